This is an optimization exercise on Yosys and OpenROAD, whose aim is small area, a short achievable clock period and few clock cycles, not a production implementation. Only simulation tests tie the RTL to the original design; equivalence was not proved. Order is by start time. A run may have started before the one above it ended, and the first run may already hold edits. Some runs may be left out. An edit can pass the tests and still lose a function that they never use. No driver is modelled on the clock port, so clocking that relies on it looks cheaper here than on a real chip. Power and IR drop assume default switching activity.

[design/flow/run.sh]
#!/bin/bash
# synth_recipe.tcl (not shown) runs the flow's synth.tcl, then flattens the netlist and writes it again
# the make line also repeats each setting of config.mk as NAME=value (left out here)
make -C /OpenROAD-flow-scripts/flow DESIGN_CONFIG=/design/flow/config.mk WORK_HOME=/design/flow/orfs CLKGATE_MAP_FILE= SYNTH_SCRIPT=/design/flow/synth_recipe.tcl finish
[design/flow/config.mk]
export PLATFORM = sky130hd
export DESIGN_NAME = fnn_imgclsfctn
export DESIGN_NICKNAME = fnn_imgclsfctn
export VERILOG_FILES = /design/flow/design.v
export SDC_FILE = /design/flow/constraint.sdc
export NUM_CORES = 4
export LEC_CHECK = 0
export CAP_MARGIN = 20
export CORE_MARGIN = 2
export CORE_UTILIZATION = 40
export SLEW_MARGIN = 20
[design/flow/design.v]
module hidden_layer (
    input              clk,
    input              acc_clr,    
    input              acc_en,     
    input              pix,        
    input              bias_en,    
    input      [159:0] w_data,     
    output reg [159:0] neu_out     
);
    reg [15:0] acc [0:9];         
    integer j;
    always @(posedge clk) begin
        for (j = 0; j < 10; j = j + 1) begin
            if (acc_en)
                acc[j] <= (acc_clr ? 16'd0 : acc[j]) + (pix ? w_data[16*j +: 16] : 16'd0);
            if (bias_en)
                neu_out[16*j +: 16] <= acc[j] + w_data[16*j +: 16];
        end
    end
endmodule
module output_layer (
    input              clk,
    input              mac_clr,      
    input              mac_en,       
    input      [15:0]  hidden_in,    
    input              bias_en,      
    input      [159:0] w_data,
    output reg [159:0] final_out     
);
    reg [15:0] acc [0:9];            
    integer k;
    always @(posedge clk) begin
        for (k = 0; k < 10; k = k + 1) begin
            if (mac_en)
                acc[k] <= (mac_clr ? 16'd0 : acc[k]) + hidden_in * w_data[16*k +: 16];
            if (bias_en)
                final_out[16*k +: 16] <= acc[k] + w_data[16*k +: 16];
        end
    end
endmodule
module hardmax (
    input      [159:0] final_out,    
    input              clk,
    input              reset,
    input              en,           
    output reg [3:0]   max_index,    
    output reg         max_done      
);
    integer i;
    reg [15:0] max_value;
    reg [3:0]  idx;
    always @(*) begin
        max_value = final_out[15:0];
        idx = 4'd0;
        for (i = 1; i < 10; i = i + 1) begin
            if (final_out[16*i +: 16] > max_value) begin
                max_value = final_out[16*i +: 16];
                idx = i[3:0];
            end
        end
    end
    always @(posedge clk or posedge reset) begin
        if (reset) begin
            max_index <= 0;
            max_done <= 0;
        end else begin
            if (en)
                max_index <= idx;
            max_done <= en;
        end
    end
endmodule
module fnn_imgclsfctn (
    input          clk,
    input          reset,
    input  [27:0]  input_image,
    output         nxt_inp,
    output [3:0]   outp,
    output         outp_valid,
    output [9:0]   w_addr,
    input  [159:0] w_data
);
    reg [9:0] step;         
    reg [4:0] col_count;    
    reg [9:0] prev;         
    reg       pix_d;        
    reg       fin_d;        
    always @(posedge clk or posedge reset) begin
        if (reset) begin
            step <= 0;
            col_count <= 0;
            prev <= 10'h3ff;
            fin_d <= 0;
        end else begin
            step <= (step == 10'd795) ? 10'd0 : step + 10'd1;
            if (step < 10'd784)
                col_count <= (col_count == 5'd27) ? 5'd0 : col_count + 5'd1;
            prev <= step;
            fin_d <= (prev == 10'd795);
        end
    end
    always @(posedge clk)
        pix_d <= input_image[col_count];
    assign w_addr  = step;
    assign nxt_inp = (step < 10'd784) && (col_count == 5'd27);
    wire [159:0] neu_out;
    wire [159:0] final_out;
    wire [3:0]   hsel = prev[3:0] - 4'd1;    
    hidden_layer u_hidden (
        .clk(clk),
        .acc_clr(prev == 10'd0),
        .acc_en(prev < 10'd784),
        .pix(pix_d),
        .bias_en(prev == 10'd784),
        .w_data(w_data),
        .neu_out(neu_out)
    );
    output_layer u_output (
        .clk(clk),
        .mac_clr(prev == 10'd785),
        .mac_en(prev >= 10'd785 && prev <= 10'd794),
        .hidden_in(neu_out[16*hsel +: 16]),
        .bias_en(prev == 10'd795),
        .w_data(w_data),
        .final_out(final_out)
    );
    hardmax u_hardmax (
        .final_out(final_out),
        .clk(clk),
        .reset(reset),
        .en(fin_d),
        .max_index(outp),
        .max_done(outp_valid)
    );
endmodule
[design/flow/constraint.sdc]
create_clock -name core_clock -period 24.0 [get_ports {clk}]
set_input_delay 4.8000 -clock core_clock [delete_from_list [all_inputs] [get_ports {clk}]]
set_output_delay 4.8000 -clock core_clock [all_outputs]
set_load 0.01 [all_outputs]
==> results of run 1 <==
[flip-flops by register name, indices dropped and copies added, names as in the netlist]
name	cells
step	10
col_count	5
u_output.acc	160
prev	10
pix_d	1
u_output.final_out	160
u_hidden.acc	160
u_hardmax.max_index	4
u_hardmax.max_done	1
fin_d	1
u_hidden.neu_out	160
[power by group through the flow]
stage / Combinational (uW) / Clock (uW) / Sequential, uW
final: 1820 / 1310 / 1680
after global routing: 2040 / 1370 / 1700
after CTS: 1820 / 1340 / 1680
after detailed placement: 1800 / 0 / 1700
after global placement: 1760 / 0 / 1700
after floorplan: 1310 / 0 / 1670
[cells in the mapped netlist, types with 119 or more instances]
| library cell | instances |
|---|---|
| inv_1 | 1846 |
| nand2_1 | 1166 |
| ha_1 | 1113 |
| fa_1 | 970 |
| and2_1 | 852 |
| edfxtp_1 | 640 |
| xnor2_1 | 611 |
| a21oi_1 | 435 |
| o21ai_0 | 291 |
| clkbuf_1 | 262 |
| nor2_1 | 250 |
| xor2_1 | 181 |
| o21bai_1 | 149 |
| a21o_1 | 119 |
[timing repair]
action                                 4_1_cts  5_1_grt
setup endpoints to repair                    0        4
endpoints found under the hold margin        0        0
gates resized for setup                      0       10
buffers inserted                             0        9
[path summary, 6_finish.rpt]
check                                        from                endpoint  slack [ps]  cells after the start
setup / recovery           u_output.final_out[31]  u_hardmax.max_index[2]        1820                    111
hold / removal                            step[7]                 prev[7]         470                      0
setup reg to reg           u_output.final_out[31]  u_hardmax.max_index[2]        1820                    111
hold reg to reg                           step[7]                 prev[7]         470                      0
max in group asynchronous                   reset                 prev[5]       19170                      3
min in group asynchronous                   reset  u_hardmax.max_index[1]        4490                      3
[layer usage]
layer / part of all wire [%] / vias up / track usage [%]
met5: 0.0096 / - / 0
met4: 2.4 / 4 / 5.66
met3: 5.8 / 295 / 2.79
met2: 46 / 1724 / 37.8
met1: 46 / 32251 / 32.5
li1: - / 30052 / -
[cells by family after synthesis]
group                    count (synthesis)
AO/OA/AOI/OAI                         1132
AND/OR/NAND/NOR                       2462
flip-flops                             672
XOR/XNOR                               792
buffers and inverters                 2170
multiplexers                           171
adder cells (fa/ha/maj)               2084
[per-stage QoR]
stage	power (uW)	worst slack, ps
floorplan	2980	3450
global placement	3460	580
detailed placement	3500	258
CTS	4840	121
global route	5110	70.8
finish	4810	1820
[critical path: cells and delay by family (launching register included)]
family | cells | cell delay [ps]
buffers and inverters | 13 | 2140
flip-flops | 1 | 400
AO/OA/AOI/OAI | 49 | 9320
adder cells (fa/ha/maj) | 9 | 2500
AND/OR/NAND/NOR | 34 | 5660
multiplexers | 6 | 1990
[cell type report]
class	instances	area (sq um)	area share, %
repair buffers	304	2880	2.95
well taps	2975	3720	3.80
clock buffers	97	2140	2.19
inverters	1846	6930	7.08
clock inverters	55	627	0.640
diodes	5	12.5	0.0128
multi-input cells	6641	61500	62.9
flip-flops and latches	672	20000	20.5
==> metrics.yaml, run 1 <==
status: "timing/DRC/antenna clean"
max_slew_margin_pct: 20.7
nNetsFinal: 11819
p_per_area_nw_per_um2: 49.2
ir_worst_vdd_uv: 57.0
dp.cells: 12429
swShare_pct: 35.1
synth_top_family_by_area: "adder cells"
synth_edf_count: 640
io_buffers: 205
avgSynthCellArea_sq_um: 9.43
clk_pin_slew_ps: 70
crit_path_top_delay_cell: "or4_1"
drc_errors: 0
syn-cell-area_sq_um: 89400
hpwl_um: 194000
drive_gt1_share_pct: 4.04
grt.total_usage_pct: 23.1
worst_setup_path_end_kind: "flop"
numCtsBuffers: 81
wl_um: 260000
clock_latency_ps: 720
finalSetupViolations: 0
yosysTopAreaCell: "fa_1"
fmax_ghz: 0.0451
power_frac_clock_pct: 27.2
crit_type: "reg -> reg"
postSynth.asyncResetShare_pct: 4.61
antenna_found_initial: 27
drt_iter0_drc: 4433
fin_area_sq_um: 97900
synth-main-ff-cell: "edfxtp_1"
ant_nets: 0
hold_violations: 0
grt_pass1_vias: 67544
worstPathRequired_ps: 24630
clock_sinks: 672
drv_slew: 0
cts_tree: "done"
syn-num-nets: 11756
synth_compound_area_share_pct: 7.53
synth_adder_area_share_pct: 37.3
io_pins: 206
tns_ps: 0
clock_skew_ps: 35.6
worstMarginPinSlew_ps: 1190
muxShareOfSynthArea_pct: 2.57
final_common_cell: "inv_1"
power_frac_comb_pct: 37.8
grt_pass1_wl_um: 405000
finish.utilization_pct: 44.0
whs_ps: 467
synth_cells: 9483
synth-seq-cells: 672
clockBufferDepth: 3
yosys-top-cells-area: "fa_1, edfxtp_1, ha_1"
die_w_um: 477
clockRootBuffer: "clkbuf_16"
path_max_fanout: 20
die_area_sq_um: 227000
grt-ovfl-total: 0
placed_area_sq_um: 95000
arrival_ps: 22810
fp.coreArea_sq_um: 222000
cts_hold_buffers: 0
syn_to_final_growth_pct: 9.48
wl_per_cell_um: 20.7
crit_path_frequent_cell: "a21o_1"
synth_xor_xnor_area_share_pct: 7.76
place_congestion: 0.890
ctsHtreeMaxLevel: 3
hold_path.class: "reg -> reg"
rsz0062_at_grt: "no"
initial_core_util_pct: 40.2
p_switching_uw: 1690
num_rows: 173
p_leak_uw: 0.0448
fillers: 21202
die_h_um: 477
synth_warnings: 6
synthDominantCellAreaShare_pct: 21.7
critPathLaunchType: "flop"
ys_seq_area_share_pct: 22.4
via_per_inst: 5.11
drt-pass1-iter-count: 6
layout_common_cells: "inv_1, nand2_1, ha_1, fa_1, and2_1"
finalNonFillerCells: 12595
cap_violations: 0
cpPeakStageDelay_ps: 510
grt_max_degree: 160
layout_min_cycle_time_ps: 22180
via_count: 64326
seqPwrFrac_pct: 34.9
yosysUniqueCellTypes: 74
synth-simple-area-share_pct: 13.3
internal_power_uw: 3120
fin_crit_sh_pct: 92.4
Testbench counts, summed over its fixed seeds: cycles 25,496.
==> inputs of run 2 (changes only) <==
==> design/flow/design.v (replaced) <==
module hidden_layer (
    input              clk,
    input              load,
    input              add,
    input              rot,
    input      [159:0] w_data,     
    output reg [159:0] neu_out     
);
    integer j;
    always @(posedge clk) begin
        for (j = 0; j < 10; j = j + 1) begin
            if (load)
                neu_out[16*j +: 16] <= w_data[16*j +: 16];
            else if (add)
                neu_out[16*j +: 16] <= neu_out[16*j +: 16] + w_data[16*j +: 16];
            else if (rot)
                neu_out[16*j +: 16] <= neu_out[16*((j+1)%10) +: 16];
        end
    end
endmodule
module output_layer (
    input              clk,
    input              reset,
    input              c_in,         
    input              v_in,         
    input              last_in,      
    input      [3:0]   k_in,         
    input      [159:0] w_data,
    input      [15:0]  hidden_in,    
    output             rot,          
    output reg [15:0]  node_val,     
    output reg [3:0]   node_k,
    output reg         node_en
);
    reg        c2, v2, last2;
    reg [3:0]  k2;
    reg [15:0] fld;
    integer k;
    reg [15:0] sel;
    always @(*) begin
        sel = 16'd0;
        for (k = 0; k < 10; k = k + 1)
            if (k_in == k) sel = sel | w_data[16*k +: 16];
    end
    always @(posedge clk or posedge reset) begin
        if (reset) begin
            c2 <= 1'b0;
            v2 <= 1'b0;
            last2 <= 1'b0;
            node_en <= 1'b0;
        end else begin
            c2 <= c_in;
            v2 <= v_in;
            last2 <= last_in;
            node_en <= last2;
        end
    end
    always @(posedge clk) begin
        fld <= sel;
        k2 <= k_in;
        node_k <= k2;
        if (c2)
            node_val <= fld;
        else if (v2)
            node_val <= node_val + fld * hidden_in;
    end
    assign rot = v2;
endmodule
module hardmax (
    input              clk,
    input              reset,
    input              en,           
    input      [15:0]  val,
    input      [3:0]   k,
    output reg [3:0]   max_index,    
    output reg         max_done      
);
    reg [15:0] max_value;
    always @(posedge clk) begin
        if (en && (k == 4'd0 || val > max_value)) begin
            max_value <= val;
            max_index <= k;
        end
    end
    always @(posedge clk or posedge reset) begin
        if (reset)
            max_done <= 1'b0;
        else
            max_done <= en && (k == 4'd9);
    end
endmodule
module fnn_imgclsfctn (
    input          clk,
    input          reset,
    input  [27:0]  input_image,
    output         nxt_inp,
    output [3:0]   outp,
    output         outp_valid,
    output [9:0]   w_addr,
    input  [159:0] w_data
);
    localparam S_B   = 2'd0;    
    localparam S_PIX = 2'd1;    
    localparam S_OUT = 2'd2;    
    reg [1:0]  state;
    reg [3:0]  kcnt;            
    reg [3:0]  icnt;            
    reg [27:0] cur;
    reg [9:0]  cur_base;        
    reg [27:0] nrow;
    reg [9:0]  nrow_base;
    reg        nrow_v;
    reg [4:0]  rows_taken;      
    reg [9:0]  take_base;       
    reg [9:0]  addr_r;
    reg        t0_bias, t0_pix, t0_c, t0_v, t0_last;
    reg [3:0]  k0;
    wire take = !nrow_v && (rows_taken != 5'd28);
    assign nxt_inp = take;
    assign w_addr  = addr_r;
    reg [4:0] col;
    integer b;
    always @(*) begin
        col = 5'd0;
        for (b = 27; b >= 0; b = b - 1)
            if (cur[b]) col = b[4:0];
    end
    wire        have = (cur != 28'd0);
    wire        pop  = (state == S_PIX) && have;
    wire [27:0] rem  = pop ? (cur & (cur - 28'd1)) : cur;
    wire        rem_empty = (rem == 28'd0);
    wire        pix_done  = rem_empty && !nrow_v && (rows_taken == 5'd28);
    always @(posedge clk or posedge reset) begin
        if (reset) begin
            state <= S_B;
            kcnt <= 4'd0;
            icnt <= 4'd0;
            cur <= 28'd0;
            nrow_v <= 1'b0;
            rows_taken <= 5'd0;
            take_base <= 10'd0;
            t0_bias <= 1'b0;
            t0_pix <= 1'b0;
            t0_c <= 1'b0;
            t0_v <= 1'b0;
            t0_last <= 1'b0;
        end else begin
            if (rem_empty) begin
                if (nrow_v) begin
                    cur <= nrow;
                    nrow_v <= 1'b0;
                end else if (take)
                    cur <= input_image;
                else
                    cur <= 28'd0;
            end else begin
                cur <= rem;
                if (take)
                    nrow_v <= (input_image != 28'd0);
            end
            if (take) begin
                rows_taken <= rows_taken + 5'd1;
                take_base <= take_base + 10'd28;
            end
            t0_bias <= 1'b0;
            t0_pix <= 1'b0;
            t0_c <= 1'b0;
            t0_v <= 1'b0;
            t0_last <= 1'b0;
            case (state)
                S_B: begin
                    t0_bias <= 1'b1;
                    state <= S_PIX;
                end
                S_PIX: begin
                    t0_pix <= have;
                    if (pix_done) begin
                        state <= S_OUT;
                        kcnt <= 4'd0;
                        icnt <= 4'd0;
                        rows_taken <= 5'd0;
                        take_base <= 10'd0;
                    end
                end
                default: begin
                    t0_c <= (icnt == 4'd0);
                    t0_v <= (icnt != 4'd0);
                    t0_last <= (icnt == 4'd10);
                    if (icnt == 4'd10) begin
                        icnt <= 4'd0;
                        kcnt <= kcnt + 4'd1;
                        if (kcnt == 4'd9)
                            state <= S_B;
                    end else
                        icnt <= icnt + 4'd1;
                end
            endcase
        end
    end
    always @(posedge clk) begin
        if (rem_empty) begin
            if (nrow_v)
                cur_base <= nrow_base;
            else
                cur_base <= take_base;
        end
        if (take) begin
            nrow <= input_image;
            nrow_base <= take_base;
        end
        case (state)
            S_B:     addr_r <= 10'd784;
            S_PIX:   addr_r <= cur_base + {5'd0, col};
            default: addr_r <= (icnt == 4'd0) ? 10'd795 : 10'd784 + {6'd0, icnt};
        endcase
        k0 <= kcnt;
    end
    reg       t1_bias, t1_pix, t1_c, t1_v, t1_last;
    reg [3:0] k1;
    always @(posedge clk or posedge reset) begin
        if (reset) begin
            t1_bias <= 1'b0;
            t1_pix <= 1'b0;
            t1_c <= 1'b0;
            t1_v <= 1'b0;
            t1_last <= 1'b0;
        end else begin
            t1_bias <= t0_bias;
            t1_pix <= t0_pix;
            t1_c <= t0_c;
            t1_v <= t0_v;
            t1_last <= t0_last;
        end
    end
    always @(posedge clk)
        k1 <= k0;
    wire [159:0] neu_out;
    wire [15:0]  node_val;
    wire [3:0]   node_k;
    wire         node_en;
    wire         rot;
    hidden_layer u_hidden (
        .clk(clk),
        .load(t1_bias),
        .add(t1_pix),
        .rot(rot),
        .w_data(w_data),
        .neu_out(neu_out)
    );
    output_layer u_output (
        .clk(clk),
        .reset(reset),
        .c_in(t1_c),
        .v_in(t1_v),
        .last_in(t1_last),
        .k_in(k1),
        .w_data(w_data),
        .hidden_in(neu_out[15:0]),
        .rot(rot),
        .node_val(node_val),
        .node_k(node_k),
        .node_en(node_en)
    );
    hardmax u_hardmax (
        .clk(clk),
        .reset(reset),
        .en(node_en),
        .val(node_val),
        .k(node_k),
        .max_index(outp),
        .max_done(outp_valid)
    );
endmodule
==> run 2 against run 1 <==
Wire length shrank 66%. Utilization grew 2.5 points. Cell count shrank 68%. Global-route usage grew 1.6 points. Clock skew grew 39 ps. Critical endpoint is now u_hidden.neu_out[142]. Die area shrank 69%. Still clean. Synthesized area shrank 69%. Sequential share of layout area grew 10 points. Design area shrank 68%. Clock-buffer cell count shrank 44. Synthesized cell count shrank 69%.
==> metrics.yaml, run 2 <==
syn-cell-area_sq_um: 27400  # was 89400 sq um
clockRootBuffer: "clkbuf_16"  # unchanged
clock_latency_ps: 620  # was 720 ps
grt.total_usage_pct: 24.7  # was 23.1%
crit_type: "in -> reg"  # was reg -> reg
io_buffers: 205  # unchanged
cts_tree: "done"  # unchanged
muxShareOfSynthArea_pct: 5.92  # was 2.57%
status: "timing/DRC/antenna clean"  # unchanged
postSynth.asyncResetShare_pct: 19.2  # was 4.61%
synth_cells: 2896  # was 9483
yosysUniqueCellTypes: 65  # was 74
syn-num-nets: 3420  # was 11756
ys_top_cells_by_count: "nand2_1, o21ai_0, edfxtp_1"  # was inv_1, nand2_1, ha_1
layout_min_cycle_time_ps: 7500  # was 22180 ps
yosysMostFrequentCell: "nand2_1"  # was inv_1
clock_skew_ps: 74.8  # was 35.6 ps
nNetsFinal: 3574  # was 11819
wl_per_cell_um: 22.1  # was 20.7 um
grt_max_degree: 125  # was 160
yosys-top-cells-area: "edfxtp_1, ha_1, fa_1"  # was fa_1, edfxtp_1, ha_1
syn_to_final_growth_pct: 15.8  # was 9.48%
tns_ps: 0  # unchanged
synth-simple-area-share_pct: 14.5  # was 13.3%
via_per_inst: 5.71  # was 5.11
grt-ovfl-total: 0  # unchanged
drt_iter0_drc: 2000  # was 4433
layout_common_cells: "nand2_1, o21ai_0, edfxtp_1, ha_1, inv_1"  # was inv_1, nand2_1, ha_1, fa_1, and2_1
die_area_sq_um: 70700  # was 227000 sq um
synth_top_family_by_area: "adder cells"  # unchanged
crit_path_frequent_cell: "o21ai_0"  # was a21o_1
die_h_um: 266  # was 477 um
worstPathRequired_ps: 24340  # was 24630 ps
worst_setup_path_end_kind: "flop"  # unchanged
io_pins: 206  # unchanged
drive_gt1_share_pct: 4.25  # was 4.04%
clockBufferDepth: 3  # unchanged
wl_um: 87800  # was 260000 um
drc_errors: 0  # unchanged
finalSetupViolations: 0  # unchanged
synth-main-ff-cell: "edfxtp_1"  # unchanged
path_cells: "clkdlybuf4s50_1 -> ha_1 -> inv_1 -> fa_1 -> nor2b_1 -> o21ai_0 -> a21boi_0 -> o211ai_1 -> nand3_1 -> a41oi_1 -> xnor2_1 -> mux2i_1 -> o21ai_0"
die_w_um: 266  # was 477 um
fin_ws_ps: 16500  # was 1820 ps
arrival_ps: 7850  # was 22810 ps
clk_pin_slew_ps: 60  # was 70 ps
rsz0062_at_grt: "no"  # unchanged
final_common_cell: "nand2_1"  # was inv_1
place_congestion: 0.945  # was 0.890
cts_hold_buffers: 0  # unchanged
via_count: 22666  # was 64326
grt_pass1_wl_um: 133000  # was 405000 um
ant_nets: 0  # unchanged
post_cts_resized: 0  # unchanged
drv_slew: 0  # unchanged
ys_seq_area_share_pct: 35.5  # was 22.4%
clock_sinks: 349  # was 672
num_rows: 96  # was 173
synthDominantCellAreaShare_pct: 26.3  # was 21.7%
crit_path_top_delay_cell: "clkdlybuf4s50_1"  # was or4_1
regMostFlops: "u_hidden.neu_out"
grt_pass1_vias: 22255  # was 67544
initial_core_util_pct: 40.2  # about the same
synth_edf_count: 240  # was 640
numCtsBuffers: 44  # was 81
max_slew_margin_pct: 28.0  # was 20.7%
ctsHtreeMaxLevel: 2  # was 3
hold_path.class: "reg -> reg"  # unchanged
largest_reg_flops: 160
fmax_ghz: 0.133  # was 0.0451 GHz
synth_warnings: 4  # was 6
fin_crit_sh_pct: 31.3  # was 92.4%
path_max_fanout: 4  # was 20
hold_violations: 0  # unchanged
synth_xor_xnor_area_share_pct: 6.10  # was 7.76%
critPathLaunchType: "input pin"  # was flop
synth_adder_area_share_pct: 18.1  # was 37.3%
reg.largest.list: "u_hidden.neu_out (160), cur (28), nrow (28)"
fp.coreArea_sq_um: 68200  # was 222000 sq um
cap_violations: 0  # unchanged
worstMarginPinSlew_ps: 1070  # was 1190 ps
synth-seq-cells: 349  # was 672
cpPeakStageDelay_ps: 770  # was 510 ps
avgSynthCellArea_sq_um: 9.47  # was 9.43 sq um
drt-pass1-iter-count: 6  # unchanged
cts_setup_buffers: 0  # unchanged
place_ws_ps: 15850  # was 258 ps
yosysTopAreaCell: "edfxtp_1"  # was fa_1
hpwl_um: 67700  # was 194000 um
synth_compound_area_share_pct: 15.3  # was 7.53%
antenna_found_initial: 7  # was 27
==> run 2: cell count changes in the layout (fill, tap and decap cells not counted), moves of 316 or more <==
cell / before / now
inv_1: 1846 / 214
ha_1: 1112 / 230
fa_1: 970 / 104
and2_1: 852 / 49
nand2_1: 1165 / 370
xnor2_1: 609 / 155
edfxtp_1: 640 / 240
a21oi_1: 434 / 118
==> run 2: worst paths after layout <==
| path | startpoint | end | slack (ps) | cells past startpoint |
|---|---|---|---|---|
| hold reg to reg | k0[2] | k1[2] | 330 | 0 |
| min in group asynchronous | reset | u_hardmax.max_done | 4760 | 3 |
| setup reg to reg | u_hidden.neu_out[1] | u_output.node_val[14] | 18090 | 17 |
| hold / removal | k0[2] | k1[2] | 330 | 0 |
| max in group asynchronous | reset | t1_pix | 18560 | 3 |
| setup / recovery | w_data[128] | u_hidden.neu_out[142] | 16500 | 13 |
==> run 2: worst max-delay path, delay by kind of cell <==
kind	cells	cell delay (ps)
AND/OR/NAND/NOR	2	250
XOR/XNOR	1	150
adder cells (fa/ha/maj)	2	680
AO/OA/AOI/OAI	5	970
buffers and inverters	2	840
multiplexers	1	130
==> run 2: kinds of logic (layout without fill, tap and decap cells) <==
| logic type | count (synthesis) | count (layout) |
|---|---|---|
| AOI/OAI and AO/OA | 681 | 681 |
| xor gates and xnor gates | 191 | 191 |
| DFF | 349 | 349 |
| buffers and inverters | 328 | 517 |
| muxes | 161 | 161 |
| other | 1 | 2 |
| adders and majority gates | 335 | 335 |
| and+or+nand+nor | 850 | 850 |
==> run 2: layer usage <==
layer	global-route usage [%]	routed length [um]	share of wire (%)	up-vias
met5	0	82	0.093	-
met4	9.63	3520	4.0	12
met3	5.15	7560	8.6	183
met2	37.9	38200	44	822
met1	34.2	38400	44	10994
li1	-	-	-	10655
==> run 2: layout make-up <==
| class | count | area (sq um) |
|---|---|---|
| diodes | 1 | 2.50 |
| clock buffers | 53 | 1200 |
| clock inverters | 28 | 211 |
| fillers | 6430 | 36500 |
| inverters | 215 | 807 |
| multi-input cells | 2219 | 16500 |
| flip-flops and latches | 349 | 9730 |
| well taps | 882 | 1100 |
| repair buffers | 221 | 2190 |
==> run 2: metrics by stage <==
step	instance area [sq um]	utilization [%]	hold WS, ps	std cells
6_report	31800	46.6	326	3968
5_1_grt	31800	46.6	338	3968
4_1_cts	31800	46.5	327	3967
3_5_place_dp	30300	44.5	312	3886
3_3_place_gp	30300	44.4	311	3885
2_1_floorplan	27400	-	310	2896
Testbench counts for the RTL of run 2, summed over its fixed seeds: cycles 13,696.
Power of run 2 is not shown: the default activity estimate is doubtful for this run.
==> inputs of run 3 (changes only) <==
--- a/design/flow/design.v
+++ b/design/flow/design.v
@@ -1,20 +1,44 @@
 module hidden_layer (
     input              clk,
-    input              load,
+    input              clr,
     input              add,
-    input              rot,
-    input      [159:0] w_data,     
-    output reg [159:0] neu_out     
+    input      [159:0] w,          
+    input      [3:0]   sel,
+    output reg [15:0]  h_out
 );
+    reg [159:0] acc;
+    reg [9:0]   cy;                
+    function [8:0] ripple8(input [7:0] a, input [7:0] b, input ci);
+        integer n;
+        reg c;
+        begin
+            c = ci;
+            for (n = 0; n < 8; n = n + 1) begin
+                ripple8[n] = a[n] ^ b[n] ^ c;
+                c = (a[n] & b[n]) | (c & (a[n] ^ b[n]));
+            end
+            ripple8[8] = c;
+        end
+    endfunction
     integer j;
+    reg [15:0] a, b;
+    reg        c;
+    reg [8:0]  lo, hi;
     always @(posedge clk) begin
         for (j = 0; j < 10; j = j + 1) begin
-            if (load)
-                neu_out[16*j +: 16] <= w_data[16*j +: 16];
-            else if (add)
-                neu_out[16*j +: 16] <= neu_out[16*j +: 16] + w_data[16*j +: 16];
-            else if (rot)
-                neu_out[16*j +: 16] <= neu_out[16*((j+1)%10) +: 16];
-        end
+            a = clr ? 16'd0 : acc[16*j +: 16];
+            b = add ? w[16*j +: 16] : 16'd0;
+            c = clr ? 1'b0 : cy[j];
+            lo = ripple8(a[7:0], b[7:0], 1'b0);
+            hi = ripple8(a[15:8], b[15:8], c);
+            acc[16*j +: 16] <= {hi[7:0], lo[7:0]};
+            cy[j] <= lo[8];
+        end
+    end
+    integer s;
+    always @(*) begin
+        h_out = 16'd0;
+        for (s = 0; s < 10; s = s + 1)
+            if (sel == s) h_out = h_out | acc[16*s +: 16];
     end
 endmodule
@@ -26,14 +50,15 @@
     input              last_in,      
     input      [3:0]   k_in,         
-    input      [159:0] w_data,
+    input      [159:0] w,
     input      [15:0]  hidden_in,    
-    output             rot,          
     output reg [15:0]  node_val,     
     output reg [3:0]   node_k,
     output reg         node_en
 );
-    reg        c2, v2, last2;
-    reg [3:0]  k2;
-    reg [15:0] fld;
+    reg        c3, last3, c4, last4;
+    reg [3:0]  k3, k4;
+    reg [15:0] fld, hv;
+    reg [15:0] p_lo;
+    reg [7:0]  p_hi;
     integer k;
     reg [15:0] sel;
@@ -41,29 +66,31 @@
         sel = 16'd0;
         for (k = 0; k < 10; k = k + 1)
-            if (k_in == k) sel = sel | w_data[16*k +: 16];
+            if (k_in == k) sel = sel | w[16*k +: 16];
     end
     always @(posedge clk or posedge reset) begin
         if (reset) begin
-            c2 <= 1'b0;
-            v2 <= 1'b0;
-            last2 <= 1'b0;
+            c3 <= 1'b0;
+            last3 <= 1'b0;
+            c4 <= 1'b0;
+            last4 <= 1'b0;
             node_en <= 1'b0;
         end else begin
-            c2 <= c_in;
-            v2 <= v_in;
-            last2 <= last_in;
-            node_en <= last2;
+            c3 <= c_in;
+            last3 <= last_in;
+            c4 <= c3;
+            last4 <= last3;
+            node_en <= last4;
         end
     end
     always @(posedge clk) begin
         fld <= sel;
-        k2 <= k_in;
-        node_k <= k2;
-        if (c2)
-            node_val <= fld;
-        else if (v2)
-            node_val <= node_val + fld * hidden_in;
-    end
-    assign rot = v2;
+        hv <= c_in ? 16'd1 : hidden_in;
+        k3 <= k_in;
+        p_lo <= fld * hv[7:0];
+        p_hi <= fld[7:0] * hv[15:8];
+        k4 <= k3;
+        node_val <= (c4 ? 16'd0 : node_val) + p_lo + {p_hi, 8'd0};
+        node_k <= k4;
+    end
 endmodule
 module hardmax (
@@ -115,5 +142,5 @@
     reg [9:0]  addr_r;
     reg        t0_bias, t0_pix, t0_c, t0_v, t0_last;
-    reg [3:0]  k0;
+    reg [3:0]  k0, i0;
     wire take = !nrow_v && (rows_taken != 5'd28);
     assign nxt_inp = take;
@@ -215,7 +242,11 @@
         endcase
         k0 <= kcnt;
+        i0 <= icnt - 4'd1;
     end
     reg       t1_bias, t1_pix, t1_c, t1_v, t1_last;
-    reg [3:0] k1;
+    reg [3:0] k1, i1;
+    reg       t2_bias, t2_pix, t2_c, t2_v, t2_last;
+    reg [3:0] k2, i2;
+    reg [159:0] wreg;
     always @(posedge clk or posedge reset) begin
         if (reset) begin
@@ -225,4 +256,9 @@
             t1_v <= 1'b0;
             t1_last <= 1'b0;
+            t2_bias <= 1'b0;
+            t2_pix <= 1'b0;
+            t2_c <= 1'b0;
+            t2_v <= 1'b0;
+            t2_last <= 1'b0;
         end else begin
             t1_bias <= t0_bias;
@@ -231,31 +267,39 @@
             t1_v <= t0_v;
             t1_last <= t0_last;
-        end
-    end
-    always @(posedge clk)
+            t2_bias <= t1_bias;
+            t2_pix <= t1_pix;
+            t2_c <= t1_c;
+            t2_v <= t1_v;
+            t2_last <= t1_last;
+        end
+    end
+    always @(posedge clk) begin
+        wreg <= w_data;
         k1 <= k0;
-    wire [159:0] neu_out;
+        i1 <= i0;
+        k2 <= k1;
+        i2 <= i1;
+    end
+    wire [15:0]  h_val;
     wire [15:0]  node_val;
     wire [3:0]   node_k;
     wire         node_en;
-    wire         rot;
     hidden_layer u_hidden (
         .clk(clk),
-        .load(t1_bias),
-        .add(t1_pix),
-        .rot(rot),
-        .w_data(w_data),
-        .neu_out(neu_out)
+        .clr(t2_bias),
+        .add(t2_bias | t2_pix),
+        .w(wreg),
+        .sel(i2),
+        .h_out(h_val)
     );
     output_layer u_output (
         .clk(clk),
         .reset(reset),
-        .c_in(t1_c),
-        .v_in(t1_v),
-        .last_in(t1_last),
-        .k_in(k1),
-        .w_data(w_data),
-        .hidden_in(neu_out[15:0]),
-        .rot(rot),
+        .c_in(t2_c),
+        .v_in(t2_v),
+        .last_in(t2_last),
+        .k_in(k2),
+        .w(wreg),
+        .hidden_in(h_val),
         .node_val(node_val),
         .node_k(node_k),
==> run 3 against run 2 <==
Largest cell class unchanged. Wire length decreased by 21%. Die area decreased by 0.44%. Clock-buffer cell count increased by 29. Sequential share of layout area increased by 8.2 points. Maximum frequency increased by 3.3%. First-iteration DRC count decreased by 34%. Critical path depth decreased by 7. Cell count decreased by 9.4%. Utilization increased by 1.7 points. Global-route usage decreased by 4.7 points. Hold slack got worse by 1.6 ps. Clock skew decreased by 26 ps.
==> metrics.yaml, run 3 <==
synth_warnings: 4  # unchanged
wl_per_cell_um: 19.4  # was 22.1 um
place_congestion: 0.854  # was 0.945
layout_min_cycle_time_ps: 7260  # was 7500 ps
p_leak_uw: 0.0136
syn-num-nets: 2990  # was 3420
fin_ws_ps: 16740  # was 16500 ps
yosys-top-cells-area: "dfxtp_1, fa_1, edfxtp_1"  # was edfxtp_1, ha_1, fa_1
io_pins: 206  # unchanged
crit_type: "reg -> out"  # was in -> reg
fin_area_sq_um: 32500  # was 31800 sq um
drc_errors: 0  # unchanged
hp-start: "u_output.k4[3]"  # was k0[2]
cts_hold_buffers: 0  # unchanged
via_per_inst: 5.11  # was 5.71
clock_latency_ps: 650  # was 620 ps
avgSynthCellArea_sq_um: 11.0  # was 9.47 sq um
post_cts_resized: 0  # unchanged
yosysMostFrequentCell: "dfxtp_1"  # was nand2_1
drt_iter0_drc: 1329  # was 2000
ir_worst_vdd_uv: 71.7
worstPathRequired_ps: 19200  # was 24340 ps
io_buffers: 205  # unchanged
die_w_um: 265  # was 266 um
layout_common_cells: "dfxtp_1, fa_1, nand2_1, clkdlybuf4s50_1, and2_1"  # was nand2_1, o21ai_0, edfxtp_1, ha_1, inv_1
ctsHtreeMaxLevel: 2  # unchanged
yosysTopAreaCell: "dfxtp_1"  # was edfxtp_1
finalPower_uw: 3390
synth_edf_count: 64  # was 240
synth_cells: 2479  # was 2896
r2r_slack_ps: 18430  # was 18090 ps
finalSetupViolations: 0  # unchanged
syn-cell-area_sq_um: 27300  # was 27400 sq um
critPathLaunchType: "flop"  # was input pin
clockBufferDepth: 3  # unchanged
drt-pass1-iter-count: 8  # was 6
rr_startpoint: "t2_bias"  # was u_hidden.neu_out[1]
p_per_area_nw_per_um2: 104
grt_pass1_wl_um: 110000  # was 133000 um
drv_slew: 0  # unchanged
finish.utilization_pct: 48.3  # was 46.6%
grt_max_degree: 80  # was 125
worstMarginPinSlew_ps: 1120  # was 1070 ps
hold_path.class: "reg -> reg"  # unchanged
fillers: 6017  # was 6430
rsz0062_at_grt: "no"  # unchanged
synthDominantCellAreaShare_pct: 32.8  # was 26.3%
grt_pass1_vias: 19523  # was 22255
cap_violations: 0  # unchanged
max_slew_margin_pct: 25.4  # was 28.0%
via_count: 18374  # was 22666
min_to: "u_output.node_k[3]"  # was k1[2]
arrival_ps: 2460  # was 7850 ps
tns_ps: 0  # unchanged
wl_um: 69700  # was 87800 um
cts_setup_buffers: 0  # unchanged
drive_gt1_share_pct: 6.80  # was 4.25%
die_h_um: 265  # was 266 um
reg.largest.list: "u_hidden.acc (160), wreg (160)"  # was u_hidden.neu_out (160), cur (28), nrow (28)
synth-seq-cells: 582  # was 349
ys_top_cells_by_count: "dfxtp_1, fa_1, nand2_1"  # was nand2_1, o21ai_0, edfxtp_1
r2r_end: "u_hidden.acc[7]"  # was u_output.node_val[14]
r2r_cells: 15  # was 17
ys_seq_area_share_pct: 46.3  # was 35.5%
path_max_fanout: 30  # was 4
final_common_cell: "dfxtp_1"  # was nand2_1
hpwl_um: 52800  # was 67700 um
fin_crit_sh_pct: 30.3  # was 31.3%
clock_skew_ps: 48.9  # was 74.8 ps
antenna_found_initial: 2  # was 7
multiInputGateArea_sq_um: 13600  # was 16500 sq um
whs_path_depth: 0  # unchanged
synth-main-ff-cell: "dfxtp_1"  # was edfxtp_1
fmax_ghz: 0.138  # was 0.133 GHz
num_rows: 95  # was 96
seq_area_sq_um: 12600  # was 9730 sq um
status: "timing/DRC/antenna clean"  # unchanged
yosysUniqueCellTypes: 71  # was 65
clock_sinks: 582  # was 349
place_ws_ps: 17400  # was 15850 ps
numCtsBuffers: 61  # was 44
ant_nets: 0  # unchanged
hold_violations: 0  # unchanged
fp.coreArea_sq_um: 67400  # was 68200 sq um
postSynth.asyncResetShare_pct: 12.0  # was 19.2%
syn_to_final_growth_pct: 19.1  # was 15.8%
initial_core_util_pct: 40.5  # was 40.2%
placed_area_sq_um: 30300  # about the same
nNetsFinal: 3179  # was 3574
die_area_sq_um: 70400  # was 70700 sq um
cts_tree: "done"  # unchanged
clockRootBuffer: "clkbuf_16"  # unchanged
grt-ovfl-total: 0  # unchanged
worst_setup_path_end_kind: "output port"  # was flop
grt.total_usage_pct: 20.0  # was 24.7%
clk_pin_slew_ps: 70  # was 60 ps
run 3: cell types whose count changed in the layout (fill, tap and decap cells not counted), moves of 129 or more:
cell and delta:
edfxtp_1 -176, nand2_1 -159, mux2i_1 -150, o21ai_0 -203, and2_1 +150, dfxtp_1 +406
ha_1 -129
run 3: logic make-up (layout without fill, tap and decap cells):
family	count (synthesis)	count (layout)	synth area share (%)
AO/OA/AOI/OAI	388	388	10.1
XOR/XNOR	86	86	2.76
adder cells (fa/ha/maj)	323	323	20.8
buffers and inverters	304	546	4.31
flip-flops	582	582	46.3
multiplexers	7	7	0.284
other	1	2	0.0137
AND/OR/NAND/NOR	788	788	15.4
run 3: metrics by stage:
step / std cells / hold WS [ps]
finish: 3595 / 324
CTS: 3594 / 324
global route: 3594 / 323
detailed placement: 3478 / 312
global placement: 3478 / 310
floorplan: 2479 / 310
run 3: how the worst max path moves through the flow:
stage	startpoint	end
floorplan	rows_taken[0]	nxt_inp
global placement	rows_taken[0]	nxt_inp
detailed placement	rows_taken[0]	nxt_inp
CTS	rows_taken[0]	nxt_inp
global route	rows_taken[0]	nxt_inp
finish	rows_taken[0]	nxt_inp
run 3: area by class of cell:
class                   instances  share of cell area, %
clock buffers                  82                   5.45
diodes                          1                0.00769
inverters                     199                   2.30
multi-input cells            1593                   41.8
repair buffers                231                   6.91
flip-flops and latches        582                   38.9
well taps                     873                   3.36
clock inverters                34                   1.28
run 3: metal layers:
metal,wire length [um],track usage [%],vias up
met1,30600,26.8,9042
met2,32900,33.0,513
met4,1980,6.66,0
met5,0,0,-
li1,-,-,8703
met3,4230,3.56,116
run 3: report_power, final:
part           switching, uW  internal [uW]
combinational            547            456
sequential               147           1230
clock                    410            598
run 3: critical path, cell delays in order, from the launching register on:
cell and delay, ps:
dfrtp_1 400, inv_1 70, ha_1 190, nand4_1 90, buf_4 300, nor2b_4 210, clkdlybuf4s50_1 530
Testbench counts for the RTL of run 3, summed over its fixed seeds: cycles 13,712.
==> inputs of run 4 (changes only) <==
==> design/flow/design.v (replaced) <==
module hidden_layer (
    input              clk,
    input              clr,
    input              add,
    input      [159:0] w,          
    input      [3:0]   sel,
    output     [15:0]  h_out
);
    reg [159:0] acc;
    reg [29:0]  cy;                
    function [4:0] ripple4(input [3:0] a, input [3:0] b, input ci);
        integer n;
        reg c;
        begin
            c = ci;
            for (n = 0; n < 4; n = n + 1) begin
                ripple4[n] = a[n] ^ b[n] ^ c;
                c = (a[n] & b[n]) | (c & (a[n] ^ b[n]));
            end
            ripple4[4] = c;
        end
    endfunction
    integer j, q;
    reg [15:0] a, b;
    reg [2:0]  c;
    reg [4:0]  s;
    always @(posedge clk) begin
        for (j = 0; j < 10; j = j + 1) begin
            a = clr ? 16'd0 : acc[16*j +: 16];
            b = add ? w[16*j +: 16] : 16'd0;
            c = clr ? 3'd0 : cy[3*j +: 3];
            for (q = 0; q < 4; q = q + 1) begin
                s = ripple4(a[4*q +: 4], b[4*q +: 4], (q == 0) ? 1'b0 : c[q-1]);
                acc[16*j + 4*q +: 4] <= s[3:0];
                if (q < 3)
                    cy[3*j + q] <= s[4];
            end
        end
    end
    integer m;
    reg [15:0] hs;
    reg [2:0]  cs;
    always @(*) begin
        hs = 16'd0;
        cs = 3'd0;
        for (m = 0; m < 10; m = m + 1)
            if (sel == m) begin
                hs = hs | acc[16*m +: 16];
                cs = cs | cy[3*m +: 3];
            end
    end
    assign h_out = hs + {cs[2], 3'd0, cs[1], 3'd0, cs[0], 4'd0};
endmodule
module output_layer (
    input              clk,
    input              reset,
    input              c_in,         
    input              last_in,      
    input      [3:0]   k_in,         
    input      [159:0] w,
    input      [15:0]  hidden_in,    
    output reg [15:0]  node_val,     
    output reg [3:0]   node_k,
    output reg         node_en
);
    reg        c2, last2;
    reg [3:0]  k2;
    reg [15:0] fld, hv;
    integer k;
    reg [15:0] sel;
    always @(*) begin
        sel = 16'd0;
        for (k = 0; k < 10; k = k + 1)
            if (k_in == k) sel = sel | w[16*k +: 16];
    end
    always @(posedge clk or posedge reset) begin
        if (reset) begin
            c2 <= 1'b0;
            last2 <= 1'b0;
            node_en <= 1'b0;
        end else begin
            c2 <= c_in;
            last2 <= last_in;
            node_en <= last2;
        end
    end
    always @(posedge clk) begin
        fld <= sel;
        hv <= c_in ? 16'd1 : hidden_in;
        k2 <= k_in;
        node_val <= (c2 ? 16'd0 : node_val) + fld * hv;
        node_k <= k2;
    end
endmodule
module hardmax (
    input              clk,
    input              reset,
    input              en,           
    input      [15:0]  val,
    input      [3:0]   k,
    output reg [3:0]   max_index,    
    output reg         max_done      
);
    reg [15:0] max_value;
    always @(posedge clk) begin
        if (en && (k == 4'd0 || val > max_value)) begin
            max_value <= val;
            max_index <= k;
        end
    end
    always @(posedge clk or posedge reset) begin
        if (reset)
            max_done <= 1'b0;
        else
            max_done <= en && (k == 4'd9);
    end
endmodule
module fnn_imgclsfctn (
    input          clk,
    input          reset,
    input  [27:0]  input_image,
    output         nxt_inp,
    output [3:0]   outp,
    output         outp_valid,
    output [9:0]   w_addr,
    input  [159:0] w_data
);
    localparam S_B   = 2'd0;    
    localparam S_PIX = 2'd1;    
    localparam S_OUT = 2'd2;    
    reg [1:0]  state;
    reg [3:0]  kcnt;            
    reg [3:0]  icnt;            
    reg [27:0] cur;
    reg [9:0]  base;            
    reg [4:0]  rows;            
    reg        take;
    reg [9:0]  addr_r;
    reg        t0_bias, t0_pix, t0_c, t0_last;
    reg [3:0]  k0, i0;
    assign nxt_inp = take;
    assign w_addr  = addr_r;
    reg [4:0] col;
    integer b;
    always @(*) begin
        col = 5'd0;
        for (b = 27; b >= 0; b = b - 1)
            if (cur[b]) col = b[4:0];
    end
    wire        have = (cur != 28'd0);
    wire        pop  = (state == S_PIX) && have;
    wire [27:0] rem  = pop ? (cur & (cur - 28'd1)) : cur;
    wire        pix_done = (state == S_PIX) && (rem == 28'd0) && (rows == 5'd28);
    reg [1:0]  state_n;
    reg [4:0]  rows_n;
    reg [27:0] cur_n;
    always @(*) begin
        state_n = state;
        case (state)
            S_B:     state_n = S_PIX;
            S_PIX:   if (pix_done) state_n = S_OUT;
            default: if (icnt == 4'd10 && kcnt == 4'd9) state_n = S_B;
        endcase
        rows_n = pix_done ? 5'd0 : take ? rows + 5'd1 : rows;
        cur_n = take ? input_image : rem;
    end
    wire cur_n_le1 = ((cur_n & (cur_n - 28'd1)) == 28'd0);
    wire take_n = !take && (rows_n != 5'd28) &&
                  ((cur_n == 28'd0) || (cur_n_le1 && state_n == S_PIX));
    always @(posedge clk or posedge reset) begin
        if (reset) begin
            state <= S_B;
            kcnt <= 4'd0;
            icnt <= 4'd0;
            cur <= 28'd0;
            rows <= 5'd0;
            take <= 1'b1;
            t0_bias <= 1'b0;
            t0_pix <= 1'b0;
            t0_c <= 1'b0;
            t0_last <= 1'b0;
        end else begin
            state <= state_n;
            rows <= rows_n;
            take <= take_n;
            cur <= cur_n;
            t0_bias <= (state == S_B);
            t0_pix <= pop;
            t0_c <= (state == S_OUT) && (icnt == 4'd0);
            t0_last <= (state == S_OUT) && (icnt == 4'd10);
            if (state == S_OUT) begin
                if (icnt == 4'd10) begin
                    icnt <= 4'd0;
                    kcnt <= (kcnt == 4'd9) ? 4'd0 : kcnt + 4'd1;
                end else
                    icnt <= icnt + 4'd1;
            end
        end
    end
    always @(posedge clk) begin
        if (take)
            base <= (rows == 5'd0) ? 10'd0 : base + 10'd28;
        case (state)
            S_B:     addr_r <= 10'd784;
            S_PIX:   addr_r <= base + {5'd0, col};
            default: addr_r <= (icnt == 4'd0) ? 10'd795 : 10'd784 + {6'd0, icnt};
        endcase
        k0 <= kcnt;
        i0 <= icnt - 4'd1;
    end
    reg       t1_bias, t1_pix, t1_c, t1_last;
    reg [3:0] k1, i1;
    always @(posedge clk or posedge reset) begin
        if (reset) begin
            t1_bias <= 1'b0;
            t1_pix <= 1'b0;
            t1_c <= 1'b0;
            t1_last <= 1'b0;
        end else begin
            t1_bias <= t0_bias;
            t1_pix <= t0_pix;
            t1_c <= t0_c;
            t1_last <= t0_last;
        end
    end
    always @(posedge clk) begin
        k1 <= k0;
        i1 <= i0;
    end
    wire [15:0]  h_val;
    wire [15:0]  node_val;
    wire [3:0]   node_k;
    wire         node_en;
    hidden_layer u_hidden (
        .clk(clk),
        .clr(t1_bias),
        .add(t1_bias | t1_pix),
        .w(w_data),
        .sel(i1),
        .h_out(h_val)
    );
    output_layer u_output (
        .clk(clk),
        .reset(reset),
        .c_in(t1_c),
        .last_in(t1_last),
        .k_in(k1),
        .w(w_data),
        .hidden_in(h_val),
        .node_val(node_val),
        .node_k(node_k),
        .node_en(node_en)
    );
    hardmax u_hardmax (
        .clk(clk),
        .reset(reset),
        .en(node_en),
        .val(node_val),
        .k(node_k),
        .max_index(outp),
        .max_done(outp_valid)
    );
endmodule
==> run 4 against run 3 <==
Global-route usage up 2.4 points. Non-clock buffer count up 2. Largest power group is now combinational logic. Combinational power about the same. Worst setup slack better by 82 ps. Clock-buffer cell count down 19. Critical endpoint is now take. Utilization down 0.19 points.
==> metrics.yaml, run 4 <==
nNetsFinal: 3111  # was 3179
drc_errors: 0  # unchanged
cts_tree: "done"  # unchanged
drive_gt1_share_pct: 4.80  # was 6.80%
via_count: 17851  # was 18374
ir_worst_vdd_uv: 81.9  # was 71.7 uV
synth_edf_count: 28  # was 64
yosysMostFrequentCell: "inv_1"  # was dfxtp_1
cts_hold_buffers: 0  # unchanged
fp.coreArea_sq_um: 56500  # was 67400 sq um
die_area_sq_um: 59200  # was 70400 sq um
ctsHtreeMaxLevel: 2  # unchanged
antenna_found_initial: 24  # was 2
worstPathRequired_ps: 24510  # was 19200 ps
status: "timing/DRC/antenna clean"  # unchanged
drt_iter0_drc: 1086  # was 1329
yosys-top-cells-area: "dfxtp_1, fa_1, dfrtp_1"  # was dfxtp_1, fa_1, edfxtp_1
yosysTopAreaCell: "dfxtp_1"  # unchanged
hold_violations: 0  # unchanged
fin_crit_sh_pct: 29.9  # was 30.3%
worst_setup_path_end_kind: "flop"  # was output port
grt-ovfl-total: 0  # unchanged
p_per_area_nw_per_um2: 96.2  # was 104 nW/um^2
synth-main-ff-cell: "dfxtp_1"  # unchanged
clock_sinks: 356  # was 582
syn_to_final_growth_pct: 18.7  # was 19.1%
fin_area_sq_um: 27200  # was 32500 sq um
drt-pass1-iter-count: 5  # was 8
p_leak_uw: 0.0124  # was 0.0136 uW
grt_pass1_vias: 18799  # was 19523
grt_pass1_wl_um: 104000  # was 110000 um
rsz0062_at_grt: "no"  # unchanged
fmax_ghz: 0.139  # was 0.138 GHz
syn-cell-area_sq_um: 22900  # was 27300 sq um
hpwl_um: 51700  # was 52800 um
ys_seq_area_share_pct: 33.6  # was 46.3%
top_usage_layer: "met2"  # unchanged
placed_area_sq_um: 25800  # was 30300 sq um
hold_path.class: "reg -> reg"  # unchanged
path_max_fanout: 7  # was 30
clk_pin_slew_ps: 60  # was 70 ps
dp.cells: 3304  # was 3478
grt.total_usage_pct: 22.5  # was 20.0%
yosysUniqueCellTypes: 72  # was 71
cap_violations: 0  # unchanged
wl_per_cell_um: 19.4  # about the same
met1_usage_pct: 28.2  # was 26.8%
regMostFlops: "u_hidden.acc"
gr-usage-met2_pct: 36.6  # was 33.0%
ant_nets: 0  # unchanged
largest_reg_flops: 160
clock_latency_ps: 560  # was 650 ps
arrival_ps: 7690  # was 2460 ps
synth-seq-cells: 356  # was 582
cts_setup_buffers: 0  # unchanged
reg.largest.list: "u_hidden.acc (160), u_hidden.cy (30), cur (28)"  # was u_hidden.acc (160), wreg (160)
place_congestion: 0.912  # was 0.854
die_h_um: 243  # was 265 um
synthDominantCellAreaShare_pct: 23.8  # was 32.8%
final_common_cell: "inv_1"  # was dfxtp_1
die_w_um: 243  # was 265 um
finalSetupViolations: 0  # unchanged
grtUsageMet3_pct: 6.09  # was 3.56%
whs_ps: 324  # about the same
synth_cells: 2425  # was 2479
initial_core_util_pct: 40.5  # about the same
numCtsBuffers: 43  # was 61
grt_max_degree: 89  # was 80
io_pins: 206  # unchanged
avgSynthCellArea_sq_um: 9.44  # was 11.0 sq um
worstMarginPinSlew_ps: 1040  # was 1120 ps
critPathLaunchType: "input pin"  # was flop
synth_warnings: 4  # unchanged
layout_common_cells: "inv_1, nand2_1, dfxtp_1, fa_1, clkdlybuf4s50_1"  # was dfxtp_1, fa_1, nand2_1, clkdlybuf4s50_1, and2_1
clockBufferDepth: 3  # unchanged
via_per_inst: 5.27  # was 5.11
clock_skew_ps: 12.8  # was 48.9 ps
postSynth.asyncResetShare_pct: 15.7  # was 12.0%
num_rows: 87  # was 95
syn-num-nets: 2942  # was 2990
drv_slew: 0  # unchanged
clockRootBuffer: "clkbuf_16"  # unchanged
crit_type: "in -> reg"  # was reg -> out
wl_um: 65800  # was 69700 um
ys_top_cells_by_count: "inv_1, nand2_1, dfxtp_1"  # was dfxtp_1, fa_1, nand2_1
io_buffers: 205  # unchanged
tns_ps: 0  # unchanged
layout_min_cycle_time_ps: 7180  # was 7260 ps
post_cts_resized: 0  # unchanged
finalNonFillerCells: 3387  # was 3595
max_slew_margin_pct: 29.7  # was 25.4%
==> run 4: cell types whose count changed in the layout (fill, tap and decap cells not counted), moves of 30 or more <==
| cell | before | now |
|---|---|---|
| nand2_1 | 211 | 319 |
| nor2b_1 | 149 | 99 |
| a21oi_1 | 77 | 47 |
| inv_1 | 196 | 351 |
| a22oi_1 | 18 | 97 |
| dfxtp_1 | 448 | 272 |
| a222oi_1 | 32 | 1 |
| edfxtp_1 | 64 | 28 |
| and2_1 | 199 | 127 |
==> run 4: worst max-delay path, stage by stage <==
cell and delay (ps):
clkdlybuf4s50_1 420, a21oi_1 240, o21ai_0 250, nor4b_2 330, nand3_1 270, or4_1 570, maj3_2 330, nor3_2 180
and4b_1 200, or3_1 110
==> run 4: final cells by class <==
cell class,instances,area [sq um]
Clock buffer,63,1210
Fill cell,5268,29300
Multi-Input combinational cell,1606,13500
Tap cell,756,946
Antenna cell,6,15.0
Timing Repair Buffer,233,2270
Sequential cell,356,7690
Clock inverter,13,176
Inverter,354,1330
==> run 4: cell families (layout without fill, tap and decap cells) <==
kind of cell | Yosys count | count (layout) | synth area share [%]
mux | 5 | 5 | 0.230
flops | 356 | 356 | 33.6
fa+ha+maj | 332 | 332 | 25.8
buf+inv | 463 | 663 | 7.64
other cells | 0 | 6 | 0
simple gates | 815 | 815 | 18.1
xor+xnor | 75 | 75 | 2.87
compound gates | 379 | 379 | 11.7
==> run 4: metal layers <==
metal	wire length (um)	share of wire [%]	up-vias
li1	-	-	8268
met1	27200	41	8811
met4	2710	4.1	36
met5	247	0.38	-
met2	30700	47	557
met3	4990	7.6	179
==> run 4: worst paths after layout <==
path	startpoint	end	slack, ps	depth (start not counted)
worst max-delay path	input_image[2]	take	16820	10
worst min-delay path	k0[2]	k1[2]	320	0
worst max register to register	u_output.fld[2]	u_output.node_val[15]	18550	22
worst min register to register	k0[2]	k1[2]	320	0
max in group asynchronous	reset	t1_bias	18670	3
min in group asynchronous	reset	icnt[1]	4770	3
==> run 4: power by group <==
part	switching [uW]	internal, uW
Combinational	556	425
Clock	259	392
Sequential	150	830
==> run 4: through the flow <==
stage               total power [uW]  setup slack (ps)  util (%)
finish                          2610             16820      48.1
global route                    2840             16680      48.1
CTS                             2630             16870      48.0
detailed placement              1960             16280      45.6
global placement                1910             16310      45.6
floorplan                       1640             17030         -
Testbench counts for the RTL of run 4, summed over its fixed seeds: cycles 13,728.
==> inputs of run 5 (changes only) <==
--- a/design/flow/design.v
+++ b/design/flow/design.v
@@ -165,7 +165,7 @@
         cur_n = take ? input_image : rem;
     end
-    wire cur_n_le1 = ((cur_n & (cur_n - 28'd1)) == 28'd0);
+    wire rem_le1 = ((rem & (rem - 28'd1)) == 28'd0);
     wire take_n = !take && (rows_n != 5'd28) &&
-                  ((cur_n == 28'd0) || (cur_n_le1 && state_n == S_PIX));
+                  ((rem == 28'd0) || (rem_le1 && state_n == S_PIX));
     always @(posedge clk or posedge reset) begin
         if (reset) begin
@@ -175,5 +175,5 @@
             cur <= 28'd0;
             rows <= 5'd0;
-            take <= 1'b1;
+            take <= 1'b0;
             t0_bias <= 1'b0;
             t0_pix <= 1'b0;
==> design/flow/flow/run.sh (new file) <==
#!/bin/bash
# The standard layout, with each port buffered by a buf_2 instead of the
# resizer's default choice (clkdlybuf4s50_1, larger and slower).
set -o pipefail
bash standard.sh "BUFFER_PORTS_ARGS=-buffer_cell sky130_fd_sc_hd__buf_2" finish > standard.log 2>&1
==> design/flow/standard.sh (new file) <==
#!/bin/bash
# synth_recipe.tcl (not shown) runs the flow's synth.tcl, then flattens the netlist and writes it again
# the make line also repeats each setting of config.mk as NAME=value (left out here)
make -C /OpenROAD-flow-scripts/flow DESIGN_CONFIG=/design/flow/config.mk WORK_HOME=/design/flow/orfs CLKGATE_MAP_FILE= SYNTH_SCRIPT=/design/flow/synth_recipe.tcl "${@:-finish}"
removed: design/flow/run.sh
==> run 5 against run 4 <==
Total power fell by 4.0%. First-iteration DRC count rose by 17%. Clock-buffer cell count fell by 10. Global-route usage fell by 0.13 points. Register-to-register slack got worse by 40 ps. Largest cell class unchanged. Largest power group is now registers.
==> metrics.yaml, run 5 <==
cts_setup_buffers: 0  # unchanged
ctsHtreeMaxLevel: 2  # unchanged
yosysUniqueCellTypes: 88  # was 72
regMostFlops: "u_hidden.acc"  # unchanged
synth-seq-cells: 356  # unchanged
postSynth.asyncResetShare_pct: 15.7  # unchanged
arrival_ps: 6680  # was 7690 ps
synth_adder_area_share_pct: 25.8  # about the same
clock_skew_ps: 35.2  # was 12.8 ps
clock_sinks: 356  # unchanged
critPathLaunchType: "input pin"  # unchanged
status: "timing/DRC/antenna clean"  # unchanged
fillers: 5422  # was 5268
antenna_found_initial: 21  # was 24
yosysTopAreaCell: "dfxtp_1"  # unchanged
hold_violations: 0  # unchanged
cpPeakStageDelay_ps: 460  # was 570 ps
synth_warnings: 4  # unchanged
grt_pass1_vias: 18341  # was 18799
place_congestion: 0.912  # about the same
p_leak_uw: 0.0122  # was 0.0124 uW
grt.total_usage_pct: 22.4  # was 22.5%
worstMarginPinSlew_ps: 967  # was 1040 ps
tns_ps: 0  # unchanged
cap_violations: 0  # unchanged
num_rows: 87  # unchanged
cts_hold_buffers: 0  # unchanged
synth-simple-area-share_pct: 17.9  # was 18.1%
syn-cell-area_sq_um: 22900  # about the same
fin_ws_ps: 17820  # was 16820 ps
worstPathRequired_ps: 24500  # was 24510 ps
via_per_inst: 5.26  # was 5.27
p_per_area_nw_per_um2: 96.1  # was 96.2 nW/um^2
grt-ovfl-total: 0  # unchanged
synth_edf_count: 28  # unchanged
clockBufferDepth: 3  # unchanged
cts_tree: "done"  # unchanged
fmax_ghz: 0.162  # was 0.139 GHz
crit_path_top_delay_cell: "fa_1"  # was or4_1
place_ws_ps: 17250  # was 16280 ps
layout_common_cells: "inv_1, nand2_1, dfxtp_1, fa_1, buf_2"  # was inv_1, nand2_1, dfxtp_1, fa_1, clkdlybuf4s50_1
synth_compound_area_share_pct: 11.7  # about the same
drt_iter0_drc: 1275  # was 1086
hpwl_um: 50700  # was 51700 um
synth_cells: 2397  # was 2425
die_h_um: 243  # about the same
crit_family: "adder cells"  # was simple AND/OR/NAND/NOR gates
drv_slew: 0  # unchanged
ant_nets: 0  # unchanged
clk_pin_slew_ps: 60  # about the same
crit_buf_inv: 4  # was 1
die_area_sq_um: 59200  # about the same
final_common_cell: "inv_1"  # unchanged
initial_core_util_pct: 40.6  # was 40.5%
synth-main-ff-cell: "dfxtp_1"  # unchanged
layout_min_cycle_time_ps: 6180  # was 7180 ps
reg.largest.list: "u_hidden.acc (160), u_hidden.cy (30), cur (28)"  # unchanged
drive_gt1_share_pct: 13.8  # was 4.80%
worst_setup_path_end_kind: "flop"  # unchanged
wl_um: 65500  # was 65800 um
synth_top_family_by_area: "adder cells"  # unchanged
crit_type: "in -> reg"  # unchanged
fin_crit_sh_pct: 25.7  # was 29.9%
max_slew_margin_pct: 35.5  # was 29.7%
post_cts_resized: 0  # unchanged
wl_per_cell_um: 19.5  # was 19.4 um
path_max_fanout: 2  # was 7
yosys-top-cells-area: "dfxtp_1, fa_1, dfrtp_1"  # unchanged
syn_to_final_growth_pct: 13.9  # was 18.7%
avgSynthCellArea_sq_um: 9.56  # was 9.44 sq um
die_w_um: 243  # about the same
numCtsBuffers: 42  # was 43
synthDominantCellAreaShare_pct: 23.8  # about the same
clockRootBuffer: "clkbuf_16"  # unchanged
path_cells: "buf_2 -> nand2_1 -> fa_1 -> inv_1 -> fa_1 -> fa_1 -> inv_1 -> fa_1 -> inv_1"  # was clkdlybuf4s50_1 -> a21oi_1 -> o21ai_0 -> nor4b_2 -> nand3_1 -> or4_1 -> maj3_2 -> nor3_2 -> and4b_1 -> or3_1
rsz0062_at_grt: "no"  # unchanged
via_count: 17641  # was 17851
ys_seq_area_share_pct: 33.5  # was 33.6%
grt_max_degree: 90  # was 89
io_buffers: 205  # unchanged
muxShareOfSynthArea_pct: 0.289  # was 0.230%
yosysMostFrequentCell: "inv_1"  # unchanged
drc_errors: 0  # unchanged
crit_path_frequent_cell: "fa_1"
hold_path.class: "reg -> reg"  # unchanged
largest_reg_flops: 160  # unchanged
finalSetupViolations: 0  # unchanged
synth_xor_xnor_area_share_pct: 2.90  # was 2.87%
ys_top_cells_by_count: "inv_1, nand2_1, dfxtp_1"  # unchanged
drt-pass1-iter-count: 6  # was 5
grt_pass1_wl_um: 103000  # was 104000 um
syn-num-nets: 2914  # was 2942
io_pins: 206  # unchanged
clock_latency_ps: 580  # was 560 ps
fp.coreArea_sq_um: 56500  # unchanged
ir_worst_vdd_uv: 107  # was 81.9 uV
nNetsFinal: 3076  # was 3111
==> run 5: report_power, final <==
group	total, uW	internal [uW]	switching, uW
clock network	631	357	274
logic	876	371	504
registers	1000	832	171
==> run 5: worst register-to-register path: stages, from the launching register on <==
cell and delay [ps]:
dfxtp_1 760, nand2_1 180, fa_1 580, inv_1 60, fa_1 530, inv_1 50, fa_1 500, inv_1 50
fa_1 540, inv_1 60, fa_1 480, inv_1 50, fa_1 400, xnor2_1 210, xnor2_1 160, xnor2_1 150
xnor2_1 120, xnor2_1 370, xnor2_1 160
==> run 5: cells by family after synthesis <==
| family | Yosys count |
|---|---|
| AO/OA/AOI/OAI | 371 |
| XOR/XNOR | 76 |
| adder cells (fa/ha/maj) | 332 |
| buffers and inverters | 462 |
| flip-flops | 356 |
| multiplexers | 4 |
| AND/OR/NAND/NOR | 796 |
==> run 5: final cells by class <==
class                      instances  area [sq um]  share of cell area [%]
sequential                       356          7690                    29.5
clock buffer                      53          1190                    4.57
tap                              756           946                    3.62
inverter                         350          1320                    5.04
clock inverter                    24           178                   0.681
antenna                            8          20.0                  0.0767
multi-input combinational       1579         13500                    51.9
timing repair buffer             230          1210                    4.65
==> run 5: final timing paths <==
check | from | end | slack [ps] | cells past startpoint
min in group asynchronous | reset | cur[24] | 4450 | 3
max in group asynchronous | reset | t1_bias | 19000 | 3
max reg2reg | u_output.hv[1] | u_output.node_val[15] | 18510 | 18
min | u_output.k2[3] | u_output.node_k[3] | 330 | 0
max | w_data[56] | u_hidden.acc[59] | 17820 | 9
min reg2reg | u_output.k2[3] | u_output.node_k[3] | 330 | 0
==> run 5: per-layer routing <==
layer,vias to the layer above,wire length [um],global-route usage (%)
li1,8153,-,-
met1,8758,27400,28.5
met2,553,31200,37.3
met3,151,4380,4.63
met4,26,2300,8.61
met5,-,170,0
==> run 5: through the flow <==
step           cells  hold slack, ps  utilization [%]  total power [uW]  cell area, sq um
5_1_grt         3354             326             46.2              2730             26100
3_5_place_dp    3271             312             43.7              1880             24700
6_report        3356             326             46.2              2510             26100
2_1_floorplan   2397             310                -              1620             22900
3_3_place_gp    3271             314             43.7              1840             24700
4_1_cts         3348             322             46.2              2530             26100
Testbench counts for the RTL of run 5, summed over its fixed seeds: cycles 13,736.
==> inputs of run 6 (changes only) <==
--- a/design/flow/design.v
+++ b/design/flow/design.v
@@ -67,4 +67,23 @@
     reg [3:0]  k2;
     reg [15:0] fld, hv;
+    integer d;
+    reg [15:0] prod_pp, prod_neg, mag, pp;
+    reg        b2, b1, b0, one, two, ng;
+    always @(*) begin
+        prod_pp = 16'd0;
+        prod_neg = 16'd0;
+        for (d = 0; d < 8; d = d + 1) begin
+            b2 = hv[2*d+1];
+            b1 = hv[2*d];
+            b0 = (d == 0) ? 1'b0 : hv[2*d-1];
+            one = b1 ^ b0;
+            two = (b2 & ~b1 & ~b0) | (~b2 & b1 & b0);
+            ng = b2 & ~(b1 & b0);
+            mag = ({16{one}} & fld) | ({16{two}} & {fld[14:0], 1'b0});
+            pp = (mag ^ {16{ng}}) << (2*d);
+            prod_pp = prod_pp + pp;
+            prod_neg[2*d] = ng;
+        end
+    end
     integer k;
     reg [15:0] sel;
@@ -89,5 +108,5 @@
         hv <= c_in ? 16'd1 : hidden_in;
         k2 <= k_in;
-        node_val <= (c2 ? 16'd0 : node_val) + fld * hv;
+        node_val <= (c2 ? 16'd0 : node_val) + prod_pp + prod_neg;
         node_k <= k2;
     end
@@ -135,5 +154,6 @@
     reg [9:0]  base;            
     reg [4:0]  rows;            
-    reg        take;
+    reg        ntake;           
+    wire       take = !ntake;
     reg [9:0]  addr_r;
     reg        t0_bias, t0_pix, t0_c, t0_last;
@@ -173,7 +193,6 @@
             kcnt <= 4'd0;
             icnt <= 4'd0;
-            cur <= 28'd0;
             rows <= 5'd0;
-            take <= 1'b0;
+            ntake <= 1'b0;
             t0_bias <= 1'b0;
             t0_pix <= 1'b0;
@@ -183,6 +202,5 @@
             state <= state_n;
             rows <= rows_n;
-            take <= take_n;
-            cur <= cur_n;
+            ntake <= !take_n;
             t0_bias <= (state == S_B);
             t0_pix <= pop;
@@ -199,4 +217,5 @@
     end
     always @(posedge clk) begin
+        cur <= cur_n;
         if (take)
             base <= (rows == 5'd0) ? 10'd0 : base + 10'd28;
==> design/flow/flow/run.sh (replaced) <==
#!/bin/bash
# The standard layout, with each port buffered by a buf_2 instead of the
# resizer's default choice (clkdlybuf4s50_1, larger and slower), and the
# resizer's timing repair asked for 18.2 ns of setup slack so that it works
# on the paths that set the achieved period.
set -o pipefail
bash standard.sh "BUFFER_PORTS_ARGS=-buffer_cell sky130_fd_sc_hd__buf_2" "SETUP_SLACK_MARGIN=18.2" finish > standard.log 2>&1
--- a/design/flow/config.mk
+++ b/design/flow/config.mk
@@ -8,4 +8,6 @@
 export CAP_MARGIN = 20
 export CORE_MARGIN = 2
-export CORE_UTILIZATION = 40
+export CORE_UTILIZATION = 60
+export CTS_CLUSTER_DIAMETER = 100
+export CTS_CLUSTER_SIZE = 20
 export SLEW_MARGIN = 20
==> run 6 against run 5 <==
Critical endpoint is now nxt_inp. Hold slack better by 7.4 ps. Sequential cell count stayed put. Utilization increased by 23 points. Synthesized cell count decreased by 3.9%. Total power down 4.5%. Highest routed layer is now met4. Critical path type is now reg -> out. Design area down 2.9%. Largest cell class unchanged.
==> metrics.yaml, run 6 <==
status: "timing/DRC/antenna clean"  # unchanged
antenna_found_initial: 1  # was 21
layout_min_cycle_time_ps: 6100  # was 6180 ps
place_ws_ps: 17330  # was 17250 ps
finish.utilization_pct: 69.4  # was 46.2%
synthDominantCellAreaShare_pct: 27.1  # was 23.8%
ctsHtreeMaxLevel: 1  # was 2
regMostFlops: "u_hidden.acc"  # unchanged
nNetsFinal: 2930  # was 3076
internal_power_uw: 1460  # was 1560 uW
synth_compound_area_share_pct: 13.9  # was 11.7%
min_to: "k1[1]"  # was u_output.node_k[3]
yosys-top-cells-area: "dfxtp_1, fa_1, ha_1"  # was dfxtp_1, fa_1, dfrtp_1
syn-num-nets: 2776  # was 2914
arrival_ps: 1300  # was 6680 ps
clock_skew_ps: 15.4  # was 35.2 ps
via_per_inst: 5.92  # was 5.26
r2r_end: "u_output.node_val[15]"  # unchanged
grt_pass1_vias: 17425  # was 18341
cap_violations: 0  # unchanged
path_max_fanout: 2  # unchanged
synth-seq-cells: 356  # unchanged
grt_pass1_wl_um: 98400  # was 103000 um
wl_per_cell_um: 21.5  # was 19.5 um
fin_ws_ps: 17900  # was 17820 ps
crit_type: "reg -> out"  # was in -> reg
syn_to_final_growth_pct: 14.3  # was 13.9%
synth_cells: 2303  # was 2397
power_frac_comb_pct: 43.5  # was 34.9%
largest_reg_flops: 160  # unchanged
rr_startpoint: "u_output.hv[1]"  # unchanged
cts_hold_buffers: 0  # unchanged
fp.coreArea_sq_um: 36500  # was 56500 sq um
max_slew_margin_pct: 22.5  # was 35.5%
seqPwrFrac_pct: 41.1  # was 39.9%
synth_adder_area_share_pct: 22.8  # was 25.8%
p_per_area_nw_per_um2: 94.6  # was 96.1 nW/um^2
hp-start: "k0[1]"  # was u_output.k2[3]
power_frac_clock_pct: 15.4  # was 25.2%
muxShareOfSynthArea_pct: 0.722  # was 0.289%
r2r_cells: 26  # was 18
grt_max_degree: 89  # was 90
rsz0062_at_grt: "yes"  # was no
clock_sinks: 356  # unchanged
die_h_um: 196  # was 243 um
cts_tree: "done"  # unchanged
critPathLaunchType: "flop"  # was input pin
place_congestion: 0.925  # was 0.912
synth-main-ff-cell: "dfxtp_1"  # unchanged
initial_core_util_pct: 60.7  # was 40.6%
swShare_pct: 39.3  # was 37.8%
postSynth.asyncResetShare_pct: 7.87  # was 15.7%
worstMarginPinSlew_ps: 1160  # was 967 ps
die_area_sq_um: 38500  # was 59200 sq um
yosysMostFrequentCell: "dfxtp_1"  # was inv_1
io_pins: 206  # unchanged
fin_crit_sh_pct: 25.4  # was 25.7%
syn-cell-area_sq_um: 22200  # was 22900 sq um
ir_worst_vdd_uv: 97.3  # was 107 uV
ys_top_cells_by_count: "dfxtp_1, inv_1, nand2_1"  # was inv_1, nand2_1, dfxtp_1
r2r_slack_ps: 18490  # was 18510 ps
synth_xor_xnor_area_share_pct: 5.10  # was 2.90%
clockRootBuffer: "clkbuf_16"  # unchanged
reg.largest.list: "u_hidden.acc (160), u_hidden.cy (30), cur (28)"  # unchanged
synth_edf_count: 28  # unchanged
grt.total_usage_pct: 33.0  # was 22.4%
die_w_um: 196  # was 243 um
hold_violations: 0  # unchanged
layout_common_cells: "dfxtp_1, nand2_1, inv_1, buf_2, fa_2"  # was inv_1, nand2_1, dfxtp_1, fa_1, buf_2
wl_um: 62900  # was 65500 um
numCtsBuffers: 21  # was 42
fmax_ghz: 0.164  # was 0.162 GHz
num_rows: 70  # was 87
clk_pin_slew_ps: 80  # was 60 ps
ant_nets: 0  # unchanged
p_leak_uw: 0.0113  # was 0.0122 uW
synth_top_family_by_area: "adder cells"  # unchanged
final_common_cell: "dfxtp_1"  # was inv_1
drc_errors: 0  # unchanged
hpwl_um: 46700  # was 50700 um
p_switching_uw: 941  # was 949 uW
finalNonFillerCells: 2933  # was 3356
drv_slew: 0  # unchanged
fillers: 2869  # was 5422
yosysUniqueCellTypes: 87  # was 88
yosysTopAreaCell: "dfxtp_1"  # unchanged
synth-simple-area-share_pct: 16.4  # was 17.9%
drt_iter0_drc: 1857  # was 1275
grt-ovfl-total: 0  # unchanged
worstPathRequired_ps: 19200  # was 24500 ps
io_buffers: 205  # unchanged
whs_ps: 333  # was 326 ps
hold_path.class: "reg -> reg"  # unchanged
dp.cells: 2890  # was 3271
worst_setup_path_end_kind: "output port"  # was flop
synth_warnings: 4  # unchanged
clock_latency_ps: 540  # was 580 ps
ys_seq_area_share_pct: 34.0  # was 33.5%
drive_gt1_share_pct: 25.0  # was 13.8%
drt-pass1-iter-count: 6  # unchanged
finalSetupViolations: 0  # unchanged
whs_path_depth: 0  # unchanged
clockBufferDepth: 3  # unchanged
avgSynthCellArea_sq_um: 9.63  # was 9.56 sq um
via_count: 17356  # was 17641
tns_ps: 0  # unchanged
-- run 6: layout make-up --
type | count | area (sq um) | share of cell area [%]
Antenna cell | 1 | 2.50 | 0.00988
Inverter | 289 | 1090 | 4.30
Clock buffer | 30 | 579 | 2.29
Sequential cell | 356 | 7560 | 29.9
Tap cell | 468 | 586 | 2.31
Timing Repair Buffer | 250 | 1640 | 6.47
Multi-Input combinational cell | 1539 | 13900 | 54.8
-- run 6: worst max path at each step --
stage                     startpoint               end  slack, ps  depth (start not counted)
after floorplan            w_data[8]  u_hidden.acc[11]      17680                          8
after global placement         ntake           nxt_inp      17370                          3
after detailed placement       ntake           nxt_inp      17330                          3
after CTS                      ntake           nxt_inp      17890                          3
after global routing           ntake           nxt_inp      17860                          3
final                          ntake           nxt_inp      17900                          3
-- run 6: through the flow --
| stage | total power [uW] | cell area [sq um] |
|---|---|---|
| 2_1_floorplan | 1700 | 22800 |
| 3_3_place_gp | 1950 | 24300 |
| 3_5_place_dp | 1990 | 24300 |
| 4_1_cts | 2380 | 25100 |
| 5_1_grt | 2590 | 25300 |
| 6_report | 2400 | 25300 |
-- run 6: layer usage --
layer  global-route usage, %  vias up  wire, um
met1                    49.2     8500     28300
met5                       0        -         0
met4                    7.83        0      1430
li1                        -     8027         -
met3                    4.61       86      5120
met2                    51.1      743     28000
-- run 6: logic make-up (layout without fill, tap and decap cells) --
kind of cell,after synthesis,count (layout)
multiplexers,15,15
other,0,1
AND/OR/NAND/NOR,684,684
adder cells (fa/ha/maj),287,287
AO/OA/AOI/OAI,424,424
flip-flops,356,356
buffers and inverters,408,569
XOR/XNOR,129,129
-- run 6: worst max-delay path, cell delays in order, from the launching register on --
cell and delay [ps]:
dfrtp_4 510, clkinv_4 70, buf_12 100, buf_6 90
-- run 6: what timing repair did --
action | in CTS | in global routing
pin swaps | 20 | 26
resized for setup | 39 | 70
buffers inserted | 4 | 6
cloned | 1 | 1
endpoints found under the setup margin | 43 | 69
-- run 6: power by group through the flow --
stage | Clock [uW] | Combinational (uW) | Sequential (uW)
2_1_floorplan | 0 | 778 | 926
3_3_place_gp | 0 | 963 | 983
3_5_place_dp | 0 | 1010 | 983
4_1_cts | 374 | 1030 | 975
5_1_grt | 396 | 1190 | 1000
6_report | 370 | 1040 | 984
Testbench counts for the RTL of run 6, summed over its fixed seeds: cycles 13,728.
==> inputs of run 7 (changes only) <==
==> design/flow/flow/run.sh (replaced) <==
#!/bin/bash
# The standard layout, with each port buffered by a buf_2 instead of the
# resizer's default choice (clkdlybuf4s50_1, larger and slower).
set -o pipefail
bash standard.sh "BUFFER_PORTS_ARGS=-buffer_cell sky130_fd_sc_hd__buf_2" finish > standard.log 2>&1
==> run 7 against run 6 <==
Combinational power down 12%. Highest routed layer unchanged. Design area down 4.4%. Largest power group is now registers. Wire length down 7.2%. Critical endpoint unchanged.
==> metrics.yaml, run 7 <==
num_rows: 70  # unchanged
drt-pass1-iter-count: 6  # unchanged
max_slew_margin_pct: 20.8  # was 22.5%
drive_gt1_share_pct: 12.8  # was 25.0%
clock_latency_ps: 530  # was 540 ps
clock_sinks: 356  # unchanged
worstPathRequired_ps: 19200  # about the same
hold_violations: 0  # unchanged
status: "timing/DRC/antenna clean"  # unchanged
layout_common_cells: "dfxtp_1, inv_1, nand2_1, buf_2, fa_1"  # was dfxtp_1, nand2_1, inv_1, buf_2, fa_2
fin_crit_sh_pct: 30.0  # was 25.4%
clock_skew_ps: 20.0  # was 15.4 ps
die_area_sq_um: 38500  # unchanged
cts_tree: "done"  # unchanged
regMostFlops: "u_hidden.acc"  # unchanged
seqPwrFrac_pct: 43.5  # was 41.1%
cts_setup_buffers: 0  # was 4
critPathLaunchType: "flop"  # unchanged
yosysUniqueCellTypes: 87  # unchanged
whs_path_depth: 0  # unchanged
grt_max_degree: 92  # was 89
synth-main-ff-cell: "dfxtp_1"  # unchanged
grt_pass1_wl_um: 94500  # was 98400 um
fmax_ghz: 0.139  # was 0.164 GHz
yosys-top-cells-area: "dfxtp_1, fa_1, ha_1"  # unchanged
path_max_fanout: 32  # was 2
p_per_area_nw_per_um2: 93.4  # was 94.6 nW/um^2
largest_reg_flops: 160  # unchanged
ant_nets: 0  # unchanged
nNetsFinal: 2917  # was 2930
internal_power_uw: 1390  # was 1460 uW
grt.total_usage_pct: 31.2  # was 33.0%
ys_seq_area_share_pct: 34.0  # unchanged
drc_errors: 0  # unchanged
syn-cell-area_sq_um: 22200  # unchanged
place_ws_ps: 17230  # was 17330 ps
crit_type: "reg -> out"  # unchanged
cts_hold_buffers: 0  # unchanged
final_common_cell: "dfxtp_1"  # unchanged
clockRootBuffer: "clkbuf_16"  # unchanged
clockBufferDepth: 3  # unchanged
ctsHtreeMaxLevel: 1  # unchanged
synth_warnings: 4  # unchanged
hpwl_um: 44300  # was 46700 um
r2r_cells: 23  # was 26
synthDominantCellAreaShare_pct: 27.1  # unchanged
swShare_pct: 38.8  # was 39.3%
reg.largest.list: "u_hidden.acc (160), u_hidden.cy (30), cur (28)"  # unchanged
p_leak_uw: 0.0112  # was 0.0113 uW
wl_um: 58400  # was 62900 um
antenna_found_initial: 4  # was 1
synth-seq-cells: 356  # unchanged
die_w_um: 196  # unchanged
syn_to_final_growth_pct: 9.28  # was 14.3%
clk_pin_slew_ps: 90  # was 80 ps
numCtsBuffers: 21  # unchanged
wl_per_cell_um: 20.0  # was 21.5 um
rsz0062_at_grt: "no"  # was yes
grt_pass1_vias: 17357  # was 17425
synth_edf_count: 28  # unchanged
yosysMostFrequentCell: "dfxtp_1"  # unchanged
avgSynthCellArea_sq_um: 9.63  # unchanged
worstMarginPinSlew_ps: 1180  # was 1160 ps
yosysTopAreaCell: "dfxtp_1"  # unchanged
arrival_ps: 2410  # was 1300 ps
p_switching_uw: 877  # was 941 uW
drv_slew: 0  # unchanged
grt-ovfl-total: 0  # unchanged
layout_min_cycle_time_ps: 7210  # was 6100 ps
synth_cells: 2303  # unchanged
drt_iter0_drc: 1474  # was 1857
postSynth.asyncResetShare_pct: 7.87  # unchanged
fin_ws_ps: 16790  # was 17900 ps
ir_worst_vdd_uv: 73.7  # was 97.3 uV
io_buffers: 205  # unchanged
hold_path.class: "reg -> reg"  # unchanged
via_per_inst: 5.90  # was 5.92
tns_ps: 0  # unchanged
syn-num-nets: 2776  # unchanged
worst_setup_path_end_kind: "output port"  # unchanged
io_pins: 206  # unchanged
power_frac_clock_pct: 15.9  # was 15.4%
via_count: 17240  # was 17356
initial_core_util_pct: 60.7  # unchanged
die_h_um: 196  # unchanged
power_frac_comb_pct: 40.6  # was 43.5%
cap_violations: 0  # unchanged
fp.coreArea_sq_um: 36500  # unchanged
post_cts_resized: 0  # was 39
finalSetupViolations: 0  # unchanged
place_congestion: 0.893  # was 0.925
ys_top_cells_by_count: "dfxtp_1, inv_1, nand2_1"  # unchanged
-- run 7: final timing paths --
kind | to | slack, ps | from
setup reg to reg | u_output.node_val[15] | 18070 | u_output.hv[1]
max in group asynchronous | t1_bias | 19260 | reset
hold reg to reg | k1[2] | 330 | k0[2]
setup / recovery | nxt_inp | 16790 | ntake
hold / removal | k1[2] | 330 | k0[2]
min in group asynchronous | rows[1] | 4320 | reset
-- run 7: cells by family (layout without fill, tap and decap cells) --
family,Yosys count,in the layout,share of synthesized area (%)
XOR/XNOR,129,129,5.10
flip-flops,356,356,34.0
AO/OA/AOI/OAI,424,424,13.9
buffers and inverters,408,556,7.03
AND/OR/NAND/NOR,684,684,16.4
adder cells (fa/ha/maj),287,287,22.8
other,0,3,0
multiplexers,15,15,0.722
-- run 7: critical path: stages, from the launching register on --
cell      delay, ps
dfrtp_1        1040
clkinv_1        310
buf_4           330
buf_2           190
-- run 7: through the flow --
stage | std cells | power [uW] | hold slack (ps) | instance area (sq um) | util, %
2_1_floorplan | 2303 | 1640 | 310 | 22200 | -
6_report | 2922 | 2260 | 331 | 24200 | 66.3
5_1_grt | 2921 | 2470 | 341 | 24200 | 66.3
3_3_place_gp | 2889 | 1850 | 312 | 23700 | 64.8
4_1_cts | 2919 | 2270 | 335 | 24200 | 66.3
3_5_place_dp | 2889 | 1900 | 312 | 23700 | 64.8
-- run 7: layout make-up --
| cell class | instances | area [sq um] |
|---|---|---|
| fillers | 3009 | 12300 |
| clock inverters | 1 | 5.00 |
| inverters | 289 | 1080 |
| multi-input cells | 1539 | 13200 |
| well taps | 468 | 586 |
| diodes | 3 | 7.51 |
| flip-flops and latches | 356 | 7550 |
| repair buffers | 237 | 1270 |
| clock buffers | 29 | 556 |
-- run 7: metal layers --
metal / global-route usage, % / routed length (um) / vias up
met1: 43.6 / 25200 / 8536
met4: 7.41 / 1220 / 0
met3: 3.85 / 4230 / 72
met5: 0 / 0 / -
li1: - / - / 7989
met2: 52.0 / 27800 / 643
-- run 7: power groups by stage --
stage | registers, uW | clock network (uW) | logic [uW]
final | 984 | 360 | 919
after floorplan | 926 | 0 | 710
after global placement | 984 | 0 | 867
after detailed placement | 986 | 0 | 918
after CTS | 977 | 370 | 924
after global routing | 1000 | 389 | 1070
==> inputs of run 8 (changes only) <==
--- a/design/flow/design.v
+++ b/design/flow/design.v
@@ -66,30 +66,38 @@
     reg        c2, last2;
     reg [3:0]  k2;
-    reg [15:0] fld, hv;
+    reg [15:0] fld;
+    reg [7:0]  d_one, d_two, d_neg;    
+    integer k;
+    reg [15:0] sel;
+    always @(*) begin
+        sel = 16'd0;
+        for (k = 0; k < 10; k = k + 1)
+            if (k_in == k) sel = sel | w[16*k +: 16];
+    end
+    integer e;
+    reg [15:0] mplr;
+    reg        b2, b1, b0;
+    reg [7:0]  e_one, e_two, e_neg;
+    always @(*) begin
+        mplr = c_in ? 16'd1 : hidden_in;
+        for (e = 0; e < 8; e = e + 1) begin
+            b2 = mplr[2*e+1];
+            b1 = mplr[2*e];
+            b0 = (e == 0) ? 1'b0 : mplr[2*e-1];
+            e_one[e] = b1 ^ b0;
+            e_two[e] = (b2 & ~b1 & ~b0) | (~b2 & b1 & b0);
+            e_neg[e] = b2 & ~(b1 & b0);
+        end
+    end
     integer d;
-    reg [15:0] prod_pp, prod_neg, mag, pp;
-    reg        b2, b1, b0, one, two, ng;
+    reg [15:0] prod_pp, prod_neg, mag;
     always @(*) begin
         prod_pp = 16'd0;
         prod_neg = 16'd0;
         for (d = 0; d < 8; d = d + 1) begin
-            b2 = hv[2*d+1];
-            b1 = hv[2*d];
-            b0 = (d == 0) ? 1'b0 : hv[2*d-1];
-            one = b1 ^ b0;
-            two = (b2 & ~b1 & ~b0) | (~b2 & b1 & b0);
-            ng = b2 & ~(b1 & b0);
-            mag = ({16{one}} & fld) | ({16{two}} & {fld[14:0], 1'b0});
-            pp = (mag ^ {16{ng}}) << (2*d);
-            prod_pp = prod_pp + pp;
-            prod_neg[2*d] = ng;
-        end
-    end
-    integer k;
-    reg [15:0] sel;
-    always @(*) begin
-        sel = 16'd0;
-        for (k = 0; k < 10; k = k + 1)
-            if (k_in == k) sel = sel | w[16*k +: 16];
+            mag = ({16{d_one[d]}} & fld) | ({16{d_two[d]}} & {fld[14:0], 1'b0});
+            prod_pp = prod_pp + ((mag ^ {16{d_neg[d]}}) << (2*d));
+            prod_neg[2*d] = d_neg[d];
+        end
     end
     always @(posedge clk or posedge reset) begin
@@ -106,5 +114,7 @@
     always @(posedge clk) begin
         fld <= sel;
-        hv <= c_in ? 16'd1 : hidden_in;
+        d_one <= e_one;
+        d_two <= e_two;
+        d_neg <= e_neg;
         k2 <= k_in;
         node_val <= (c2 ? 16'd0 : node_val) + prod_pp + prod_neg;
@@ -145,4 +155,5 @@
     input  [159:0] w_data
 );
+    localparam S_INIT = 2'd3;   
     localparam S_B   = 2'd0;    
     localparam S_PIX = 2'd1;    
@@ -154,6 +165,5 @@
     reg [9:0]  base;            
     reg [4:0]  rows;            
-    reg        ntake;           
-    wire       take = !ntake;
+    reg        take;
     reg [9:0]  addr_r;
     reg        t0_bias, t0_pix, t0_c, t0_last;
@@ -178,7 +188,8 @@
         state_n = state;
         case (state)
+            S_INIT:  state_n = S_B;
             S_B:     state_n = S_PIX;
             S_PIX:   if (pix_done) state_n = S_OUT;
-            default: if (icnt == 4'd10 && kcnt == 4'd9) state_n = S_B;
+            S_OUT:   if (icnt == 4'd10 && kcnt == 4'd9) state_n = S_B;
         endcase
         rows_n = pix_done ? 5'd0 : take ? rows + 5'd1 : rows;
@@ -187,12 +198,12 @@
     wire rem_le1 = ((rem & (rem - 28'd1)) == 28'd0);
     wire take_n = !take && (rows_n != 5'd28) &&
-                  ((rem == 28'd0) || (rem_le1 && state_n == S_PIX));
+                  ((state == S_INIT) || (rem == 28'd0) || (rem_le1 && state_n == S_PIX));
     always @(posedge clk or posedge reset) begin
         if (reset) begin
-            state <= S_B;
+            state <= S_INIT;
             kcnt <= 4'd0;
             icnt <= 4'd0;
             rows <= 5'd0;
-            ntake <= 1'b0;
+            take <= 1'b0;
             t0_bias <= 1'b0;
             t0_pix <= 1'b0;
@@ -202,5 +213,5 @@
             state <= state_n;
             rows <= rows_n;
-            ntake <= !take_n;
+            take <= take_n;
             t0_bias <= (state == S_B);
             t0_pix <= pop;
@@ -221,7 +232,7 @@
             base <= (rows == 5'd0) ? 10'd0 : base + 10'd28;
         case (state)
-            S_B:     addr_r <= 10'd784;
             S_PIX:   addr_r <= base + {5'd0, col};
-            default: addr_r <= (icnt == 4'd0) ? 10'd795 : 10'd784 + {6'd0, icnt};
+            S_OUT:   addr_r <= (icnt == 4'd0) ? 10'd795 : 10'd784 + {6'd0, icnt};
+            default: addr_r <= 10'd784;
         endcase
         k0 <= kcnt;
==> run 8 against run 7 <==
Global-route usage shrank 0.059 points. Non-clock buffer count decreased by 4. Register-to-register slack gained 570 ps. Hold slack lost 11 ps. Synthesized cell count rose by 2.4%. Clock power grew 9.2%. Design area increased by 2.6%. First-iteration DRC count down 15%. Largest cell class unchanged. Die area is 2.8% higher. Worst setup slack gained 1000 ps. Sequential power down 0.4%.
==> metrics.yaml, run 8 <==
drt_iter0_drc: 1254  # was 1474
initial_core_util_pct: 60.7  # about the same
syn-num-nets: 2835  # was 2776
synth-seq-cells: 364  # was 356
antenna_found_initial: 2  # was 4
drc_errors: 0  # unchanged
syn-cell-area_sq_um: 22800  # was 22200 sq um
largest_reg_flops: 160  # unchanged
io_buffers: 205  # unchanged
ant_nets: 0  # unchanged
p_switching_uw: 884  # was 877 uW
via_count: 17442  # was 17240
clockRootBuffer: "clkbuf_16"  # unchanged
synth-main-ff-cell: "dfxtp_1"  # unchanged
wl_um: 59200  # was 58400 um
yosysMostFrequentCell: "dfxtp_1"  # unchanged
hpwl_um: 45000  # was 44300 um
avgSynthCellArea_sq_um: 9.67  # was 9.63 sq um
seqPwrFrac_pct: 42.4  # was 43.5%
finalSetupViolations: 0  # unchanged
grt.total_usage_pct: 31.1  # was 31.2%
cts_hold_buffers: 0  # unchanged
ctsHtreeMaxLevel: 1  # unchanged
post_cts_resized: 0  # unchanged
p_per_area_nw_per_um2: 93.0  # was 93.4 nW/um^2
crit_type: "in -> reg"  # was reg -> out
synth_edf_count: 28  # unchanged
grt-ovfl-total: 0  # unchanged
regMostFlops: "u_hidden.acc"  # unchanged
p_leak_uw: 0.0112  # about the same
max_slew_margin_pct: 35.1  # was 20.8%
ys_seq_area_share_pct: 33.8  # was 34.0%
yosys-top-cells-area: "dfxtp_1, fa_1, ha_1"  # unchanged
cts_tree: "done"  # unchanged
r2r_cells: 20  # was 23
power_frac_clock_pct: 17.0  # was 15.9%
ir_worst_vdd_uv: 75.3  # was 73.7 uV
finish.utilization_pct: 66.1  # was 66.3%
nNetsFinal: 2963  # was 2917
synth_cells: 2358  # was 2303
layout_common_cells: "dfxtp_1, inv_1, nand2_1, buf_2, fa_1"  # unchanged
grt_max_degree: 89  # was 92
drt-pass1-iter-count: 5  # was 6
status: "timing/DRC/antenna clean"  # unchanged
path_max_fanout: 2  # was 32
yosysUniqueCellTypes: 90  # was 87
internal_power_uw: 1430  # was 1390 uW
io_pins: 206  # unchanged
numCtsBuffers: 22  # was 21
clock_sinks: 364  # was 356
grt_pass1_wl_um: 96100  # was 94500 um
drv_slew: 0  # unchanged
place_congestion: 0.896  # was 0.893
die_h_um: 199  # was 196 um
final_common_cell: "dfxtp_1"  # unchanged
die_area_sq_um: 39600  # was 38500 sq um
ys_top_cells_by_count: "dfxtp_1, inv_1, nand2_1"  # unchanged
whs_path_depth: 0  # unchanged
clock_skew_ps: 19.9  # was 20.0 ps
worstMarginPinSlew_ps: 948  # was 1180 ps
antenna_cells: 0  # was 3
reg.largest.list: "u_hidden.acc (160), u_hidden.cy (30), cur (28)"  # unchanged
critPathLaunchType: "input pin"  # was flop
via_per_inst: 5.80  # was 5.90
clockBufferDepth: 3  # unchanged
hold_violations: 0  # unchanged
power_frac_comb_pct: 40.6  # about the same
clk_pin_slew_ps: 90  # about the same
grt_pass1_vias: 17916  # was 17357
cts_setup_buffers: 0  # unchanged
worstPathRequired_ps: 24500  # was 19200 ps
finalPower_uw: 2310  # was 2260 uW
wl_per_cell_um: 19.7  # was 20.0 um
fp.coreArea_sq_um: 37600  # was 36500 sq um
fin_crit_sh_pct: 25.7  # was 30.0%
rsz0062_at_grt: "no"  # unchanged
yosysTopAreaCell: "dfxtp_1"  # unchanged
drive_gt1_share_pct: 13.2  # was 12.8%
synthDominantCellAreaShare_pct: 27.1  # about the same
tns_ps: 0  # unchanged
swShare_pct: 38.2  # was 38.8%
postSynth.asyncResetShare_pct: 7.69  # was 7.87%
cap_violations: 0  # unchanged
layout_min_cycle_time_ps: 6160  # was 7210 ps
num_rows: 71  # was 70
die_w_um: 199  # was 196 um
fmax_ghz: 0.162  # was 0.139 GHz
arrival_ps: 6660  # was 2410 ps
worst_setup_path_end_kind: "flop"  # was output port
syn_to_final_growth_pct: 9.01  # was 9.28%
clock_latency_ps: 560  # was 530 ps
hold_path.class: "reg -> reg"  # unchanged
synth_warnings: 4  # unchanged
-- run 8: logic make-up after synthesis --
logic type,count (synthesis),synth area share (%)
XOR/XNOR,132,5.07
AO/OA/AOI/OAI,437,13.6
AND/OR/NAND/NOR,693,16.2
flip-flops,364,33.8
adder cells (fa/ha/maj),291,22.4
multiplexers,30,1.95
buffers and inverters,411,6.94
-- run 8: stage by stage --
step | cells | hold WS (ps) | setup WS, ps | area (sq um)
after floorplan | 2358 | 310 | 17510 | 22800
after global placement | 2973 | 311 | 17300 | 24200
after detailed placement | 2973 | 312 | 17270 | 24200
after CTS | 3006 | 332 | 17850 | 24800
after global routing | 3006 | 330 | 17720 | 24800
final | 3006 | 320 | 17840 | 24800
-- run 8: cell type report --
class,count,area (sq um)
flip-flops and latches,364,7710
clock buffers,32,629
fillers,3155,12700
clock inverters,1,16.3
repair buffers,233,1240
multi-input cells,1583,13600
well taps,511,639
inverters,282,1060
-- run 8: power groups by stage --
| stage | clock, uW | sequential [uW] | combinational, uW |
|---|---|---|---|
| detailed placement | 0 | 986 | 937 |
| CTS | 403 | 976 | 949 |
| finish | 393 | 980 | 938 |
| global placement | 0 | 983 | 897 |
| global route | 424 | 1000 | 1110 |
| floorplan | 0 | 929 | 727 |
-- run 8: routing by layer --
layer	vias up	GRT usage (%)	routed length, um
met4	2	9.18	1750
li1	8148	-	-
met3	96	3.51	3740
met5	-	0	10
met1	8607	41.4	24600
met2	589	53.6	29100
-- run 8: critical path, stage by stage --
cell	delay, ps
buf_2	130
nand2_1	80
fa_1	170
inv_1	50
fa_1	450
fa_1	430
inv_1	90
fa_1	390
inv_1	60
-- run 8: path summary, 6_finish.rpt --
| path | slack [ps] | from | to |
|---|---|---|---|
| worst min-delay path | 320 | i0[3] | i1[3] |
| max in group asynchronous | 19380 | reset | state[0] |
| worst min register to register | 320 | i0[3] | i1[3] |
| worst max register to register | 18640 | u_output.fld[1] | u_output.node_val[15] |
| worst max-delay path | 17840 | w_data[56] | u_hidden.acc[59] |
| min in group asynchronous | 4300 | reset | u_hardmax.max_done |
Testbench counts for the RTL of run 8, summed over its fixed seeds: cycles 13,736.
==> inputs of run 9 (changes only) <==
--- a/design/flow/design.v
+++ b/design/flow/design.v
@@ -8,47 +8,41 @@
 );
     reg [159:0] acc;
-    reg [29:0]  cy;                
-    function [4:0] ripple4(input [3:0] a, input [3:0] b, input ci);
-        integer n;
-        reg c;
-        begin
-            c = ci;
-            for (n = 0; n < 4; n = n + 1) begin
-                ripple4[n] = a[n] ^ b[n] ^ c;
-                c = (a[n] & b[n]) | (c & (a[n] ^ b[n]));
-            end
-            ripple4[4] = c;
-        end
-    endfunction
-    integer j, q;
+    reg [49:0]  cy;                
+    integer j, n;
     reg [15:0] a, b;
-    reg [2:0]  c;
-    reg [4:0]  s;
+    reg [4:0]  c, co;
+    reg [15:0] s;
+    reg        t;
     always @(posedge clk) begin
         for (j = 0; j < 10; j = j + 1) begin
             a = clr ? 16'd0 : acc[16*j +: 16];
             b = add ? w[16*j +: 16] : 16'd0;
-            c = clr ? 3'd0 : cy[3*j +: 3];
-            for (q = 0; q < 4; q = q + 1) begin
-                s = ripple4(a[4*q +: 4], b[4*q +: 4], (q == 0) ? 1'b0 : c[q-1]);
-                acc[16*j + 4*q +: 4] <= s[3:0];
-                if (q < 3)
-                    cy[3*j + q] <= s[4];
+            c = clr ? 5'd0 : cy[5*j +: 5];
+            t = 1'b0;
+            for (n = 0; n < 16; n = n + 1) begin
+                if (n % 3 == 0 && n > 0) begin
+                    co[n/3 - 1] = t;
+                    t = c[n/3 - 1];
+                end
+                s[n] = a[n] ^ b[n] ^ t;
+                t = (a[n] & b[n]) | (t & (a[n] ^ b[n]));
             end
+            acc[16*j +: 16] <= s;
+            cy[5*j +: 5] <= co;
         end
     end
     integer m;
     reg [15:0] hs;
-    reg [2:0]  cs;
+    reg [4:0]  cs;
     always @(*) begin
         hs = 16'd0;
-        cs = 3'd0;
+        cs = 5'd0;
         for (m = 0; m < 10; m = m + 1)
             if (sel == m) begin
                 hs = hs | acc[16*m +: 16];
-                cs = cs | cy[3*m +: 3];
+                cs = cs | cy[5*m +: 5];
             end
     end
-    assign h_out = hs + {cs[2], 3'd0, cs[1], 3'd0, cs[0], 4'd0};
+    assign h_out = hs + {cs[4], 2'd0, cs[3], 2'd0, cs[2], 2'd0, cs[1], 2'd0, cs[0], 3'd0};
 endmodule
 module output_layer (
==> run 9 against run 8 <==
Still clean on timing, DRC and antenna. Sequential cell count grew 20. Maximum frequency rose by 3.3%. Clock-buffer cell count down 2. Sequential share of layout area increased by 0.43 points. Sequential power up 8%. Clock power up 3%. Critical path depth down 8. Utilization up 0.29 points. Non-clock buffer count is 2 lower. Critical path type is now reg -> out. Critical endpoint is now nxt_inp. Largest power group unchanged. Highest routed layer unchanged.
==> metrics.yaml, run 9 <==
status: "timing/DRC/antenna clean"  # unchanged
ctsHtreeMaxLevel: 1  # unchanged
via_count: 18548  # was 17442
synth_top_family_by_area: "adder cells"  # unchanged
wl_um: 66600  # was 59200 um
clock_sinks: 384  # was 364
ir_worst_vdd_uv: 84.4  # was 75.3 uV
initial_core_util_pct: 61.1  # was 60.7%
fillers: 3205  # was 3155
crit_type: "reg -> out"  # was in -> reg
clock_latency_ps: 580  # was 560 ps
avgSynthCellArea_sq_um: 9.58  # was 9.67 sq um
hpwl_um: 50200  # was 45000 um
synth_xor_xnor_area_share_pct: 5.02  # was 5.07%
arrival_ps: 1160  # was 6660 ps
synth-seq-cells: 384  # was 364
wl_per_cell_um: 21.3  # was 19.7 um
grt.total_usage_pct: 32.6  # was 31.1%
synth-main-ff-cell: "dfxtp_1"  # unchanged
io_buffers: 205  # unchanged
synth-simple-area-share_pct: 16.5  # was 16.2%
io_pins: 206  # unchanged
rsz0062_at_grt: "no"  # unchanged
clockBufferDepth: 3  # unchanged
clock_skew_ps: 30.1  # was 19.9 ps
grt_max_degree: 115  # was 89
r2r_end: "u_output.node_val[15]"  # unchanged
finalSetupViolations: 0  # unchanged
whs_path_depth: 0  # unchanged
hold_violations: 0  # unchanged
via_per_inst: 5.93  # was 5.80
syn-cell-area_sq_um: 23700  # was 22800 sq um
tns_ps: 0  # unchanged
num_rows: 72  # was 71
rr_startpoint: "u_output.fld[0]"  # was u_output.fld[1]
yosysTopAreaCell: "dfxtp_1"  # unchanged
cts_setup_buffers: 0  # unchanged
synth_cells: 2476  # was 2358
drc_errors: 0  # unchanged
endpoint: "nxt_inp"  # was u_hidden.acc[59]
largest_reg_flops: 160  # unchanged
hold_path.class: "reg -> reg"  # unchanged
r2r_cells: 21  # was 20
crit_family: "flip-flops"  # was adder cells
cap_violations: 0  # unchanged
cts_tree: "done"  # unchanged
yosysUniqueCellTypes: 85  # was 90
p_leak_uw: 0.0120  # was 0.0112 uW
grt_pass1_vias: 18483  # was 17916
final_common_cell: "inv_1"  # was dfxtp_1
synth_compound_area_share_pct: 13.9  # was 13.6%
postSynth.asyncResetShare_pct: 7.29  # was 7.69%
crit_start: "take"  # was w_data[56]
post_cts_resized: 0  # unchanged
clockRootBuffer: "clkbuf_16"  # unchanged
fmax_ghz: 0.168  # was 0.162 GHz
numCtsBuffers: 23  # was 22
p_per_area_nw_per_um2: 93.8  # was 93.0 nW/um^2
path_max_fanout: 2  # unchanged
crit_buf_inv: 1  # was 4
worst_setup_path_end_kind: "output port"  # was flop
die_w_um: 203  # was 199 um
fp.coreArea_sq_um: 38800  # was 37600 sq um
ys_seq_area_share_pct: 34.2  # was 33.8%
r2r_slack_ps: 18290  # was 18640 ps
yosysMostFrequentCell: "inv_1"  # was dfxtp_1
clk_pin_slew_ps: 80  # was 90 ps
path_cells: "buf_2"  # was buf_2 -> nand2_1 -> fa_1 -> inv_1 -> fa_1 -> fa_1 -> inv_1 -> fa_1 -> inv_1
yosys-top-cells-area: "dfxtp_1, fa_1, inv_1"  # was dfxtp_1, fa_1, ha_1
finish.utilization_pct: 66.4  # was 66.1%
cts_hold_buffers: 0  # unchanged
grt_pass1_wl_um: 104000  # was 96100 um
worst-path-stages: 1  # was 9
finalPower_uw: 2420  # was 2310 uW
layout_common_cells: "inv_1, dfxtp_1, buf_2, fa_1, nand2_1"  # was dfxtp_1, inv_1, nand2_1, buf_2, fa_1
ys_top_cells_by_count: "inv_1, dfxtp_1, fa_1"  # was dfxtp_1, inv_1, nand2_1
synthDominantCellAreaShare_pct: 27.7  # was 27.1%
worstMarginPinSlew_ps: 1070  # was 948 ps
fin_crit_sh_pct: 24.8  # was 25.7%
grt-ovfl-total: 0  # unchanged
nNetsFinal: 3077  # was 2963
syn-num-nets: 2954  # was 2835
drv_slew: 0  # unchanged
synth_adder_area_share_pct: 21.5  # was 22.4%
ant_nets: 0  # unchanged
synth_warnings: 4  # unchanged
muxShareOfSynthArea_pct: 1.17  # was 1.95%
max_slew_margin_pct: 28.6  # was 35.1%
critPathLaunchType: "flop"  # was input pin
drive_gt1_share_pct: 11.5  # was 13.2%
regMostFlops: "u_hidden.acc"  # unchanged
die_area_sq_um: 41100  # was 39600 sq um
synth_edf_count: 28  # unchanged
reg.largest.list: "u_hidden.acc (160), u_hidden.cy (50), cur (28)"  # was u_hidden.acc (160), u_hidden.cy (30), cur (28)
antenna_found_initial: 7  # was 2
place_congestion: 0.933  # was 0.896
die_h_um: 203  # was 199 um
drt-pass1-iter-count: 9  # was 5
layout_min_cycle_time_ps: 5960  # was 6160 ps
cpPeakStageDelay_ps: 430  # was 450 ps
syn_to_final_growth_pct: 8.75  # was 9.01%
drt_iter0_drc: 1637  # was 1254
crit_path_top_delay_cell: "dfrtp_2"  # was fa_1
worstPathRequired_ps: 19200  # was 24500 ps
## run 9: cell type report
type	instances	area (sq um)	area share (%)
Multi-Input combinational cell	1610	13900	53.7
Tap cell	518	648	2.51
Clock buffer	30	602	2.33
Antenna cell	5	12.5	0.0485
Timing Repair Buffer	231	1220	4.74
Clock inverter	3	26.3	0.102
Inverter	349	1310	5.08
Sequential cell	384	8120	31.5
## run 9: per-stage QoR
step | instance area (sq um) | hold WS (ps) | std cells | worst slack (ps)
finish | 25800 | 331 | 3130 | 18040
global route | 25800 | 336 | 3129 | 17960
CTS | 25800 | 332 | 3125 | 18020
detailed placement | 25100 | 312 | 3092 | 17550
global placement | 25100 | 310 | 3092 | 17550
floorplan | 23700 | 310 | 2476 | 17810
## run 9: cells by family after synthesis
group | Yosys count
AND/OR/NAND/NOR | 703
buffers and inverters | 482
flip-flops | 384
multiplexers | 27
adder cells (fa/ha/maj) | 290
XOR/XNOR | 136
AO/OA/AOI/OAI | 454
## run 9: per-layer routing
| layer | vias up | routed length (um) | GRT usage [%] |
|---|---|---|---|
| met1 | 9110 | 28600 | 46.0 |
| met3 | 129 | 5920 | 6.08 |
| met2 | 800 | 29700 | 51.0 |
| li1 | 8503 | - | - |
| met5 | - | 34 | 0 |
| met4 | 6 | 2250 | 10.4 |
## run 9: worst min-delay path by stage
stage,to,slack [ps],startpoint
after floorplan,i1[0],310,i0[0]
after global placement,i1[1],310,i0[1]
after detailed placement,k1[0],310,k0[0]
after CTS,k1[0],330,k0[0]
after global routing,k1[0],340,k0[0]
final,k1[0],330,k0[0]
## run 9: report_power, final
group          leakage [uW]  internal, uW  switching, uW
combinational       0.00835           403            556
sequential          0.00334           889            169
clock              0.000305           178            225
Testbench counts for the RTL of run 9, summed over its fixed seeds: cycles 13,736.
==> inputs of run 10 (changes only) <==
--- a/design/flow/design.v
+++ b/design/flow/design.v
@@ -7,5 +7,6 @@
     output     [15:0]  h_out
 );
-    reg [159:0] acc;
+    reg [159:0] nacc;              
+    wire [159:0] acc = ~nacc;
     reg [49:0]  cy;                
     integer j, n;
@@ -26,7 +27,7 @@
                 end
                 s[n] = a[n] ^ b[n] ^ t;
-                t = (a[n] & b[n]) | (t & (a[n] ^ b[n]));
+                t = (a[n] & b[n]) | (a[n] & t) | (b[n] & t);
             end
-            acc[16*j +: 16] <= s;
+            nacc[16*j +: 16] <= ~s;
             cy[5*j +: 5] <= co;
         end
==> run 10 against run 9 <==
Worst setup slack better by 14 ps. Design area shrank 1.9%. Sequential share of layout area is 0.62 points higher. Sequential power about the same. Clock skew down 12 ps. Wire length shrank 2.2%. Critical path depth stayed put. Critical endpoint unchanged.
==> metrics.yaml, run 10 <==
syn-cell-area_sq_um: 23300  # was 23700 sq um
drive_gt1_share_pct: 13.3  # was 11.5%
clk_pin_slew_ps: 80  # about the same
grt_pass1_vias: 17663  # was 18483
worst_setup_path_end_kind: "output port"  # unchanged
hpwl_um: 50300  # was 50200 um
place_ws_ps: 17520  # was 17550 ps
initial_core_util_pct: 60.5  # was 61.1%
io_buffers: 205  # unchanged
yosysMostFrequentCell: "dfxtp_1"  # was inv_1
avgSynthCellArea_sq_um: 9.57  # was 9.58 sq um
clock_sinks: 384  # unchanged
tns_ps: 0  # unchanged
finalNonFillerCells: 3077  # was 3130
wl_um: 65100  # was 66600 um
layout_min_cycle_time_ps: 5950  # was 5960 ps
cts_hold_buffers: 0  # unchanged
yosysTopAreaCell: "dfxtp_1"  # unchanged
ant_nets: 0  # unchanged
rsz0062_at_grt: "no"  # unchanged
synth-seq-cells: 384  # unchanged
via_count: 18104  # was 18548
grt-ovfl-total: 0  # unchanged
fmax_ghz: 0.168  # about the same
fin_ws_ps: 18050  # was 18040 ps
grt_pass1_wl_um: 101000  # was 104000 um
largest_reg_flops: 160  # unchanged
finalSetupViolations: 0  # unchanged
layout_common_cells: "dfxtp_1, inv_1, buf_2, fa_1, nor2_1"  # was inv_1, dfxtp_1, buf_2, fa_1, nand2_1
hold_violations: 0  # unchanged
grt.total_usage_pct: 32.6  # about the same
status: "timing/DRC/antenna clean"  # unchanged
numCtsBuffers: 23  # unchanged
fp.coreArea_sq_um: 38500  # was 38800 sq um
wl_per_cell_um: 21.2  # was 21.3 um
hold_path.class: "reg -> reg"  # unchanged
ir_worst_vdd_uv: 94.9  # was 84.4 uV
p_leak_uw: 0.0113  # was 0.0120 uW
path_max_fanout: 2  # unchanged
ys_seq_area_share_pct: 34.8  # was 34.2%
reg.largest.list: "u_hidden.nacc (160), u_hidden.cy (50), cur (28)"  # was u_hidden.acc (160), u_hidden.cy (50), cur (28)
crit_type: "reg -> out"  # unchanged
crit_buf_inv: 1  # unchanged
drt-pass1-iter-count: 6  # was 9
nNetsFinal: 3026  # was 3077
synth_edf_count: 28  # unchanged
dp.cells: 3041  # was 3092
via_per_inst: 5.88  # was 5.93
path_cells: "buf_2"  # unchanged
drc_errors: 0  # unchanged
worstPathRequired_ps: 19200  # about the same
p_per_area_nw_per_um2: 94.1  # was 93.8 nW/um^2
grt_max_degree: 98  # was 115
clockRootBuffer: "clkbuf_16"  # unchanged
die_h_um: 201  # was 203 um
finish.utilization_pct: 65.7  # was 66.4%
cap_violations: 0  # unchanged
synth_cells: 2433  # was 2476
yosys-top-cells-area: "dfxtp_1, fa_1, ha_1"  # was dfxtp_1, fa_1, inv_1
die_area_sq_um: 40400  # was 41100 sq um
final_common_cell: "dfxtp_1"  # was inv_1
critPathLaunchType: "flop"  # unchanged
yosysUniqueCellTypes: 85  # unchanged
clock_latency_ps: 570  # was 580 ps
cts_tree: "done"  # unchanged
worstMarginPinSlew_ps: 1130  # was 1070 ps
syn-num-nets: 2911  # was 2954
crit_family: "flip-flops"  # unchanged
drv_slew: 0  # unchanged
place_congestion: 0.963  # was 0.933
num_rows: 72  # unchanged
die_w_um: 201  # was 203 um
synthDominantCellAreaShare_pct: 28.2  # was 27.7%
post_cts_resized: 0  # unchanged
clock_skew_ps: 18.3  # was 30.1 ps
postSynth.asyncResetShare_pct: 7.29  # unchanged
ys_top_cells_by_count: "dfxtp_1, inv_1, fa_1"  # was inv_1, dfxtp_1, fa_1
antenna_found_initial: 7  # unchanged
max_slew_margin_pct: 24.5  # was 28.6%
clockBufferDepth: 3  # unchanged
syn_to_final_growth_pct: 8.59  # was 8.75%
arrival_ps: 1150  # was 1160 ps
regMostFlops: "u_hidden.nacc"  # was u_hidden.acc
cts_setup_buffers: 0  # unchanged
whs_ps: 330  # was 331 ps
drt_iter0_drc: 1839  # was 1637
ctsHtreeMaxLevel: 1  # unchanged
crit_path_top_delay_cell: "dfrtp_2"  # unchanged
cpPeakStageDelay_ps: 430  # about the same
synth-main-ff-cell: "dfxtp_1"  # unchanged
fin_crit_sh_pct: 24.8  # about the same
io_pins: 206  # unchanged
synth_warnings: 4  # unchanged
## run 10: cell types whose count changed in the layout (fill, tap and decap cells not counted), sizes merged, moves of 44 or more
cell    before  now
nand2b     158   21
o22ai        6   60
and2        56  112
nor2        64  195
inv        352  285
nand2      177  133
## run 10: cell type report
type,instances,area (sq um)
flip-flops and latches,384,8120
well taps,518,648
fillers,3211,13200
multi-input cells,1628,13600
diodes,3,7.51
clock buffers,30,602
clock inverters,3,30.0
repair buffers,227,1190
inverters,284,1070
## run 10: power by group
group	switching (uW)	internal, uW	total, uW
Clock	220	178	398
Sequential	196	886	1080
Combinational	498	403	901
Total	914	1470	2380
## run 10: kinds of logic (layout without fill, tap and decap cells)
group	Yosys count	count (layout)	share of synthesized area [%]
other	0	3	0
and+or+nand+nor	717	717	16.0
xor gates and xnor gates	137	137	5.15
buffers and inverters	421	544	6.86
DFF	384	384	34.8
AOI/OAI and AO/OA	467	467	14.3
adders and majority gates	292	292	21.9
muxes	15	15	0.994
## run 10: layer usage
| metal | share of wire, % | wire [um] | vias to the layer above | global-route usage [%] |
|---|---|---|---|---|
| li1 | - | - | 8380 | - |
| met1 | 45 | 29100 | 8847 | 49.1 |
| met2 | 42 | 27200 | 783 | 46.7 |
| met3 | 11 | 7250 | 88 | 8.78 |
| met4 | 2.4 | 1540 | 6 | 7.51 |
| met5 | 0.063 | 41 | - | 0 |
## run 10: per-stage QoR
stage / cell area (sq um) / power [uW]
2_1_floorplan: 23300 / 1690
3_3_place_gp: 24600 / 1930
3_5_place_dp: 24600 / 1980
4_1_cts: 25300 / 2390
5_1_grt: 25300 / 2580
6_report: 25300 / 2380
## run 10: worst paths after layout
path / startpoint / endpoint / slack (ps) / cells past startpoint
min in group asynchronous: reset / rows[0] / 4280 / 3
setup reg to reg: u_output.fld[0] / u_output.node_val[15] / 18490 / 21
setup / recovery: take / nxt_inp / 18050 / 1
hold / removal: u_output.k2[0] / u_output.node_k[0] / 330 / 0
max in group asynchronous: reset / state[0] / 19410 / 3
hold reg to reg: u_output.k2[0] / u_output.node_k[0] / 330 / 0
Testbench counts for the RTL of run 10, summed over its fixed seeds: cycles 13,736.
==> inputs of run 11 (changes only) <==
--- a/design/flow/design.v
+++ b/design/flow/design.v
@@ -9,41 +9,47 @@
     reg [159:0] nacc;              
     wire [159:0] acc = ~nacc;
-    reg [49:0]  cy;                
-    integer j, n;
+    reg [29:0]  cy;                
+    function [4:0] ripple4(input [3:0] a, input [3:0] b, input ci);
+        integer n;
+        reg c;
+        begin
+            c = ci;
+            for (n = 0; n < 4; n = n + 1) begin
+                ripple4[n] = a[n] ^ b[n] ^ c;
+                c = (a[n] & b[n]) | (a[n] & c) | (b[n] & c);
+            end
+            ripple4[4] = c;
+        end
+    endfunction
+    integer j, q;
     reg [15:0] a, b;
-    reg [4:0]  c, co;
-    reg [15:0] s;
-    reg        t;
+    reg [2:0]  c;
+    reg [4:0]  s;
     always @(posedge clk) begin
         for (j = 0; j < 10; j = j + 1) begin
             a = clr ? 16'd0 : acc[16*j +: 16];
             b = add ? w[16*j +: 16] : 16'd0;
-            c = clr ? 5'd0 : cy[5*j +: 5];
-            t = 1'b0;
-            for (n = 0; n < 16; n = n + 1) begin
-                if (n % 3 == 0 && n > 0) begin
-                    co[n/3 - 1] = t;
-                    t = c[n/3 - 1];
-                end
-                s[n] = a[n] ^ b[n] ^ t;
-                t = (a[n] & b[n]) | (a[n] & t) | (b[n] & t);
-            end
-            nacc[16*j +: 16] <= ~s;
-            cy[5*j +: 5] <= co;
+            c = clr ? 3'd0 : cy[3*j +: 3];
+            for (q = 0; q < 4; q = q + 1) begin
+                s = ripple4(a[4*q +: 4], b[4*q +: 4], (q == 0) ? 1'b0 : c[q-1]);
+                nacc[16*j + 4*q +: 4] <= ~s[3:0];
+                if (q < 3)
+                    cy[3*j + q] <= s[4];
+            end
         end
     end
     integer m;
     reg [15:0] hs;
-    reg [4:0]  cs;
+    reg [2:0]  cs;
     always @(*) begin
         hs = 16'd0;
-        cs = 5'd0;
+        cs = 3'd0;
         for (m = 0; m < 10; m = m + 1)
             if (sel == m) begin
                 hs = hs | acc[16*m +: 16];
-                cs = cs | cy[5*m +: 5];
-            end
-    end
-    assign h_out = hs + {cs[4], 2'd0, cs[3], 2'd0, cs[2], 2'd0, cs[1], 2'd0, cs[0], 3'd0};
+                cs = cs | cy[3*m +: 3];
+            end
+    end
+    assign h_out = hs + {cs[2], 3'd0, cs[1], 3'd0, cs[0], 4'd0};
 endmodule
 module output_layer (
==> run 11 against run 10 <==
Still clean on timing, DRC and antenna. Wire length shrank 1.7%. Register-to-register slack gained 140 ps. Sequential power shrank 6%. Sequential cell count shrank 20. First-iteration DRC count shrank 28%. Worst setup slack lost 300 ps. Cell count shrank 3.1%. Design area shrank 2.9%. Critical endpoint is now u_hidden.nacc[27]. Largest power group unchanged.
==> metrics.yaml, run 11 <==
antenna_found_initial: 0  # was 7
path_max_fanout: 2  # unchanged
clock_skew_ps: 24.0  # was 18.3 ps
yosysTopAreaCell: "dfxtp_1"  # unchanged
crit_type: "in -> reg"  # was reg -> out
yosys-top-cells-area: "dfxtp_1, fa_1, ha_1"  # unchanged
fmax_ghz: 0.160  # was 0.168 GHz
via_per_inst: 5.97  # was 5.88
numCtsBuffers: 22  # was 23
arrival_ps: 6730  # was 1150 ps
via_count: 17795  # was 18104
drt_iter0_drc: 1328  # was 1839
nNetsFinal: 2941  # was 3026
hp-start: "u_output.k2[2]"  # was u_output.k2[0]
grt.total_usage_pct: 33.4  # was 32.6%
max_slew_margin_pct: 29.9  # was 24.5%
ys_seq_area_share_pct: 34.2  # was 34.8%
hold_violations: 0  # unchanged
finalSetupViolations: 0  # unchanged
largest_reg_flops: 160  # unchanged
synth_cells: 2343  # was 2433
whs_ps: 330  # about the same
wl_um: 64000  # was 65100 um
finalNonFillerCells: 2983  # was 3077
seq_area_sq_um: 7720  # was 8120 sq um
clock_latency_ps: 560  # was 570 ps
dp.cells: 2951  # was 3041
fin_crit_sh_pct: 26.0  # was 24.8%
regMostFlops: "u_hidden.nacc"  # unchanged
cts_setup_buffers: 0  # unchanged
die_area_sq_um: 39200  # was 40400 sq um
rr_startpoint: "u_output.fld[0]"  # unchanged
final_common_cell: "dfxtp_1"  # unchanged
drc_errors: 0  # unchanged
clockBufferDepth: 3  # unchanged
drv_slew: 0  # unchanged
antenna_cells: 0  # was 3
initial_core_util_pct: 60.4  # was 60.5%
avgSynthCellArea_sq_um: 9.63  # was 9.57 sq um
cts_hold_buffers: 0  # unchanged
clk_pin_slew_ps: 80  # about the same
worst_setup_path_end_kind: "flop"  # was output port
crit_start: "w_data[24]"  # was take
layout_common_cells: "dfxtp_1, inv_1, buf_2, fa_1, nand2_1"  # was dfxtp_1, inv_1, buf_2, fa_1, nor2_1
r2r_slack_ps: 18630  # was 18490 ps
ys_top_cells_by_count: "dfxtp_1, inv_1, fa_1"  # unchanged
synth-main-ff-cell: "dfxtp_1"  # unchanged
grt-ovfl-total: 0  # unchanged
synth_warnings: 4  # unchanged
multiInputGateArea_sq_um: 13500  # was 13600 sq um
status: "timing/DRC/antenna clean"  # unchanged
rsz0062_at_grt: "no"  # unchanged
fp.coreArea_sq_um: 37400  # was 38500 sq um
syn-num-nets: 2820  # was 2911
die_w_um: 198  # was 201 um
layout_min_cycle_time_ps: 6250  # was 5950 ps
reg.largest.list: "u_hidden.nacc (160), u_hidden.cy (30), cur (28)"  # was u_hidden.nacc (160), u_hidden.cy (50), cur (28)
synth_edf_count: 28  # unchanged
synth-seq-cells: 364  # was 384
die_h_um: 198  # was 201 um
clockRootBuffer: "clkbuf_16"  # unchanged
grt_pass1_wl_um: 100000  # was 101000 um
grt_pass1_vias: 17848  # was 17663
io_buffers: 205  # unchanged
synthDominantCellAreaShare_pct: 27.3  # was 28.2%
syn_to_final_growth_pct: 8.80  # was 8.59%
worstMarginPinSlew_ps: 1050  # was 1130 ps
p_per_area_nw_per_um2: 96.8  # was 94.1 nW/um^2
place_ws_ps: 17200  # was 17520 ps
ir_worst_vdd_uv: 65.7  # was 94.9 uV
grt_max_degree: 108  # was 98
hold_path.class: "reg -> reg"  # unchanged
clock_sinks: 364  # was 384
tns_ps: 0  # unchanged
critPathLaunchType: "input pin"  # was flop
syn-cell-area_sq_um: 22600  # was 23300 sq um
ctsHtreeMaxLevel: 1  # unchanged
drt-pass1-iter-count: 8  # was 6
cts_tree: "done"  # unchanged
drive_gt1_share_pct: 15.2  # was 13.3%
finish.utilization_pct: 65.7  # about the same
wl_per_cell_um: 21.4  # was 21.2 um
fillers: 3159  # was 3211
yosysMostFrequentCell: "dfxtp_1"  # unchanged
fin_ws_ps: 17750  # was 18050 ps
worstPathRequired_ps: 24490  # was 19200 ps
post_cts_resized: 0  # unchanged
hpwl_um: 48900  # was 50300 um
place_congestion: 0.937  # was 0.963
p_leak_uw: 0.0110  # was 0.0113 uW
postSynth.asyncResetShare_pct: 7.69  # was 7.29%
io_pins: 206  # unchanged
yosysUniqueCellTypes: 86  # was 85
num_rows: 71  # was 72
cap_violations: 0  # unchanged
ant_nets: 0  # unchanged
run 11: cell types whose count changed in the layout (fill, tap and decap cells not counted), moves of 9 or more:
| cell | before | now |
|---|---|---|
| and2_1 | 112 | 84 |
| nor2_1 | 194 | 153 |
| inv_1 | 280 | 244 |
| nor3_1 | 41 | 32 |
| nand2_1 | 133 | 157 |
| xor2_1 | 52 | 42 |
| dfxtp_1 | 328 | 307 |
| or2_2 | 43 | 74 |
run 11: metal layers:
layer	global-route usage, %	wire length, um	vias to the layer above
li1	-	-	8149
met1	46.2	27200	8767
met2	52.9	29000	726
met3	5.67	5240	153
met4	12.6	2620	0
met5	0	0	-
run 11: critical path: stages:
cell and delay [ps]:
buf_2 120, and2_1 160, fa_1 170, inv_1 50
fa_1 450, fa_1 420, inv_1 90, fa_1 400
inv_1 60
run 11: kinds of logic after synthesis:
| logic type | count (synthesis) | synth area share, % |
|---|---|---|
| AND/OR/NAND/NOR | 710 | 16.6 |
| buffers and inverters | 377 | 6.35 |
| adder cells (fa/ha/maj) | 292 | 22.6 |
| flip-flops | 364 | 34.2 |
| XOR/XNOR | 130 | 5.04 |
| multiplexers | 18 | 1.15 |
| AO/OA/AOI/OAI | 452 | 14.1 |
run 11: stage by stage:
stage,total power (uW),cell area (sq um)
after global placement,1940,23900
after CTS,2380,24600
after global routing,2570,24600
final,2380,24600
after detailed placement,1990,23900
after floorplan,1670,22600
run 11: final cells by class:
cell class                      instances  area share (%)
Multi-Input combinational cell       1602            54.8
Inverter                              247            3.78
Clock inverter                          1          0.0662
Sequential cell                       364            31.4
Clock buffer                           31            2.47
Timing Repair Buffer                  227            4.85
Tap cell                              511            2.60
run 11: power by group:
part	switching, uW	internal, uW	total, uW
Combinational	538	434	971
Clock	212	177	389
Sequential	174	843	1020
run 11: worst paths after layout:
check,end,depth (start not counted)
max,u_hidden.nacc[27],9
min,u_output.node_k[2],0
max reg2reg,u_output.node_val[15],20
min reg2reg,u_output.node_k[2],0
max in group asynchronous,t1_bias,3
min in group asynchronous,t1_last,3
Testbench counts for the RTL of run 11, summed over its fixed seeds: cycles 13,736.
==> inputs of run 12 (changes only) <==
--- a/design/flow/design.v
+++ b/design/flow/design.v
@@ -9,47 +9,41 @@
     reg [159:0] nacc;              
     wire [159:0] acc = ~nacc;
-    reg [29:0]  cy;                
-    function [4:0] ripple4(input [3:0] a, input [3:0] b, input ci);
-        integer n;
-        reg c;
-        begin
-            c = ci;
-            for (n = 0; n < 4; n = n + 1) begin
-                ripple4[n] = a[n] ^ b[n] ^ c;
-                c = (a[n] & b[n]) | (a[n] & c) | (b[n] & c);
-            end
-            ripple4[4] = c;
-        end
-    endfunction
-    integer j, q;
+    reg [49:0]  cy;                
+    integer j, n;
     reg [15:0] a, b;
-    reg [2:0]  c;
-    reg [4:0]  s;
+    reg [4:0]  c, co;
+    reg [15:0] s;
+    reg        t;
     always @(posedge clk) begin
         for (j = 0; j < 10; j = j + 1) begin
             a = clr ? 16'd0 : acc[16*j +: 16];
             b = add ? w[16*j +: 16] : 16'd0;
-            c = clr ? 3'd0 : cy[3*j +: 3];
-            for (q = 0; q < 4; q = q + 1) begin
-                s = ripple4(a[4*q +: 4], b[4*q +: 4], (q == 0) ? 1'b0 : c[q-1]);
-                nacc[16*j + 4*q +: 4] <= ~s[3:0];
-                if (q < 3)
-                    cy[3*j + q] <= s[4];
+            c = clr ? 5'd0 : cy[5*j +: 5];
+            t = 1'b0;
+            for (n = 0; n < 16; n = n + 1) begin
+                if (n % 3 == 0 && n > 0) begin
+                    co[n/3 - 1] = t;
+                    t = c[n/3 - 1];
+                end
+                s[n] = a[n] ^ b[n] ^ t;
+                t = (a[n] & b[n]) | (a[n] & t) | (b[n] & t);
             end
+            nacc[16*j +: 16] <= ~s;
+            cy[5*j +: 5] <= co;
         end
     end
     integer m;
     reg [15:0] hs;
-    reg [2:0]  cs;
+    reg [4:0]  cs;
     always @(*) begin
         hs = 16'd0;
-        cs = 3'd0;
+        cs = 5'd0;
         for (m = 0; m < 10; m = m + 1)
             if (sel == m) begin
                 hs = hs | acc[16*m +: 16];
-                cs = cs | cy[3*m +: 3];
+                cs = cs | cy[5*m +: 5];
             end
     end
-    assign h_out = hs + {cs[2], 3'd0, cs[1], 3'd0, cs[0], 4'd0};
+    assign h_out = hs + {cs[4], 2'd0, cs[3], 2'd0, cs[2], 2'd0, cs[1], 2'd0, cs[0], 3'd0};
 endmodule
 module output_layer (
@@ -163,8 +157,12 @@
     reg [3:0]  kcnt;            
     reg [3:0]  icnt;            
-    reg [27:0] cur;
-    reg [9:0]  base;            
     reg [4:0]  rows;            
     reg        take;
+    reg        fresh;           
+    reg [4:0]  lastc;           
+    reg [9:0]  rbase;           
+    reg        took;            
+    reg        colv;            
+    reg [4:0]  colr;
     reg [9:0]  addr_r;
     reg        t0_bias, t0_pix, t0_c, t0_last;
@@ -172,32 +170,23 @@
     assign nxt_inp = take;
     assign w_addr  = addr_r;
+    wire scan = (state == S_B || state == S_PIX) && (rows != 5'd28);
+    reg [27:0] m;
+    integer b;
+    always @(*) begin
+        for (b = 0; b < 28; b = b + 1)
+            m[b] = input_image[b] && (fresh || b > lastc);
+    end
     reg [4:0] col;
-    integer b;
     always @(*) begin
         col = 5'd0;
         for (b = 27; b >= 0; b = b - 1)
-            if (cur[b]) col = b[4:0];
-    end
-    wire        have = (cur != 28'd0);
-    wire        pop  = (state == S_PIX) && have;
-    wire [27:0] rem  = pop ? (cur & (cur - 28'd1)) : cur;
-    wire        pix_done = (state == S_PIX) && (rem == 28'd0) && (rows == 5'd28);
-    reg [1:0]  state_n;
-    reg [4:0]  rows_n;
-    reg [27:0] cur_n;
-    always @(*) begin
-        state_n = state;
-        case (state)
-            S_INIT:  state_n = S_B;
-            S_B:     state_n = S_PIX;
-            S_PIX:   if (pix_done) state_n = S_OUT;
-            S_OUT:   if (icnt == 4'd10 && kcnt == 4'd9) state_n = S_B;
-        endcase
-        rows_n = pix_done ? 5'd0 : take ? rows + 5'd1 : rows;
-        cur_n = take ? input_image : rem;
-    end
-    wire rem_le1 = ((rem & (rem - 28'd1)) == 28'd0);
-    wire take_n = !take && (rows_n != 5'd28) &&
-                  ((state == S_INIT) || (rem == 28'd0) || (rem_le1 && state_n == S_PIX));
+            if (m[b]) col = b[4:0];
+    end
+    wire [27:0] m1 = m & (m - 28'd1);       
+    wire [27:0] m2 = m1 & (m1 - 28'd1);     
+    wire        le2 = (m2 == 28'd0);
+    wire have = scan && (m != 28'd0);
+    wire pix_done = (state == S_PIX) && (rows == 5'd28);
+    wire take_n = scan && !take && le2;
     always @(posedge clk or posedge reset) begin
         if (reset) begin
@@ -207,4 +196,7 @@
             rows <= 5'd0;
             take <= 1'b0;
+            fresh <= 1'b1;
+            took <= 1'b0;
+            colv <= 1'b0;
             t0_bias <= 1'b0;
             t0_pix <= 1'b0;
@@ -212,9 +204,23 @@
             t0_last <= 1'b0;
         end else begin
-            state <= state_n;
-            rows <= rows_n;
+            case (state)
+                S_INIT:  state <= S_B;
+                S_B:     state <= S_PIX;
+                S_PIX:   if (pix_done) state <= S_OUT;
+                S_OUT:   if (icnt == 4'd10 && kcnt == 4'd9) state <= S_B;
+            endcase
+            if (pix_done)
+                rows <= 5'd0;
+            else if (take)
+                rows <= rows + 5'd1;
             take <= take_n;
+            if (take)
+                fresh <= 1'b1;
+            else if (have)
+                fresh <= 1'b0;
+            took <= take;
+            colv <= have;
             t0_bias <= (state == S_B);
-            t0_pix <= pop;
+            t0_pix <= (state == S_PIX) && colv;
             t0_c <= (state == S_OUT) && (icnt == 4'd0);
             t0_last <= (state == S_OUT) && (icnt == 4'd10);
@@ -229,9 +235,14 @@
     end
     always @(posedge clk) begin
-        cur <= cur_n;
-        if (take)
-            base <= (rows == 5'd0) ? 10'd0 : base + 10'd28;
+        if (have) begin
+            lastc <= col;
+            colr <= col;
+        end
+        if (pix_done || state == S_INIT)
+            rbase <= 10'd0;
+        else if (took)
+            rbase <= rbase + 10'd28;
         case (state)
-            S_PIX:   addr_r <= base + {5'd0, col};
+            S_PIX:   addr_r <= rbase + {5'd0, colr};
             S_OUT:   addr_r <= (icnt == 4'd0) ? 10'd795 : 10'd784 + {6'd0, icnt};
             default: addr_r <= 10'd784;
==> run 12 against run 11 <==
Sequential share of layout area decreased by 0.71 points. Clock skew decreased by 1.7 ps. Largest cell class unchanged. Die area rose by 2.4%. Register-to-register slack gained 80 ps. Critical path depth up 1. Utilization up 0.61 points. Maximum frequency shrank 11%. Via count is 2.6% higher. Worst setup slack lost 740 ps. Sequential cell count is the same. Still clean.
==> metrics.yaml, run 12 <==
die_area_sq_um: 40100  # was 39200 sq um
io_pins: 206  # unchanged
p_per_area_nw_per_um2: 84.7  # was 96.8 nW/um^2
highest_layer: "met5"  # was met4
place_congestion: 0.959  # was 0.937
finish.utilization_pct: 66.3  # was 65.7%
ys_top_cells_by_count: "dfxtp_1, inv_1, fa_1"  # unchanged
worst_setup_path_end_kind: "flop"  # unchanged
critPathLaunchType: "input pin"  # unchanged
hold_path.class: "reg -> reg"  # unchanged
grt-ovfl-total: 0  # unchanged
max_slew_margin_pct: 17.7  # was 29.9%
syn-num-nets: 2894  # was 2820
multiInputGateArea_sq_um: 13800  # was 13500 sq um
cap_violations: 0  # unchanged
synth-seq-cells: 364  # unchanged
whs_ps: 325  # was 330 ps
numCtsBuffers: 22  # unchanged
initial_core_util_pct: 61.1  # was 60.4%
rsz0062_at_grt: "no"  # unchanged
hpwl_um: 52500  # was 48900 um
yosysUniqueCellTypes: 100  # was 86
fillers: 3152  # was 3159
drv_slew: 0  # unchanged
wl_met2_um: 29200  # was 29000 um
power_frac_clock_pct: 18.3  # was 16.4%
postSynth.asyncResetShare_pct: 8.52  # was 7.69%
post_cts_resized: 0  # unchanged
ys_seq_area_share_pct: 33.3  # was 34.2%
seq_area_sq_um: 7700  # was 7720 sq um
syn-cell-area_sq_um: 23100  # was 22600 sq um
avgSynthCellArea_sq_um: 9.57  # was 9.63 sq um
cts_setup_buffers: 0  # unchanged
worstPathRequired_ps: 24460  # was 24490 ps
io_buffers: 205  # unchanged
p_leak_uw: 0.0113  # was 0.0110 uW
grt_pass1_wl_um: 105000  # was 100000 um
synth_cells: 2416  # was 2343
cts_hold_buffers: 0  # unchanged
tns_ps: 0  # unchanged
r2r_cells: 19  # was 20
yosysMostFrequentCell: "dfxtp_1"  # unchanged
drt-pass1-iter-count: 6  # was 8
clock_latency_ps: 560  # about the same
wl_um: 68100  # was 64000 um
path_max_fanout: 11  # was 2
routed-wl-met3_um: 8780  # was 5240 um
whs_path_depth: 0  # unchanged
drt-met1-wl_um: 28800  # was 27200 um
num_rows: 71  # unchanged
drt_iter0_drc: 1684  # was 1328
yosys-top-cells-area: "dfxtp_1, fa_1, ha_1"  # unchanged
status: "timing/DRC/antenna clean"  # unchanged
die_w_um: 200  # was 198 um
power_frac_comb_pct: 35.1  # was 40.9%
antenna_found_initial: 3  # was 0
synth_edf_count: 25  # was 28
finalSetupViolations: 0  # unchanged
internal_power_uw: 1330  # was 1450 uW
grt_pass1_vias: 18311  # was 17848
worstMarginPinSlew_ps: 1230  # was 1050 ps
clockBufferDepth: 3  # unchanged
via_per_inst: 5.96  # was 5.97
ant_nets: 0  # unchanged
drive_gt1_share_pct: 14.2  # was 15.2%
ir_worst_vdd_uv: 65.1  # was 65.7 uV
yosysTopAreaCell: "dfxtp_1"  # unchanged
die_h_um: 200  # was 198 um
synthDominantCellAreaShare_pct: 26.7  # was 27.3%
via_count: 18255  # was 17795
finalPower_uw: 2130  # was 2380 uW
layout_common_cells: "dfxtp_1, inv_1, buf_2, fa_1, nor2_1"  # was dfxtp_1, inv_1, buf_2, fa_1, nand2_1
grt_max_degree: 103  # was 108
synth_warnings: 4  # unchanged
seqPwrFrac_pct: 46.6  # was 42.8%
fin_crit_sh_pct: 29.1  # was 26.0%
fp.coreArea_sq_um: 37800  # was 37400 sq um
final_common_cell: "dfxtp_1"  # unchanged
syn_to_final_growth_pct: 8.49  # was 8.80%
clk_pin_slew_ps: 90  # was 80 ps
swShare_pct: 37.4  # was 38.9%
wl_per_cell_um: 22.3  # was 21.4 um
fmax_ghz: 0.143  # was 0.160 GHz
ctsHtreeMaxLevel: 1  # unchanged
grt.total_usage_pct: 34.0  # was 33.4%
cts_tree: "done"  # unchanged
clock_skew_ps: 22.3  # was 24.0 ps
regMostFlops: "u_hidden.nacc"  # unchanged
fin_area_sq_um: 25100  # was 24600 sq um
reg.largest.list: "u_hidden.nacc (160), u_hidden.cy (50)"  # was u_hidden.nacc (160), u_hidden.cy (30), cur (28)
clockRootBuffer: "clkbuf_16"  # unchanged
placed_area_sq_um: 24400  # was 23900 sq um
layout_min_cycle_time_ps: 6980  # was 6250 ps
nNetsFinal: 3018  # was 2941
p_switching_uw: 796  # was 924 uW
crit_type: "in -> reg"  # unchanged
clock_sinks: 364  # unchanged
synth-main-ff-cell: "dfxtp_1"  # unchanged
largest_reg_flops: 160  # unchanged
hold_violations: 0  # unchanged
drc_errors: 0  # unchanged
arrival_ps: 7450  # was 6730 ps
==> run 12: changes by cell type after synthesis, moves of 8 or more <==
cell      before  now
a21boi_0       0   10
a22oi_1      122  134
a31oi_1        3   11
and2_1        84  116
clkbuf_1     114   95
inv_1        244  290
nand2_1      157  115
nor2_1       153  183
nor2b_1       58   67
o21ai_0       67   50
or2_2         75   49
xnor2_1       88   79
xor2_1        42   57
==> run 12: through the flow <==
step           setup slack [ps]  std cells
2_1_floorplan             16980       2416
3_3_place_gp              16540       3026
3_5_place_dp              16510       3026
4_1_cts                   17060       3058
5_1_grt                   16770       3061
6_report                  17020       3061
==> run 12: path summary, 6_finish.rpt <==
check	startpoint	to	slack [ps]
max	input_image[1]	take	17020
min	k0[1]	k1[1]	320
max reg2reg	u_output.d_neg[2]	u_output.node_val[15]	18710
min reg2reg	k0[1]	k1[1]	320
max in group asynchronous	reset	fresh	19350
min in group asynchronous	reset	u_output.last2	4310
==> run 12: area by class of cell <==
class / instances / share of cell area [%]
Multi-Input combinational cell: 1637 / 55.2
Sequential cell: 364 / 30.7
Timing Repair Buffer: 224 / 4.65
Inverter: 291 / 4.35
Tap cell: 511 / 2.55
Clock buffer: 30 / 2.44
Clock inverter: 2 / 0.0698
Antenna cell: 2 / 0.0200
==> run 12: cells by family after synthesis <==
family	after synthesis	synth area share (%)
simple gates	718	16.6
compound gates	471	14.7
buf+inv	415	7.11
flops	364	33.3
fa+ha+maj	291	22.0
xor+xnor	136	5.15
mux	21	1.11
==> run 12: power groups by stage <==
| stage | clock network, uW | registers (uW) | logic [uW] |
|---|---|---|---|
| global placement | 0 | 990 | 693 |
| detailed placement | 0 | 990 | 738 |
| floorplan | 0 | 915 | 565 |
| global route | 413 | 1010 | 870 |
| CTS | 391 | 981 | 745 |
| finish | 389 | 991 | 745 |
==> run 12: routing by layer <==
| metal | vias up | track usage [%] |
|---|---|---|
| li1 | 8345 | - |
| met1 | 8979 | 47.3 |
| met2 | 834 | 50.8 |
| met3 | 95 | 13.0 |
| met4 | 2 | 7.43 |
| met5 | - | 0 |
==> run 12: critical path, cell delays in order <==
cell	delay [ps]
buf_2	140
o21a_1	190
a31oi_1	370
o21ai_2	290
nor4_4	460
a31oi_1	160
a221oi_1	360
o2111ai_1	150
or3_1	340
a211oi_2	190
Testbench counts for the RTL of run 12, summed over its fixed seeds: cycles 13,738.
==> inputs of run 13 (changes only) <==
--- a/design/flow/config.mk
+++ b/design/flow/config.mk
@@ -10,4 +10,4 @@
 export CORE_UTILIZATION = 60
 export CTS_CLUSTER_DIAMETER = 100
-export CTS_CLUSTER_SIZE = 20
+export CTS_CLUSTER_SIZE = 30
 export SLEW_MARGIN = 20
==> run 13 against run 12 <==
Via count rose by 0.36%. First-iteration DRC count fell by 2.7%. Die area did not move. Clock skew rose by 5.8 ps. Clock-buffer cell count fell by 9. Critical endpoint unchanged. Hold slack improved by 5.1 ps. Largest power group unchanged. Still clean on timing, DRC and antenna. Global-route usage fell by 0.26 points. Clock power fell by 12%. Non-clock buffer count did not move.
==> metrics.yaml, run 13 <==
syn-cell-area_sq_um: 23100  # unchanged
layout_common_cells: "dfxtp_1, inv_1, buf_2, fa_1, nor2_1"  # unchanged
synth_adder_area_share_pct: 22.0  # unchanged
worstPathRequired_ps: 24450  # was 24460 ps
met1_usage_pct: 47.5  # was 47.3%
largest_reg_flops: 160  # unchanged
dp.cells: 3026  # unchanged
swShare_pct: 37.8  # was 37.4%
rsz0062_at_grt: "no"  # unchanged
worstMarginPinSlew_ps: 1210  # was 1230 ps
worst_setup_path_end_kind: "flop"  # unchanged
grt.total_usage_pct: 33.8  # was 34.0%
gr-usage-met2_pct: 50.1  # was 50.8%
clock_skew_ps: 28.1  # was 22.3 ps
initial_core_util_pct: 61.1  # unchanged
max_slew_margin_pct: 19.0  # was 17.7%
cts_setup_buffers: 0  # unchanged
syn-num-nets: 2894  # unchanged
via_count: 18321  # was 18255
grt-ovfl-total: 0  # unchanged
clock_latency_ps: 540  # was 560 ps
clockRootBuffer: "clkbuf_16"  # unchanged
ir_worst_vdd_uv: 62.1  # was 65.1 uV
p_leak_uw: 0.0112  # was 0.0113 uW
synth_edf_count: 25  # unchanged
drive_gt1_share_pct: 14.0  # was 14.2%
grtUsageMet3_pct: 12.1  # was 13.0%
synth_compound_area_share_pct: 14.7  # unchanged
drt_iter0_drc: 1638  # was 1684
p_switching_uw: 787  # was 796 uW
die_h_um: 200  # unchanged
avgSynthCellArea_sq_um: 9.57  # unchanged
synth_xor_xnor_area_share_pct: 5.15  # unchanged
crit_type: "in -> reg"  # unchanged
yosysTopAreaCell: "dfxtp_1"  # unchanged
ys_top_cells_by_count: "dfxtp_1, inv_1, fa_1"  # unchanged
clock_sinks: 364  # unchanged
tns_ps: 0  # unchanged
drc_errors: 0  # unchanged
hold_path.class: "reg -> reg"  # unchanged
io_pins: 206  # unchanged
die_w_um: 200  # unchanged
via_per_inst: 6.00  # was 5.96
drt-pass1-iter-count: 6  # unchanged
syn_to_final_growth_pct: 7.92  # was 8.49%
ctsHtreeMaxLevel: 1  # unchanged
synth_warnings: 4  # unchanged
drv_slew: 0  # unchanged
power_frac_clock_pct: 16.5  # was 18.3%
yosysUniqueCellTypes: 100  # unchanged
numCtsBuffers: 16  # was 22
path_max_fanout: 11  # unchanged
internal_power_uw: 1290  # was 1330 uW
grt_max_degree: 103  # unchanged
critPathLaunchType: "input pin"  # unchanged
die_area_sq_um: 40100  # unchanged
seq_area_sq_um: 7700  # unchanged
fp.coreArea_sq_um: 37800  # unchanged
synth-simple-area-share_pct: 16.6  # unchanged
synth_top_family_by_area: "adder cells"  # unchanged
synth_cells: 2416  # unchanged
regMostFlops: "u_hidden.nacc"  # unchanged
synth-seq-cells: 364  # unchanged
nNetsFinal: 3012  # was 3018
muxShareOfSynthArea_pct: 1.11  # unchanged
num_rows: 71  # unchanged
hold_violations: 0  # unchanged
finish.utilization_pct: 65.9  # was 66.3%
grt_pass1_vias: 18270  # was 18311
clk_pin_slew_ps: 120  # was 90 ps
place_congestion: 0.959  # unchanged
synth-main-ff-cell: "dfxtp_1"  # unchanged
p_per_area_nw_per_um2: 83.4  # was 84.7 nW/um^2
reg.largest.list: "u_hidden.nacc (160), u_hidden.cy (50)"  # unchanged
yosys-top-cells-area: "dfxtp_1, fa_1, ha_1"  # unchanged
status: "timing/DRC/antenna clean"  # unchanged
fin_area_sq_um: 25000  # was 25100 sq um
power_frac_comb_pct: 35.8  # was 35.1%
multiInputGateArea_sq_um: 13800  # unchanged
fin_crit_sh_pct: 29.1  # about the same
finalNonFillerCells: 3054  # was 3061
cts_tree: "done"  # unchanged
wl_um: 67700  # was 68100 um
top_usage_layer: "met2"  # unchanged
finalSetupViolations: 0  # unchanged
ys_seq_area_share_pct: 33.3  # unchanged
final_common_cell: "dfxtp_1"  # unchanged
layout_min_cycle_time_ps: 6980  # about the same
synthDominantCellAreaShare_pct: 26.7  # unchanged
cts_hold_buffers: 0  # unchanged
hpwl_um: 52500  # unchanged
cap_violations: 0  # unchanged
fmax_ghz: 0.143  # about the same
seqPwrFrac_pct: 47.7  # was 46.6%
ant_nets: 0  # unchanged
arrival_ps: 7430  # was 7450 ps
placed_area_sq_um: 24400  # unchanged
yosysMostFrequentCell: "dfxtp_1"  # unchanged
fillers: 3161  # was 3152
grt_pass1_wl_um: 105000  # about the same
io_buffers: 205  # unchanged
post_cts_resized: 0  # unchanged
antenna_found_initial: 2  # was 3
postSynth.asyncResetShare_pct: 8.52  # unchanged
wl_per_cell_um: 22.2  # was 22.3 um
clockBufferDepth: 3  # unchanged
## run 13: critical path, cell delays in order
cell and delay, ps:
buf_2 140, o21a_1 190, a31oi_1 370, o21ai_2 290, nor4_4 450, a31oi_1 160
a221oi_1 350, o2111ai_1 150, or3_1 340, a211oi_2 190
## run 13: cells by family after synthesis
kind of cell | after synthesis
and+or+nand+nor | 718
AOI/OAI and AO/OA | 471
xor gates and xnor gates | 136
adders and majority gates | 291
buffers and inverters | 415
DFF | 364
muxes | 21
## run 13: path summary, 6_finish.rpt
kind | startpoint | to | slack (ps) | depth (start not counted)
hold reg to reg | k0[1] | k1[1] | 330 | 0
max in group asynchronous | reset | fresh | 19330 | 3
hold / removal | k0[1] | k1[1] | 330 | 0
min in group asynchronous | reset | t1_c | 4340 | 3
setup / recovery | input_image[1] | take | 17020 | 10
setup reg to reg | u_output.fld[0] | u_output.node_val[15] | 18730 | 20
## run 13: final cells by class
type	count	share of cell area [%]
Clock buffer	21	1.77
Sequential cell	364	30.9
Clock inverter	4	0.236
Timing Repair Buffer	224	4.67
Tap cell	511	2.56
Inverter	291	4.38
Antenna cell	2	0.0201
Multi-Input combinational cell	1637	55.5
## run 13: power by group through the flow
stage / Sequential, uW / Clock [uW] / Combinational, uW
after floorplan: 915 / 0 / 565
final: 992 / 343 / 746
after detailed placement: 990 / 0 / 738
after global routing: 1010 / 367 / 870
after global placement: 990 / 0 / 693
after CTS: 980 / 348 / 746
## run 13: per-stage QoR
| stage | hold slack (ps) | total power [uW] | worst slack (ps) |
|---|---|---|---|
| final | 330 | 2080 | 17020 |
| after floorplan | 310 | 1480 | 16980 |
| after global placement | 312 | 1680 | 16540 |
| after global routing | 343 | 2240 | 16760 |
| after CTS | 335 | 2070 | 17050 |
| after detailed placement | 312 | 1730 | 16510 |
## run 13: per-layer routing
| layer | wire [um] | share of wire, % |
|---|---|---|
| met2 | 28900 | 43 |
| met4 | 1590 | 2.3 |
| met5 | 0 | 0 |
| met3 | 8600 | 13 |
| met1 | 28600 | 42 |
==> inputs of run 14 (changes only) <==
--- a/design/flow/design.v
+++ b/design/flow/design.v
@@ -56,9 +56,7 @@
     input      [15:0]  hidden_in,    
     output reg [15:0]  node_val,     
-    output reg [3:0]   node_k,
     output reg         node_en
 );
     reg        c2, last2;
-    reg [3:0]  k2;
     reg [15:0] fld;
     reg [7:0]  d_one, d_two, d_neg;    
@@ -112,7 +110,5 @@
         d_two <= e_two;
         d_neg <= e_neg;
-        k2 <= k_in;
         node_val <= (c2 ? 16'd0 : node_val) + prod_pp + prod_neg;
-        node_k <= k2;
     end
 endmodule
@@ -122,9 +118,9 @@
     input              en,           
     input      [15:0]  val,
-    input      [3:0]   k,
     output reg [3:0]   max_index,    
     output reg         max_done      
 );
     reg [15:0] max_value;
+    reg [3:0]  k;                    
     always @(posedge clk) begin
         if (en && (k == 4'd0 || val > max_value)) begin
@@ -134,8 +130,12 @@
     end
     always @(posedge clk or posedge reset) begin
-        if (reset)
+        if (reset) begin
+            k <= 4'd0;
             max_done <= 1'b0;
-        else
+        end else begin
+            if (en)
+                k <= (k == 4'd9) ? 4'd0 : k + 4'd1;
             max_done <= en && (k == 4'd9);
+        end
     end
 endmodule
@@ -157,36 +157,40 @@
     reg [3:0]  kcnt;            
     reg [3:0]  icnt;            
+    reg [27:0] cur;
+    reg [9:0]  base;            
     reg [4:0]  rows;            
     reg        take;
-    reg        fresh;           
-    reg [4:0]  lastc;           
-    reg [9:0]  rbase;           
-    reg        took;            
-    reg        colv;            
-    reg [4:0]  colr;
     reg [9:0]  addr_r;
     reg        t0_bias, t0_pix, t0_c, t0_last;
-    reg [3:0]  k0, i0;
     assign nxt_inp = take;
     assign w_addr  = addr_r;
-    wire scan = (state == S_B || state == S_PIX) && (rows != 5'd28);
-    reg [27:0] m;
+    reg [4:0] col;
     integer b;
-    always @(*) begin
-        for (b = 0; b < 28; b = b + 1)
-            m[b] = input_image[b] && (fresh || b > lastc);
-    end
-    reg [4:0] col;
     always @(*) begin
         col = 5'd0;
         for (b = 27; b >= 0; b = b - 1)
-            if (m[b]) col = b[4:0];
-    end
-    wire [27:0] m1 = m & (m - 28'd1);       
-    wire [27:0] m2 = m1 & (m1 - 28'd1);     
-    wire        le2 = (m2 == 28'd0);
-    wire have = scan && (m != 28'd0);
-    wire pix_done = (state == S_PIX) && (rows == 5'd28);
-    wire take_n = scan && !take && le2;
+            if (cur[b]) col = b[4:0];
+    end
+    wire        have = (cur != 28'd0);
+    wire        pop  = (state == S_PIX) && have;
+    wire [27:0] rem  = pop ? (cur & (cur - 28'd1)) : cur;
+    wire        pix_done = (state == S_PIX) && (rem == 28'd0) && (rows == 5'd28);
+    reg [1:0]  state_n;
+    reg [4:0]  rows_n;
+    reg [27:0] cur_n;
+    always @(*) begin
+        state_n = state;
+        case (state)
+            S_INIT:  state_n = S_B;
+            S_B:     state_n = S_PIX;
+            S_PIX:   if (pix_done) state_n = S_OUT;
+            S_OUT:   if (icnt == 4'd10 && kcnt == 4'd9) state_n = S_B;
+        endcase
+        rows_n = pix_done ? 5'd0 : take ? rows + 5'd1 : rows;
+        cur_n = take ? input_image : rem;
+    end
+    wire rem_le1 = ((rem & (rem - 28'd1)) == 28'd0);
+    wire take_n = !take && (rows_n != 5'd28) &&
+                  ((state == S_INIT) || (rem == 28'd0) || (rem_le1 && state_n == S_PIX));
     always @(posedge clk or posedge reset) begin
         if (reset) begin
@@ -196,7 +200,4 @@
             rows <= 5'd0;
             take <= 1'b0;
-            fresh <= 1'b1;
-            took <= 1'b0;
-            colv <= 1'b0;
             t0_bias <= 1'b0;
             t0_pix <= 1'b0;
@@ -204,23 +205,9 @@
             t0_last <= 1'b0;
         end else begin
-            case (state)
-                S_INIT:  state <= S_B;
-                S_B:     state <= S_PIX;
-                S_PIX:   if (pix_done) state <= S_OUT;
-                S_OUT:   if (icnt == 4'd10 && kcnt == 4'd9) state <= S_B;
-            endcase
-            if (pix_done)
-                rows <= 5'd0;
-            else if (take)
-                rows <= rows + 5'd1;
+            state <= state_n;
+            rows <= rows_n;
             take <= take_n;
-            if (take)
-                fresh <= 1'b1;
-            else if (have)
-                fresh <= 1'b0;
-            took <= take;
-            colv <= have;
             t0_bias <= (state == S_B);
-            t0_pix <= (state == S_PIX) && colv;
+            t0_pix <= pop;
             t0_c <= (state == S_OUT) && (icnt == 4'd0);
             t0_last <= (state == S_OUT) && (icnt == 4'd10);
@@ -235,22 +222,16 @@
     end
     always @(posedge clk) begin
-        if (have) begin
-            lastc <= col;
-            colr <= col;
-        end
-        if (pix_done || state == S_INIT)
-            rbase <= 10'd0;
-        else if (took)
-            rbase <= rbase + 10'd28;
+        cur <= cur_n;
+        if (take)
+            base <= (rows == 5'd0) ? 10'd0 : base + 10'd28;
         case (state)
-            S_PIX:   addr_r <= rbase + {5'd0, colr};
+            S_PIX:   addr_r <= base + {5'd0, col};
             S_OUT:   addr_r <= (icnt == 4'd0) ? 10'd795 : 10'd784 + {6'd0, icnt};
             default: addr_r <= 10'd784;
         endcase
-        k0 <= kcnt;
-        i0 <= icnt - 4'd1;
     end
     reg       t1_bias, t1_pix, t1_c, t1_last;
-    reg [3:0] k1, i1;
+    reg [3:0] k1;               
+    reg [3:0] i1;               
     always @(posedge clk or posedge reset) begin
         if (reset) begin
@@ -267,10 +248,12 @@
     end
     always @(posedge clk) begin
-        k1 <= k0;
-        i1 <= i0;
+        if (t1_bias)
+            k1 <= 4'd0;
+        else if (t1_last)
+            k1 <= k1 + 4'd1;
+        i1 <= t1_c ? 4'd0 : i1 + 4'd1;
     end
     wire [15:0]  h_val;
     wire [15:0]  node_val;
-    wire [3:0]   node_k;
     wire         node_en;
     hidden_layer u_hidden (
@@ -291,5 +274,4 @@
         .hidden_in(h_val),
         .node_val(node_val),
-        .node_k(node_k),
         .node_en(node_en)
     );
@@ -299,5 +281,4 @@
         .en(node_en),
         .val(node_val),
-        .k(node_k),
         .max_index(outp),
         .max_done(outp_valid)
--- a/design/flow/config.mk
+++ b/design/flow/config.mk
@@ -10,4 +10,4 @@
 export CORE_UTILIZATION = 60
 export CTS_CLUSTER_DIAMETER = 100
-export CTS_CLUSTER_SIZE = 30
+export CTS_CLUSTER_SIZE = 20
 export SLEW_MARGIN = 20
==> run 14 against run 13 <==
Cell count up 4.6%. Utilization is 0.14 points higher. Worst setup slack improved by 540 ps. Synthesized area increased by 2.7%. Design area rose by 2.8%. Sequential power up 9.9%. First-iteration DRC count up 20%. Wire length up 7.3%. Sequential share of layout area decreased by 0.082 points. Global-route usage grew 2.0 points. Sequential cell count grew 8.
==> metrics.yaml, run 14 <==
via_per_inst: 6.03  # was 6.00
io_buffers: 205  # unchanged
synth_edf_count: 28  # was 25
initial_core_util_pct: 61.2  # was 61.1%
finish.utilization_pct: 66.1  # was 65.9%
synth_adder_area_share_pct: 21.6  # was 22.0%
synth-seq-cells: 372  # was 364
clock_skew_ps: 17.6  # was 28.1 ps
layout_min_cycle_time_ps: 6440  # was 6980 ps
cts_setup_buffers: 0  # unchanged
fmax_ghz: 0.155  # was 0.143 GHz
finalNonFillerCells: 3195  # was 3054
swShare_pct: 40.3  # was 37.8%
synth_top_family_by_area: "adder cells"  # unchanged
regMostFlops: "u_hidden.nacc"  # unchanged
wl_um: 72600  # was 67700 um
grt_max_degree: 99  # was 103
syn-cell-area_sq_um: 23700  # was 23100 sq um
seqPwrFrac_pct: 42.0  # was 47.7%
arrival_ps: 1640  # was 7430 ps
synth_cells: 2564  # was 2416
clockRootBuffer: "clkbuf_16"  # unchanged
drive_gt1_share_pct: 12.8  # was 14.0%
path_max_fanout: 72  # was 11
die_w_um: 203  # was 200 um
post_cts_resized: 0  # unchanged
grt_pass1_vias: 19168  # was 18270
place_congestion: 0.935  # was 0.959
clock_sinks: 372  # was 364
critPathLaunchType: "flop"  # was input pin
synth-main-ff-cell: "dfxtp_1"  # unchanged
yosysMostFrequentCell: "dfxtp_1"  # unchanged
synth_warnings: 4  # unchanged
p_per_area_nw_per_um2: 101  # was 83.4 nW/um^2
finalSetupViolations: 0  # unchanged
p_switching_uw: 1040  # was 787 uW
grt_pass1_wl_um: 112000  # was 105000 um
ant_nets: 0  # unchanged
reg.largest.list: "u_hidden.nacc (160), u_hidden.cy (50), cur (28)"  # was u_hidden.nacc (160), u_hidden.cy (50)
hold_path.class: "reg -> reg"  # unchanged
final_common_cell: "dfxtp_1"  # unchanged
ctsHtreeMaxLevel: 1  # unchanged
fillers: 3307  # was 3161
cts_hold_buffers: 0  # unchanged
syn-num-nets: 3046  # was 2894
postSynth.asyncResetShare_pct: 8.60  # was 8.52%
cts_tree: "done"  # unchanged
avgSynthCellArea_sq_um: 9.26  # was 9.57 sq um
worstPathRequired_ps: 19200  # was 24450 ps
synth_xor_xnor_area_share_pct: 5.09  # was 5.15%
internal_power_uw: 1550  # was 1290 uW
synthDominantCellAreaShare_pct: 26.3  # was 26.7%
crit_start: "take"  # was input_image[1]
yosysUniqueCellTypes: 85  # was 100
power_frac_comb_pct: 42.9  # was 35.8%
die_h_um: 203  # was 200 um
ys_seq_area_share_pct: 33.2  # was 33.3%
worst_setup_path_end_kind: "output port"  # was flop
fin_crit_sh_pct: 26.8  # was 29.1%
antenna_found_initial: 6  # was 2
syn_to_final_growth_pct: 8.03  # was 7.92%
status: "timing/DRC/antenna clean"  # unchanged
tns_ps: 0  # unchanged
via_count: 19252  # was 18321
ir_worst_vdd_uv: 66.7  # was 62.1 uV
cap_violations: 0  # unchanged
grt.total_usage_pct: 35.8  # was 33.8%
place_ws_ps: 17470  # was 16510 ps
whs_path_depth: 0  # unchanged
worstMarginPinSlew_ps: 1210  # about the same
hpwl_um: 54400  # was 52500 um
hp-start: "t0_c"  # was k0[1]
muxShareOfSynthArea_pct: 1.41  # was 1.11%
synth-simple-area-share_pct: 17.3  # was 16.6%
clockBufferDepth: 3  # unchanged
drc_errors: 0  # unchanged
power_frac_clock_pct: 15.1  # was 16.5%
placed_area_sq_um: 25000  # was 24400 sq um
nNetsFinal: 3147  # was 3012
dp.cells: 3159  # was 3026
yosys-top-cells-area: "dfxtp_1, fa_1, ha_1"  # unchanged
wl_per_cell_um: 22.7  # was 22.2 um
ys_top_cells_by_count: "dfxtp_1, inv_1, nor2_1"  # was dfxtp_1, inv_1, fa_1
drt-pass1-iter-count: 6  # unchanged
crit_type: "reg -> out"  # was in -> reg
synth_compound_area_share_pct: 14.3  # was 14.7%
drv_slew: 0  # unchanged
max_slew_margin_pct: 19.3  # was 19.0%
io_pins: 206  # unchanged
yosysTopAreaCell: "dfxtp_1"  # unchanged
rr_startpoint: "u_output.fld[0]"  # unchanged
clock_latency_ps: 570  # was 540 ps
r2r_cells: 21  # was 20
rsz0062_at_grt: "no"  # unchanged
grt-ovfl-total: 0  # unchanged
fin_area_sq_um: 25700  # was 25000 sq um
largest_reg_flops: 160  # unchanged
layout_common_cells: "dfxtp_1, inv_1, nor2_1, buf_2, fa_1"  # was dfxtp_1, inv_1, buf_2, fa_1, nor2_1
num_rows: 72  # was 71
fp.coreArea_sq_um: 38800  # was 37800 sq um
numCtsBuffers: 22  # was 16
fin_ws_ps: 17560  # was 17020 ps
hold_violations: 0  # unchanged
die_area_sq_um: 41200  # was 40100 sq um
p_leak_uw: 0.0115  # was 0.0112 uW
clk_pin_slew_ps: 80  # was 120 ps
drt_iter0_drc: 1969  # was 1638
## run 14: cell types whose count changed after synthesis, sizes merged, moves of 14 or more
cell	previous run	this run
o21ai	53	105
nand2	115	166
a22oi	135	89
clkbuf	97	127
nor2	185	206
mux2i	11	29
a221oi	23	9
## run 14: cell type report
cell class / instances / area (sq um) / area share [%]
multi-input cells: 1749 / 14200 / 55.3
flip-flops and latches: 372 / 7900 / 30.8
repair buffers: 226 / 1180 / 4.61
inverters: 294 / 1100 / 4.30
well taps: 518 / 648 / 2.53
clock buffers: 29 / 598 / 2.33
clock inverters: 2 / 12.5 / 0.0488
diodes: 5 / 12.5 / 0.0488
## run 14: through the flow
step           hold WS (ps)  power [uW]
6_report                350        2590
5_1_grt                 367        2820
4_1_cts                 357        2590
3_5_place_dp            336        2190
3_3_place_gp            335        2140
2_1_floorplan           331        1850
## run 14: kinds of logic (layout without fill, tap and decap cells)
logic type / after synthesis / after routing
and+or+nand+nor: 787 / 787
DFF: 372 / 372
buffers and inverters: 443 / 551
muxes: 33 / 33
AOI/OAI and AO/OA: 497 / 497
xor gates and xnor gates: 138 / 138
adders and majority gates: 294 / 294
other: 0 / 5
## run 14: worst paths after layout
path / slack (ps) / endpoint
max in group asynchronous: 19350 / state[1]
worst max register to register: 18320 / u_output.node_val[15]
worst max-delay path: 17560 / nxt_inp
worst min-delay path: 350 / t1_c
min in group asynchronous: 4310 / u_hardmax.k[0]
worst min register to register: 350 / t1_c
## run 14: metal layers
metal | GRT usage (%) | vias to the layer above | share of wire, % | routed length, um
met3 | 8.41 | 172 | 11 | 7790
met4 | 12.3 | 4 | 3.9 | 2870
met2 | 53.8 | 976 | 43 | 31200
met1 | 50.9 | 9359 | 42 | 30700
li1 | - | 8741 | - | -
met5 | 0 | - | 0.044 | 32
## run 14: worst max-delay path, stage by stage, from the launching register on
cell,delay [ps]
dfrtp_2,350
buf_4,480
buf_2,240
## run 14: power by group through the flow
| stage | clock network, uW | logic, uW | registers, uW |
|---|---|---|---|
| finish | 392 | 1110 | 1090 |
| global route | 418 | 1300 | 1110 |
| CTS | 397 | 1120 | 1080 |
| detailed placement | 0 | 1100 | 1090 |
| global placement | 0 | 1050 | 1090 |
| floorplan | 0 | 843 | 1010 |
Testbench counts for the RTL of run 14, summed over its fixed seeds: cycles 13,736.
==> inputs of run 15 (changes only) <==
--- a/design/flow/design.v
+++ b/design/flow/design.v
@@ -8,27 +8,25 @@
 );
     reg [159:0] nacc;              
-    wire [159:0] acc = ~nacc;
-    reg [49:0]  cy;                
+    reg [49:0]  ncy;               
     integer j, n;
-    reg [15:0] a, b;
-    reg [4:0]  c, co;
-    reg [15:0] s;
-    reg        t;
+    reg [15:0] na, nb, ns;         
+    reg [4:0]  nci, nco;           
+    reg        nt;                 
     always @(posedge clk) begin
         for (j = 0; j < 10; j = j + 1) begin
-            a = clr ? 16'd0 : acc[16*j +: 16];
-            b = add ? w[16*j +: 16] : 16'd0;
-            c = clr ? 5'd0 : cy[5*j +: 5];
-            t = 1'b0;
+            na = nacc[16*j +: 16] | {16{clr}};
+            nb = ~(w[16*j +: 16] & {16{add}});
+            nci = ncy[5*j +: 5] | {5{clr}};
+            nt = 1'b1;
             for (n = 0; n < 16; n = n + 1) begin
                 if (n % 3 == 0 && n > 0) begin
-                    co[n/3 - 1] = t;
-                    t = c[n/3 - 1];
+                    nco[n/3 - 1] = nt;
+                    nt = nci[n/3 - 1];
                 end
-                s[n] = a[n] ^ b[n] ^ t;
-                t = (a[n] & b[n]) | (a[n] & t) | (b[n] & t);
+                ns[n] = na[n] ^ nb[n] ^ nt;
+                nt = (na[n] & nb[n]) | (na[n] & nt) | (nb[n] & nt);
             end
-            nacc[16*j +: 16] <= ~s;
-            cy[5*j +: 5] <= co;
+            nacc[16*j +: 16] <= ns;
+            ncy[5*j +: 5] <= nco;
         end
     end
@@ -41,6 +39,6 @@
         for (m = 0; m < 10; m = m + 1)
             if (sel == m) begin
-                hs = hs | acc[16*m +: 16];
-                cs = cs | cy[5*m +: 5];
+                hs = hs | ~nacc[16*m +: 16];
+                cs = cs | ~ncy[5*m +: 5];
             end
     end
@@ -56,7 +54,9 @@
     input      [15:0]  hidden_in,    
     output reg [15:0]  node_val,     
+    output reg [3:0]   node_k,
     output reg         node_en
 );
     reg        c2, last2;
+    reg [3:0]  k2;
     reg [15:0] fld;
     reg [7:0]  d_one, d_two, d_neg;    
@@ -110,5 +110,7 @@
         d_two <= e_two;
         d_neg <= e_neg;
+        k2 <= k_in;
         node_val <= (c2 ? 16'd0 : node_val) + prod_pp + prod_neg;
+        node_k <= k2;
     end
 endmodule
@@ -118,9 +120,9 @@
     input              en,           
     input      [15:0]  val,
+    input      [3:0]   k,
     output reg [3:0]   max_index,    
     output reg         max_done      
 );
     reg [15:0] max_value;
-    reg [3:0]  k;                    
     always @(posedge clk) begin
         if (en && (k == 4'd0 || val > max_value)) begin
@@ -130,12 +132,8 @@
     end
     always @(posedge clk or posedge reset) begin
-        if (reset) begin
-            k <= 4'd0;
+        if (reset)
             max_done <= 1'b0;
-        end else begin
-            if (en)
-                k <= (k == 4'd9) ? 4'd0 : k + 4'd1;
+        else
             max_done <= en && (k == 4'd9);
-        end
     end
 endmodule
@@ -163,4 +161,5 @@
     reg [9:0]  addr_r;
     reg        t0_bias, t0_pix, t0_c, t0_last;
+    reg [3:0]  k0, i0;
     assign nxt_inp = take;
     assign w_addr  = addr_r;
@@ -230,8 +229,9 @@
             default: addr_r <= 10'd784;
         endcase
+        k0 <= kcnt;
+        i0 <= icnt - 4'd1;
     end
     reg       t1_bias, t1_pix, t1_c, t1_last;
-    reg [3:0] k1;               
-    reg [3:0] i1;               
+    reg [3:0] k1, i1;
     always @(posedge clk or posedge reset) begin
         if (reset) begin
@@ -248,12 +248,10 @@
     end
     always @(posedge clk) begin
-        if (t1_bias)
-            k1 <= 4'd0;
-        else if (t1_last)
-            k1 <= k1 + 4'd1;
-        i1 <= t1_c ? 4'd0 : i1 + 4'd1;
+        k1 <= k0;
+        i1 <= i0;
     end
     wire [15:0]  h_val;
     wire [15:0]  node_val;
+    wire [3:0]   node_k;
     wire         node_en;
     hidden_layer u_hidden (
@@ -274,4 +272,5 @@
         .hidden_in(h_val),
         .node_val(node_val),
+        .node_k(node_k),
         .node_en(node_en)
     );
@@ -281,4 +280,5 @@
         .en(node_en),
         .val(node_val),
+        .k(node_k),
         .max_index(outp),
         .max_done(outp_valid)
==> run 15 against run 14 <==
Wire length fell by 19%. Via count is 10% lower. Utilization up 0.20 points. Total power down 8.7%. First-iteration DRC count down 41%. Die area fell by 5.2%. Hold slack worse by 23 ps. Sequential share of layout area is 2.5 points higher. Synthesized area shrank 5.3%. Largest cell class unchanged.
==> metrics.yaml, run 15 <==
crit_path_top_delay_cell: "fa_1"  # was buf_4
fmax_ghz: 0.167  # was 0.155 GHz
hpwl_um: 44600  # was 54400 um
rsz0062_at_grt: "no"  # unchanged
grt_pass1_wl_um: 94500  # was 112000 um
clk_pin_slew_ps: 80  # about the same
worstMarginPinSlew_ps: 1080  # was 1210 ps
drc_errors: 0  # unchanged
yosysUniqueCellTypes: 85  # unchanged
grt_pass1_vias: 17509  # was 19168
clock_latency_ps: 570  # about the same
max_slew_margin_pct: 27.9  # was 19.3%
clockRootBuffer: "clkbuf_16"  # unchanged
yosysTopAreaCell: "dfxtp_1"  # unchanged
cpPeakStageDelay_ps: 490  # was 480 ps
synth_edf_count: 28  # unchanged
numCtsBuffers: 23  # was 22
fp.coreArea_sq_um: 36800  # was 38800 sq um
r2r_slack_ps: 18560  # was 18320 ps
synth_warnings: 4  # unchanged
clockBufferDepth: 3  # unchanged
synth-seq-cells: 384  # was 372
layout_min_cycle_time_ps: 5990  # was 6440 ps
ctsHtreeMaxLevel: 1  # unchanged
post_cts_resized: 0  # unchanged
whs_ps: 327  # was 350 ps
path_cells: "buf_2 -> nand2_1 -> fa_1 -> fa_1 -> fa_1"  # was buf_4 -> buf_2
ys_seq_area_share_pct: 36.1  # was 33.2%
avgSynthCellArea_sq_um: 9.84  # was 9.26 sq um
crit_start: "w_data[67]"  # was take
finalSetupViolations: 0  # unchanged
ant_nets: 0  # unchanged
via_count: 17289  # was 19252
die_area_sq_um: 39000  # was 41200 sq um
grt-ovfl-total: 0  # unchanged
clock_skew_ps: 19.0  # was 17.6 ps
crit_type: "in -> reg"  # was reg -> out
hold_violations: 0  # unchanged
cts_hold_buffers: 0  # unchanged
layout_common_cells: "dfxtp_1, nand2_1, buf_2, fa_1, or2_2"  # was dfxtp_1, inv_1, nor2_1, buf_2, fa_1
rr_startpoint: "u_output.fld[1]"  # was u_output.fld[0]
synth_cells: 2285  # was 2564
arrival_ps: 6440  # was 1640 ps
largest_reg_flops: 160  # unchanged
r2r_end: "u_output.node_val[15]"  # unchanged
ir_worst_vdd_uv: 80.4  # was 66.7 uV
reg.largest.list: "u_hidden.nacc (160), u_hidden.ncy (50), cur (28)"  # was u_hidden.nacc (160), u_hidden.cy (50), cur (28)
yosysMostFrequentCell: "dfxtp_1"  # unchanged
drive_gt1_share_pct: 19.6  # was 12.8%
initial_core_util_pct: 61.1  # was 61.2%
num_rows: 70  # was 72
die_h_um: 198  # was 203 um
hold_path.class: "reg -> reg"  # unchanged
antenna_found_initial: 2  # was 6
r2r_cells: 21  # unchanged
clock_sinks: 384  # was 372
worst_setup_path_end_kind: "flop"  # was output port
syn-num-nets: 2763  # was 3046
synth-main-ff-cell: "dfxtp_1"  # unchanged
wl_um: 58700  # was 72600 um
yosys-top-cells-area: "dfxtp_1, fa_1, ha_1"  # unchanged
path_max_fanout: 2  # was 72
io_pins: 206  # unchanged
die_w_um: 198  # was 203 um
critPathLaunchType: "input pin"  # was flop
nNetsFinal: 2872  # was 3147
fin_crit_sh_pct: 25.0  # was 26.8%
grt.total_usage_pct: 30.9  # was 35.8%
regMostFlops: "u_hidden.nacc"  # unchanged
postSynth.asyncResetShare_pct: 7.29  # was 8.60%
whs_path_depth: 0  # unchanged
fillers: 3049  # was 3307
io_buffers: 205  # unchanged
cts_setup_buffers: 0  # unchanged
syn-cell-area_sq_um: 22500  # was 23700 sq um
final_common_cell: "dfxtp_1"  # unchanged
via_per_inst: 6.02  # was 6.03
cts_tree: "done"  # unchanged
ys_top_cells_by_count: "dfxtp_1, nand2_1, fa_1"  # was dfxtp_1, inv_1, nor2_1
tns_ps: 0  # unchanged
syn_to_final_growth_pct: 8.43  # was 8.03%
worstPathRequired_ps: 24440  # was 19200 ps
grt_max_degree: 128  # was 99
p_per_area_nw_per_um2: 97.1  # was 101 nW/um^2
drt_iter0_drc: 1162  # was 1969
cap_violations: 0  # unchanged
drv_slew: 0  # unchanged
wl_per_cell_um: 20.4  # was 22.7 um
hp-start: "k0[1]"  # was t0_c
min_to: "k1[1]"  # was t1_c
status: "timing/DRC/antenna clean"  # unchanged
drt-pass1-iter-count: 6  # unchanged
crit_path_frequent_cell: "fa_1"
synthDominantCellAreaShare_pct: 29.2  # was 26.3%
p_leak_uw: 0.0108  # was 0.0115 uW
place_congestion: 0.928  # was 0.935
[run 15: cell type report]
class | instances | area [sq um] | share of cell area, %
timing repair buffer | 224 | 1170 | 4.79
antenna | 2 | 5.00 | 0.0205
clock buffer | 31 | 606 | 2.48
inverter | 124 | 465 | 1.91
tap | 468 | 586 | 2.40
multi-input combinational | 1637 | 13400 | 55.0
clock inverter | 2 | 25.0 | 0.103
sequential | 384 | 8120 | 33.3
[run 15: cells by family after synthesis]
logic type | count (synthesis) | share of synthesized area [%]
buffers and inverters | 264 | 4.53
AO/OA/AOI/OAI | 470 | 14.2
AND/OR/NAND/NOR | 734 | 16.8
XOR/XNOR | 134 | 5.22
adder cells (fa/ha/maj) | 293 | 22.8
multiplexers | 6 | 0.334
flip-flops | 384 | 36.1
[run 15: routing by layer]
metal / routed length [um] / GRT usage (%) / up-vias
li1: - / - / 8050
met4: 2020 / 10.4 / 0
met3: 3690 / 3.93 / 109
met1: 24700 / 41.7 / 8481
met5: 0 / 0 / -
met2: 28300 / 51.8 / 649
[run 15: critical path, delay by kind of cell]
kind | cells | cell delay (ps)
buf+inv | 1 | 110
simple gates | 1 | 80
fa+ha+maj | 3 | 1440
[run 15: per-stage QoR]
stage                     cells  setup slack [ps]  utilization [%]  power, uW  cell area (sq um)
after global placement     2837             17480             64.5       1920              23700
after CTS                  2870             18030             66.3       2380              24400
after global routing       2871             17970             66.3       2560              24400
final                      2872             18010             66.3       2370              24400
after floorplan            2285             17680                -       1710              22500
after detailed placement   2837             17420             64.5       1970              23700
[run 15: worst max-delay path by stage]
stage | end | cells after the start | slack, ps
2_1_floorplan | u_hidden.nacc[107] | 4 | 17680
3_3_place_gp | u_hidden.nacc[8] | 5 | 17480
3_5_place_dp | u_hidden.nacc[69] | 5 | 17420
4_1_cts | u_hidden.nacc[69] | 5 | 18030
5_1_grt | u_hidden.nacc[24] | 5 | 17970
6_report | u_hidden.nacc[69] | 5 | 18010
[run 15: report_power, final]
group	internal (uW)	leakage, uW	switching, uW
registers	892	0.00334	165
logic	437	0.00711	475
clock network	178	0.000305	219
Testbench counts for the RTL of run 15, summed over its fixed seeds: cycles 13,736.
==> inputs of run 16 (changes only) <==
--- a/design/flow/design.v
+++ b/design/flow/design.v
@@ -158,9 +158,11 @@
     reg [9:0]  base;            
     reg [4:0]  rows;            
-    reg        take;
+    reg        take_o;          
+    reg        ntake;           
+    wire       take = !ntake;
     reg [9:0]  addr_r;
     reg        t0_bias, t0_pix, t0_c, t0_last;
     reg [3:0]  k0, i0;
-    assign nxt_inp = take;
+    assign nxt_inp = take_o;
     assign w_addr  = addr_r;
     reg [4:0] col;
@@ -198,5 +200,6 @@
             icnt <= 4'd0;
             rows <= 5'd0;
-            take <= 1'b0;
+            take_o <= 1'b0;
+            ntake <= 1'b1;
             t0_bias <= 1'b0;
             t0_pix <= 1'b0;
@@ -206,5 +209,6 @@
             state <= state_n;
             rows <= rows_n;
-            take <= take_n;
+            take_o <= take_n;
+            ntake <= !take_n;
             t0_bias <= (state == S_B);
             t0_pix <= pop;
==> run 16 against run 15 <==
Still clean. Total power grew 6.9%. First-iteration DRC count up 20%. Sequential share of layout area shrank 0.29 points. Register-to-register slack got worse by 100 ps. Design area grew 1.2%. Synthesized cell count fell by 1.1%. Critical path depth is the same. Non-clock buffer count grew 3.
==> metrics.yaml, run 16 <==
grt_pass1_wl_um: 99800  # was 94500 um
hpwl_um: 48000  # was 44600 um
fmax_ghz: 0.167  # about the same
synth_cells: 2260  # was 2285
status: "timing/DRC/antenna clean"  # unchanged
wl_per_cell_um: 22.0  # was 20.4 um
drt_iter0_drc: 1398  # was 1162
regMostFlops: "u_hidden.nacc"  # unchanged
yosysUniqueCellTypes: 81  # was 85
synth_warnings: 4  # unchanged
numCtsBuffers: 23  # unchanged
wl_um: 64200  # was 58700 um
cap_violations: 0  # unchanged
die_w_um: 198  # about the same
final_common_cell: "dfxtp_1"  # unchanged
crit_path_top_delay_cell: "fa_1"  # unchanged
rsz0062_at_grt: "no"  # unchanged
io_buffers: 205  # unchanged
hp-start: "u_output.k2[0]"  # was k0[1]
worstPathRequired_ps: 24450  # was 24440 ps
yosys-top-cells-area: "dfxtp_1, fa_1, ha_1"  # unchanged
grt_max_degree: 96  # was 128
max_slew_margin_pct: 18.3  # was 27.9%
critPathLaunchType: "input pin"  # unchanged
grt_pass1_vias: 17255  # was 17509
largest_reg_flops: 160  # unchanged
yosysMostFrequentCell: "dfxtp_1"  # unchanged
path_max_fanout: 2  # unchanged
clock_sinks: 385  # was 384
path_cells: "buf_2 -> nand2_1 -> fa_1 -> fa_1 -> fa_1"  # unchanged
num_rows: 71  # was 70
cts_hold_buffers: 0  # unchanged
syn-num-nets: 2738  # was 2763
synth-seq-cells: 385  # was 384
place_congestion: 0.898  # was 0.928
via_per_inst: 5.97  # was 6.02
ant_nets: 0  # unchanged
worst_setup_path_end_kind: "flop"  # unchanged
p_per_area_nw_per_um2: 103  # was 97.1 nW/um^2
drc_errors: 0  # unchanged
grt.total_usage_pct: 33.4  # was 30.9%
crit_start: "w_data[12]"  # was w_data[67]
synthDominantCellAreaShare_pct: 29.0  # was 29.2%
crit_buf_inv: 1  # unchanged
p_leak_uw: 0.0108  # about the same
ys_seq_area_share_pct: 36.0  # was 36.1%
cpPeakStageDelay_ps: 490  # about the same
postSynth.asyncResetShare_pct: 7.53  # was 7.29%
clockBufferDepth: 3  # unchanged
cts_tree: "done"  # unchanged
layout_min_cycle_time_ps: 5980  # was 5990 ps
drt-pass1-iter-count: 5  # was 6
finalSetupViolations: 0  # unchanged
hold_violations: 0  # unchanged
cts_setup_buffers: 0  # unchanged
fp.coreArea_sq_um: 37400  # was 36800 sq um
tns_ps: 0  # unchanged
layout_common_cells: "dfxtp_1, nand2_1, buf_2, fa_1, or2_2"  # unchanged
fin_crit_sh_pct: 24.9  # was 25.0%
nNetsFinal: 2866  # was 2872
placed_area_sq_um: 24000  # was 23700 sq um
antenna_found_initial: 13  # was 2
fin_area_sq_um: 24700  # was 24400 sq um
syn_to_final_growth_pct: 9.14  # was 8.43%
multiInputGateArea_sq_um: 13500  # was 13400 sq um
clk_pin_slew_ps: 90  # was 80 ps
io_pins: 206  # unchanged
fillers: 3125  # was 3049
drive_gt1_share_pct: 20.6  # was 19.6%
syn-cell-area_sq_um: 22600  # was 22500 sq um
initial_core_util_pct: 60.4  # was 61.1%
reg.largest.list: "u_hidden.nacc (160), u_hidden.ncy (50), cur (28)"  # unchanged
clock_skew_ps: 22.9  # was 19.0 ps
avgSynthCellArea_sq_um: 10.0  # was 9.84 sq um
clock_latency_ps: 580  # was 570 ps
crit_path_frequent_cell: "fa_1"  # unchanged
drv_slew: 0  # unchanged
crit_type: "in -> reg"  # unchanged
worstMarginPinSlew_ps: 1220  # was 1080 ps
ir_worst_vdd_uv: 83.5  # was 80.4 uV
yosysTopAreaCell: "dfxtp_1"  # unchanged
die_area_sq_um: 39200  # was 39000 sq um
rr_startpoint: "u_output.fld[0]"  # was u_output.fld[1]
clockRootBuffer: "clkbuf_16"  # unchanged
die_h_um: 198  # about the same
synth_edf_count: 28  # unchanged
crit_family: "adder cells"  # unchanged
arrival_ps: 6430  # was 6440 ps
via_count: 17443  # was 17289
hold_path.class: "reg -> reg"  # unchanged
grt-ovfl-total: 0  # unchanged
ys_top_cells_by_count: "dfxtp_1, nand2_1, fa_1"  # unchanged
ctsHtreeMaxLevel: 1  # unchanged
seq_area_sq_um: 8140  # was 8120 sq um
synth-main-ff-cell: "dfxtp_1"  # unchanged
post_cts_resized: 0  # unchanged
[run 16: cell types whose count changed in the layout (fill, tap and decap cells not counted), moves of 8 or more]
cell     change
o21ai_0     -13
mux2i_1      +9
nand2_1     -29
diode_2     +10
nand3_1     +10
inv_1       +10
mux2_2      +13
a21oi_1      -8
o22ai_1     -17
[run 16: stage by stage]
stage               utilization, %  worst slack, ps  instances  hold slack [ps]  power [uW]
global route                  66.0            17970       2918              336        2740
detailed placement            64.2            17440       2874              312        2120
finish                        66.0            18020       2920              330        2530
CTS                           65.9            18030       2908              332        2530
global placement              64.2            17470       2874              310        2070
floorplan                        -            17680       2260              310        1810
[run 16: kinds of logic (layout without fill, tap and decap cells)]
logic type	count (synthesis)	after routing	synth area share, %
and+or+nand+nor	714	714	16.4
AOI/OAI and AO/OA	442	442	13.5
DFF	385	385	36.0
adders and majority gates	295	295	22.7
buffers and inverters	257	394	4.36
xor gates and xnor gates	135	135	5.23
muxes	32	32	1.78
other	0	12	0
[run 16: path summary, 6_finish.rpt]
path                                         endpoint  slack [ps]  depth (start not counted)
worst max register to register  u_output.node_val[15]       18460                         21
worst min-delay path               u_output.node_k[0]         330                          0
worst min register to register     u_output.node_k[0]         330                          0
worst max-delay path                u_hidden.nacc[14]       18020                          5
min in group asynchronous              u_output.last2        4280                          3
max in group asynchronous                    state[1]       19400                          3
[run 16: metal layers]
layer	GRT usage [%]	routed length, um	vias up
li1	-	-	8007
met1	46.8	27300	8561
met2	52.6	29500	749
met3	5.52	5210	124
met4	12.0	2150	2
met5	0	17	-
[run 16: report_power, final]
group	internal, uW	switching (uW)	leakage [uW]
clock network	178	223	0.000307
logic	495	555	0.00713
registers	902	176	0.00335
total	1580	954	0.0108
[run 16: area by class of cell]
cell class	count	share of cell area (%)
diodes	12	0.122
clock buffers	31	2.45
clock inverters	3	0.107
inverters	133	2.02
multi-input cells	1618	54.9
flip-flops and latches	385	33.0
well taps	511	2.59
repair buffers	227	4.83
Testbench counts for the RTL of run 16, summed over its fixed seeds: cycles 13,736.
==> inputs of run 17 (changes only) <==
==> design/flow/flow/run.sh (replaced) <==
#!/bin/bash
# The standard layout, with each port buffered by a buf_2 instead of the
# resizer's default choice (clkdlybuf4s50_1, larger and slower), and the
# resizer's timing repair asked for 18.15 ns of setup slack, so that it
# works on the few paths that set the achieved period (those over 5.85 ns).
set -o pipefail
bash standard.sh "BUFFER_PORTS_ARGS=-buffer_cell sky130_fd_sc_hd__buf_2" "SETUP_SLACK_MARGIN=18.15" finish > standard.log 2>&1
==> run 17 against run 16 <==
Clock-buffer cell count is the same. Largest cell class unchanged. Highest routed layer unchanged. Still clean on timing, DRC and antenna. Critical path depth shrank 4. Design area grew 2.7%. Sequential power is essentially flat. Critical path type is now reg -> out.
==> metrics.yaml, run 17 <==
yosysTopAreaCell: "dfxtp_1"  # unchanged
grt.total_usage_pct: 34.0  # was 33.4%
layout_common_cells: "dfxtp_1, buf_2, or2_2, nand2_1, inv_1"  # was dfxtp_1, nand2_1, buf_2, fa_1, or2_2
fin_area_sq_um: 25300  # was 24700 sq um
power_frac_comb_pct: 43.3  # was 41.5%
fillers: 3001  # was 3125
drt_iter0_drc: 1528  # was 1398
grt_max_degree: 115  # was 96
ctsHtreeMaxLevel: 1  # unchanged
seq_area_sq_um: 8150  # was 8140 sq um
path_max_fanout: 1  # was 2
synth_warnings: 4  # unchanged
antenna_found_initial: 8  # was 13
syn-cell-area_sq_um: 22600  # unchanged
clockBufferDepth: 3  # unchanged
initial_core_util_pct: 60.4  # unchanged
grt_pass1_wl_um: 101000  # was 99800 um
whs_ps: 330  # about the same
drt-pass1-iter-count: 6  # was 5
critPathLaunchType: "flop"  # was input pin
seqPwrFrac_pct: 41.2  # was 42.6%
internal_power_uw: 1620  # was 1580 uW
die_w_um: 198  # unchanged
drc_errors: 0  # unchanged
yosys-top-cells-area: "dfxtp_1, fa_1, ha_1"  # unchanged
avgSynthCellArea_sq_um: 10.0  # unchanged
grt_pass1_vias: 17726  # was 17255
clock_skew_ps: 20.0  # was 22.9 ps
worst_setup_path_end_kind: "output port"  # was flop
power_frac_clock_pct: 15.5  # was 15.9%
regMostFlops: "u_hidden.nacc"  # unchanged
drive_gt1_share_pct: 28.0  # was 20.6%
max_slew_margin_pct: 31.7  # was 18.3%
grt-ovfl-total: 0  # unchanged
multiInputGateArea_sq_um: 14200  # was 13500 sq um
placed_area_sq_um: 24600  # was 24000 sq um
worstMarginPinSlew_ps: 1020  # was 1220 ps
syn-num-nets: 2738  # unchanged
p_per_area_nw_per_um2: 104  # was 103 nW/um^2
status: "timing/DRC/antenna clean"  # unchanged
cts_setup_buffers: 0  # unchanged
p_switching_uw: 1010  # was 954 uW
fmax_ghz: 0.169  # was 0.167 GHz
crit_buf_inv: 1  # unchanged
ir_worst_vdd_uv: 67.5  # was 83.5 uV
finish.utilization_pct: 67.8  # was 66.0%
swShare_pct: 38.3  # was 37.7%
crit_path_top_delay_cell: "dfrtp_1"  # was fa_1
cpPeakStageDelay_ps: 400  # was 490 ps
worstPathRequired_ps: 19200  # was 24450 ps
die_h_um: 198  # unchanged
via_count: 17468  # was 17443
place_congestion: 0.960  # was 0.898
dp.cells: 2876  # was 2874
finalNonFillerCells: 2915  # was 2920
nNetsFinal: 2868  # was 2866
synthDominantCellAreaShare_pct: 29.0  # unchanged
rsz0062_at_grt: "yes"  # was no
cap_violations: 0  # unchanged
crit_family: "flip-flops"  # was adder cells
yosysMostFrequentCell: "dfxtp_1"  # unchanged
io_pins: 206  # unchanged
clk_pin_slew_ps: 90  # about the same
p_leak_uw: 0.0108  # about the same
synth_cells: 2260  # unchanged
num_rows: 71  # unchanged
hold_path.class: "reg -> reg"  # unchanged
layout_min_cycle_time_ps: 5910  # was 5980 ps
ys_seq_area_share_pct: 36.0  # unchanged
syn_to_final_growth_pct: 12.1  # was 9.14%
crit_type: "reg -> out"  # was in -> reg
hold_violations: 0  # unchanged
cts_tree: "done"  # unchanged
finalSetupViolations: 0  # unchanged
yosysUniqueCellTypes: 81  # unchanged
drv_slew: 0  # unchanged
fp.coreArea_sq_um: 37400  # unchanged
hpwl_um: 48400  # was 48000 um
fin_crit_sh_pct: 24.6  # was 24.9%
largest_reg_flops: 160  # unchanged
synth-main-ff-cell: "dfxtp_1"  # unchanged
tns_ps: 0  # unchanged
path_cells: "buf_2"  # was buf_2 -> nand2_1 -> fa_1 -> fa_1 -> fa_1
clock_latency_ps: 570  # was 580 ps
arrival_ps: 1110  # was 6430 ps
clock_sinks: 385  # unchanged
io_buffers: 205  # unchanged
postSynth.asyncResetShare_pct: 7.53  # unchanged
die_area_sq_um: 39200  # unchanged
final_common_cell: "dfxtp_1"  # unchanged
ys_top_cells_by_count: "dfxtp_1, nand2_1, fa_1"  # unchanged
via_per_inst: 5.99  # was 5.97
ant_nets: 0  # unchanged
synth-seq-cells: 385  # unchanged
wl_per_cell_um: 22.3  # was 22.0 um
numCtsBuffers: 23  # unchanged
synth_edf_count: 28  # unchanged
reg.largest.list: "u_hidden.nacc (160), u_hidden.ncy (50), cur (28)"  # unchanged
clockRootBuffer: "clkbuf_16"  # unchanged
wl_um: 65100  # was 64200 um
## run 17: cell counts after synthesis
No cell type changed its count.
## run 17: logic make-up after synthesis
kind of cell / synth area share [%]
buffers and inverters: 4.36
AND/OR/NAND/NOR: 16.4
flip-flops: 36.0
AO/OA/AOI/OAI: 13.5
multiplexers: 1.78
XOR/XNOR: 5.23
adder cells (fa/ha/maj): 22.7
## run 17: cell type report
class | count | area share, %
Tap cell | 511 | 2.52
Inverter | 133 | 1.97
Multi-Input combinational cell | 1618 | 55.9
Clock buffer | 31 | 2.43
Clock inverter | 2 | 0.143
Sequential cell | 385 | 32.2
Timing Repair Buffer | 229 | 4.86
Antenna cell | 6 | 0.0592
## run 17: through the flow
stage          power, uW  setup WS, ps
2_1_floorplan       1860         17950
3_3_place_gp        2140         17750
3_5_place_dp        2200         17710
4_1_cts             2620         18070
5_1_grt             2830         18030
6_report            2630         18090
## run 17: repair_timing
item                                    CTS  global route
gates resized for setup                   0            12
hold endpoints to repair                  0             0
gates cloned                              0             0
hold buffers                              0             0
endpoints found under the setup margin    6            14
## run 17: final timing paths
path                                      start               endpoint  slack [ps]  cells after the start
worst max-delay path                     take_o                nxt_inp       18090                      1
worst min-delay path                      k0[0]                  k1[0]         330                      0
worst max register to register  u_output.fld[3]  u_output.node_val[15]       18420                     21
worst min register to register            k0[0]                  k1[0]         330                      0
max in group asynchronous                 reset                  ntake       19390                      3
min in group asynchronous                 reset                 t1_pix        4290                      3
## run 17: power groups by stage
stage	sequential [uW]	clock, uW	combinational [uW]
2_1_floorplan	1000	0	861
3_3_place_gp	1080	0	1060
3_5_place_dp	1080	0	1120
4_1_cts	1070	413	1140
5_1_grt	1100	435	1300
6_report	1080	406	1140
## run 17: layer usage
layer | global-route usage (%) | vias to the layer above | part of all wire (%)
li1 | - | 8011 | -
met1 | 48.4 | 8504 | 44
met2 | 50.9 | 821 | 43
met3 | 8.58 | 130 | 9.7
met4 | 10.9 | 2 | 3.4
met5 | 0 | - | 0.017
==> inputs of run 18 (changes only) <==
--- a/design/flow/design.v
+++ b/design/flow/design.v
@@ -158,11 +158,9 @@
     reg [9:0]  base;            
     reg [4:0]  rows;            
-    reg        take_o;          
-    reg        ntake;           
-    wire       take = !ntake;
+    reg        take;
     reg [9:0]  addr_r;
     reg        t0_bias, t0_pix, t0_c, t0_last;
     reg [3:0]  k0, i0;
-    assign nxt_inp = take_o;
+    assign nxt_inp = take;
     assign w_addr  = addr_r;
     reg [4:0] col;
@@ -200,6 +198,5 @@
             icnt <= 4'd0;
             rows <= 5'd0;
-            take_o <= 1'b0;
-            ntake <= 1'b1;
+            take <= 1'b0;
             t0_bias <= 1'b0;
             t0_pix <= 1'b0;
@@ -209,6 +206,5 @@
             state <= state_n;
             rows <= rows_n;
-            take_o <= take_n;
-            ntake <= !take_n;
+            take <= take_n;
             t0_bias <= (state == S_B);
             t0_pix <= pop;
==> design/flow/flow/run.sh (replaced) <==
#!/bin/bash
# The standard layout, with each port buffered by a buf_2 instead of the
# resizer's default choice (clkdlybuf4s50_1, larger and slower).
set -o pipefail
bash standard.sh "BUFFER_PORTS_ARGS=-buffer_cell sky130_fd_sc_hd__buf_2" finish > standard.log 2>&1
--- a/design/flow/config.mk
+++ b/design/flow/config.mk
@@ -8,5 +8,5 @@
 export CAP_MARGIN = 20
 export CORE_MARGIN = 2
-export CORE_UTILIZATION = 60
+export CORE_UTILIZATION = 70
 export CTS_CLUSTER_DIAMETER = 100
 export CTS_CLUSTER_SIZE = 20
==> run 18 against run 17 <==
Still clean on timing, DRC and antenna. Die area shrank 14%. Clock skew grew 3.4 ps. Clock-buffer cell count shrank 1. Combinational power shrank 19%. Maximum frequency shrank 1.7%. Clock power shrank 4%. Global-route usage grew 1.5 points. Register-to-register slack gained 20 ps. Synthesized area shrank 0.54%. Wire length shrank 10%. Critical endpoint is now u_hidden.nacc[8].
==> metrics.yaml, run 18 <==
status: "timing/DRC/antenna clean"  # unchanged
synth_xor_xnor_area_share_pct: 5.22  # was 5.23%
place_congestion: 0.912  # was 0.960
ant_nets: 0  # unchanged
synth_warnings: 4  # unchanged
largest_reg_flops: 160  # unchanged
clockBufferDepth: 3  # unchanged
drt_iter0_drc: 1779  # was 1528
synth_top_family_by_area: "adder cells"  # unchanged
finalNonFillerCells: 2803  # was 2915
die_h_um: 183  # was 198 um
critPathLaunchType: "input pin"  # was flop
p_switching_uw: 862  # was 1010 uW
clock_sinks: 384  # was 385
whs_path_depth: 0  # unchanged
ys_seq_area_share_pct: 36.1  # was 36.0%
antenna_found_initial: 2  # was 8
fin_crit_sh_pct: 25.1  # was 24.6%
crit_buf_inv: 1  # unchanged
r2r_cells: 21  # unchanged
nNetsFinal: 2872  # was 2868
yosysMostFrequentCell: "dfxtp_1"  # unchanged
hold_violations: 0  # unchanged
drt-pass1-iter-count: 8  # was 6
cap_violations: 0  # unchanged
dp.cells: 2771  # was 2876
io_buffers: 205  # unchanged
synth-main-ff-cell: "dfxtp_1"  # unchanged
cts_setup_buffers: 0  # unchanged
muxShareOfSynthArea_pct: 0.334  # was 1.78%
ctsHtreeMaxLevel: 1  # unchanged
via_count: 17673  # was 17468
drv_slew: 0  # unchanged
arrival_ps: 6440  # was 1110 ps
finish.utilization_pct: 77.0  # was 67.8%
final_common_cell: "dfxtp_1"  # unchanged
synth_edf_count: 28  # unchanged
fillers: 2224  # was 3001
p_per_area_nw_per_um2: 97.7  # was 104 nW/um^2
syn_to_final_growth_pct: 8.00  # was 12.1%
fin_area_sq_um: 24300  # was 25300 sq um
post_cts_resized: 0  # unchanged
worstMarginPinSlew_ps: 1040  # was 1020 ps
synth_compound_area_share_pct: 14.2  # was 13.5%
cpPeakStageDelay_ps: 500  # was 400 ps
grt_pass1_vias: 18151  # was 17726
finalSetupViolations: 0  # unchanged
internal_power_uw: 1510  # was 1620 uW
swShare_pct: 36.4  # was 38.3%
cts_hold_buffers: 0  # unchanged
syn-cell-area_sq_um: 22500  # was 22600 sq um
numCtsBuffers: 23  # unchanged
avgSynthCellArea_sq_um: 9.84  # was 10.0 sq um
seqPwrFrac_pct: 44.6  # was 41.2%
initial_core_util_pct: 71.3  # was 60.4%
io_pins: 206  # unchanged
gr-usage-met2_pct: 59.8  # was 50.9%
path_max_fanout: 2  # was 1
synth-simple-area-share_pct: 16.8  # was 16.4%
synth-seq-cells: 384  # was 385
hpwl_um: 43600  # was 48400 um
crit_path_frequent_cell: "fa_1"
power_frac_comb_pct: 39.0  # was 43.3%
reg.largest.list: "u_hidden.nacc (160), u_hidden.ncy (50), cur (28)"  # unchanged
drive_gt1_share_pct: 19.5  # was 28.0%
ys_top_cells_by_count: "dfxtp_1, nand2_1, fa_1"  # unchanged
fp.coreArea_sq_um: 31600  # was 37400 sq um
drc_errors: 0  # unchanged
clockRootBuffer: "clkbuf_16"  # unchanged
grtUsageMet3_pct: 5.20  # was 8.58%
worstPathRequired_ps: 24420  # was 19200 ps
postSynth.asyncResetShare_pct: 7.29  # was 7.53%
fmax_ghz: 0.166  # was 0.169 GHz
hold_path.class: "reg -> reg"  # unchanged
placed_area_sq_um: 23700  # was 24600 sq um
rsz0062_at_grt: "no"  # was yes
layout_min_cycle_time_ps: 6020  # was 5910 ps
wl_per_cell_um: 20.8  # was 22.3 um
synthDominantCellAreaShare_pct: 29.2  # was 29.0%
crit_family: "adder cells"  # was flip-flops
ir_worst_vdd_uv: 99.2  # was 67.5 uV
top_usage_layer: "met2"  # unchanged
clock_skew_ps: 23.4  # was 20.0 ps
die_area_sq_um: 33600  # was 39200 sq um
wl_um: 58300  # was 65100 um
max_slew_margin_pct: 30.5  # was 31.7%
crit_path_top_delay_cell: "fa_1"  # was dfrtp_1
path_cells: "buf_2 -> nand2_1 -> fa_1 -> fa_1 -> fa_1"  # was buf_2
worst-path-stages: 5  # was 1
syn-num-nets: 2763  # was 2738
finalPower_uw: 2370  # was 2630 uW
crit_type: "in -> reg"  # was reg -> out
regMostFlops: "u_hidden.nacc"  # unchanged
grt_max_degree: 109  # was 115
yosys-top-cells-area: "dfxtp_1, fa_1, ha_1"  # unchanged
via_per_inst: 6.31  # was 5.99
worst_setup_path_end_kind: "flop"  # was output port
synth_cells: 2285  # was 2260
grt.total_usage_pct: 35.4  # was 34.0%
yosysTopAreaCell: "dfxtp_1"  # unchanged
p_leak_uw: 0.0107  # was 0.0108 uW
num_rows: 65  # was 71
die_w_um: 183  # was 198 um
power_frac_clock_pct: 16.4  # was 15.5%
met1_usage_pct: 46.3  # was 48.4%
tns_ps: 0  # unchanged
grt_pass1_wl_um: 93800  # was 101000 um
clk_pin_slew_ps: 80  # was 90 ps
grt-ovfl-total: 0  # unchanged
clock_latency_ps: 550  # was 570 ps
layout_common_cells: "dfxtp_1, nand2_1, buf_2, fa_1, or2_2"  # was dfxtp_1, buf_2, or2_2, nand2_1, inv_1
cts_tree: "done"  # unchanged
yosysUniqueCellTypes: 85  # was 81
synth_adder_area_share_pct: 22.8  # was 22.7%
-- run 18: through the flow --
step / worst slack [ps] / hold slack, ps
after floorplan: 17680 / 310
final: 17980 / 330
after global placement: 17490 / 310
after detailed placement: 17460 / 312
after global routing: 17940 / 336
after CTS: 18000 / 333
-- run 18: area by class of cell --
type | count | area (sq um) | area share (%)
clock inverter | 1 | 16.3 | 0.0670
sequential | 384 | 8120 | 33.4
inverter | 124 | 465 | 1.92
antenna | 1 | 2.50 | 0.0103
timing repair buffer | 224 | 1170 | 4.81
clock buffer | 30 | 602 | 2.48
multi-input combinational | 1637 | 13400 | 55.2
tap | 402 | 503 | 2.07
-- run 18: kinds of logic after synthesis --
| logic type | count (synthesis) |
|---|---|
| xor+xnor | 134 |
| compound gates | 470 |
| buf+inv | 264 |
| simple gates | 734 |
| mux | 6 |
| fa+ha+maj | 293 |
| flops | 384 |
-- run 18: path summary, 6_finish.rpt --
| check | to | from | slack, ps |
|---|---|---|---|
| hold reg to reg | k1[1] | k0[1] | 330 |
| min in group asynchronous | u_output.node_en | reset | 4320 |
| setup / recovery | u_hidden.nacc[8] | w_data[6] | 17980 |
| setup reg to reg | u_output.node_val[15] | u_output.fld[1] | 18440 |
| max in group asynchronous | state[1] | reset | 19370 |
| hold / removal | k1[1] | k0[1] | 330 |
-- run 18: power groups by stage --
stage	Combinational, uW	Sequential (uW)	Clock, uW
2_1_floorplan	724	989	0
3_3_place_gp	851	1050	0
3_5_place_dp	916	1060	0
4_1_cts	928	1050	397
5_1_grt	1060	1080	417
6_report	924	1060	390
-- run 18: metal layers --
metal	wire, um	part of all wire [%]	vias to the layer above
met5	10	0.017	-
met4	2630	4.5	2
met3	4560	7.8	167
met2	28000	48	843
met1	23100	40	8605
li1	-	-	8056
Testbench counts for the RTL of run 18, summed over its fixed seeds: cycles 13,736.
==> inputs of run 19 (changes only) <==
--- a/design/flow/design.v
+++ b/design/flow/design.v
@@ -7,25 +7,34 @@
     output     [15:0]  h_out
 );
-    reg [159:0] nacc;              
+    localparam [15:0] INV = 16'b1101101101101101;    
+    reg [159:0] st;                
     reg [49:0]  ncy;               
     integer j, n;
-    reg [15:0] na, nb, ns;         
+    reg [15:0] x, y, s;            
     reg [4:0]  nci, nco;           
-    reg        nt;                 
+    reg        t;                  
     always @(posedge clk) begin
         for (j = 0; j < 10; j = j + 1) begin
-            na = nacc[16*j +: 16] | {16{clr}};
-            nb = ~(w[16*j +: 16] & {16{add}});
+            for (n = 0; n < 16; n = n + 1) begin
+                if (INV[n]) begin
+                    x[n] = st[16*j + n] | clr;               
+                    y[n] = ~(w[16*j + n] & add);             
+                end else begin
+                    x[n] = st[16*j + n] & ~clr;              
+                    y[n] = w[16*j + n] & add;                
+                end
+            end
             nci = ncy[5*j +: 5] | {5{clr}};
-            nt = 1'b1;
+            t = 1'b1;                                        
             for (n = 0; n < 16; n = n + 1) begin
                 if (n % 3 == 0 && n > 0) begin
-                    nco[n/3 - 1] = nt;
-                    nt = nci[n/3 - 1];
-                end
-                ns[n] = na[n] ^ nb[n] ^ nt;
-                nt = (na[n] & nb[n]) | (na[n] & nt) | (nb[n] & nt);
-            end
-            nacc[16*j +: 16] <= ns;
+                    nco[n/3 - 1] = t;                        
+                    t = nci[n/3 - 1];
+                end else if (n > 0 && INV[n] != INV[n-1])
+                    t = ~t;
+                s[n] = x[n] ^ y[n] ^ t;
+                t = (x[n] & y[n]) | (x[n] & t) | (y[n] & t);
+            end
+            st[16*j +: 16] <= s;
             ncy[5*j +: 5] <= nco;
         end
@@ -39,5 +48,5 @@
         for (m = 0; m < 10; m = m + 1)
             if (sel == m) begin
-                hs = hs | ~nacc[16*m +: 16];
+                hs = hs | (st[16*m +: 16] ^ INV);
                 cs = cs | ~ncy[5*m +: 5];
             end
--- a/design/flow/config.mk
+++ b/design/flow/config.mk
@@ -8,5 +8,5 @@
 export CAP_MARGIN = 20
 export CORE_MARGIN = 2
-export CORE_UTILIZATION = 70
+export CORE_UTILIZATION = 60
 export CTS_CLUSTER_DIAMETER = 100
 export CTS_CLUSTER_SIZE = 20
==> run 19 against run 18 <==
Synthesized area up 2.9%. Maximum frequency down 6.0%. Clock-buffer cell count up 2. Clock power up 4%. Via count up 3.5%. Design area rose by 3.6%. Sequential share of layout area decreased by 1.2 points. Register-to-register slack better by 110 ps. Utilization is 10 points lower. Wire length grew 19%. Non-clock buffer count grew 8. Largest cell class unchanged. Largest power group unchanged. Highest routed layer unchanged.
==> metrics.yaml, run 19 <==
grtUsageMet3_pct: 8.12  # was 5.20%
syn_to_final_growth_pct: 8.70  # was 8.00%
regMostFlops: "u_hidden.st"  # was u_hidden.nacc
path_max_fanout: 55  # was 2
via_count: 18297  # was 17673
nNetsFinal: 2944  # was 2872
wl_per_cell_um: 23.2  # was 20.8 um
critPathLaunchType: "flop"  # was input pin
p_leak_uw: 0.0112  # was 0.0107 uW
worst_setup_path_end_kind: "output port"  # was flop
gr-usage-met2_pct: 51.4  # was 59.8%
top_usage_layer: "met1"  # was met2
grt_pass1_wl_um: 107000  # was 93800 um
synth-seq-cells: 384  # unchanged
postSynth.asyncResetShare_pct: 7.29  # unchanged
arrival_ps: 1600  # was 6440 ps
numCtsBuffers: 23  # unchanged
layout_min_cycle_time_ps: 6400  # was 6020 ps
clk_pin_slew_ps: 90  # was 80 ps
cpPeakStageDelay_ps: 440  # was 500 ps
drive_gt1_share_pct: 18.3  # was 19.5%
r2r_slack_ps: 18550  # was 18440 ps
worstMarginPinSlew_ps: 1060  # was 1040 ps
cts_tree: "done"  # unchanged
largest_reg_flops: 160  # unchanged
synth_cells: 2346  # was 2285
p_per_area_nw_per_um2: 98.6  # was 97.7 nW/um^2
fillers: 3141  # was 2224
place_congestion: 0.981  # was 0.912
crit_path_top_delay_cell: "buf_4"  # was fa_1
syn-cell-area_sq_um: 23100  # was 22500 sq um
num_rows: 71  # was 65
final_common_cell: "dfxtp_1"  # unchanged
post_cts_resized: 0  # unchanged
hold_path.class: "reg -> reg"  # unchanged
worstPathRequired_ps: 19200  # was 24420 ps
via_per_inst: 6.12  # was 6.31
wl_um: 69500  # was 58300 um
fmax_ghz: 0.156  # was 0.166 GHz
crit_family: "buffers and inverters"  # was adder cells
syn-num-nets: 2824  # was 2763
yosysTopAreaCell: "dfxtp_1"  # unchanged
synth_edf_count: 28  # unchanged
tns_ps: 0  # unchanged
drv_slew: 0  # unchanged
rsz0062_at_grt: "no"  # unchanged
multiInputGateArea_sq_um: 13900  # was 13400 sq um
yosys-top-cells-area: "dfxtp_1, fa_1, ha_1"  # unchanged
synth_warnings: 4  # unchanged
avgSynthCellArea_sq_um: 9.87  # was 9.84 sq um
die_w_um: 200  # was 183 um
initial_core_util_pct: 61.2  # was 71.3%
fp.coreArea_sq_um: 37800  # was 31600 sq um
synthDominantCellAreaShare_pct: 28.4  # was 29.2%
cap_violations: 0  # unchanged
hpwl_um: 53500  # was 43600 um
hold_violations: 0  # unchanged
grt-ovfl-total: 0  # unchanged
ys_seq_area_share_pct: 35.0  # was 36.1%
crit_type: "reg -> out"  # was in -> reg
seq_area_sq_um: 8110  # was 8120 sq um
drt-pass1-iter-count: 5  # was 8
ant_nets: 0  # unchanged
cts_hold_buffers: 0  # unchanged
ir_worst_vdd_uv: 73.6  # was 99.2 uV
fin_crit_sh_pct: 26.7  # was 25.1%
finalPower_uw: 2480  # was 2370 uW
clockBufferDepth: 3  # unchanged
reg.largest.list: "u_hidden.st (160), u_hidden.ncy (50), cur (28)"  # was u_hidden.nacc (160), u_hidden.ncy (50), cur (28)
drt_iter0_drc: 1977  # was 1779
antenna_found_initial: 4  # was 2
yosysUniqueCellTypes: 94  # was 85
ctsHtreeMaxLevel: 1  # unchanged
clock_latency_ps: 560  # was 550 ps
clockRootBuffer: "clkbuf_16"  # unchanged
drc_errors: 0  # unchanged
ys_top_cells_by_count: "dfxtp_1, nand2_1, fa_1"  # unchanged
status: "timing/DRC/antenna clean"  # unchanged
clock_skew_ps: 24.5  # was 23.4 ps
clock_sinks: 384  # unchanged
layout_common_cells: "dfxtp_1, nand2_1, buf_2, fa_1, inv_1"  # was dfxtp_1, nand2_1, buf_2, fa_1, or2_2
synth-main-ff-cell: "dfxtp_1"  # unchanged
die_area_sq_um: 40200  # was 33600 sq um
yosysMostFrequentCell: "dfxtp_1"  # unchanged
grt.total_usage_pct: 34.7  # was 35.4%
die_h_um: 200  # was 183 um
io_buffers: 205  # unchanged
met1_usage_pct: 51.6  # was 46.3%
finalSetupViolations: 0  # unchanged
grt_max_degree: 118  # was 109
cts_setup_buffers: 0  # unchanged
path_cells: "buf_4 -> buf_2"  # was buf_2 -> nand2_1 -> fa_1 -> fa_1 -> fa_1
max_slew_margin_pct: 29.5  # was 30.5%
io_pins: 206  # unchanged
crit_buf_inv: 2  # was 1
grt_pass1_vias: 18168  # was 18151
run 19: cell families (layout without fill, tap and decap cells):
kind of cell | count (synthesis) | in the layout | synth area share [%]
and+or+nand+nor | 720 | 720 | 16.7
other | 0 | 5 | 0
muxes | 28 | 28 | 1.32
AOI/OAI and AO/OA | 482 | 482 | 14.8
DFF | 384 | 384 | 35.0
buffers and inverters | 311 | 440 | 5.23
xor gates and xnor gates | 131 | 131 | 4.96
adders and majority gates | 290 | 290 | 22.0
run 19: cell type report:
class,instances,share of cell area (%)
multi-input cells,1651,55.2
clock buffers,32,2.42
flip-flops and latches,384,32.2
repair buffers,232,4.88
diodes,5,0.0497
clock inverters,2,0.0995
well taps,511,2.54
inverters,174,2.60
run 19: worst paths after layout:
path | from | endpoint | cells after the start
max | take | nxt_inp | 2
min | u_output.k2[0] | u_output.node_k[0] | 0
max reg2reg | u_output.fld[1] | u_output.node_val[15] | 20
min reg2reg | u_output.k2[0] | u_output.node_k[0] | 0
max in group asynchronous | reset | state[1] | 3
min in group asynchronous | reset | u_hardmax.max_done | 3
run 19: power by group:
part,leakage [uW],internal [uW],switching [uW]
logic,0.00752,457,539
registers,0.00334,891,190
clock network,0.000306,179,225
run 19: stage by stage:
step           util [%]  hold WS [ps]  area (sq um)  setup WS [ps]  instances
2_1_floorplan         -           310         23100          17820       2346
3_3_place_gp       64.8           310         24500          17620       2952
3_5_place_dp       64.8           314         24500          17560       2952
4_1_cts            66.5           331         25100          17570       2986
5_1_grt            66.5           339         25200          17500       2989
6_report           66.5           332         25200          17600       2991
run 19: per-layer routing:
layer	wire, um	share of wire, %	vias to the layer above
met1	30300	44	9017
met5	12	0.017	-
met2	29600	43	865
li1	-	-	8294
met4	2090	3.0	2
met3	7510	11	119
Testbench counts for the RTL of run 19, summed over its fixed seeds: cycles 13,736.
==> inputs of run 20 (changes only) <==
--- a/design/flow/design.v
+++ b/design/flow/design.v
@@ -7,34 +7,25 @@
     output     [15:0]  h_out
 );
-    localparam [15:0] INV = 16'b1101101101101101;    
-    reg [159:0] st;                
+    reg [159:0] nacc;              
     reg [49:0]  ncy;               
     integer j, n;
-    reg [15:0] x, y, s;            
+    reg [15:0] na, nb, ns;         
     reg [4:0]  nci, nco;           
-    reg        t;                  
+    reg        nt;                 
     always @(posedge clk) begin
         for (j = 0; j < 10; j = j + 1) begin
-            for (n = 0; n < 16; n = n + 1) begin
-                if (INV[n]) begin
-                    x[n] = st[16*j + n] | clr;               
-                    y[n] = ~(w[16*j + n] & add);             
-                end else begin
-                    x[n] = st[16*j + n] & ~clr;              
-                    y[n] = w[16*j + n] & add;                
-                end
-            end
+            na = nacc[16*j +: 16] | {16{clr}};
+            nb = ~(w[16*j +: 16] & {16{add}});
             nci = ncy[5*j +: 5] | {5{clr}};
-            t = 1'b1;                                        
+            nt = 1'b1;
             for (n = 0; n < 16; n = n + 1) begin
                 if (n % 3 == 0 && n > 0) begin
-                    nco[n/3 - 1] = t;                        
-                    t = nci[n/3 - 1];
-                end else if (n > 0 && INV[n] != INV[n-1])
-                    t = ~t;
-                s[n] = x[n] ^ y[n] ^ t;
-                t = (x[n] & y[n]) | (x[n] & t) | (y[n] & t);
+                    nco[n/3 - 1] = nt;
+                    nt = nci[n/3 - 1];
+                end
+                ns[n] = na[n] ^ nb[n] ^ nt;
+                nt = (na[n] & nb[n]) | (na[n] & nt) | (nb[n] & nt);
             end
-            st[16*j +: 16] <= s;
+            nacc[16*j +: 16] <= ns;
             ncy[5*j +: 5] <= nco;
         end
@@ -48,5 +39,5 @@
         for (m = 0; m < 10; m = m + 1)
             if (sel == m) begin
-                hs = hs | (st[16*m +: 16] ^ INV);
+                hs = hs | ~nacc[16*m +: 16];
                 cs = cs | ~ncy[5*m +: 5];
             end
==> design/flow/flow/run.sh (replaced) <==
#!/bin/bash
# The standard layout, with each port buffered by a buf_1 instead of the
# resizer's default choice (clkdlybuf4s50_1, larger and slower).
set -o pipefail
bash standard.sh "BUFFER_PORTS_ARGS=-buffer_cell sky130_fd_sc_hd__buf_1" finish > standard.log 2>&1
==> run 20 against run 19 <==
Critical endpoint is now u_hidden.nacc[24]. Worst setup slack improved by 360 ps. Clock skew fell by 5.8 ps. Largest cell class unchanged. Sequential power about the same. Wire length fell by 16%. Global-route usage shrank 3.9 points. Die area down 2.8%. Design area decreased by 4.1%. Cell count down 4.0%. Total power down 4.8%. Clock power is essentially flat.
==> metrics.yaml, run 20 <==
worstMarginPinSlew_ps: 1080  # was 1060 ps
dp.cells: 2839  # was 2952
syn_to_final_growth_pct: 7.36  # was 8.70%
clockRootBuffer: "clkbuf_16"  # unchanged
antenna_found_initial: 1  # was 4
avgSynthCellArea_sq_um: 9.84  # was 9.87 sq um
synth_warnings: 4  # unchanged
initial_core_util_pct: 61.1  # was 61.2%
max_slew_margin_pct: 27.9  # was 29.5%
swShare_pct: 36.3  # was 38.4%
via_count: 17190  # was 18297
largest_reg_flops: 160  # unchanged
p_per_area_nw_per_um2: 97.9  # was 98.6 nW/um^2
top_usage_layer: "met2"  # was met1
gr-usage-met2_pct: 52.3  # was 51.4%
layout_common_cells: "dfxtp_1, nand2_1, buf_1, fa_1, or2_2"  # was dfxtp_1, nand2_1, buf_2, fa_1, inv_1
power_frac_clock_pct: 17.0  # was 16.3%
grt_pass1_wl_um: 93700  # was 107000 um
drive_gt1_share_pct: 11.1  # was 18.3%
layout_min_cycle_time_ps: 6040  # was 6400 ps
whs_ps: 333  # was 332 ps
finalSetupViolations: 0  # unchanged
ys_top_cells_by_count: "dfxtp_1, nand2_1, fa_1"  # unchanged
crit_type: "in -> reg"  # was reg -> out
place_ws_ps: 17380  # was 17560 ps
drt_iter0_drc: 1232  # was 1977
io_buffers: 205  # unchanged
multiInputGateArea_sq_um: 13400  # was 13900 sq um
ctsHtreeMaxLevel: 1  # unchanged
p_switching_uw: 859  # was 954 uW
clock_latency_ps: 560  # about the same
fin_ws_ps: 17960  # was 17600 ps
tns_ps: 0  # unchanged
grt-ovfl-total: 0  # unchanged
hold_violations: 0  # unchanged
die_area_sq_um: 39000  # was 40200 sq um
worst_setup_path_end_kind: "flop"  # was output port
p_leak_uw: 0.0102  # was 0.0112 uW
die_w_um: 198  # was 200 um
fin_crit_sh_pct: 25.2  # was 26.7%
wl_um: 58700  # was 69500 um
clk_pin_slew_ps: 90  # about the same
cap_violations: 0  # unchanged
cts_hold_buffers: 0  # unchanged
clock_sinks: 384  # unchanged
fp.coreArea_sq_um: 36800  # was 37800 sq um
synth_cells: 2285  # was 2346
r2r_cells: 21  # was 20
io_pins: 206  # unchanged
antenna_cells: 0  # was 5
arrival_ps: 6470  # was 1600 ps
met1_usage_pct: 40.4  # was 51.6%
grt.total_usage_pct: 30.8  # was 34.7%
hpwl_um: 44200  # was 53500 um
postSynth.asyncResetShare_pct: 7.29  # unchanged
seqPwrFrac_pct: 44.6  # was 43.6%
ant_nets: 0  # unchanged
syn-num-nets: 2763  # was 2824
grt_pass1_vias: 17617  # was 18168
synth-main-ff-cell: "dfxtp_1"  # unchanged
grt_max_degree: 128  # was 118
seq_area_sq_um: 8120  # was 8110 sq um
final_common_cell: "dfxtp_1"  # unchanged
post_cts_resized: 0  # unchanged
ir_worst_vdd_uv: 78.0  # was 73.6 uV
hold_path.class: "reg -> reg"  # unchanged
power_frac_comb_pct: 38.3  # was 40.2%
wl_per_cell_um: 20.4  # was 23.2 um
drv_slew: 0  # unchanged
reg.largest.list: "u_hidden.nacc (160), u_hidden.ncy (50), cur (28)"  # was u_hidden.st (160), u_hidden.ncy (50), cur (28)
grtUsageMet3_pct: 4.70  # was 8.12%
finalNonFillerCells: 2872  # was 2991
yosysMostFrequentCell: "dfxtp_1"  # unchanged
drt-pass1-iter-count: 5  # unchanged
drc_errors: 0  # unchanged
syn-cell-area_sq_um: 22500  # was 23100 sq um
internal_power_uw: 1500  # was 1530 uW
yosysTopAreaCell: "dfxtp_1"  # unchanged
yosys-top-cells-area: "dfxtp_1, fa_1, ha_1"  # unchanged
r2r_slack_ps: 18450  # was 18550 ps
cts_tree: "done"  # unchanged
cts_setup_buffers: 0  # unchanged
path_max_fanout: 2  # was 55
synth-seq-cells: 384  # unchanged
place_congestion: 0.910  # was 0.981
critPathLaunchType: "input pin"  # was flop
nNetsFinal: 2874  # was 2944
status: "timing/DRC/antenna clean"  # unchanged
whs_path_depth: 0  # unchanged
fmax_ghz: 0.166  # was 0.156 GHz
clock_skew_ps: 18.7  # was 24.5 ps
num_rows: 70  # was 71
die_h_um: 198  # was 200 um
numCtsBuffers: 23  # unchanged
clockBufferDepth: 3  # unchanged
synth_edf_count: 28  # unchanged
worstPathRequired_ps: 24430  # was 19200 ps
synthDominantCellAreaShare_pct: 29.2  # was 28.4%
ys_seq_area_share_pct: 36.1  # was 35.0%
regMostFlops: "u_hidden.nacc"  # was u_hidden.st
via_per_inst: 5.99  # was 6.12
fillers: 3155  # was 3141
rsz0062_at_grt: "no"  # unchanged
yosysUniqueCellTypes: 85  # was 94
## run 20: worst paths after layout
| kind | end | from |
|---|---|---|
| worst max-delay path | u_hidden.nacc[24] | w_data[22] |
| worst min-delay path | u_output.node_k[1] | u_output.k2[1] |
| worst max register to register | u_output.node_val[15] | u_output.fld[1] |
| worst min register to register | u_output.node_k[1] | u_output.k2[1] |
| max in group asynchronous | state[1] | reset |
| min in group asynchronous | rows[1] | reset |
## run 20: critical path, stage by stage
cell	delay, ps
buf_1	160
nand2_1	100
fa_1	460
fa_1	470
fa_1	490
## run 20: per-layer routing
metal / vias to the layer above / part of all wire (%)
li1: 8054 / -
met1: 8420 / 42
met2: 607 / 48
met3: 107 / 6.5
met4: 2 / 3.7
met5: - / 0.022
## run 20: metrics by stage
stage	utilization, %	power, uW	instance area (sq um)
finish	65.6	2360	24100
global route	65.6	2560	24100
CTS	65.6	2370	24100
detailed placement	63.9	1960	23500
global placement	63.9	1910	23500
floorplan	-	1710	22500
## run 20: cell families after synthesis
| group | after synthesis | share of synthesized area, % |
|---|---|---|
| mux | 6 | 0.334 |
| compound gates | 470 | 14.2 |
| buf+inv | 264 | 4.53 |
| flops | 384 | 36.1 |
| simple gates | 734 | 16.8 |
| fa+ha+maj | 293 | 22.8 |
| xor+xnor | 134 | 5.22 |
## run 20: power by group through the flow
stage	logic (uW)	clock network [uW]	registers [uW]
after floorplan	724	0	989
after global placement	856	0	1060
after detailed placement	907	0	1060
after CTS	915	410	1050
after global routing	1050	432	1080
final	906	402	1050
## run 20: final cells by class
cell class	count	share of cell area [%]
Clock buffer	32	2.57
Clock inverter	1	0.0674
Inverter	124	1.93
Multi-Input combinational cell	1637	55.6
Sequential cell	384	33.6
Tap cell	468	2.43
Timing Repair Buffer	226	3.84
Testbench counts for the RTL of run 20, summed over its fixed seeds: cycles 13,736.
==> inputs of run 21 (changes only) <==
==> design/flow/flow/run.sh (replaced) <==
#!/bin/bash
# The standard layout, with each port buffered by a buf_2 instead of the
# resizer's default choice (clkdlybuf4s50_1, larger and slower).
set -o pipefail
bash standard.sh "BUFFER_PORTS_ARGS=-buffer_cell sky130_fd_sc_hd__buf_2" finish > standard.log 2>&1
--- a/design/flow/config.mk
+++ b/design/flow/config.mk
@@ -9,5 +9,6 @@
 export CORE_MARGIN = 2
 export CORE_UTILIZATION = 60
-export CTS_CLUSTER_DIAMETER = 100
-export CTS_CLUSTER_SIZE = 20
+export CTS_BUF_LIST = sky130_fd_sc_hd__clkbuf_8
+export CTS_CLUSTER_DIAMETER = 60
+export CTS_CLUSTER_SIZE = 12
 export SLEW_MARGIN = 20
==> run 21 against run 20 <==
Design area rose by 1.4%. Sequential cell count did not move. Die area unchanged. Combinational power is 0.4% higher. Total power is 0.63% higher. Global-route usage is 0.47 points higher. Still clean. Critical path type is now reg -> out. Worst setup slack better by 87 ps. First-iteration DRC count decreased by 8.4%.
==> metrics.yaml, run 21 <==
post_cts_resized: 0  # unchanged
grt.total_usage_pct: 31.3  # was 30.8%
synth-seq-cells: 384  # unchanged
wl_per_cell_um: 20.3  # was 20.4 um
rsz0062_at_grt: "no"  # unchanged
drc_errors: 0  # unchanged
clockBufferDepth: 3  # unchanged
fillers: 3022  # was 3155
layout_common_cells: "dfxtp_1, nand2_1, buf_2, fa_1, or2_2"  # was dfxtp_1, nand2_1, buf_1, fa_1, or2_2
clock_sinks: 384  # unchanged
crit_family: "flip-flops"  # was adder cells
final_common_cell: "dfxtp_1"  # unchanged
crit_type: "reg -> out"  # was in -> reg
fin_area_sq_um: 24500  # was 24100 sq um
placed_area_sq_um: 23700  # was 23500 sq um
fp.coreArea_sq_um: 36800  # unchanged
regMostFlops: "u_hidden.nacc"  # unchanged
num_rows: 70  # unchanged
via_per_inst: 5.98  # was 5.99
endpoint: "nxt_inp"  # was u_hidden.nacc[24]
grt_pass1_vias: 17654  # was 17617
synth_cells: 2285  # unchanged
largest_reg_flops: 160  # unchanged
r2r_cells: 21  # unchanged
via_count: 17373  # was 17190
initial_core_util_pct: 61.1  # unchanged
numCtsBuffers: 40  # was 23
ir_worst_vdd_uv: 81.3  # was 78.0 uV
ctsHtreeMaxLevel: 2  # was 1
reg.largest.list: "u_hidden.nacc (160), u_hidden.ncy (50), cur (28)"  # unchanged
finish.utilization_pct: 66.5  # was 65.6%
grt_pass1_wl_um: 94900  # was 93700 um
io_buffers: 205  # unchanged
drt_iter0_drc: 1128  # was 1232
cpPeakStageDelay_ps: 410  # was 490 ps
hpwl_um: 44600  # was 44200 um
place_congestion: 0.928  # was 0.910
cts_hold_buffers: 0  # unchanged
whs_ps: 329  # was 333 ps
nNetsFinal: 2889  # was 2874
cts_tree: "done"  # unchanged
path_cells: "buf_2"  # was buf_1 -> nand2_1 -> fa_1 -> fa_1 -> fa_1
worstMarginPinSlew_ps: 1070  # was 1080 ps
layout_min_cycle_time_ps: 5950  # was 6040 ps
ys_seq_area_share_pct: 36.1  # unchanged
syn-num-nets: 2763  # unchanged
fin_crit_sh_pct: 24.8  # was 25.2%
syn-cell-area_sq_um: 22500  # unchanged
grt-ovfl-total: 0  # unchanged
yosysMostFrequentCell: "dfxtp_1"  # unchanged
die_area_sq_um: 39000  # unchanged
worst-path-stages: 1  # was 5
hold_path.class: "reg -> reg"  # unchanged
yosysTopAreaCell: "dfxtp_1"  # unchanged
cts_setup_buffers: 0  # unchanged
syn_to_final_growth_pct: 8.84  # was 7.36%
drt-pass1-iter-count: 6  # was 5
cap_violations: 0  # unchanged
synthDominantCellAreaShare_pct: 29.2  # unchanged
crit_path_top_delay_cell: "dfrtp_2"  # was fa_1
tns_ps: 0  # unchanged
arrival_ps: 1150  # was 6470 ps
yosys-top-cells-area: "dfxtp_1, fa_1, ha_1"  # unchanged
r2r_slack_ps: 18540  # was 18450 ps
p_leak_uw: 0.0109  # was 0.0102 uW
postSynth.asyncResetShare_pct: 7.29  # unchanged
crit_buf_inv: 1  # unchanged
grt_max_degree: 128  # unchanged
status: "timing/DRC/antenna clean"  # unchanged
wl_um: 59000  # was 58700 um
ant_nets: 0  # unchanged
ys_top_cells_by_count: "dfxtp_1, nand2_1, fa_1"  # unchanged
finalNonFillerCells: 2903  # was 2872
antenna_found_initial: 2  # was 1
critPathLaunchType: "flop"  # was input pin
finalSetupViolations: 0  # unchanged
io_pins: 206  # unchanged
worst_setup_path_end_kind: "output port"  # was flop
max_slew_margin_pct: 28.6  # was 27.9%
rr_startpoint: "u_output.fld[1]"  # unchanged
drive_gt1_share_pct: 20.4  # was 11.1%
die_w_um: 198  # unchanged
r2r_end: "u_output.node_val[15]"  # unchanged
yosysUniqueCellTypes: 85  # unchanged
avgSynthCellArea_sq_um: 9.84  # unchanged
path_max_fanout: 2  # unchanged
die_h_um: 198  # unchanged
clock_skew_ps: 35.8  # was 18.7 ps
crit_start: "take"  # was w_data[22]
synth_warnings: 4  # unchanged
clockRootBuffer: "clkbuf_8"  # was clkbuf_16
fmax_ghz: 0.168  # was 0.166 GHz
hold_violations: 0  # unchanged
p_per_area_nw_per_um2: 97.1  # was 97.9 nW/um^2
worstPathRequired_ps: 19200  # was 24430 ps
drv_slew: 0  # unchanged
synth-main-ff-cell: "dfxtp_1"  # unchanged
clock_latency_ps: 620  # was 560 ps
synth_edf_count: 28  # unchanged
dp.cells: 2837  # was 2839
clk_pin_slew_ps: 70  # was 90 ps
==> run 21: cell counts after synthesis <==
Identical to the previous run, type by type.
==> run 21: power by group <==
| part | switching (uW) | internal, uW | total (uW) |
|---|---|---|---|
| Clock | 234 | 176 | 410 |
| Sequential | 165 | 892 | 1060 |
| Combinational | 473 | 437 | 910 |
==> run 21: layout make-up <==
| class | instances | area (sq um) | share of cell area [%] |
|---|---|---|---|
| Tap cell | 468 | 586 | 2.39 |
| Clock buffer | 46 | 633 | 2.59 |
| Multi-Input combinational cell | 1637 | 13400 | 54.8 |
| Timing Repair Buffer | 224 | 1170 | 4.78 |
| Clock inverter | 19 | 92.6 | 0.378 |
| Antenna cell | 1 | 2.50 | 0.0102 |
| Inverter | 124 | 465 | 1.90 |
| Sequential cell | 384 | 8120 | 33.2 |
==> run 21: worst min path at each step <==
stage,from,end,slack (ps),cells after the start
6_report,k0[3],k1[3],330,0
5_1_grt,k0[3],k1[3],340,0
4_1_cts,k0[3],k1[3],330,0
3_5_place_dp,k0[1],k1[1],310,0
3_3_place_gp,k0[1],k1[1],310,0
2_1_floorplan,i0[0],i1[0],310,0
==> run 21: logic make-up (layout without fill, tap and decap cells) <==
family / Yosys count / in the layout / synth area share, %
mux: 6 / 6 / 0.334
xor+xnor: 134 / 134 / 5.22
simple gates: 734 / 734 / 16.8
fa+ha+maj: 293 / 293 / 22.8
buf+inv: 264 / 413 / 4.53
flops: 384 / 384 / 36.1
compound gates: 470 / 470 / 14.2
other cells: 0 / 1 / 0
==> run 21: stage by stage <==
stage          setup WS, ps  total power (uW)
2_1_floorplan         17680              1710
3_3_place_gp          17480              1920
3_5_place_dp          17420              1970
4_1_cts               17990              2390
5_1_grt               17980              2580
6_report              18050              2380
==> run 21: routing by layer <==
metal / vias up / GRT usage (%) / part of all wire, %
li1: 8083 / - / -
met1: 8491 / 41.7 / 42
met2: 661 / 51.3 / 47
met3: 136 / 4.88 / 7.1
met4: 2 / 12.7 / 3.7
met5: - / 0 / 0.019
==> run 21: worst register-to-register path: cells and delay by family, from the launching register on <==
kind            cells  cell delay, ps
xor+xnor            2             310
flops               1             740
buf+inv             2             100
fa+ha+maj           7            2700
compound gates      8            1410
simple gates        2             150
==> inputs of run 22 (changes only) <==
==> design/flow/flow/run.sh (replaced) <==
#!/bin/bash
# The standard layout, with two changes:
#  - each port is buffered by a buf_1 instead of the resizer's default
#    choice (clkdlybuf4s50_1, larger and slower);
#  - after clock tree synthesis, the resizer swaps the inputs of gates with
#    interchangeable inputs (pin swapping only: no cell is added, removed or
#    resized) so that the latest signals use the fastest pins, on the paths
#    longer than 5.85 ns; then the standard flow goes on from there.
set -eo pipefail
PORTS="BUFFER_PORTS_ARGS=-buffer_cell sky130_fd_sc_hd__buf_1"
bash standard.sh "$PORTS" cts > standard_to_cts.log 2>&1
RES=$PWD/orfs/results/$FLOW_PLATFORM/fnn_imgclsfctn/base
RES=$RES openroad -exit flow/swap_pins.tcl > swap_pins.log 2>&1
bash standard.sh "$PORTS" finish > standard_to_finish.log 2>&1
==> design/flow/flow/swap_pins.tcl (new file) <==
# Pin swapping on the layout after clock tree synthesis (4_cts.odb), in place.
set P $::env(FLOW_HOME)/platforms/$::env(FLOW_PLATFORM)
read_liberty $P/lib/sky130_fd_sc_hd__tt_025C_1v80.lib
read_db $::env(RES)/4_cts.odb
read_sdc $::env(RES)/4_cts.sdc
source $P/setRC.tcl
set_propagated_clock [all_clocks]
estimate_parasitics -placement
puts "worst setup slack before: [worst_slack -max]"
repair_timing -setup -setup_margin [expr {$::env(FLOW_PERIOD_NS) - 5.85}] -sequence swap -verbose
estimate_parasitics -placement
puts "worst setup slack after: [worst_slack -max]"
write_db $::env(RES)/4_cts.odb
--- a/design/flow/config.mk
+++ b/design/flow/config.mk
@@ -9,6 +9,5 @@
 export CORE_MARGIN = 2
 export CORE_UTILIZATION = 60
-export CTS_BUF_LIST = sky130_fd_sc_hd__clkbuf_8
-export CTS_CLUSTER_DIAMETER = 60
-export CTS_CLUSTER_SIZE = 12
+export CTS_CLUSTER_DIAMETER = 100
+export CTS_CLUSTER_SIZE = 20
 export SLEW_MARGIN = 20
==> run 22 against run 21 <==
Critical path type unchanged. Maximum frequency grew 0.58%. Design area down 1.3%. Largest cell class unchanged. Die area is the same. Highest routed layer unchanged.
==> metrics.yaml, run 22 <==
power_frac_comb_pct: 38.2  # was 38.3%
ys_top_cells_by_count: "dfxtp_1, nand2_1, fa_1"  # unchanged
worstPathRequired_ps: 19200  # about the same
largest_reg_flops: 160  # unchanged
ys_seq_area_share_pct: 36.1  # unchanged
cap_violations: 0  # unchanged
tns_ps: 0  # unchanged
place_ws_ps: 17380  # was 17420 ps
die_w_um: 198  # unchanged
via_count: 17229  # was 17373
yosysTopAreaCell: "dfxtp_1"  # unchanged
grt_pass1_vias: 17688  # was 17654
finalSetupViolations: 0  # unchanged
worstMarginPinSlew_ps: 1060  # was 1070 ps
path_cells: "buf_1"  # was buf_2
syn-num-nets: 2763  # unchanged
fin_crit_sh_pct: 24.7  # was 24.8%
grt_pass1_wl_um: 94000  # was 94900 um
fin_ws_ps: 18080  # was 18050 ps
layout_common_cells: "dfxtp_1, nand2_1, buf_1, fa_1, or2_2"  # was dfxtp_1, nand2_1, buf_2, fa_1, or2_2
crit_type: "reg -> out"  # unchanged
cts_setup_buffers: 0  # unchanged
status: "timing/DRC/antenna clean"  # unchanged
grt-ovfl-total: 0  # unchanged
drt_iter0_drc: 1263  # was 1128
syn_to_final_growth_pct: 7.38  # was 8.84%
via_per_inst: 5.99  # was 5.98
die_area_sq_um: 39000  # unchanged
p_switching_uw: 863  # was 872 uW
path_max_fanout: 2  # unchanged
hold_path.class: "reg -> reg"  # unchanged
post_cts_resized: 0  # unchanged
hold_violations: 0  # unchanged
rsz0062_at_grt: "no"  # unchanged
drv_slew: 0  # unchanged
die_h_um: 198  # unchanged
hpwl_um: 44200  # was 44600 um
synth-seq-cells: 384  # unchanged
clockRootBuffer: "clkbuf_16"  # was clkbuf_8
worst_setup_path_end_kind: "output port"  # unchanged
arrival_ps: 1120  # was 1150 ps
ant_nets: 0  # unchanged
clock_sinks: 384  # unchanged
p_per_area_nw_per_um2: 97.8  # was 97.1 nW/um^2
drive_gt1_share_pct: 11.1  # was 20.4%
reg.largest.list: "u_hidden.nacc (160), u_hidden.ncy (50), cur (28)"  # unchanged
crit_family: "flip-flops"  # unchanged
fmax_ghz: 0.169  # was 0.168 GHz
swShare_pct: 36.5  # was 36.7%
layout_min_cycle_time_ps: 5920  # was 5950 ps
regMostFlops: "u_hidden.nacc"  # unchanged
drt-pass1-iter-count: 5  # was 6
p_leak_uw: 0.0102  # was 0.0109 uW
power_frac_clock_pct: 17.1  # was 17.2%
postSynth.asyncResetShare_pct: 7.29  # unchanged
crit_path_top_delay_cell: "dfrtp_2"  # unchanged
synthDominantCellAreaShare_pct: 29.2  # unchanged
cpPeakStageDelay_ps: 420  # was 410 ps
yosys-top-cells-area: "dfxtp_1, fa_1, ha_1"  # unchanged
grt_max_degree: 128  # unchanged
critPathLaunchType: "flop"  # unchanged
drc_errors: 0  # unchanged
internal_power_uw: 1500  # about the same
initial_core_util_pct: 61.1  # unchanged
antenna_found_initial: 1  # was 2
synth_warnings: 4  # unchanged
wl_um: 58700  # was 59000 um
whs_ps: 332  # was 329 ps
max_slew_margin_pct: 29.4  # was 28.6%
place_congestion: 0.910  # was 0.928
cts_tree: "done"  # unchanged
num_rows: 70  # unchanged
clock_skew_ps: 20.1  # was 35.8 ps
crit_buf_inv: 1  # unchanged
avgSynthCellArea_sq_um: 9.84  # unchanged
grt.total_usage_pct: 30.9  # was 31.3%
yosysUniqueCellTypes: 85  # unchanged
synth-main-ff-cell: "dfxtp_1"  # unchanged
synth_cells: 2285  # unchanged
wl_per_cell_um: 20.4  # was 20.3 um
clk_pin_slew_ps: 90  # was 70 ps
ctsHtreeMaxLevel: 1  # was 2
io_buffers: 205  # unchanged
io_pins: 206  # unchanged
syn-cell-area_sq_um: 22500  # unchanged
yosysMostFrequentCell: "dfxtp_1"  # unchanged
clock_latency_ps: 560  # was 620 ps
ir_worst_vdd_uv: 78.5  # was 81.3 uV
nNetsFinal: 2874  # was 2889
numCtsBuffers: 23  # was 40
seqPwrFrac_pct: 44.7  # was 44.5%
cts_hold_buffers: 0  # unchanged
synth_edf_count: 28  # unchanged
final_common_cell: "dfxtp_1"  # unchanged
fp.coreArea_sq_um: 36800  # unchanged
clockBufferDepth: 3  # unchanged
run 22: power by group through the flow:
stage	clock [uW]	sequential, uW	combinational [uW]
2_1_floorplan	0	989	724
4_1_cts	410	1050	915
3_5_place_dp	0	1060	907
6_report	403	1060	903
5_1_grt	432	1080	1050
3_3_place_gp	0	1060	856
run 22: cells by family after synthesis:
logic type               count (synthesis)  synth area share [%]
buffers and inverters                  264                  4.53
AND/OR/NAND/NOR                        734                  16.8
AO/OA/AOI/OAI                          470                  14.2
multiplexers                             6                 0.334
flip-flops                             384                  36.1
adder cells (fa/ha/maj)                293                  22.8
XOR/XNOR                               134                  5.22
run 22: final timing paths:
| kind | from | endpoint | slack [ps] | cells past startpoint |
|---|---|---|---|---|
| setup / recovery | take | nxt_inp | 18080 | 1 |
| hold / removal | u_output.k2[1] | u_output.node_k[1] | 330 | 0 |
| setup reg to reg | u_output.fld[1] | u_output.node_val[15] | 18440 | 21 |
| hold reg to reg | u_output.k2[1] | u_output.node_k[1] | 330 | 0 |
| max in group asynchronous | reset | state[1] | 19420 | 3 |
| min in group asynchronous | reset | rows[1] | 4260 | 3 |
run 22: area by class of cell:
cell class	count	area, sq um
well taps	468	586
inverters	124	465
flip-flops and latches	384	8120
fillers	3157	12600
repair buffers	226	927
multi-input cells	1637	13400
diodes	2	5.00
clock buffers	32	619
clock inverters	1	16.3
run 22: metal layers:
metal	track usage, %	routed length (um)	up-vias
met3	4.80	3930	122
met1	40.7	24200	8421
met4	10.8	2360	2
met5	0	13	-
li1	-	-	8053
met2	52.2	28200	631
run 22: metrics by stage:
stage | cell area, sq um | std cells | utilization, % | total power (uW)
detailed placement | 23500 | 2839 | 63.9 | 1960
floorplan | 22500 | 2285 | - | 1710
global route | 24100 | 2872 | 65.6 | 2560
global placement | 23500 | 2839 | 63.9 | 1910
finish | 24100 | 2874 | 65.6 | 2360
CTS | 24100 | 2872 | 65.6 | 2370
==> inputs of run 23 (changes only) <==
--- a/design/flow/design.v
+++ b/design/flow/design.v
@@ -158,9 +158,11 @@
     reg [9:0]  base;            
     reg [4:0]  rows;            
-    reg        take;
+    reg        take_o;          
+    reg        ntake;           
+    wire       take = !ntake;
     reg [9:0]  addr_r;
     reg        t0_bias, t0_pix, t0_c, t0_last;
     reg [3:0]  k0, i0;
-    assign nxt_inp = take;
+    assign nxt_inp = take_o;
     assign w_addr  = addr_r;
     reg [4:0] col;
@@ -198,5 +200,6 @@
             icnt <= 4'd0;
             rows <= 5'd0;
-            take <= 1'b0;
+            take_o <= 1'b0;
+            ntake <= 1'b1;
             t0_bias <= 1'b0;
             t0_pix <= 1'b0;
@@ -206,5 +209,6 @@
             state <= state_n;
             rows <= rows_n;
-            take <= take_n;
+            take_o <= take_n;
+            ntake <= !take_n;
             t0_bias <= (state == S_B);
             t0_pix <= pop;
==> run 23 against run 22 <==
Worst setup slack got worse by 30 ps. Clock-buffer cell count decreased by 1. Clock skew increased by 6.5 ps. Largest power group unchanged. Critical path type is now in -> reg. Sequential cell count increased by 1. Design area increased by 1.1%. Register-to-register slack got worse by 30 ps. Critical path depth increased by 4. Highest routed layer is now met4. Synthesized cell count decreased by 1.1%. Critical endpoint is now u_hidden.nacc[110]. Clock power about the same. Combinational power increased by 15%. Still clean on timing, DRC and antenna.
==> metrics.yaml, run 23 <==
fp.coreArea_sq_um: 37400  # was 36800 sq um
regMostFlops: "u_hidden.nacc"  # unchanged
io_buffers: 205  # unchanged
rr_startpoint: "u_output.fld[1]"  # unchanged
wl_per_cell_um: 21.9  # was 20.4 um
clockBufferDepth: 3  # unchanged
post_cts_resized: 0  # unchanged
min_to: "u_output.node_k[0]"  # was u_output.node_k[1]
tns_ps: 0  # unchanged
cts_tree: "done"  # unchanged
path_max_fanout: 2  # unchanged
yosysUniqueCellTypes: 81  # was 85
worst_setup_path_end_kind: "flop"  # was output port
syn_to_final_growth_pct: 7.99  # was 7.38%
ys_seq_area_share_pct: 36.0  # was 36.1%
nNetsFinal: 2866  # was 2874
drt_iter0_drc: 1520  # was 1263
die_area_sq_um: 39200  # was 39000 sq um
rsz0062_at_grt: "no"  # unchanged
grt_pass1_wl_um: 99600  # was 94000 um
clockRootBuffer: "clkbuf_16"  # unchanged
yosysTopAreaCell: "dfxtp_1"  # unchanged
crit_path_frequent_cell: "fa_1"
r2r_slack_ps: 18410  # was 18440 ps
synth_edf_count: 28  # unchanged
muxShareOfSynthArea_pct: 1.78  # was 0.334%
synth_xor_xnor_area_share_pct: 5.23  # was 5.22%
layout_min_cycle_time_ps: 5950  # was 5920 ps
fin_area_sq_um: 24400  # was 24100 sq um
numCtsBuffers: 23  # unchanged
worstMarginPinSlew_ps: 1060  # about the same
fillers: 3110  # was 3157
fin_crit_sh_pct: 24.8  # was 24.7%
synthDominantCellAreaShare_pct: 29.0  # was 29.2%
io_pins: 206  # unchanged
fmax_ghz: 0.168  # was 0.169 GHz
crit_buf_inv: 1  # unchanged
critPathLaunchType: "input pin"  # was flop
yosys-top-cells-area: "dfxtp_1, fa_1, ha_1"  # unchanged
max_slew_margin_pct: 28.8  # was 29.4%
avgSynthCellArea_sq_um: 10.0  # was 9.84 sq um
cts_hold_buffers: 0  # unchanged
hold_violations: 0  # unchanged
synth_cells: 2260  # was 2285
yosysMostFrequentCell: "dfxtp_1"  # unchanged
grt_max_degree: 89  # was 128
ys_top_cells_by_count: "dfxtp_1, nand2_1, fa_1"  # unchanged
ctsHtreeMaxLevel: 1  # unchanged
drive_gt1_share_pct: 12.0  # was 11.1%
hold_path.class: "reg -> reg"  # unchanged
worst-path-stages: 5  # was 1
antenna_found_initial: 8  # was 1
synth-simple-area-share_pct: 16.4  # was 16.8%
cts_setup_buffers: 0  # unchanged
dp.cells: 2874  # was 2839
grt.total_usage_pct: 33.2  # was 30.9%
arrival_ps: 6370  # was 1120 ps
status: "timing/DRC/antenna clean"  # unchanged
syn-num-nets: 2738  # was 2763
clock_skew_ps: 26.6  # was 20.1 ps
synth_compound_area_share_pct: 13.5  # was 14.2%
crit_family: "adder cells"  # was flip-flops
p_leak_uw: 0.0102  # about the same
ant_nets: 0  # unchanged
p_per_area_nw_per_um2: 103  # was 97.8 nW/um^2
syn-cell-area_sq_um: 22600  # was 22500 sq um
finalSetupViolations: 0  # unchanged
path_cells: "buf_1 -> nand2_1 -> fa_1 -> fa_1 -> fa_1"  # was buf_1
synth-main-ff-cell: "dfxtp_1"  # unchanged
grt-ovfl-total: 0  # unchanged
wl_um: 63900  # was 58700 um
drv_slew: 0  # unchanged
final_common_cell: "dfxtp_1"  # unchanged
finish.utilization_pct: 65.3  # was 65.6%
ir_worst_vdd_uv: 72.0  # was 78.5 uV
die_h_um: 198  # about the same
via_per_inst: 6.01  # was 5.99
grt_pass1_vias: 17618  # was 17688
clock_latency_ps: 570  # was 560 ps
finalNonFillerCells: 2914  # was 2874
hpwl_um: 47600  # was 44200 um
worstPathRequired_ps: 24430  # was 19200 ps
largest_reg_flops: 160  # unchanged
reg.largest.list: "u_hidden.nacc (160), u_hidden.ncy (50), cur (28)"  # unchanged
initial_core_util_pct: 60.4  # was 61.1%
crit_path_top_delay_cell: "fa_1"  # was dfrtp_2
drc_errors: 0  # unchanged
cpPeakStageDelay_ps: 450  # was 420 ps
hp-start: "u_output.k2[0]"  # was u_output.k2[1]
place_congestion: 0.914  # was 0.910
whs_path_depth: 0  # unchanged
synth_adder_area_share_pct: 22.7  # was 22.8%
cap_violations: 0  # unchanged
die_w_um: 198  # about the same
crit_type: "in -> reg"  # was reg -> out
clk_pin_slew_ps: 90  # about the same
via_count: 17514  # was 17229
r2r_cells: 21  # unchanged
synth_top_family_by_area: "adder cells"  # unchanged
layout_common_cells: "dfxtp_1, nand2_1, buf_1, fa_1, or2_2"  # unchanged
drt-pass1-iter-count: 5  # unchanged
clock_sinks: 385  # was 384
num_rows: 71  # was 70
synth-seq-cells: 385  # was 384
postSynth.asyncResetShare_pct: 7.53  # was 7.29%
whs_ps: 320  # was 332 ps
placed_area_sq_um: 23700  # was 23500 sq um
r2r_end: "u_output.node_val[15]"  # unchanged
synth_warnings: 4  # unchanged
## run 23: cells by family (layout without fill, tap and decap cells)
group,count (synthesis),count (layout)
simple gates,714,714
compound gates,442,442
flops,385,385
fa+ha+maj,295,295
buf+inv,257,393
xor+xnor,135,135
mux,32,32
other cells,0,7
## run 23: worst max-delay path by stage
stage	slack, ps	startpoint	end
2_1_floorplan	17680	w_data[99]	u_hidden.nacc[101]
3_3_place_gp	17400	w_data[28]	u_hidden.nacc[30]
3_5_place_dp	17370	w_data[108]	u_hidden.nacc[110]
4_1_cts	17920	w_data[108]	u_hidden.nacc[110]
5_1_grt	18030	u_output.fld[1]	u_output.node_val[15]
6_report	18050	w_data[108]	u_hidden.nacc[110]
## run 23: per-layer routing
layer / track usage [%] / share of wire [%]
met5: 0 / 0
met4: 10.9 / 3.4
met3: 4.07 / 8.0
met2: 53.0 / 46
met1: 47.2 / 43
## run 23: per-stage QoR
stage,setup slack (ps),power [uW]
2_1_floorplan,17680,1810
3_3_place_gp,17400,2060
3_5_place_dp,17370,2120
4_1_cts,17920,2530
5_1_grt,18030,2730
6_report,18050,2520
## run 23: final cells by class
cell class | instances | area (sq um) | area share (%)
Inverter | 133 | 499 | 2.04
Sequential cell | 385 | 8140 | 33.3
Clock inverter | 2 | 36.3 | 0.149
Antenna cell | 7 | 17.5 | 0.0718
Timing Repair Buffer | 227 | 935 | 3.83
Multi-Input combinational cell | 1618 | 13500 | 55.5
Tap cell | 511 | 639 | 2.62
Clock buffer | 31 | 606 | 2.48
## run 23: report_power, final
group          internal, uW  switching, uW
registers               902            181
logic                   484            555
clock network           180            221
Testbench counts for the RTL of run 23, summed over its fixed seeds: cycles 13,736.

-- what the ideal ports hide --
How much do the figures lean on ideal ports? The routed layouts below were timed once more, with nothing changed but the port constraints.
Step 1 sets driving cells, clkbuf_16 on the clock port and buf_2 on the other inputs (assumed; they add their load-dependent delay and slew).
Step 2 also shifts input and output timing later by t, the mid clock arrival at the registers, as if the neighbouring blocks saw the same clock.
Slacks: ideal ports / drivers / drivers and shift; pairs: ideal ports / drivers.
run	shift t [ns]	setup slack, ns	worst setup path after step 2	worst data-port slew with drivers (ns)	cell pins on the clock port's net
run 1	0.798	1.818 / 1.818 / 1.818	register to register	0.16	1
run 2	0.648	16.495 / 16.488 / 15.840	input to register	0.13	1
run 3	0.696	16.736 / 16.670 / 17.366	register to output	0.05	1
run 4	0.617	16.818 / 16.855 / 16.239	input to register	0.11	1
run 5	0.626	17.823 / 17.863 / 17.237	input to register	0.10	1
run 6	0.589	17.897 / 17.842 / 17.416	input to register	0.09	1
run 7	0.579	16.793 / 16.737 / 17.242	input to register	0.10	1
run 8	0.605	17.841 / 17.863 / 17.258	input to register	0.08	1
run 9	0.627	18.039 / 17.981 / 17.506	input to register	0.10	1
run 10	0.617	18.052 / 17.997 / 17.511	input to register	0.09	1
run 11	0.606	17.752 / 17.785 / 17.179	input to register	0.05	1
run 12	0.607	17.015 / 17.054 / 16.446	input to register	0.08	1
run 13	0.583	17.017 / 17.054 / 16.471	input to register	0.09	1
run 14	0.620	17.561 / 17.504 / 17.463	input to register	0.10	1
run 15	0.615	18.006 / 18.019 / 17.419	input to register	0.06	1
run 16	0.617	18.024 / 18.036 / 17.437	input to register	0.12	1
run 17	0.621	18.087 / 18.030 / 17.675	input to register	0.11	1
run 18	0.587	17.982 / 18.008 / 17.421	input to register	0.07	1
run 19	0.610	17.599 / 17.544 / 17.548	input to register	0.10	1
run 20	0.607	17.962 / 17.993 / 17.385	input to register	0.07	1
run 21	0.645	18.049 / 18.002 / 17.428	input to register	0.06	1
run 22	0.607	18.083 / 18.030 / 17.523	input to register	0.06	1
run 23	0.609	18.053 / 18.071 / 17.465	input to register	0.10	1
After both steps every run listed still meets setup and hold. The setup slack of run 2, which loses most, moves by -0.007 ns with the drivers and by -0.655 ns with both steps.
